Source: an optimization exercise on an open RTL-to-GDS flow (aim: small area and a short achievable clock period). Production flows keep margins and buffers that such runs may drop. Where RTL was checked, it was by simulation tests only, not by an equivalence proof against the original. The runs stand in the order in which they began. Some may have run side by side, so a run need not build on the results above it, and the first need not be the original design. Some runs may be left out. An edit can pass the tests and still lose a function that they never use. Function not checked in run 2: the RTL went through the layout flow alone. No driver is modelled on the clock port, so clocking that relies on it looks cheaper here than on a real chip. Power and IR drop assume default switching activity.

==> flow/config.mk <==
export PLATFORM = sky130hd
export DESIGN_NAME = alu_top
export DESIGN_NICKNAME = alu_top
export VERILOG_FILES = /design/flow/design.v
export SDC_FILE = /design/flow/constraint.sdc
export NUM_CORES = 4
export LEC_CHECK = 0
export CAP_MARGIN = 20
export CORE_MARGIN = 2
export CORE_UTILIZATION = 40
export PLACE_DENSITY = 0.6
export SLEW_MARGIN = 20
==> flow/constraint.sdc <==
create_clock -name core_clock -period 7.0 [get_ports {clk}]
set_input_delay 1.4000 -clock core_clock [delete_from_list [all_inputs] [get_ports {clk}]]
set_output_delay 1.4000 -clock core_clock [all_outputs]
set_load 0.01 [all_outputs]
==> flow/design.v <==
`timescale 1ns / 1ps
module alu_top (
    input  logic        clk,
    input  logic [31:0] op1,
    input  logic [31:0] op2,
    input  logic [3:0]  alu_ctrl,
    output logic [31:0] alu_result,
    output logic        zero
    );
logic [31:0] op1_q;
logic [31:0] op2_q;
logic [3:0]  alu_ctrl_q;
logic [31:0] result_d;
logic        zero_d;
always_ff @(posedge clk)
begin
    op1_q      <= op1;
    op2_q      <= op2;
    alu_ctrl_q <= alu_ctrl;
    alu_result <= result_d;
    zero       <= zero_d;
end
alu computation (
    .op1(op1_q),
    .op2(op2_q),
    .alu_ctrl(alu_ctrl_q),
    .alu_result(result_d),
    .zero(zero_d)
    );
endmodule

`timescale 1ns / 1ps
module alu (
    input logic [31:0] op1,
    input logic [31:0] op2,
    input logic [3:0] alu_ctrl,
    output logic [31:0] alu_result,
    output logic zero
    );
logic [31:0]add_result;
logic [31:0]sub_result;
logic [31:0]and_result;
logic [31:0]or_result;
logic [31:0]xor_result;
logic [31:0]sll_result;
logic [31:0]srl_result;
logic [31:0]sra_result;
logic [31:0]slt_result;
logic [31:0]sltu_result;
assign add_result = op1 + op2 ;
assign sub_result = op1 - op2 ;
assign or_result  = op1 | op2 ; 
assign and_result = op1 & op2 ;
assign xor_result  = op1 ^ op2 ;
assign sll_result  = op1 << op2 ;
assign srl_result  = op1 >> op2 ;
assign sra_result  = $signed(op1) >>> op2 ;
assign slt_result  = ($signed(op1) < $signed(op2)) ? 1 : 0 ;
assign sltu_result  = (op1 < op2) ? 1 : 0 ;
always@(*)
begin
    case(alu_ctrl)
       4'b0000: alu_result = add_result ;
       4'b1000: alu_result = sub_result ;
       4'b0001: alu_result = sll_result ;
       4'b0010: alu_result = slt_result ;
       4'b0011: alu_result = sltu_result ;
       4'b0100: alu_result = xor_result ;
       4'b0101: alu_result = srl_result ;
       4'b1101: alu_result = sra_result ;
       4'b0110: alu_result = or_result ;
       4'b0111: alu_result = and_result ;
       default: alu_result = 32'b0 ;
    endcase
end
assign zero = (alu_result == 0)? 1 : 0 ;    
endmodule
==> flow/run.sh <==
#!/bin/bash
# synth_recipe.tcl (not shown) runs the flow's synth.tcl, then flattens the netlist and writes it again
# the make line also repeats each setting of config.mk as NAME=value (left out here)
make -C /OpenROAD-flow-scripts/flow DESIGN_CONFIG=/design/flow/config.mk WORK_HOME=/design/flow/orfs CLKGATE_MAP_FILE= SYNTH_SCRIPT=/design/flow/synth_recipe.tcl finish
==> qor.yml, run 1 <==
clock_tree:
  postCtsResizedCells: 0
  cts_made_buffers: 9
  cts-hold-fix-buffers: 0
  clk_pin_slew_worst_paths_ns: 0.07
  clkLatencyLatePin_ns: 0.39
  htree_levels: 3
  clk_path_buf_depth: 2
  post_cts_buffers: 0
  root_buffer: "clkbuf_16"
  cts_sinks: 101
  cts_tree: "built"
synthesis:
  synth_edf_count: 0
  synthArstFlopShare_pct: 0
  synthTopCellsByArea: "dfxtp_1 16%, ha_1 9.9%, mux4_2 7.7%"
  syn_nets: 1799
  syn_area_um2: 12300
  synth_seq_cells: 101
  synth.distinct_cells: 87
  synth_top_area_share_pct: 16.4
  syn_avg_cell_area_um2: 7.54
  yosysSeqAreaShare_pct: 16.4
  synthCells: 1631
  yosys.area.top_type: "dfxtp_1"
  synth_flop_cell: "dfxtp_1"
  ys.warnings.count: 2
placement:
  port_buffers: 101
  place.gp.congestion: 1.09
  place_hpwl_um: 50600
die:
  start_util_pct: 40.4
  core-area_um2: 30400
  die_h_um: 179
  die_area_um2: 32200
  die_w_um: 179
  rows: 64
  ios: 102
pwr:
  p_leak_nw: 5.52
  p_per_area_nw_per_um2: 158
  max-vdd-ir-drop_mv: 0.131
detailed_routing:
  routed_via_density: 6.94
  drc: 0
  vias: 14300
  drtPass1Iterations: 7
  wl_per_cell_um: 31.1
  wirelength_um: 64300
  ant_nets: 0
  drtIter0Drc: 2122
run:
  max-cap-violations: 0
timing:
  final.period_utilization_pct: 85.4
  relSlewSlack_pct: 24.0
  tightest_slew_ns: 1.13
  rsz0062_at_grt: "false"
  setup_viol_count_final: 0
  whs_ns: 0.972
  finClkSkew_ns: 0.0117
  period_needed_ns: 5.98
  final.setup.tns_ns: 0
  hold_violations: 0
  fmax_ghz: 0.167
  report.final.slew_viol_count: 0
grt:
  grt_usage_pct: 40.0
  antenna_found_initial: 7
  grt_pass1_wl_um: 92300
  overflow: 0
  grt_pass1_vias: 13200
  grt_max_degree: 61
setup_path:
  r2r-start: "op2_q[2]$_DFF_P_"
  rrSetupSlack_ns: 1.02
  r2r_cells: 14
  arrival_ns: 6.30
  path_class: "reg2reg"
  startpoint_type: "register"
  crit_required_ns: 7.32
  r2r-end: "zero$_DFF_P_"
  crit_path_end_kind: "register"
  crit_fanout: 36
cells_and_area:
  nets: 1833
  area_delta_synth_final_pct: 14.3
  final_core_util_pct: 46.2
  drive_gt1_share_pct: 10.1
  fillCellCount: 3153
  layout_common_cells: "157 x nor2_1, 133 x a21oi_1, 124 x nand2_1"
  final_common_cell: "nor2_1"
min_path:
  hold_path.class: "reg2reg"
  holdPathStages: 3
  min_from: "alu_ctrl_q[2]$_DFF_P_"
  hold_end: "alu_result[29]$_DFF_P_"
outcome:
  status: "finished clean"
[synth_stat cells (19+ instances only)]
library cell,instances
a31oi_1,22
buf_1,21
nor4_1,19
nand2_1,124
o22ai_1,34
a211oi_1,55
mux2_2,21
mux2i_1,50
o21ai_0,93
dfxtp_1,101
nor2_1,157
clkbuf_1,95
nor3_1,50
a21oi_1,133
inv_1,91
o211ai_1,34
nand3_1,32
ha_1,97
mux4_2,42
[critical path: stages, from the launching register on]
cell,delay [ns]
dfxtp_4,0.63
inv_2,0.34
ha_1,0.47
nor2_1,0.18
o221ai_1,0.30
a211oi_1,0.74
nor3_1,0.21
xnor2_1,0.27
o22ai_1,0.15
nand4b_1,0.22
or4b_2,0.69
or4_1,0.49
or4_1,0.49
or4b_1,0.53
nor3_2,0.17
[flip-flops by register name, indices dropped and copies added (netlist names)]
name        cells
op2_q          32
op1_q          32
alu_ctrl_q      4
zero            1
alu_result     32
[metrics by stage]
stage | power [mW] | cell area (um^2) | setup WS, ns | instances
6_report | 2.22 | 14100 | 1.02 | 2067
5_1_grt | 2.29 | 14100 | 0.926 | 2066
4_1_cts | 2.19 | 14100 | 1.28 | 2066
3_5_place_dp | 1.57 | 13700 | 1.34 | 2050
3_3_place_gp | 1.57 | 13700 | 1.34 | 2049
2_1_floorplan | 1.22 | 12300 | 1.59 | 1631
[cell families after synthesis]
kind of cell             share of synthesized area [%]
adder cells (fa/ha/maj)                           10.2
AND/OR/NAND/NOR                                   19.5
XOR/XNOR                                          1.50
multiplexers                                      14.4
buffers and inverters                             7.47
AO/OA/AOI/OAI                                     30.4
flip-flops                                        16.4
[worst max path at each step]
stage	from	to	slack, ns	cells past startpoint
after floorplan	op2_q[1]$_DFF_P_	zero$_DFF_P_	1.59	17
after global placement	op2_q[2]$_DFF_P_	zero$_DFF_P_	1.34	14
after detailed placement	op2_q[2]$_DFF_P_	zero$_DFF_P_	1.34	14
after CTS	op2_q[2]$_DFF_P_	zero$_DFF_P_	1.28	14
after global routing	op2_q[2]$_DFF_P_	zero$_DFF_P_	0.93	14
final	op2_q[2]$_DFF_P_	zero$_DFF_P_	1.02	14
[power breakdown]
| part | total [mW] | switching (mW) | internal, mW |
|---|---|---|---|
| Sequential | 0.701 | 0.0829 | 0.618 |
| Combinational | 0.897 | 0.542 | 0.355 |
| Clock | 0.619 | 0.258 | 0.361 |
| Total | 2.22 | 0.883 | 1.33 |
[routing by layer]
layer,global-route usage (%),vias to the layer above,wire length [um]
met5,0,-,27
met4,16.7,4,2740
met3,7.24,169,7030
met2,60.9,989,27900
met1,55.6,6976,26600
li1,-,6197,-
[cell type report]
cell class	count	area (um^2)	area share, %
repair buffers	158	1450	10.3
flip-flops and latches	101	2030	14.5
clock buffers	11	243	1.73
well taps	396	495	3.53
inverters	98	368	2.62
clock inverters	5	105	0.748
diodes	1	2.50	0.0178
multi-input cells	1297	9360	66.6
==> run 2: changes to the inputs <==
==> flow/design.v (replaced) <==
`timescale 1ns / 1ps
module alu_top (
    input  logic        clk,
    input  logic [31:0] op1,
    input  logic [31:0] op2,
    input  logic [3:0]  alu_ctrl,
    output logic [31:0] alu_result,
    output logic        zero
    );
logic [31:0] op1_q;
logic [31:0] op2_q;
logic [3:0]  alu_ctrl_q;
logic [31:0] result_d;
logic        zero_d;
always_ff @(posedge clk)
begin
    op1_q      <= op1;
    op2_q      <= op2;
    alu_ctrl_q <= alu_ctrl;
    alu_result <= result_d;
    zero       <= zero_d;
end
alu computation (
    .op1(op1_q),
    .op2(op2_q),
    .alu_ctrl(alu_ctrl_q),
    .alu_result(result_d),
    .zero(zero_d)
    );
endmodule

`timescale 1ns / 1ps
module alu (
    input  logic [31:0] op1,
    input  logic [31:0] op2,
    input  logic [3:0]  alu_ctrl,
    output logic [31:0] alu_result,
    output logic        zero
    );
logic c3, c2, c1, c0;
assign {c3, c2, c1, c0} = alu_ctrl;
logic sel_add, sel_lt, sel_xor, sel_or, sel_and, sel_sr, sel_sll;
assign sel_add = ~c2 & ~c1 & ~c0;                
assign sel_sll = ~c3 & ~c2 & ~c1 &  c0;          
assign sel_lt  = ~c3 & ~c2 &  c1;                
assign sel_xor = ~c3 &  c2 & ~c1 & ~c0;          
assign sel_sr  =        c2 & ~c1 &  c0;          
assign sel_or  = ~c3 &  c2 &  c1 & ~c0;          
assign sel_and = ~c3 &  c2 &  c1 &  c0;          
logic        sub;
logic [31:0] bx;
logic [32:0] sum;
assign sub = c3 | (c1 & ~c2);                     
assign bx  = op2 ^ {32{sub}};
assign sum = {1'b0, op1} + {1'b0, bx} + {32'b0, sub};
logic lt;
assign lt = ~sum[32] ^ (~c0 & (op1[31] ^ op2[31]));
logic [31:0] a_rev, x, r, r_rev;
logic [4:0]  sh;
logic        big, fill;
always_comb for (int i = 0; i < 32; i++) a_rev[i] = op1[31-i];
assign x    = c2 ? op1 : a_rev;                   
assign sh   = op2[4:0];
assign big  = |op2[31:5];
assign fill = c3 & op1[31];                       
always_comb begin
    r = x;
    if (sh[0]) r = {{1{fill}},  r[31:1]};
    if (sh[1]) r = {{2{fill}},  r[31:2]};
    if (sh[2]) r = {{4{fill}},  r[31:4]};
    if (sh[3]) r = {{8{fill}},  r[31:8]};
    if (sh[4]) r = {{16{fill}}, r[31:16]};
    if (big)   r = {32{fill}};
end
always_comb for (int i = 0; i < 32; i++) r_rev[i] = r[31-i];
assign alu_result = ({32{sel_add}} & sum[31:0])
                  | ({32{sel_xor}} & (op1 ^ op2))
                  | ({32{sel_or}}  & (op1 | op2))
                  | ({32{sel_and}} & (op1 & op2))
                  | ({32{sel_sr}}  & r)
                  | ({32{sel_sll}} & r_rev)
                  | {31'b0, sel_lt & lt};
assign zero = ~|alu_result;
endmodule
==> run 2 against run 1 <==
Net effect: critical endpoint unchanged; still clean; global-route usage is 9.4 points lower; critical path type unchanged; critical path depth is 2 higher; die area is 25% lower; cell area is 23% lower; non-clock buffer count is 39 lower; sequential share of layout area is 4.3 points higher; clock-buffer cell count is 1 lower; flip-flop and latch count stayed put.
==> qor.yml, run 2 <==
cells_and_area:
  nets: 1296  # -29%
  top_regs: "alu_result: 32 flops, op1_q: 32 flops, op2_q: 32 flops"
  layout_common_cells: "103 x ha_1, 101 x clkdlybuf4s50_1, 99 x dfxtp_1"
  drive_gt1_share_pct: 9.40  # -0.66 points
  final_common_cell: "ha_1"
  diodes: 0  # -1
  fillCellCount: 2207  # -30%
  area_delta_synth_final_pct: 16.7
clock_tree:
  post_cts_buffers: 0  # unchanged
  clk_path_buf_depth: 2  # unchanged
  cts_made_buffers: 9  # unchanged
  clk_pin_slew_worst_paths_ns: 0.08  # about the same
  htree_levels: 3  # unchanged
  cts_tree: "built"
  cts-hold-fix-buffers: 0  # unchanged
  postCtsResizedCells: 0  # unchanged
  root_buffer: "clkbuf_16"
  cts_sinks: 101  # unchanged
  clkLatencyLatePin_ns: 0.37  # -0.02 ns
setup_path:
  startpoint_type: "register"
  arrival_ns: 5.21  # -1.09 ns
  crit_path_end_kind: "register"
  path_class: "reg2reg"
  crit_required_ns: 7.27  # -0.05 ns
  crit_fanout: 19  # -47%
detailed_routing:
  vias: 9053  # -37%
  ant_nets: 0  # unchanged
  wl_per_cell_um: 26.0  # -16%
  drtIter0Drc: 1148  # -46%
  routed_via_density: 6.41  # -7.6%
  wirelength_um: 36800  # -43%
  drc: 0  # unchanged
  drtPass1Iterations: 6  # -1
synthesis:
  ys.warnings.count: 2  # unchanged
  yosys.area.top_type: "dfxtp_1"
  synth_top_area_share_pct: 21.9  # +5.5 points
  synth.distinct_cells: 80  # -8.0%
  synth_seq_cells: 101  # unchanged
  synth.top_cells.by_count: "103 x ha_1, 101 x dfxtp_1, 73 x nor2_1, 68 x nand2_1, 67 x inv_1"
  synthTopCellsByArea: "dfxtp_1 22%, ha_1 14%, mux4_2 7.8%"
  syn_area_um2: 9220  # -25%
  synth_edf_count: 0  # unchanged
  syn_nets: 1234  # -31%
  syn_avg_cell_area_um2: 8.69  # +15%
  synthArstFlopShare_pct: 0  # unchanged
  synthCells: 1061  # -35%
  synth_flop_cell: "dfxtp_1"
  yosysSeqAreaShare_pct: 21.9  # +5.5 points
  yosysMostFrequentCell: "ha_1"
grt:
  overflow: 0  # unchanged
  grt_pass1_vias: 8411  # -36%
  antenna_found_initial: 0  # -7
  grt_usage_pct: 30.6  # -9.4 points
  grt_pass1_wl_um: 55300  # -40%
  grt_max_degree: 51  # -16%
timing:
  period_needed_ns: 4.94  # -1.04 ns
  tightest_slew_ns: 1.05  # -0.0786 ns
  final.setup.tns_ns: 0  # unchanged
  hold_violations: 0  # unchanged
  setup_viol_count_final: 0  # unchanged
  finClkSkew_ns: 0.0192  # +0.00755 ns
  report.final.slew_viol_count: 0  # unchanged
  fmax_ghz: 0.202  # +21%
  timing.final.ws_setup_ns: 2.06  # +1.04 ns
  rsz0062_at_grt: "false"
  final.period_utilization_pct: 70.6  # -15 points
  relSlewSlack_pct: 29.9  # +5.9 points
pwr:
  max-vdd-ir-drop_mv: 0.132  # +0.88%
  p_leak_nw: 4.46  # -19%
  p_per_area_nw_per_um2: 186  # +18%
  total_power_mw: 2.00  # -9.9%
die:
  die_w_um: 156  # -13%
  die_h_um: 156  # -13%
  die_area_um2: 24300  # -25%
  ios: 102  # unchanged
  rows: 55  # -14%
  start_util_pct: 40.7  # +0.29 points
  core-area_um2: 22600  # -26%
outcome:
  status: "finished clean"
placement:
  place_hpwl_um: 28500  # -44%
  port_buffers: 101  # unchanged
  place_ws_ns: 2.14  # +0.803 ns
  place.gp.congestion: 0.989  # -9.0%
min_path:
  hold_path.class: "reg2reg"
run:
  max-cap-violations: 0  # unchanged
run 2: stage by stage:
| step | utilization [%] | area, um^2 | cells | hold slack (ns) |
|---|---|---|---|---|
| 6_report | 47.5 | 10800 | 1413 | 0.859 |
| 4_1_cts | 47.5 | 10800 | 1413 | 0.845 |
| 2_1_floorplan | - | 9220 | 1061 | 0.663 |
| 3_5_place_dp | 46.1 | 10400 | 1397 | 0.813 |
| 5_1_grt | 47.5 | 10800 | 1413 | 0.914 |
| 3_3_place_gp | 46.1 | 10400 | 1397 | 0.818 |
run 2: cells by family (layout without fill, tap and decap cells):
| group | count (synthesis) | in the layout | share of synthesized area [%] |
|---|---|---|---|
| compound gates | 325 | 325 | 24.3 |
| simple gates | 256 | 256 | 13.6 |
| buf+inv | 137 | 204 | 6.20 |
| fa+ha+maj | 104 | 104 | 14.2 |
| flops | 101 | 101 | 21.9 |
| mux | 86 | 86 | 14.8 |
| xor+xnor | 52 | 52 | 4.94 |
run 2: routing by layer:
layer  routed length (um)  GRT usage [%]
met1                16200           43.4
met2                15500           45.6
met3                 3420           6.08
met4                 1740           12.2
met5                    0              0
run 2: path summary, 6_finish.rpt:
kind / from / end / slack [ns] / cells past startpoint
worst min register to register: op2_q[27]$_DFF_P_ / alu_result[27]$_DFF_P_ / 0.86 / 5
worst max register to register: alu_ctrl_q[1]$_DFF_P_ / zero$_DFF_P_ / 2.06 / 16
worst min-delay path: op2_q[27]$_DFF_P_ / alu_result[27]$_DFF_P_ / 0.86 / 5
worst max-delay path: alu_ctrl_q[1]$_DFF_P_ / zero$_DFF_P_ / 2.06 / 16
run 2: power breakdown:
| part | internal (mW) | switching [mW] | total, mW |
|---|---|---|---|
| combinational | 0.329 | 0.436 | 0.765 |
| clock | 0.295 | 0.256 | 0.551 |
| sequential | 0.619 | 0.0626 | 0.681 |
run 2: area by class of cell:
class / instances / area, um^2 / area share [%]
Clock buffer: 10 / 239 / 2.22
Clock inverter: 6 / 77.6 / 0.721
Inverter: 69 / 259 / 2.41
Multi-Input combinational cell: 823 / 6650 / 61.9
Sequential cell: 101 / 2020 / 18.8
Tap cell: 285 / 357 / 3.32
Timing Repair Buffer: 119 / 1150 / 10.7
run 2: critical path: stages (launching register included):
cell	delay, ns
dfxtp_1	0.59
nor2b_1	0.40
nor2_4	0.19
buf_4	0.30
xnor2_1	0.26
ha_1	0.31
a21oi_1	0.22
o21ai_0	0.13
nor3_1	0.27
xnor2_1	0.14
a221oi_1	0.33
nand3_1	0.18
or4_1	0.55
nor4_1	0.39
and4b_1	0.26
nand4_1	0.10
nor4b_2	0.22
==> run 3: changes to the inputs <==
==> flow/design.v (replaced) <==
`timescale 1ns / 1ps
module alu_top (
    input  logic        clk,
    input  logic [31:0] op1,
    input  logic [31:0] op2,
    input  logic [3:0]  alu_ctrl,
    output logic [31:0] alu_result,
    output logic        zero
    );
logic [31:0] op1_q;
logic [31:0] op2_q;
logic [3:0]  alu_ctrl_q;
logic [31:0] result_d;
logic        zero_d;
always_ff @(posedge clk)
begin
    op1_q      <= op1;
    op2_q      <= op2;
    alu_ctrl_q <= alu_ctrl;
    alu_result <= result_d;
    zero       <= zero_d;
end
alu computation (
    .op1(op1_q),
    .op2(op2_q),
    .alu_ctrl(alu_ctrl_q),
    .alu_result(result_d),
    .zero(zero_d)
    );
endmodule

`timescale 1ns / 1ps
module alu (
    input  logic [31:0] op1,
    input  logic [31:0] op2,
    input  logic [3:0]  alu_ctrl,
    output logic [31:0] alu_result,
    output logic        zero
    );
logic c3, c2, c1, c0;
assign {c3, c2, c1, c0} = alu_ctrl;
logic       big;
logic [4:0] sh;
assign big = |op2[31:5];
assign sh  = op2[4:0] | {5{big}};
logic sel_add, sel_lt, sel_xor, sel_or, sel_and, sel_sr, sel_sll;
assign sel_add = ~c2 & ~c1 & ~c0;                        
assign sel_sll = ~c3 & ~c2 & ~c1 &  c0 & ~big;           
assign sel_lt  = ~c3 & ~c2 &  c1;                        
assign sel_xor = ~c3 &  c2 & ~c1 & ~c0;                  
assign sel_sr  =        c2 & ~c1 &  c0 & (c3 | ~big);    
assign sel_or  = ~c3 &  c2 &  c1 & ~c0;                  
assign sel_and = ~c3 &  c2 &  c1 &  c0;                  
logic        sub;
logic [31:0] bx, p, g;
assign sub = c3 | (c1 & ~c2);                             
assign bx  = op2 ^ {32{sub}};
assign p   = op1 ^ bx;
assign g   = op1 & bx;
logic [31:0] cin_v, sum;
logic        cout;
logic g0c;
assign g0c = g[0] | (p[0] & sub);
logic G1_1, P1_1;
assign G1_1 = g[1] | (p[1] & g0c);
assign P1_1 = p[1] & p[0];
logic G1_3, P1_3;
assign G1_3 = g[3] | (p[3] & g[2]);
assign P1_3 = p[3] & p[2];
logic G1_5, P1_5;
assign G1_5 = g[5] | (p[5] & g[4]);
assign P1_5 = p[5] & p[4];
logic G1_7, P1_7;
assign G1_7 = g[7] | (p[7] & g[6]);
assign P1_7 = p[7] & p[6];
logic G1_9, P1_9;
assign G1_9 = g[9] | (p[9] & g[8]);
assign P1_9 = p[9] & p[8];
logic G1_11, P1_11;
assign G1_11 = g[11] | (p[11] & g[10]);
assign P1_11 = p[11] & p[10];
logic G1_13, P1_13;
assign G1_13 = g[13] | (p[13] & g[12]);
assign P1_13 = p[13] & p[12];
logic G1_15, P1_15;
assign G1_15 = g[15] | (p[15] & g[14]);
assign P1_15 = p[15] & p[14];
logic G1_17, P1_17;
assign G1_17 = g[17] | (p[17] & g[16]);
assign P1_17 = p[17] & p[16];
logic G1_19, P1_19;
assign G1_19 = g[19] | (p[19] & g[18]);
assign P1_19 = p[19] & p[18];
logic G1_21, P1_21;
assign G1_21 = g[21] | (p[21] & g[20]);
assign P1_21 = p[21] & p[20];
logic G1_23, P1_23;
assign G1_23 = g[23] | (p[23] & g[22]);
assign P1_23 = p[23] & p[22];
logic G1_25, P1_25;
assign G1_25 = g[25] | (p[25] & g[24]);
assign P1_25 = p[25] & p[24];
logic G1_27, P1_27;
assign G1_27 = g[27] | (p[27] & g[26]);
assign P1_27 = p[27] & p[26];
logic G1_29, P1_29;
assign G1_29 = g[29] | (p[29] & g[28]);
assign P1_29 = p[29] & p[28];
logic G1_31, P1_31;
assign G1_31 = g[31] | (p[31] & g[30]);
assign P1_31 = p[31] & p[30];
logic G2_2, P2_2;
assign G2_2 = g[2] | (p[2] & G1_1);
assign P2_2 = p[2] & P1_1;
logic G2_3, P2_3;
assign G2_3 = G1_3 | (P1_3 & G1_1);
assign P2_3 = P1_3 & P1_1;
logic G2_6, P2_6;
assign G2_6 = g[6] | (p[6] & G1_5);
assign P2_6 = p[6] & P1_5;
logic G2_7, P2_7;
assign G2_7 = G1_7 | (P1_7 & G1_5);
assign P2_7 = P1_7 & P1_5;
logic G2_10, P2_10;
assign G2_10 = g[10] | (p[10] & G1_9);
assign P2_10 = p[10] & P1_9;
logic G2_11, P2_11;
assign G2_11 = G1_11 | (P1_11 & G1_9);
assign P2_11 = P1_11 & P1_9;
logic G2_14, P2_14;
assign G2_14 = g[14] | (p[14] & G1_13);
assign P2_14 = p[14] & P1_13;
logic G2_15, P2_15;
assign G2_15 = G1_15 | (P1_15 & G1_13);
assign P2_15 = P1_15 & P1_13;
logic G2_18, P2_18;
assign G2_18 = g[18] | (p[18] & G1_17);
assign P2_18 = p[18] & P1_17;
logic G2_19, P2_19;
assign G2_19 = G1_19 | (P1_19 & G1_17);
assign P2_19 = P1_19 & P1_17;
logic G2_22, P2_22;
assign G2_22 = g[22] | (p[22] & G1_21);
assign P2_22 = p[22] & P1_21;
logic G2_23, P2_23;
assign G2_23 = G1_23 | (P1_23 & G1_21);
assign P2_23 = P1_23 & P1_21;
logic G2_26, P2_26;
assign G2_26 = g[26] | (p[26] & G1_25);
assign P2_26 = p[26] & P1_25;
logic G2_27, P2_27;
assign G2_27 = G1_27 | (P1_27 & G1_25);
assign P2_27 = P1_27 & P1_25;
logic G2_30, P2_30;
assign G2_30 = g[30] | (p[30] & G1_29);
assign P2_30 = p[30] & P1_29;
logic G2_31, P2_31;
assign G2_31 = G1_31 | (P1_31 & G1_29);
assign P2_31 = P1_31 & P1_29;
logic G3_4, P3_4;
assign G3_4 = g[4] | (p[4] & G2_3);
assign P3_4 = p[4] & P2_3;
logic G3_5, P3_5;
assign G3_5 = G1_5 | (P1_5 & G2_3);
assign P3_5 = P1_5 & P2_3;
logic G3_6, P3_6;
assign G3_6 = G2_6 | (P2_6 & G2_3);
assign P3_6 = P2_6 & P2_3;
logic G3_7, P3_7;
assign G3_7 = G2_7 | (P2_7 & G2_3);
assign P3_7 = P2_7 & P2_3;
logic G3_12, P3_12;
assign G3_12 = g[12] | (p[12] & G2_11);
assign P3_12 = p[12] & P2_11;
logic G3_13, P3_13;
assign G3_13 = G1_13 | (P1_13 & G2_11);
assign P3_13 = P1_13 & P2_11;
logic G3_14, P3_14;
assign G3_14 = G2_14 | (P2_14 & G2_11);
assign P3_14 = P2_14 & P2_11;
logic G3_15, P3_15;
assign G3_15 = G2_15 | (P2_15 & G2_11);
assign P3_15 = P2_15 & P2_11;
logic G3_20, P3_20;
assign G3_20 = g[20] | (p[20] & G2_19);
assign P3_20 = p[20] & P2_19;
logic G3_21, P3_21;
assign G3_21 = G1_21 | (P1_21 & G2_19);
assign P3_21 = P1_21 & P2_19;
logic G3_22, P3_22;
assign G3_22 = G2_22 | (P2_22 & G2_19);
assign P3_22 = P2_22 & P2_19;
logic G3_23, P3_23;
assign G3_23 = G2_23 | (P2_23 & G2_19);
assign P3_23 = P2_23 & P2_19;
logic G3_28, P3_28;
assign G3_28 = g[28] | (p[28] & G2_27);
assign P3_28 = p[28] & P2_27;
logic G3_29, P3_29;
assign G3_29 = G1_29 | (P1_29 & G2_27);
assign P3_29 = P1_29 & P2_27;
logic G3_30, P3_30;
assign G3_30 = G2_30 | (P2_30 & G2_27);
assign P3_30 = P2_30 & P2_27;
logic G3_31, P3_31;
assign G3_31 = G2_31 | (P2_31 & G2_27);
assign P3_31 = P2_31 & P2_27;
logic G4_8, P4_8;
assign G4_8 = g[8] | (p[8] & G3_7);
assign P4_8 = p[8] & P3_7;
logic G4_9, P4_9;
assign G4_9 = G1_9 | (P1_9 & G3_7);
assign P4_9 = P1_9 & P3_7;
logic G4_10, P4_10;
assign G4_10 = G2_10 | (P2_10 & G3_7);
assign P4_10 = P2_10 & P3_7;
logic G4_11, P4_11;
assign G4_11 = G2_11 | (P2_11 & G3_7);
assign P4_11 = P2_11 & P3_7;
logic G4_12, P4_12;
assign G4_12 = G3_12 | (P3_12 & G3_7);
assign P4_12 = P3_12 & P3_7;
logic G4_13, P4_13;
assign G4_13 = G3_13 | (P3_13 & G3_7);
assign P4_13 = P3_13 & P3_7;
logic G4_14, P4_14;
assign G4_14 = G3_14 | (P3_14 & G3_7);
assign P4_14 = P3_14 & P3_7;
logic G4_15, P4_15;
assign G4_15 = G3_15 | (P3_15 & G3_7);
assign P4_15 = P3_15 & P3_7;
logic G4_24, P4_24;
assign G4_24 = g[24] | (p[24] & G3_23);
assign P4_24 = p[24] & P3_23;
logic G4_25, P4_25;
assign G4_25 = G1_25 | (P1_25 & G3_23);
assign P4_25 = P1_25 & P3_23;
logic G4_26, P4_26;
assign G4_26 = G2_26 | (P2_26 & G3_23);
assign P4_26 = P2_26 & P3_23;
logic G4_27, P4_27;
assign G4_27 = G2_27 | (P2_27 & G3_23);
assign P4_27 = P2_27 & P3_23;
logic G4_28, P4_28;
assign G4_28 = G3_28 | (P3_28 & G3_23);
assign P4_28 = P3_28 & P3_23;
logic G4_29, P4_29;
assign G4_29 = G3_29 | (P3_29 & G3_23);
assign P4_29 = P3_29 & P3_23;
logic G4_30, P4_30;
assign G4_30 = G3_30 | (P3_30 & G3_23);
assign P4_30 = P3_30 & P3_23;
logic G4_31, P4_31;
assign G4_31 = G3_31 | (P3_31 & G3_23);
assign P4_31 = P3_31 & P3_23;
logic G5_16, P5_16;
assign G5_16 = g[16] | (p[16] & G4_15);
assign P5_16 = p[16] & P4_15;
logic G5_17, P5_17;
assign G5_17 = G1_17 | (P1_17 & G4_15);
assign P5_17 = P1_17 & P4_15;
logic G5_18, P5_18;
assign G5_18 = G2_18 | (P2_18 & G4_15);
assign P5_18 = P2_18 & P4_15;
logic G5_19, P5_19;
assign G5_19 = G2_19 | (P2_19 & G4_15);
assign P5_19 = P2_19 & P4_15;
logic G5_20, P5_20;
assign G5_20 = G3_20 | (P3_20 & G4_15);
assign P5_20 = P3_20 & P4_15;
logic G5_21, P5_21;
assign G5_21 = G3_21 | (P3_21 & G4_15);
assign P5_21 = P3_21 & P4_15;
logic G5_22, P5_22;
assign G5_22 = G3_22 | (P3_22 & G4_15);
assign P5_22 = P3_22 & P4_15;
logic G5_23, P5_23;
assign G5_23 = G3_23 | (P3_23 & G4_15);
assign P5_23 = P3_23 & P4_15;
logic G5_24, P5_24;
assign G5_24 = G4_24 | (P4_24 & G4_15);
assign P5_24 = P4_24 & P4_15;
logic G5_25, P5_25;
assign G5_25 = G4_25 | (P4_25 & G4_15);
assign P5_25 = P4_25 & P4_15;
logic G5_26, P5_26;
assign G5_26 = G4_26 | (P4_26 & G4_15);
assign P5_26 = P4_26 & P4_15;
logic G5_27, P5_27;
assign G5_27 = G4_27 | (P4_27 & G4_15);
assign P5_27 = P4_27 & P4_15;
logic G5_28, P5_28;
assign G5_28 = G4_28 | (P4_28 & G4_15);
assign P5_28 = P4_28 & P4_15;
logic G5_29, P5_29;
assign G5_29 = G4_29 | (P4_29 & G4_15);
assign P5_29 = P4_29 & P4_15;
logic G5_30, P5_30;
assign G5_30 = G4_30 | (P4_30 & G4_15);
assign P5_30 = P4_30 & P4_15;
logic G5_31, P5_31;
assign G5_31 = G4_31 | (P4_31 & G4_15);
assign P5_31 = P4_31 & P4_15;
assign cin_v = {G5_30, G5_29, G5_28, G5_27, G5_26, G5_25, G5_24, G5_23, G5_22, G5_21, G5_20, G5_19, G5_18, G5_17, G5_16, G4_15, G4_14, G4_13, G4_12, G4_11, G4_10, G4_9, G4_8, G3_7, G3_6, G3_5, G3_4, G2_3, G2_2, G1_1, g0c, sub};
assign sum   = p ^ cin_v;
assign cout  = G5_31;
logic lt;
assign lt = ~cout ^ (~c0 & (op1[31] ^ op2[31]));
logic [31:0] a_rev, x, r, r_rev;
logic        fill;
for (genvar k = 0; k < 32; k++) begin : rv
    assign a_rev[k] = op1[31-k];
    assign r_rev[k] = r[31-k];
end
assign x    = c2 ? op1 : a_rev;                           
assign fill = c3 & op1[31];                               
always_comb begin
    r = x;
    if (sh[0]) r = {{1{fill}},  r[31:1]};
    if (sh[1]) r = {{2{fill}},  r[31:2]};
    if (sh[2]) r = {{4{fill}},  r[31:4]};
    if (sh[3]) r = {{8{fill}},  r[31:8]};
    if (sh[4]) r = {{16{fill}}, r[31:16]};
end
logic [31:0] res_other;
assign res_other  = ({32{sel_xor}} & p)
                  | ({32{sel_or}}  & (op1 | op2))
                  | ({32{sel_and}} & (op1 & op2))
                  | ({32{sel_sr}}  & r)
                  | ({32{sel_sll}} & r_rev);
assign alu_result = ({32{sel_add}} & sum) | res_other | {31'b0, sel_lt & lt};
assign zero = ~|alu_result;
endmodule
--- a/flow/config.mk
+++ b/flow/config.mk
@@ -5,8 +5,10 @@
 export SDC_FILE = /design/flow/constraint.sdc
 export NUM_CORES = 4
 export LEC_CHECK = 0
+export ABC_AREA = 1
 export CAP_MARGIN = 20
 export CORE_MARGIN = 2
 export CORE_UTILIZATION = 40
 export PLACE_DENSITY = 0.6
+export SETUP_SLACK_MARGIN = 4
 export SLEW_MARGIN = 20
==> run 3 against run 2 <==
Net effect: largest cell class unchanged; critical path type unchanged; clock skew decreased by 0.0060 ns; cell area decreased by 2.8%; synthesized cell count increased by 22%; power decreased by 9.1%; die area decreased by 13%; cell count increased by 19%; critical endpoint unchanged; largest power group is now sequential cells; global-route usage decreased by 1.6 points; flip-flop and latch count unchanged; utilization increased by 6.0 points; non-clock buffer count increased by 38; sequential power decreased by 3.2%; clock-buffer cell count decreased by 1.
==> qor.yml, run 3 <==
outcome:
  status: "finished clean"
pwr:
  p_per_area_nw_per_um2: 174  # -6.5%
  p_leak_nw: 4.74  # +6.3%
  max-vdd-ir-drop_mv: 0.156  # +18%
cells_and_area:
  design_area_um2: 10500  # -2.8%
  nets: 1522  # +17%
  multi_input_area_um2: 5680  # -15%
  layout_common_cells: "322 x nand3_1, 318 x nand2_1, 117 x inv_1"
  top_regs: "alu_result: 32 flops, op1_q: 32 flops, op2_q: 32 flops"
  final_core_util_pct: 53.5  # +6.0 points
  seqCellArea_um2: 2030  # +0.31%
  fillCellCount: 2001  # -9.3%
  final_common_cell: "nand3_1"
  drive_gt1_share_pct: 12.7  # +3.3 points
  final_cells: 1683  # +19%
  area_delta_synth_final_pct: 31.0
  diodes: 0  # unchanged
synthesis:
  synth.area.mux_share_pct: 0  # -15 points
  synth_top_area_share_pct: 25.3  # +3.4 points
  synthCells: 1297  # +22%
  ys.warnings.count: 2  # unchanged
  synth.top_cells.by_count: "335 x nand2_1, 333 x nand3_1, 124 x inv_1, 101 x dfxtp_1, 88 x nor2_1"
  synthXorXnorAreaFrac_pct: 3.95  # -0.99 points
  synth_top_family_by_area: "simple AND/OR/NAND/NOR gates"
  synthArstFlopShare_pct: 0  # unchanged
  yosys.area.top_type: "dfxtp_1"
  syn_nets: 1406  # +14%
  synthSimpleGateAreaFrac_pct: 44.0  # +30 points
  syn_area_um2: 7980  # -13%
  yosys.area_share.adder_pct: 6.74  # -7.5 points
  synthTopCellsByArea: "dfxtp_1 25%, nand3_1 21%, nand2_1 16%"
  synth.distinct_cells: 42  # -48%
  yosysMostFrequentCell: "nand2_1"
  synth_flop_cell: "dfxtp_1"
  synth_compound_area_share_pct: 10.2  # -14 points
  synth_seq_cells: 101  # unchanged
  syn_avg_cell_area_um2: 6.15  # -29%
  yosysSeqAreaShare_pct: 25.3  # +3.4 points
  synth_edf_count: 0  # unchanged
setup_path:
  crit_fanout: 6  # -13
  path_class: "reg2reg"
  slowest_stage: "ha_1"
  worstPathCellList: "buf_12 -> o21ai_4 -> buf_12 -> buf_8 -> xor2_1 -> ha_1 -> nand2_1 -> o21ai_1 -> a21oi_4 -> nand2_4 -> inv_2 -> fa_2 -> or2_4 -> a311oi_2 -> nand3_1 -> nor2_1 -> nand3_1 -> nor2_1 -> nand2_1 -> nor2_1"
  max_stage_delay_ns: 0.37  # -0.22 ns
  cp_top_family: "simple AND/OR/NAND/NOR gates"
  crit_required_ns: 7.30  # +0.03 ns
  startpoint_type: "register"
  crit_path_end_kind: "register"
  path_buf_inv: 4  # +3
  crit_top_cell: "nor2_1"
  arrival_ns: 3.83  # -1.38 ns
die:
  core-area_um2: 19500  # -14%
  start_util_pct: 40.9  # +0.17 points
  rows: 51  # -7.3%
  die_w_um: 145  # -6.8%
  die_h_um: 145  # -6.8%
  ios: 102  # unchanged
  die_area_um2: 21100  # -13%
detailed_routing:
  wl_met2_um: 13900  # -10%
  ant_nets: 0  # unchanged
  drc: 0  # unchanged
  drtIter0Drc: 1104  # -3.8%
  wl_met3_um: 3360  # -1.7%
  wirelength_um: 32300  # -12%
  wl_per_cell_um: 19.2  # -26%
  routed_via_density: 5.62  # -12%
  highest_layer: "met5"
  met1Wirelength_um: 13500  # -17%
  vias: 9462  # +4.5%
  drtPass1Iterations: 6  # unchanged
placement:
  dpl_cell_area_um2: 9160  # -12%
  place_ws_ns: 2.32  # +0.176 ns
  place.gp.congestion: 1.01  # +1.8%
  place_inst: 1613  # +15%
  place_hpwl_um: 23100  # -19%
  port_buffers: 101  # unchanged
timing:
  relSlewSlack_pct: 34.0  # +4.1 points
  hold_violations: 0  # unchanged
  fmax_ghz: 0.284  # +40%
  timing.final.ws_setup_ns: 3.47  # +1.42 ns
  setup_viol_count_final: 0  # unchanged
  final.period_utilization_pct: 50.4  # -20 points
  period_needed_ns: 3.53  # -1.42 ns
  rsz0062_at_grt: "true"
  report.final.slew_viol_count: 0  # unchanged
  tightest_slew_ns: 0.989  # -0.0618 ns
  final.setup.tns_ns: 0  # unchanged
  finClkSkew_ns: 0.0132  # -0.00598 ns
clock_tree:
  cts_made_buffers: 9  # unchanged
  root_buffer: "clkbuf_16"
  htree_levels: 3  # unchanged
  cts-hold-fix-buffers: 0  # unchanged
  cts_tree: "built"
  clk_path_buf_depth: 2  # unchanged
  clk_pin_slew_worst_paths_ns: 0.08  # about the same
  cts_sinks: 101  # unchanged
  clkLatencyLatePin_ns: 0.37  # about the same
grt:
  grt_pass1_vias: 8426  # +0.18%
  grt_pass1_wl_um: 47700  # -14%
  overflow: 0  # unchanged
  grt_usage_pct: 29.0  # -1.6 points
  antenna_found_initial: 2  # +2
  grt_max_degree: 37  # -27%
run:
  max-cap-violations: 0  # unchanged
min_path:
  hold_path.class: "reg2reg"
[run 3: cell count changes after synthesis, moves of 27 or more]
cell	before	now
a21oi_1	60	31
ha_1	103	35
inv_1	67	124
mux2i_1	27	0
mux4_2	32	0
nand2_1	68	335
nand3_1	25	333
xnor2_1	44	3
[run 3: stage by stage]
stage,hold slack [ns],power [mW]
2_1_floorplan,0.546,0.983
3_3_place_gp,0.682,1.16
3_5_place_dp,0.693,1.16
4_1_cts,0.708,1.75
5_1_grt,0.721,1.90
6_report,0.723,1.82
[run 3: kinds of logic (layout without fill, tap and decap cells)]
| group | count (synthesis) | count (layout) |
|---|---|---|
| AO/OA/AOI/OAI | 138 | 139 |
| XOR/XNOR | 36 | 36 |
| adder cells (fa/ha/maj) | 40 | 40 |
| buffers and inverters | 189 | 305 |
| flip-flops | 101 | 101 |
| AND/OR/NAND/NOR | 793 | 797 |
[run 3: repair_timing]
action,CTS,global route
gates cloned,6,2
buffers inserted,30,16
gates resized for setup,56,73
setup endpoints to repair,33,33
pin swaps,22,26
[run 3: area by class of cell]
cell class                 count  share of cell area, %
clock buffer                   9                   2.15
sequential                   101                   19.4
timing repair buffer         157                   14.9
clock inverter                 7                  0.826
inverter                     130                   5.10
tap                          265                   3.17
timing repair inverter         2                  0.144
multi-input combinational   1012                   54.3
[run 3: power breakdown]
group | internal (mW) | total, mW | leakage (nW) | switching [mW]
clock network | 0.257 | 0.538 | 0.151 | 0.281
registers | 0.616 | 0.659 | 0.847 | 0.0431
logic | 0.267 | 0.619 | 3.74 | 0.352
[run 3: final timing paths]
check | start | end | slack, ns | cells after the start
hold / removal | op2_q[8]$_DFF_P_ | alu_result[8]$_DFF_P_ | 0.72 | 2
setup / recovery | alu_ctrl_q[2]$_DFF_P_ | zero$_DFF_P_ | 3.47 | 20
setup reg to reg | alu_ctrl_q[2]$_DFF_P_ | zero$_DFF_P_ | 3.47 | 20
hold reg to reg | op2_q[8]$_DFF_P_ | alu_result[8]$_DFF_P_ | 0.72 | 2
[run 3: per-layer routing]
| metal | GRT usage (%) | vias to the layer above |
|---|---|---|
| met5 | 0 | - |
| met4 | 13.7 | 2 |
| met3 | 7.39 | 78 |
| met2 | 43.4 | 514 |
| met1 | 39.0 | 4312 |
| li1 | - | 4556 |
[run 3: tightest hold or removal path, stage by stage, from the launching register on]
cell      delay, ns
dfxtp_1        0.44
a311oi_2       0.16
nand3_1        0.09
==> run 4: changes to the inputs <==
==> flow/flow/run.sh (new file) <==
#!/bin/bash
# Own layout flow: the standard ORFS flow (standard.sh) with two changes:
#  - ADDER_MAP_FILE empty: Yosys does not extract half/full adder cells before ABC,
#    so ABC maps the adder logic itself (smaller and faster here);
#  - port buffers are sky130_fd_sc_hd__buf_1 instead of ORFS's default choice.
# Every port still gets its buffer; synthesis, registers, clock and constraints
# are otherwise the standard flow's own.
set -euo pipefail
export ADDER_MAP_FILE=
export BUFFER_PORTS_ARGS="-buffer_cell sky130_fd_sc_hd__buf_1"
bash standard.sh > standard.log 2>&1
==> flow/standard.sh (new file) <==
#!/bin/bash
# synth_recipe.tcl (not shown) runs the flow's synth.tcl, then flattens the netlist and writes it again
# the make line also repeats each setting of config.mk as NAME=value (left out here)
make -C /OpenROAD-flow-scripts/flow DESIGN_CONFIG=/design/flow/config.mk WORK_HOME=/design/flow/orfs CLKGATE_MAP_FILE= SYNTH_SCRIPT=/design/flow/synth_recipe.tcl "${@:-finish}"
removed: flow/run.sh
==> run 4 against run 3 <==
Net effect: clock power increased by 1%; worst hold slack improved by 0.027 ns; synthesized area grew 5.6%; worst setup slack improved by 0.51 ns; largest power group unchanged; register-to-register slack gained 0.51 ns; global-route usage increased by 4.4 points; fmax grew 17%; largest cell class unchanged; clock skew decreased by 0.0041 ns; clock-buffer cell count unchanged; utilization is 0.47 points higher.
==> qor.yml, run 4 <==
cells_and_area:
  design_area_um2: 11200  # +7.6%
  drive_gt1_share_pct: 20.8  # +8.1 points
  area_delta_synth_final_pct: 33.4
  final_common_cell: "nand2_1"
  top_regs: "alu_result: 32 flops, op1_q: 32 flops, op2_q: 32 flops"
  seqCellArea_um2: 2070  # +2.1%
  nets: 1759  # +16%
  diodes: 0  # unchanged
  layout_common_cells: "428 x nand2_1, 322 x nand3_1, 167 x inv_1"
  final_cells: 1970  # +17%
  multi_input_area_um2: 6440  # +13%
  fillCellCount: 2162  # +8.0%
grt:
  grt_max_degree: 50  # +35%
  grt_pass1_wl_um: 56300  # +18%
  antenna_found_initial: 0  # -2
  grt_pass1_vias: 9889  # +17%
  grt_usage_pct: 33.5  # +4.4 points
  overflow: 0  # unchanged
detailed_routing:
  drtPass1Iterations: 8  # +2
  routed_via_density: 5.81  # +3.3%
  wirelength_um: 39600  # +23%
  drtIter0Drc: 1516  # +37%
  vias: 11400  # +21%
  wl_per_cell_um: 20.1  # +4.8%
  drc: 0  # unchanged
  ant_nets: 0  # unchanged
timing:
  tightest_slew_ns: 0.843  # -0.146 ns
  fmax_ghz: 0.332  # +17%
  rsz0062_at_grt: "true"
  final.period_utilization_pct: 43.1  # -7.3 points
  relSlewSlack_pct: 43.7  # +9.7 points
  final.setup.tns_ns: 0  # unchanged
  report.final.slew_viol_count: 0  # unchanged
  setup_viol_count_final: 0  # unchanged
  finClkSkew_ns: 0.00909  # -0.00415 ns
  hold_violations: 0  # unchanged
  period_needed_ns: 3.01  # -0.513 ns
setup_path:
  r2r-start: "op2_q[26]$_DFF_P_"
  path_class: "reg2reg"
  cp-startpoint: "op2_q[26]$_DFF_P_"
  arrival_ns: 3.31  # -0.52 ns
  crit_required_ns: 7.30  # about the same
  r2r_cells: 21  # +5.0%
  startpoint_type: "register"
  crit_fanout: 11  # +5
  crit_path_end_kind: "register"
min_path:
  hold_path.class: "reg2reg"
  min_from: "op2_q[8]$_DFF_P_"
  holdPathStages: 4  # +2
synthesis:
  synth_flop_cell: "dfxtp_1"
  syn_area_um2: 8430  # +5.6%
  synthArstFlopShare_pct: 0  # unchanged
  ys.warnings.count: 2  # unchanged
  syn_nets: 1615  # +15%
  synth_edf_count: 0  # unchanged
  synth.top_cells.by_count: "507 x nand2_1, 367 x nand3_1, 173 x inv_1, 101 x dfxtp_1, 98 x nor2_1"
  syn_avg_cell_area_um2: 5.45  # -11%
  synthTopCellsByArea: "dfxtp_1 24%, nand2_1 23%, nand3_1 22%"
  synth.distinct_cells: 39  # -7.1%
  synth_top_area_share_pct: 24.0  # -1.3 points
  yosys.area.top_type: "dfxtp_1"
  yosysSeqAreaShare_pct: 24.0  # -1.3 points
  yosysMostFrequentCell: "nand2_1"
  synthCells: 1546  # +19%
  synth_seq_cells: 101  # unchanged
clock_tree:
  cts_sinks: 101  # unchanged
  cts_made_buffers: 9  # unchanged
  cts_tree: "built"
  clk_path_buf_depth: 2  # unchanged
  clkLatencyLatePin_ns: 0.36  # about the same
  root_buffer: "clkbuf_16"
  clk_pin_slew_worst_paths_ns: 0.08  # about the same
  htree_levels: 3  # unchanged
die:
  start_util_pct: 40.5  # -0.39 points
  die_area_um2: 22300  # +5.5%
  die_h_um: 149  # +2.7%
  rows: 53  # +3.9%
  die_w_um: 149  # +2.7%
  ios: 102  # unchanged
  core-area_um2: 20800  # +6.6%
pwr:
  p_per_area_nw_per_um2: 160  # -8.1%
  max-vdd-ir-drop_mv: 0.159  # +1.6%
  p_leak_nw: 5.33  # +12%
  total_power_mw: 1.79  # -1.2%
placement:
  port_buffers: 101  # unchanged
  place_inst: 1865  # +16%
  place.gp.congestion: 1.03  # +1.8%
  dpl_cell_area_um2: 8960  # -2.1%
  place_hpwl_um: 27000  # +17%
run:
  max-cap-violations: 0  # unchanged
outcome:
  status: "finished clean"
[run 4: changes by cell type after synthesis, sizes merged, moves of 7 or more]
cell / previous run / this run
nand2: 338 / 516
inv: 125 / 183
ha: 35 / 0
nand3: 334 / 368
xor2: 33 / 7
clkbuf: 27 / 51
o22ai: 1 / 24
a21oi: 31 / 51
buf: 32 / 17
o211ai: 12 / 4
nor2: 94 / 101
[run 4: worst max-delay path: stages, from the launching register on]
cell,delay (ns)
dfxtp_2,0.35
nor2_2,0.12
nand2_1,0.11
nor2_2,0.11
nand2_2,0.11
nor2_4,0.24
buf_6,0.16
buf_12,0.12
nand3_1,0.11
nand2_1,0.12
nand2_1,0.07
nand2_1,0.08
nand2_1,0.09
nand3_1,0.18
nand3_2,0.15
nand3_2,0.11
nand4_1,0.12
nor2_1,0.15
nand2_1,0.10
nor2_2,0.14
nand2_2,0.07
nor2_1,0.11
[run 4: final cells by class]
| type | count | share of cell area [%] |
|---|---|---|
| Clock inverter | 7 | 0.890 |
| Timing Repair Buffer | 188 | 11.3 |
| Clock buffer | 9 | 2.00 |
| Tap cell | 275 | 3.06 |
| Inverter | 185 | 6.73 |
| Multi-Input combinational cell | 1201 | 57.3 |
| Timing Repair inverter | 4 | 0.300 |
| Sequential cell | 101 | 18.4 |
[run 4: power breakdown]
| group | total, mW | internal, mW | switching [mW] |
|---|---|---|---|
| clock | 0.546 | 0.289 | 0.256 |
| combinational | 0.590 | 0.194 | 0.395 |
| sequential | 0.659 | 0.614 | 0.0454 |
| total | 1.79 | 1.10 | 0.697 |
[run 4: worst paths after layout]
| path | slack [ns] | endpoint |
|---|---|---|
| worst max register to register | 3.99 | zero$_DFF_P_ |
| worst max-delay path | 3.99 | zero$_DFF_P_ |
| worst min-delay path | 0.75 | alu_result[8]$_DFF_P_ |
| worst min register to register | 0.75 | alu_result[8]$_DFF_P_ |
[run 4: per-stage QoR]
step	worst slack, ns	hold slack (ns)	util, %
2_1_floorplan	4.51	0.637	-
5_1_grt	3.89	0.837	54.0
4_1_cts	4.00	0.775	47.6
6_report	3.99	0.750	54.0
3_5_place_dp	2.48	0.746	43.0
3_3_place_gp	2.60	0.748	43.0
[run 4: repair_timing]
item / 4_1_cts / 5_1_grt
setup endpoints to repair: 33 / 1
resized for setup: 86 / 225
pin swaps: 11 / 64
cloned: 9 / 10
setup buffers: 21 / 49
hold buffers: 0 / 0
[run 4: routing by layer]
layer	share of wire [%]	track usage, %	up-vias
li1	-	-	5348
met1	40	45.3	5203
met2	42	50.5	749
met3	11	5.87	139
met4	6.5	18.2	0
met5	0	0	-
[run 4: logic make-up after synthesis]
| family | share of synthesized area, % |
|---|---|
| simple gates | 52.0 |
| buf+inv | 11.9 |
| compound gates | 10.8 |
| flops | 24.0 |
| xor+xnor | 1.22 |
| fa+ha+maj | 0.119 |
==> run 5: changes to the inputs <==
==> flow/design.v (replaced) <==
`timescale 1ns / 1ps
module alu_top (
    input  logic        clk,
    input  logic [31:0] op1,
    input  logic [31:0] op2,
    input  logic [3:0]  alu_ctrl,
    output logic [31:0] alu_result,
    output logic        zero
    );
logic [31:0] op1_q;
logic [31:0] op2_q;
logic [3:0]  alu_ctrl_q;
logic [31:0] result_d;
logic        zero_d;
always_ff @(posedge clk)
begin
    op1_q      <= op1;
    op2_q      <= op2;
    alu_ctrl_q <= alu_ctrl;
    alu_result <= result_d;
    zero       <= zero_d;
end
alu computation (
    .op1(op1_q),
    .op2(op2_q),
    .alu_ctrl(alu_ctrl_q),
    .alu_result(result_d),
    .zero(zero_d)
    );
endmodule

`timescale 1ns / 1ps
module alu (
    input  logic [31:0] op1,
    input  logic [31:0] op2,
    input  logic [3:0]  alu_ctrl,
    output logic [31:0] alu_result,
    output logic        zero
    );
logic c3, c2, c1, c0;
assign {c3, c2, c1, c0} = alu_ctrl;
logic       big;
logic [4:0] sh;
assign big = |op2[31:5];
assign sh  = op2[4:0];
logic sel_add, sel_lt, sel_xor, sel_or, sel_and, sel_sr, sel_sll, sra_big;
assign sel_add = ~c2 & ~c1 & ~c0;                        
assign sel_sll = ~c3 & ~c2 & ~c1 &  c0 & ~big;           
assign sel_lt  = ~c3 & ~c2 &  c1;                        
assign sel_xor = ~c3 &  c2 & ~c1 & ~c0;                  
assign sel_sr  =        c2 & ~c1 &  c0 & ~big;           
assign sel_or  = ~c3 &  c2 &  c1 & ~c0;                  
assign sel_and = ~c3 &  c2 &  c1 &  c0;                  
assign sra_big =  c3 &  c2 & ~c1 &  c0 & big & op1[31];  
logic        sub;
logic [31:0] bx, p, g;
assign sub = c3 | (c1 & ~c2);                             
assign bx  = op2 ^ {32{sub}};
assign p   = op1 ^ bx;
assign g   = op1 & bx;
logic [31:0] cin_v, sum;
logic        cout;
logic g0c;
assign g0c = g[0] | (p[0] & sub);
logic G1_1, P1_1;
assign G1_1 = g[1] | (p[1] & g0c);
assign P1_1 = p[1] & p[0];
logic G1_3, P1_3;
assign G1_3 = g[3] | (p[3] & g[2]);
assign P1_3 = p[3] & p[2];
logic G1_5, P1_5;
assign G1_5 = g[5] | (p[5] & g[4]);
assign P1_5 = p[5] & p[4];
logic G1_7, P1_7;
assign G1_7 = g[7] | (p[7] & g[6]);
assign P1_7 = p[7] & p[6];
logic G1_9, P1_9;
assign G1_9 = g[9] | (p[9] & g[8]);
assign P1_9 = p[9] & p[8];
logic G1_11, P1_11;
assign G1_11 = g[11] | (p[11] & g[10]);
assign P1_11 = p[11] & p[10];
logic G1_13, P1_13;
assign G1_13 = g[13] | (p[13] & g[12]);
assign P1_13 = p[13] & p[12];
logic G1_15, P1_15;
assign G1_15 = g[15] | (p[15] & g[14]);
assign P1_15 = p[15] & p[14];
logic G1_17, P1_17;
assign G1_17 = g[17] | (p[17] & g[16]);
assign P1_17 = p[17] & p[16];
logic G1_19, P1_19;
assign G1_19 = g[19] | (p[19] & g[18]);
assign P1_19 = p[19] & p[18];
logic G1_21, P1_21;
assign G1_21 = g[21] | (p[21] & g[20]);
assign P1_21 = p[21] & p[20];
logic G1_23, P1_23;
assign G1_23 = g[23] | (p[23] & g[22]);
assign P1_23 = p[23] & p[22];
logic G1_25, P1_25;
assign G1_25 = g[25] | (p[25] & g[24]);
assign P1_25 = p[25] & p[24];
logic G1_27, P1_27;
assign G1_27 = g[27] | (p[27] & g[26]);
assign P1_27 = p[27] & p[26];
logic G1_29, P1_29;
assign G1_29 = g[29] | (p[29] & g[28]);
assign P1_29 = p[29] & p[28];
logic G1_31, P1_31;
assign G1_31 = g[31] | (p[31] & g[30]);
assign P1_31 = p[31] & p[30];
logic G2_3, P2_3;
assign G2_3 = G1_3 | (P1_3 & G1_1);
assign P2_3 = P1_3 & P1_1;
logic G2_7, P2_7;
assign G2_7 = G1_7 | (P1_7 & G1_5);
assign P2_7 = P1_7 & P1_5;
logic G2_11, P2_11;
assign G2_11 = G1_11 | (P1_11 & G1_9);
assign P2_11 = P1_11 & P1_9;
logic G2_15, P2_15;
assign G2_15 = G1_15 | (P1_15 & G1_13);
assign P2_15 = P1_15 & P1_13;
logic G2_19, P2_19;
assign G2_19 = G1_19 | (P1_19 & G1_17);
assign P2_19 = P1_19 & P1_17;
logic G2_23, P2_23;
assign G2_23 = G1_23 | (P1_23 & G1_21);
assign P2_23 = P1_23 & P1_21;
logic G2_27, P2_27;
assign G2_27 = G1_27 | (P1_27 & G1_25);
assign P2_27 = P1_27 & P1_25;
logic G2_31, P2_31;
assign G2_31 = G1_31 | (P1_31 & G1_29);
assign P2_31 = P1_31 & P1_29;
logic G3_7, P3_7;
assign G3_7 = G2_7 | (P2_7 & G2_3);
assign P3_7 = P2_7 & P2_3;
logic G3_15, P3_15;
assign G3_15 = G2_15 | (P2_15 & G2_11);
assign P3_15 = P2_15 & P2_11;
logic G3_23, P3_23;
assign G3_23 = G2_23 | (P2_23 & G2_19);
assign P3_23 = P2_23 & P2_19;
logic G3_31, P3_31;
assign G3_31 = G2_31 | (P2_31 & G2_27);
assign P3_31 = P2_31 & P2_27;
logic G4_15, P4_15;
assign G4_15 = G3_15 | (P3_15 & G3_7);
assign P4_15 = P3_15 & P3_7;
logic G4_31, P4_31;
assign G4_31 = G3_31 | (P3_31 & G3_23);
assign P4_31 = P3_31 & P3_23;
logic G5_31, P5_31;
assign G5_31 = G4_31 | (P4_31 & G4_15);
assign P5_31 = P4_31 & P4_15;
logic G6_23, P6_23;
assign G6_23 = G3_23 | (P3_23 & G4_15);
assign P6_23 = P3_23 & P4_15;
logic G7_11, P7_11;
assign G7_11 = G2_11 | (P2_11 & G3_7);
assign P7_11 = P2_11 & P3_7;
logic G7_19, P7_19;
assign G7_19 = G2_19 | (P2_19 & G4_15);
assign P7_19 = P2_19 & P4_15;
logic G7_27, P7_27;
assign G7_27 = G2_27 | (P2_27 & G6_23);
assign P7_27 = P2_27 & P6_23;
logic G8_5, P8_5;
assign G8_5 = G1_5 | (P1_5 & G2_3);
assign P8_5 = P1_5 & P2_3;
logic G8_9, P8_9;
assign G8_9 = G1_9 | (P1_9 & G3_7);
assign P8_9 = P1_9 & P3_7;
logic G8_13, P8_13;
assign G8_13 = G1_13 | (P1_13 & G7_11);
assign P8_13 = P1_13 & P7_11;
logic G8_17, P8_17;
assign G8_17 = G1_17 | (P1_17 & G4_15);
assign P8_17 = P1_17 & P4_15;
logic G8_21, P8_21;
assign G8_21 = G1_21 | (P1_21 & G7_19);
assign P8_21 = P1_21 & P7_19;
logic G8_25, P8_25;
assign G8_25 = G1_25 | (P1_25 & G6_23);
assign P8_25 = P1_25 & P6_23;
logic G8_29, P8_29;
assign G8_29 = G1_29 | (P1_29 & G7_27);
assign P8_29 = P1_29 & P7_27;
logic G9_2, P9_2;
assign G9_2 = g[2] | (p[2] & G1_1);
assign P9_2 = p[2] & P1_1;
logic G9_4, P9_4;
assign G9_4 = g[4] | (p[4] & G2_3);
assign P9_4 = p[4] & P2_3;
logic G9_6, P9_6;
assign G9_6 = g[6] | (p[6] & G8_5);
assign P9_6 = p[6] & P8_5;
logic G9_8, P9_8;
assign G9_8 = g[8] | (p[8] & G3_7);
assign P9_8 = p[8] & P3_7;
logic G9_10, P9_10;
assign G9_10 = g[10] | (p[10] & G8_9);
assign P9_10 = p[10] & P8_9;
logic G9_12, P9_12;
assign G9_12 = g[12] | (p[12] & G7_11);
assign P9_12 = p[12] & P7_11;
logic G9_14, P9_14;
assign G9_14 = g[14] | (p[14] & G8_13);
assign P9_14 = p[14] & P8_13;
logic G9_16, P9_16;
assign G9_16 = g[16] | (p[16] & G4_15);
assign P9_16 = p[16] & P4_15;
logic G9_18, P9_18;
assign G9_18 = g[18] | (p[18] & G8_17);
assign P9_18 = p[18] & P8_17;
logic G9_20, P9_20;
assign G9_20 = g[20] | (p[20] & G7_19);
assign P9_20 = p[20] & P7_19;
logic G9_22, P9_22;
assign G9_22 = g[22] | (p[22] & G8_21);
assign P9_22 = p[22] & P8_21;
logic G9_24, P9_24;
assign G9_24 = g[24] | (p[24] & G6_23);
assign P9_24 = p[24] & P6_23;
logic G9_26, P9_26;
assign G9_26 = g[26] | (p[26] & G8_25);
assign P9_26 = p[26] & P8_25;
logic G9_28, P9_28;
assign G9_28 = g[28] | (p[28] & G7_27);
assign P9_28 = p[28] & P7_27;
logic G9_30, P9_30;
assign G9_30 = g[30] | (p[30] & G8_29);
assign P9_30 = p[30] & P8_29;
assign cin_v = {G9_30, G8_29, G9_28, G7_27, G9_26, G8_25, G9_24, G6_23, G9_22, G8_21, G9_20, G7_19, G9_18, G8_17, G9_16, G4_15, G9_14, G8_13, G9_12, G7_11, G9_10, G8_9, G9_8, G3_7, G9_6, G8_5, G9_4, G2_3, G9_2, G1_1, g0c, sub};
assign sum   = p ^ cin_v;
assign cout  = G5_31;
logic lt;
assign lt = ~cout ^ (~c0 & (op1[31] ^ op2[31]));
logic [31:0] a_rev, x, r, r_rev;
logic        fill;
for (genvar k = 0; k < 32; k++) begin : rv
    assign a_rev[k] = op1[31-k];
    assign r_rev[k] = r[31-k];
end
assign x    = c2 ? op1 : a_rev;                           
assign fill = c3 & op1[31];                               
always_comb begin
    r = x;
    if (sh[0]) r = {{1{fill}},  r[31:1]};
    if (sh[1]) r = {{2{fill}},  r[31:2]};
    if (sh[2]) r = {{4{fill}},  r[31:4]};
    if (sh[3]) r = {{8{fill}},  r[31:8]};
    if (sh[4]) r = {{16{fill}}, r[31:16]};
end
logic [31:0] res_other;
assign res_other  = ({32{sel_xor}} & p)
                  | ({32{sel_or}}  & (op1 | op2))
                  | ({32{sel_and}} & (op1 & op2))
                  | ({32{sel_sr}}  & r)
                  | ({32{sel_sll}} & r_rev)
                  | {32{sra_big}};
assign alu_result = ({32{sel_add}} & sum) | res_other | {31'b0, sel_lt & lt};
assign zero = ~|alu_result;
endmodule
==> flow/flow/run.sh (replaced) <==
#!/bin/bash
# Own layout flow: the standard ORFS flow (standard.sh), run in two parts,
# with these changes:
#  - ADDER_MAP_FILE empty: Yosys does not extract half/full adder cells before
#    ABC, so ABC maps the adder logic itself (smaller and faster here);
#  - port buffers are sky130_fd_sc_hd__buf_1 instead of ORFS's default choice
#    (every port still gets its buffer);
set -euo pipefail
export ADDER_MAP_FILE=
export BUFFER_PORTS_ARGS="-buffer_cell sky130_fd_sc_hd__buf_1"
SETUP_SLACK_MARGIN=4 bash standard.sh cts > standard_cts.log 2>&1
SETUP_SLACK_MARGIN=3.8 bash standard.sh finish > standard_finish.log 2>&1
--- a/flow/config.mk
+++ b/flow/config.mk
@@ -10,5 +10,4 @@
 export CORE_MARGIN = 2
 export CORE_UTILIZATION = 40
 export PLACE_DENSITY = 0.6
-export SETUP_SLACK_MARGIN = 4
 export SLEW_MARGIN = 20
==> run 5 against run 4 <==
Net effect: clock skew rose by 0.0038 ns; clock-buffer cell count up 1; critical path type unchanged; highest routed layer unchanged; flip-flop and latch count stayed put; still clean on timing, DRC and antenna; largest cell class unchanged.
==> qor.yml, run 5 <==
detailed_routing:
  drtIter0Drc: 1085  # -28%
  wl_per_cell_um: 18.8  # -6.4%
  routed_via_density: 5.61  # -3.4%
  drc: 0  # unchanged
  drtPass1Iterations: 8  # unchanged
  vias: 9628  # -16%
  ant_nets: 0  # unchanged
  wirelength_um: 32300  # -18%
pwr:
  swShare_pct: 38.5  # -0.35 points
  seq_power_share_pct: 38.4  # +1.7 points
  netSwitchingPower_mw: 0.658  # -5.7%
  p_int_mw: 1.05  # -4.3%
  power.share.clock_pct: 28.1  # -2.3 points
  p_per_area_nw_per_um2: 182  # +14%
  max-vdd-ir-drop_mv: 0.103  # -35%
  p_leak_nw: 4.54  # -15%
  comb_power_share_pct: 33.5  # +0.6 points
die:
  rows: 51  # -3.8%
  ios: 102  # unchanged
  core-area_um2: 19300  # -7.5%
  die_h_um: 144  # -3.7%
  start_util_pct: 40.5  # about the same
  die_w_um: 144  # -3.7%
  die_area_um2: 20600  # -7.3%
setup_path:
  crit_required_ns: 7.27  # -0.03 ns
  path_class: "reg2reg"
  crit_fanout: 20  # +9
  startpoint_type: "register"
  crit_path_end_kind: "register"
  arrival_ns: 3.32  # about the same
synthesis:
  synth_flop_cell: "dfxtp_1"
  syn_area_um2: 7800  # -7.5%
  synth.distinct_cells: 47  # +21%
  syn_avg_cell_area_um2: 5.77  # +5.9%
  synth.top_cells.by_count: "390 x nand2_1, 305 x nand3_1, 129 x inv_1, 101 x dfxtp_1, 92 x nor2_1"
  ys.warnings.count: 2  # unchanged
  yosys.area.top_type: "dfxtp_1"
  synthArstFlopShare_pct: 0  # unchanged
  synthCells: 1351  # -13%
  synthTopCellsByArea: "dfxtp_1 26%, nand3_1 20%, nand2_1 19%"
  synth_top_area_share_pct: 25.9  # +1.9 points
  synth_seq_cells: 101  # unchanged
  yosysMostFrequentCell: "nand2_1"
  yosysSeqAreaShare_pct: 25.9  # +1.9 points
  syn_nets: 1420  # -12%
  synth_edf_count: 0  # unchanged
clock_tree:
  root_buffer: "clkbuf_16"
  clkLatencyLatePin_ns: 0.37  # about the same
  cts_sinks: 101  # unchanged
  cts_tree: "built"
  clk_path_buf_depth: 2  # unchanged
  cts-hold-fix-buffers: 0  # unchanged
  cts_made_buffers: 9  # unchanged
  clk_pin_slew_worst_paths_ns: 0.08  # about the same
  htree_levels: 3  # unchanged
cells_and_area:
  layout_common_cells: "378 x nand2_1, 300 x nand3_1, 125 x inv_1"
  final_common_cell: "nand2_1"
  top_regs: "alu_result: 32 flops, op1_q: 32 flops, op2_q: 32 flops"
  nets: 1515  # -14%
  multi_input_area_um2: 5250  # -19%
  fillCellCount: 2081  # -3.7%
  area_delta_synth_final_pct: 20.0
  final_cells: 1716  # -13%
  drive_gt1_share_pct: 10.6  # -10 points
  seqCellArea_um2: 2040  # -1.5%
  diodes: 0  # unchanged
placement:
  place_inst: 1671  # -10%
  port_buffers: 101  # unchanged
  place_hpwl_um: 23000  # -15%
  place.gp.congestion: 0.974  # -5.0%
timing:
  hold_violations: 0  # unchanged
  setup_viol_count_final: 0  # unchanged
  fmax_ghz: 0.328  # -1.1%
  relSlewSlack_pct: 44.2  # +0.51 points
  finClkSkew_ns: 0.0129  # +0.00377 ns
  tightest_slew_ns: 0.830  # -0.0131 ns
  final.period_utilization_pct: 43.5  # +0.46 points
  report.final.slew_viol_count: 0  # unchanged
  final.setup.tns_ns: 0  # unchanged
  rsz0062_at_grt: "false"
  period_needed_ns: 3.05  # +0.0321 ns
  whs_ns: 0.741  # -0.00834 ns
grt:
  grt_pass1_wl_um: 48300  # -14%
  overflow: 0  # unchanged
  grt_max_degree: 38  # -24%
  antenna_found_initial: 0  # unchanged
  grt_usage_pct: 31.0  # -2.5 points
  grt_pass1_vias: 8515  # -14%
outcome:
  status: "finished clean"
run:
  max-cap-violations: 0  # unchanged
min_path:
  hold_path.class: "reg2reg"
==> run 5: changes by cell type in the layout (fill, tap and decap cells not counted), sizes merged, moves of 5 or more <==
cell,delta
o211ai,+10
nor2,-8
nand3,-64
o22ai,-23
o21ai,-17
a21oi,+19
nand2,-102
o221ai,+5
buf,-46
or2,+11
a221oi,+5
inv,-52
a31oi,+5
xor2,+11
==> run 5: area by class of cell <==
type | count | area share (%)
Tap cell | 265 | 3.54
Inverter | 137 | 6.03
Timing Repair inverter | 2 | 0.147
Timing Repair Buffer | 141 | 9.50
Sequential cell | 101 | 21.8
Multi-Input combinational cell | 1054 | 56.0
Clock inverter | 6 | 0.508
Clock buffer | 10 | 2.45
==> run 5: routing by layer <==
| metal | vias up | routed length [um] | track usage [%] |
|---|---|---|---|
| li1 | 4685 | - | - |
| met3 | 82 | 3110 | 6.50 |
| met1 | 4349 | 13500 | 41.3 |
| met4 | 0 | 1410 | 13.1 |
| met2 | 512 | 14300 | 48.6 |
| met5 | - | 0 | 0 |
==> run 5: logic make-up after synthesis <==
group | synth area share [%]
compound gates | 13.4
xor+xnor | 2.02
fa+ha+maj | 0.257
buf+inv | 10.3
flops | 25.9
simple gates | 48.1
==> run 5: power groups by stage <==
stage,logic [mW],clock network (mW),registers (mW)
floorplan,0.362,0,0.658
global placement,0.499,0,0.665
detailed placement,0.502,0,0.665
CTS,0.537,0.495,0.654
global route,0.637,0.520,0.659
finish,0.573,0.480,0.656
==> run 5: path summary, 6_finish.rpt <==
check	slack (ns)	from	depth (start not counted)	end
worst max-delay path	3.95	op2_q[31]$_DFF_P_	20	zero$_DFF_P_
worst min-delay path	0.74	alu_ctrl_q[3]$_DFF_P_	3	alu_result[0]$_DFF_P_
worst max register to register	3.95	op2_q[31]$_DFF_P_	20	zero$_DFF_P_
worst min register to register	0.74	alu_ctrl_q[3]$_DFF_P_	3	alu_result[0]$_DFF_P_
==> run 5: timing repair <==
item / CTS / global route
setup endpoints to repair: 22 / 1
gates resized for setup: 59 / 48
gates cloned: 8 / 3
pin swaps: 7 / 13
buffers inserted: 11 / 7
==> run 5: critical path, stage by stage, from the launching register on <==
cell,delay (ns)
dfxtp_1,0.40
inv_1,0.10
nand3_1,0.11
nor3_2,0.30
nand3_2,0.23
buf_4,0.21
nor3_2,0.09
buf_4,0.29
clkinv_2,0.21
a21oi_1,0.25
nor2_1,0.08
nand2_1,0.10
nor2_1,0.06
nand3_1,0.10
nor2_2,0.04
nand2_2,0.11
nor2_4,0.06
nand2_1,0.05
nor2_1,0.03
nand3_1,0.08
nor2_1,0.04
==> run 5: per-stage QoR <==
stage	total power [mW]	instance area, um^2	worst slack (ns)	util, %
2_1_floorplan	1.02	7800	4.55	-
6_report	1.71	9360	3.95	48.6
3_5_place_dp	1.17	8370	3.21	43.4
3_3_place_gp	1.16	8370	3.24	43.4
4_1_cts	1.69	9090	4.01	47.2
5_1_grt	1.82	9360	3.77	48.6
==> run 6: changes to the inputs <==
--- a/flow/design.v
+++ b/flow/design.v
@@ -54,7 +54,7 @@
 assign sra_big =  c3 &  c2 & ~c1 &  c0 & big & op1[31];  
 logic        sub;
 logic [31:0] bx, p, g;
-assign sub = c3 | (c1 & ~c2);                             
+assign sub = c3 | c1;                                    
 assign bx  = op2 ^ {32{sub}};
 assign p   = op1 ^ bx;
 assign g   = op1 & bx;
==> run 6 against run 5 <==
Net effect: still clean; sequential power about the same; cell count decreased by 0.70%; flip-flop and latch count unchanged; via count decreased by 0.95%; worst hold slack got worse by 0.041 ns; global-route usage increased by 0.21 points; synthesized cell count increased by 0.15%; highest routed layer unchanged.
==> qor.yml, run 6 <==
pwr:
  p_per_area_nw_per_um2: 186  # +2.0%
  max-vdd-ir-drop_mv: 0.115  # +12%
  p_leak_nw: 4.42  # -2.6%
synthesis:
  synth_top_area_share_pct: 25.8  # -0.091 points
  syn_avg_cell_area_um2: 5.79  # +0.20%
  synthTopCellsByArea: "dfxtp_1 26%, nand2_1 19%, nand3_1 19%"
  synth.distinct_cells: 46  # -2.1%
  ys.warnings.count: 2  # unchanged
  synth_edf_count: 0  # unchanged
  synthCells: 1353  # +0.15%
  syn_area_um2: 7830  # +0.35%
  synthArstFlopShare_pct: 0  # unchanged
  synth.top_cells.by_count: "400 x nand2_1, 295 x nand3_1, 129 x inv_1, 101 x dfxtp_1, 81 x nor2_1"
  yosys.area.top_type: "dfxtp_1"
  syn_nets: 1422  # +0.14%
  synth_seq_cells: 101  # unchanged
  yosysSeqAreaShare_pct: 25.8  # -0.091 points
  synth_flop_cell: "dfxtp_1"
  yosysMostFrequentCell: "nand2_1"
setup_path:
  worstSetupPathDepth: 20  # unchanged
  r2r_cells: 20  # unchanged
  crit_top_cell: "nand2_1"
  slowest_stage: "dfxtp_1"
  path_class: "reg2reg"
  path_buf_inv: 2  # -2
  cp_top_family: "simple AND/OR/NAND/NOR gates"
  r2r-start: "op2_q[13]$_DFF_P_"
  crit_required_ns: 7.30  # +0.03 ns
  worstPathCellList: "inv_1 -> nand4_1 -> nor3_2 -> nand3_1 -> nand2_1 -> buf_6 -> o211ai_1 -> nor2_2 -> nand2_1 -> nor2_1 -> nand2_1 -> nor2_2 -> nand2_1 -> nor2_1 -> nand2_1 -> nor2_2 -> nand2_1 -> nor2_1 -> nand3_1 -> nor2_1"
  startpoint_type: "register"
  crit_fanout: 18  # -10%
  max_stage_delay_ns: 0.31  # -0.09 ns
  rrSetupSlack_ns: 3.94  # -0.02 ns
  crit_path_end_kind: "register"
  r2r-end: "zero$_DFF_P_"
  arrival_ns: 3.36  # +0.04 ns
detailed_routing:
  routed_via_density: 5.60  # -0.25%
  drc: 0  # unchanged
  ant_nets: 0  # unchanged
  vias: 9537  # -0.95%
  drtIter0Drc: 999  # -7.9%
  wirelength_um: 32100  # -0.66%
  drtPass1Iterations: 6  # -2
  wl_per_cell_um: 18.8  # about the same
cells_and_area:
  top_regs: "alu_result: 32 flops, op1_q: 32 flops, op2_q: 32 flops"
  layout_common_cells: "396 x nand2_1, 292 x nand3_1, 122 x inv_1"
  seqCellArea_um2: 2040  # -0.31%
  diodes: 0  # unchanged
  area_delta_synth_final_pct: 15.3
  final_core_util_pct: 46.7  # -1.9 points
  fillCellCount: 2116  # +1.7%
  design_area_um2: 9030  # -3.6%
  multi_input_area_um2: 5080  # -3.1%
  drive_gt1_share_pct: 9.66  # -0.95 points
  final_common_cell: "nand2_1"
  nets: 1503  # -0.79%
placement:
  place.gp.congestion: 1.03  # +5.8%
  dpl_cell_area_um2: 8360  # -0.10%
  place_hpwl_um: 23800  # +3.4%
  place_ws_ns: 3.15  # -0.0603 ns
  port_buffers: 101  # unchanged
grt:
  grt.met1_usage_pct: 39.8  # -1.5 points
  antenna_found_initial: 0  # unchanged
  grt_pass1_wl_um: 48400  # +0.32%
  grt-busiest-layer: "met2"
  grtUsageMet2_pct: 48.8  # +0.25 points
  overflow: 0  # unchanged
  met3_usage_pct: 6.76  # +0.27 points
  grt_usage_pct: 31.2  # +0.21 points
  grt_pass1_vias: 8660  # +1.7%
  grt_max_degree: 44  # +16%
clock_tree:
  root_buffer: "clkbuf_16"
  cts_tree: "built"
  clk_path_buf_depth: 2  # unchanged
  cts_sinks: 101  # unchanged
  clk_pin_slew_worst_paths_ns: 0.07  # about the same
  cts-hold-fix-buffers: 0  # unchanged
  cts_made_buffers: 9  # unchanged
  clkLatencyLatePin_ns: 0.37  # about the same
  htree_levels: 3  # unchanged
timing:
  final.period_utilization_pct: 43.7  # +0.22 points
  final.setup.tns_ns: 0  # unchanged
  hold_violations: 0  # unchanged
  whs_ns: 0.700  # -0.0410 ns
  tightest_slew_ns: 0.647  # -0.184 ns
  report.final.slew_viol_count: 0  # unchanged
  period_needed_ns: 3.06  # +0.0152 ns
  fmax_ghz: 0.327  # -0.50%
  relSlewSlack_pct: 56.8  # +13 points
  setup_viol_count_final: 0  # unchanged
  rsz0062_at_grt: "false"
  finClkSkew_ns: 0.00795  # -0.00491 ns
  timing.final.ws_setup_ns: 3.94  # -0.0152 ns
die:
  die_h_um: 144  # +0.17%
  die_area_um2: 20700  # +0.34%
  core-area_um2: 19300  # +0.33%
  start_util_pct: 40.5  # about the same
  ios: 102  # unchanged
  die_w_um: 144  # +0.17%
  rows: 51  # unchanged
outcome:
  status: "finished clean"
run:
  max-cap-violations: 0  # unchanged
min_path:
  hold_end: "alu_result[0]$_DFF_P_"
  hold_path.class: "reg2reg"
  holdPathStages: 2  # -1
  min_from: "alu_ctrl_q[1]$_DFF_P_"
run 6: cell count changes in the layout (fill, tap and decap cells not counted), moves of 5 or more:
cell / change
or2_1: -6
o221ai_1: -6
nor2_1: -9
nand3_1: -8
nand2_4: -6
o21ai_0: +13
nand2_1: +18
or2_2: +5
run 6: area by class of cell:
cell class / count / area share (%)
timing repair inverter: 4 / 0.249
clock buffer: 10 / 2.65
inverter: 134 / 5.75
tap: 265 / 3.67
sequential: 101 / 22.6
clock inverter: 6 / 0.513
multi-input combinational: 1050 / 56.3
timing repair buffer: 134 / 8.30
run 6: what timing repair did:
item,4_1_cts,5_1_grt
gates cloned,4,2
endpoints found under the setup margin,18,1
resized for setup,48,17
buffers inserted,8,5
pin swaps,2,4
endpoints found under the hold margin,0,0
run 6: per-layer routing:
| layer | vias up | part of all wire (%) |
|---|---|---|
| met3 | 91 | 9.0 |
| li1 | 4639 | - |
| met1 | 4302 | 42 |
| met5 | - | 0 |
| met4 | 0 | 5.7 |
| met2 | 505 | 44 |
run 6: worst max path at each step:
| stage | startpoint | endpoint |
|---|---|---|
| after CTS | op2_q[3]$_DFF_P_ | zero$_DFF_P_ |
| final | op2_q[13]$_DFF_P_ | zero$_DFF_P_ |
| after detailed placement | op2_q[0]$_DFF_P_ | zero$_DFF_P_ |
| after floorplan | alu_ctrl_q[3]$_DFF_P_ | zero$_DFF_P_ |
| after global placement | op2_q[0]$_DFF_P_ | zero$_DFF_P_ |
| after global routing | alu_ctrl_q[3]$_DFF_P_ | zero$_DFF_P_ |
run 6: cells by family after synthesis:
logic type | after synthesis | synth area share [%]
simple gates | 841 | 47.6
flops | 101 | 25.8
compound gates | 193 | 14.2
xor+xnor | 16 | 1.89
buf+inv | 202 | 10.5
run 6: where the power goes:
part	internal (mW)	switching, mW	total [mW]
logic	0.172	0.361	0.533
registers	0.614	0.0393	0.653
clock network	0.254	0.239	0.493
run 6: worst min-delay path: stages, from the launching register on:
cell     delay [ns]
dfxtp_2        0.37
nand2_1        0.18
o21ai_2        0.10
run 6: per-stage QoR:
step | total power, mW | std cells
2_1_floorplan | 1.01 | 1353
3_3_place_gp | 1.16 | 1669
3_5_place_dp | 1.16 | 1669
4_1_cts | 1.67 | 1697
5_1_grt | 1.78 | 1704
6_report | 1.68 | 1704
==> run 7: changes to the inputs <==
--- a/flow/design.v
+++ b/flow/design.v
@@ -262,5 +262,18 @@
                   | ({32{sel_sll}} & r_rev)
                   | {32{sra_big}};
 assign alu_result = ({32{sel_add}} & sum) | res_other | {31'b0, sel_lt & lt};
-assign zero = ~|alu_result;
+logic [31:0] zk, keep;
+logic        zero_add, zero_sh, zero_lg;
+assign zk       = {op1[30:0] | bx[30:0], sub};
+assign zero_add = &(p ~^ zk);
+for (genvar k = 0; k < 32; k++) begin : th
+    assign keep[k] = (k >= sh);
+end
+assign zero_sh  = ~|(x & keep);
+assign zero_lg  = ~|(({32{sel_xor}} & p) | ({32{sel_or}} & (op1 | op2)) | ({32{sel_and}} & (op1 & op2)));
+assign zero     = sel_add ? zero_add
+                : sel_lt  ? ~lt
+                : (sel_sr | sel_sll) ? zero_sh
+                : sra_big ? 1'b0
+                : zero_lg;
 endmodule
--- a/flow/flow/run.sh
+++ b/flow/flow/run.sh
@@ -8,5 +8,5 @@
 set -euo pipefail
 export ADDER_MAP_FILE=
 export BUFFER_PORTS_ARGS="-buffer_cell sky130_fd_sc_hd__buf_1"
-SETUP_SLACK_MARGIN=4 bash standard.sh cts > standard_cts.log 2>&1
-SETUP_SLACK_MARGIN=3.8 bash standard.sh finish > standard_finish.log 2>&1
+SETUP_SLACK_MARGIN=4.5 bash standard.sh cts > standard_cts.log 2>&1
+SETUP_SLACK_MARGIN=4.3 bash standard.sh finish > standard_finish.log 2>&1
==> run 7 against run 6 <==
Net effect: cell count up 3.8%; non-clock buffer count up 37; critical path depth down 10; worst setup slack better by 0.42 ns; critical path type unchanged; highest routed layer unchanged.
==> qor.yml, run 7 <==
cells_and_area:
  top_regs: "alu_result: 32 flops, op1_q: 32 flops, op2_q: 32 flops"
  layout_common_cells: "351 x nand2_1, 132 x o21ai_0, 115 x inv_1"
  fillCellCount: 2147  # +1.5%
  final_common_cell: "nand2_1"
  area_delta_synth_final_pct: 25.6
  nets: 1563  # +4.0%
  seqCellArea_um2: 2050  # +0.55%
  diodes: 0  # unchanged
  drive_gt1_share_pct: 19.8  # +10 points
  multi_input_area_um2: 6060  # +19%
detailed_routing:
  ant_nets: 0  # unchanged
  wl_per_cell_um: 22.3  # +18%
  vias: 10400  # +8.9%
  drtPass1Iterations: 8  # +2
  drc: 0  # unchanged
  drtIter0Drc: 1351  # +35%
  routed_via_density: 5.87  # +4.9%
  wirelength_um: 39400  # +23%
synthesis:
  synth_edf_count: 0  # unchanged
  synthCells: 1375  # +1.6%
  syn_avg_cell_area_um2: 6.08  # +5.1%
  synth_seq_cells: 101  # unchanged
  ys.warnings.count: 2  # unchanged
  yosys.area.top_type: "dfxtp_1"
  syn_area_um2: 8360  # +6.8%
  yosysMostFrequentCell: "nand2_1"
  synth.top_cells.by_count: "386 x nand2_1, 172 x o21ai_0, 119 x inv_1, 101 x dfxtp_1, 92 x nor2_1"
  yosysSeqAreaShare_pct: 24.2  # -1.7 points
  synth_flop_cell: "dfxtp_1"
  synth.distinct_cells: 57  # +24%
  syn_nets: 1444  # +1.5%
  synthArstFlopShare_pct: 0  # unchanged
  synth_top_area_share_pct: 24.2  # -1.7 points
  synthTopCellsByArea: "dfxtp_1 24%, nand2_1 17%, o21ai_0 10%"
die:
  start_util_pct: 41.1  # +0.58 points
  die_w_um: 149  # +3.3%
  ios: 102  # unchanged
  rows: 52  # +2.0%
  core-area_um2: 20400  # +5.3%
  die_area_um2: 22100  # +6.6%
  die_h_um: 149  # +3.3%
setup_path:
  path_buf_inv: 1  # -1
  cp_top_family: "compound AO/OA/AOI/OAI gates"
  path_class: "reg2reg"
  crit_top_cell: "o21ai_0"
  max_stage_delay_ns: 0.61  # +0.30 ns
  crit_path_end_kind: "register"
  crit_required_ns: 7.29  # about the same
  r2r-start: "alu_ctrl_q[2]$_DFF_P_"
  crit_fanout: 31  # +13
  worstPathCellList: "buf_12 -> o21ai_1 -> mux2i_1 -> o21ai_0 -> o21ai_0 -> o22ai_1 -> a21oi_2 -> o21ai_0 -> a21oi_1 -> o21ai_0"
  arrival_ns: 2.93  # -0.43 ns
  cp-startpoint: "alu_ctrl_q[2]$_DFF_P_"
  slowest_stage: "o21ai_1"
  startpoint_type: "register"
clock_tree:
  cts_tree: "built"
  cts_sinks: 101  # unchanged
  htree_levels: 3  # unchanged
  clk_pin_slew_worst_paths_ns: 0.08  # about the same
  clk_path_buf_depth: 2  # unchanged
  cts-hold-fix-buffers: 0  # unchanged
  cts_made_buffers: 9  # unchanged
  root_buffer: "clkbuf_16"
  clkLatencyLatePin_ns: 0.37  # about the same
grt:
  grt_pass1_vias: 9106  # +5.2%
  met3_usage_pct: 11.0  # +4.2 points
  antenna_found_initial: 0  # unchanged
  grtUsageMet2_pct: 47.5  # -1.3 points
  overflow: 0  # unchanged
  grt-busiest-layer: "met1"
  grt_usage_pct: 35.1  # +3.9 points
  grt_max_degree: 63  # +43%
  grt_pass1_wl_um: 57000  # +18%
  grt.met1_usage_pct: 51.4  # +12 points
placement:
  place_hpwl_um: 29000  # +22%
  port_buffers: 101  # unchanged
  place.gp.congestion: 1.01  # -1.9%
min_path:
  min_from: "op1_q[18]$_DFF_P_"
  hold_path.class: "reg2reg"
timing:
  relSlewSlack_pct: 50.3  # -6.6 points
  rsz0062_at_grt: "true"
  hold_violations: 0  # unchanged
  fmax_ghz: 0.379  # +16%
  period_needed_ns: 2.64  # -0.422 ns
  finClkSkew_ns: 0.0131  # +0.00518 ns
  whs_ns: 0.723  # +0.0233 ns
  final.period_utilization_pct: 37.7  # -6.0 points
  tightest_slew_ns: 0.741  # +0.0941 ns
  report.final.slew_viol_count: 0  # unchanged
  setup_viol_count_final: 0  # unchanged
  final.setup.tns_ns: 0  # unchanged
pwr:
  p_leak_nw: 4.63  # +4.7%
  total_power_mw: 1.89  # +13%
  max-vdd-ir-drop_mv: 0.118  # +2.0%
  p_per_area_nw_per_um2: 180  # -3.2%
outcome:
  status: "finished clean"
run:
  max-cap-violations: 0  # unchanged
run 7: cell types whose count changed in the layout (fill, tap and decap cells not counted), moves of 9 or more:
cell,change
nand4_1,+14
o21ai_0,+70
o21ai_1,+33
o22ai_1,+28
nor2_1,+9
nand2_1,-45
nand3_1,-234
buf_4,+25
mux2i_1,+13
o22ai_2,+11
nand2_4,+24
nand2_2,+42
run 7: cell type report:
type                    instances  share of cell area, %
multi-input cells            1076                   57.7
repair buffers                171                   11.4
well taps                     270                   3.22
clock inverters                 7                  0.810
flip-flops and latches        101                   19.5
clock buffers                   9                   2.14
inverters                     135                   5.24
run 7: metal layers:
metal | share of wire [%] | wire [um]
met1 | 44 | 17200
met2 | 39 | 15300
met4 | 4.5 | 1790
met5 | 0 | 0
met3 | 13 | 5150
run 7: cell families (layout without fill, tap and decap cells):
kind of cell,Yosys count,in the layout,synth area share (%)
AND/OR/NAND/NOR,680,681,36.7
AO/OA/AOI/OAI,362,362,25.0
buffers and inverters,199,322,9.77
flip-flops,101,101,24.2
XOR/XNOR,19,19,2.62
multiplexers,13,13,1.56
adder cells (fa/ha/maj),1,1,0.120
run 7: what timing repair did:
item | in CTS | in global routing
hold endpoints to repair | 0 | 0
cloned | 7 | 3
buffers inserted | 31 | 16
gates resized for setup | 133 | 84
pin swaps | 15 | 34
endpoints found under the setup margin | 33 | 19
run 7: per-stage QoR:
stage | instances | area (um^2) | worst slack (ns) | utilization [%]
finish | 1769 | 10500 | 4.36 | 51.6
floorplan | 1375 | 8360 | 4.84 | -
global placement | 1696 | 8890 | 3.02 | 43.6
global route | 1769 | 10500 | 4.28 | 51.6
detailed placement | 1696 | 8890 | 3.05 | 43.6
CTS | 1750 | 10100 | 4.47 | 49.4
run 7: worst min-delay path, cell delays in order (launching register included):
cell	delay (ns)
dfxtp_1	0.35
nand2_2	0.14
a21oi_1	0.09
o21ai_1	0.12
run 7: power breakdown:
part / internal, mW / total [mW] / switching (mW) / leakage, nW
clock network: 0.282 / 0.535 / 0.253 / 0.149
registers: 0.614 / 0.655 / 0.0408 / 0.849
logic: 0.235 / 0.702 / 0.467 / 3.63
run 7: path summary, 6_finish.rpt:
check	endpoint	slack [ns]	cells past startpoint
setup / recovery	alu_result[21]$_DFF_P_	4.36	10
hold reg to reg	alu_result[19]$_DFF_P_	0.72	3
setup reg to reg	alu_result[21]$_DFF_P_	4.36	10
hold / removal	alu_result[19]$_DFF_P_	0.72	3
==> run 8: changes to the inputs <==
--- a/flow/design.v
+++ b/flow/design.v
@@ -262,18 +262,5 @@
                   | ({32{sel_sll}} & r_rev)
                   | {32{sra_big}};
 assign alu_result = ({32{sel_add}} & sum) | res_other | {31'b0, sel_lt & lt};
-logic [31:0] zk, keep;
-logic        zero_add, zero_sh, zero_lg;
-assign zk       = {op1[30:0] | bx[30:0], sub};
-assign zero_add = &(p ~^ zk);
-for (genvar k = 0; k < 32; k++) begin : th
-    assign keep[k] = (k >= sh);
-end
-assign zero_sh  = ~|(x & keep);
-assign zero_lg  = ~|(({32{sel_xor}} & p) | ({32{sel_or}} & (op1 | op2)) | ({32{sel_and}} & (op1 & op2)));
-assign zero     = sel_add ? zero_add
-                : sel_lt  ? ~lt
-                : (sel_sr | sel_sll) ? zero_sh
-                : sra_big ? 1'b0
-                : zero_lg;
+assign zero = ~|alu_result;
 endmodule
--- a/flow/flow/run.sh
+++ b/flow/flow/run.sh
@@ -8,5 +8,8 @@
 set -euo pipefail
 export ADDER_MAP_FILE=
 export BUFFER_PORTS_ARGS="-buffer_cell sky130_fd_sc_hd__buf_1"
-SETUP_SLACK_MARGIN=4.5 bash standard.sh cts > standard_cts.log 2>&1
-SETUP_SLACK_MARGIN=4.3 bash standard.sh finish > standard_finish.log 2>&1
+export POST_CTS_TCL="$PWD/flow/post_cts.tcl"
+export SKIP_CTS_REPAIR_TIMING=1
+export SKEW_CELLS="sky130_fd_sc_hd__clkbuf_2 sky130_fd_sc_hd__clkbuf_4"
+SETUP_SLACK_MARGIN=4.3 bash standard.sh cts > standard_cts.log 2>&1
+SETUP_SLACK_MARGIN=4.1 bash standard.sh finish > standard_finish.log 2>&1
==> flow/flow/post_cts.tcl (new file) <==
# Useful skew for the ALU's register-to-register paths. After CTS, each leaf
# clock net that reaches result registers (alu_result, zero) drives them
# through a short chain of clock buffers, so their clock arrives later than the
# operand registers'. This helps the operand -> result paths inside the design
# only: the result -> output port paths see the later clock and get slower.
# CTS's own timing repair is skipped (SKIP_CTS_REPAIR_TIMING=1) and run here,
# after the change, as cts.tcl would have.
set block [ord::get_db_block]
set db [ord::get_db]
set cells $::env(SKEW_CELLS)
set groups [dict create]
foreach inst [$block getInsts] {
  set name [$inst getName]
  if {[string match "alu_result*" $name] || [string match "zero*" $name]} {
    set it [$inst findITerm CLK]
    if {$it == "NULL"} continue
    dict lappend groups [[$it getNet] getName] $it
  }
}
set k 0
dict for {netname iterms} $groups {
  set src [$block findNet $netname]
  set sx 0; set sy 0
  foreach it $iterms {
    set loc [[$it getInst] getLocation]
    set sx [expr $sx + [lindex $loc 0]]; set sy [expr $sy + [lindex $loc 1]]
  }
  set n [llength $iterms]
  set x [expr int($sx / $n)]; set y [expr int($sy / $n)]
  set j 0
  foreach c $cells {
    set dst [odb::dbNet_create $block "clk_skew_${k}_${j}"]
    $dst setSigType CLOCK
    set b [odb::dbInst_create $block [$db findMaster $c] "clk_skew_buf_${k}_${j}"]
    [$b findITerm A] connect $src
    [$b findITerm X] connect $dst
    $b setLocation $x $y
    $b setPlacementStatus PLACED
    set src $dst
    incr j
  }
  foreach it $iterms { $it disconnect; $it connect $src }
  puts "skew: leaf $netname -> $n result registers through [llength $cells] buffer(s)"
  incr k
}
global_connect
detailed_placement
estimate_parasitics -placement
repair_timing_helper
detailed_placement
check_placement -verbose
estimate_parasitics -placement
report_worst_slack
==> run 8 against run 7 <==
Net effect: flip-flop and latch count is the same; synthesized area shrank 6.4%; cell count shrank 2.9%; clock power grew 12%; highest routed layer unchanged; die area shrank 6.2%; via count shrank 7.5%; utilization shrank 4.0 points; cell area shrank 12%; worst setup slack lost 0.14 ns; routed wire length shrank 18%.
==> qor.yml, run 8 <==
cells_and_area:
  top_regs: "alu_result: 32 flops, op1_q: 32 flops, op2_q: 32 flops"
  diodes: 0  # unchanged
  final_cells: 1717  # -2.9%
  nets: 1516  # -3.0%
  fillCellCount: 2096  # -2.4%
  final_common_cell: "nand2_1"
  area_delta_synth_final_pct: 17.6
  drive_gt1_share_pct: 11.2  # -8.6 points
  layout_common_cells: "394 x nand2_1, 290 x nand3_1, 122 x inv_1"
die:
  ios: 102  # unchanged
  rows: 51  # -1.9%
  start_util_pct: 40.5  # -0.58 points
  die_h_um: 144  # -3.2%
  die_area_um2: 20700  # -6.2%
  die_w_um: 144  # -3.2%
  core-area_um2: 19300  # -5.1%
grt:
  antenna_found_initial: 0  # unchanged
  grt_pass1_wl_um: 49200  # -14%
  grt_max_degree: 44  # -30%
  grt_usage_pct: 31.6  # -3.5 points
  overflow: 0  # unchanged
  grt_pass1_vias: 8813  # -3.2%
timing:
  final.period_utilization_pct: 39.7  # +2.0 points
  rsz0062_at_grt: "false"
  hold_violations: 0  # unchanged
  finClkSkew_ns: 0.260  # +0.247 ns
  final.setup.tns_ns: 0  # unchanged
  setup_viol_count_final: 0  # unchanged
  fmax_ghz: 0.360  # -5.1%
  relSlewSlack_pct: 57.9  # +7.6 points
  period_needed_ns: 2.78  # +0.141 ns
  tightest_slew_ns: 0.631  # -0.110 ns
  report.final.slew_viol_count: 0  # unchanged
clock_tree:
  clkLatencyLatePin_ns: 0.61  # +0.24 ns
  cts_tree: "built"
  cts_sinks: 101  # unchanged
  clk_pin_slew_worst_paths_ns: 0.08  # about the same
placement:
  place.gp.congestion: 1.03  # +2.0%
  place_hpwl_um: 23800  # -18%
  port_buffers: 101  # unchanged
  place_inst: 1669  # -1.6%
detailed_routing:
  highest_layer: "met4"
  met1Wirelength_um: 13100  # -24%
  wirelength_um: 32500  # -18%
  routed_via_density: 5.60  # -4.7%
  drc: 0  # unchanged
  drtPass1Iterations: 6  # -2
  ant_nets: 0  # unchanged
  drtIter0Drc: 1001  # -26%
  wl_met2_um: 14300  # -6.2%
  wl_met3_um: 3040  # -41%
  wl_per_cell_um: 18.9  # -15%
  vias: 9607  # -7.5%
pwr:
  p_leak_nw: 4.51  # -2.7%
  total_power_mw: 1.79  # -5.2%
  p_per_area_nw_per_um2: 195  # +8.1%
  max-vdd-ir-drop_mv: 0.136  # +15%
setup_path:
  startpoint_type: "register"
  r2r_cells: 18  # +8
  slowest_stage: "dfxtp_1"
  path_buf_inv: 3  # +2
  path_class: "reg2reg"
  worstPathCellList: "buf_6 -> inv_1 -> buf_4 -> o21ai_0 -> o21ai_0 -> a21oi_2 -> nand2_1 -> nor2_1 -> nand2_1 -> nor2_4 -> nand2_1 -> nor2_1 -> nand2_1 -> nor2_2 -> nand2_1 -> nor2_1 -> nand3_1 -> nor2_1"
  cp-startpoint: "alu_ctrl_q[0]$_DFF_P_"
  crit_path_end_kind: "register"
  cp_top_family: "simple AND/OR/NAND/NOR gates"
  crit_fanout: 43  # +39%
  arrival_ns: 3.32  # +0.39 ns
  rrSetupSlack_ns: 4.22  # -0.14 ns
  r2r-end: "zero$_DFF_P_"
  worstSetupPathDepth: 18  # +8
  critPathCapture: "zero$_DFF_P_"
  crit_required_ns: 7.54  # +0.25 ns
  max_stage_delay_ns: 0.40  # -0.21 ns
  r2r-start: "alu_ctrl_q[0]$_DFF_P_"
  crit_top_cell: "nand2_1"
synthesis:
  syn_nets: 1422  # -1.5%
  synth.top_cells.by_count: "400 x nand2_1, 295 x nand3_1, 129 x inv_1, 101 x dfxtp_1, 81 x nor2_1"
  yosys.area.top_type: "dfxtp_1"
  synth_edf_count: 0  # unchanged
  syn_avg_cell_area_um2: 5.79  # -4.9%
  ys.warnings.count: 2  # unchanged
  yosysSeqAreaShare_pct: 25.8  # +1.7 points
  synth_top_area_share_pct: 25.8  # +1.7 points
  synthArstFlopShare_pct: 0  # unchanged
  synthCells: 1353  # -1.6%
  synth.distinct_cells: 46  # -19%
  synthTopCellsByArea: "dfxtp_1 26%, nand2_1 19%, nand3_1 19%"
  yosysMostFrequentCell: "nand2_1"
  syn_area_um2: 7830  # -6.4%
  synth_seq_cells: 101  # unchanged
  synth_flop_cell: "dfxtp_1"
outcome:
  status: "finished clean"
run:
  max-cap-violations: 0  # unchanged
min_path:
  hold_path.class: "reg2reg"
==> run 8: layout make-up, clock buffers not listed <==
| class | instances | area, um^2 | share of cell area, % |
|---|---|---|---|
| tap | 265 | 332 | 3.60 |
| multi-input combinational | 1050 | 5140 | 55.8 |
| timing repair buffer | 133 | 786 | 8.53 |
| timing repair inverter | 4 | 25.0 | 0.272 |
| buffer | 14 | 87.6 | 0.951 |
| inverter | 134 | 519 | 5.64 |
| sequential | 101 | 2040 | 22.1 |
| clock inverter | 6 | 46.3 | 0.503 |
==> run 8: power by group <==
part	leakage [nW]	internal (mW)	total [mW]	switching, mW
clock network	0.202	0.325	0.597	0.272
logic	3.46	0.177	0.542	0.365
registers	0.848	0.614	0.654	0.0396
==> run 8: tightest hold or removal path, stage by stage (launching register included) <==
cell and delay [ns]:
dfxtp_2 0.37, nand2_1 0.17, o21ai_2 0.11
==> run 8: logic make-up after synthesis <==
logic type | after synthesis | share of synthesized area, %
flip-flops | 101 | 25.8
buffers and inverters | 202 | 10.5
XOR/XNOR | 16 | 1.89
AO/OA/AOI/OAI | 193 | 14.2
AND/OR/NAND/NOR | 841 | 47.6
==> run 8: metrics by stage <==
step	area (um^2)	hold WS, ns	utilization, %	setup WS [ns]
floorplan	7830	0.521	-	4.66
global placement	8360	0.730	43.3	3.11
detailed placement	8360	0.726	43.3	3.15
global route	9210	0.498	47.6	4.10
finish	9210	0.469	47.6	4.22
==> run 8: how the worst min path moves through the flow <==
stage / from / cells past startpoint / slack [ns] / endpoint
3_5_place_dp: alu_ctrl_q[1]$_DFF_P_ / 2 / 0.73 / alu_result[0]$_DFF_P_
3_3_place_gp: alu_ctrl_q[1]$_DFF_P_ / 2 / 0.73 / alu_result[0]$_DFF_P_
2_1_floorplan: alu_ctrl_q[1]$_DFF_P_ / 2 / 0.52 / alu_result[0]$_DFF_P_
5_1_grt: alu_ctrl_q[1]$_DFF_P_ / 2 / 0.50 / alu_result[0]$_DFF_P_
6_report: alu_ctrl_q[1]$_DFF_P_ / 2 / 0.47 / alu_result[0]$_DFF_P_
==> run 8: metal layers <==
metal / track usage [%] / vias to the layer above
met5: 0 / -
met4: 18.2 / 0
met3: 7.13 / 103
met2: 49.3 / 533
met1: 40.1 / 4294
li1: - / 4677
==> run 9: changes to the inputs <==
--- a/flow/design.v
+++ b/flow/design.v
@@ -262,5 +262,18 @@
                   | ({32{sel_sll}} & r_rev)
                   | {32{sra_big}};
 assign alu_result = ({32{sel_add}} & sum) | res_other | {31'b0, sel_lt & lt};
-assign zero = ~|alu_result;
+logic [31:0] zk, keep;
+logic        zero_add, zero_sh, zero_lg;
+assign zk       = {op1[30:0] | bx[30:0], sub};
+assign zero_add = &(p ~^ zk);
+for (genvar k = 0; k < 32; k++) begin : th
+    assign keep[k] = (k >= sh);
+end
+assign zero_sh  = ~|(x & keep);
+assign zero_lg  = ~|(({32{sel_xor}} & p) | ({32{sel_or}} & (op1 | op2)) | ({32{sel_and}} & (op1 & op2)));
+assign zero     = sel_add ? zero_add
+                : sel_lt  ? ~lt
+                : (sel_sr | sel_sll) ? zero_sh
+                : sra_big ? 1'b0
+                : zero_lg;
 endmodule
--- a/flow/flow/run.sh
+++ b/flow/flow/run.sh
@@ -11,5 +11,6 @@
 export POST_CTS_TCL="$PWD/flow/post_cts.tcl"
 export SKIP_CTS_REPAIR_TIMING=1
 export SKEW_CELLS="sky130_fd_sc_hd__clkbuf_2 sky130_fd_sc_hd__clkbuf_4"
-SETUP_SLACK_MARGIN=4.3 bash standard.sh cts > standard_cts.log 2>&1
-SETUP_SLACK_MARGIN=4.1 bash standard.sh finish > standard_finish.log 2>&1
+export SKEW_MAX_FANOUT=6
+SETUP_SLACK_MARGIN=4.6 bash standard.sh cts > standard_cts.log 2>&1
+SETUP_SLACK_MARGIN=4.4 bash standard.sh finish > standard_finish.log 2>&1
--- a/flow/flow/post_cts.tcl
+++ b/flow/flow/post_cts.tcl
@@ -27,8 +27,11 @@
   }
   set n [llength $iterms]
   set x [expr int($sx / $n)]; set y [expr int($sy / $n)]
+  # all but the last buffer are shared by the leaf's result registers; the
+  # last one drives at most SKEW_MAX_FANOUT of them (nearest by x), to keep
+  # the clock pins' slew low
   set j 0
-  foreach c $cells {
+  foreach c [lrange $cells 0 end-1] {
     set dst [odb::dbNet_create $block "clk_skew_${k}_${j}"]
     $dst setSigType CLOCK
     set b [odb::dbInst_create $block [$db findMaster $c] "clk_skew_buf_${k}_${j}"]
@@ -39,8 +42,28 @@
     set src $dst
     incr j
   }
-  foreach it $iterms { $it disconnect; $it connect $src }
-  puts "skew: leaf $netname -> $n result registers through [llength $cells] buffer(s)"
+  set sorted [lsort -command {apply {{a b} {expr {[lindex [[$a getInst] getLocation] 0] - [lindex [[$b getInst] getLocation] 0]}}}} $iterms]
+  set maxf $::env(SKEW_MAX_FANOUT)
+  set nchunk [expr {($n + $maxf - 1) / $maxf}]
+  set per [expr {($n + $nchunk - 1) / $nchunk}]
+  for {set ci 0} {$ci < $nchunk} {incr ci} {
+    set chunk [lrange $sorted [expr {$ci * $per}] [expr {($ci + 1) * $per - 1}]]
+    if {[llength $chunk] == 0} continue
+    set cx 0; set cy 0
+    foreach it $chunk {
+      set loc [[$it getInst] getLocation]
+      set cx [expr $cx + [lindex $loc 0]]; set cy [expr $cy + [lindex $loc 1]]
+    }
+    set dst [odb::dbNet_create $block "clk_skew_${k}_${j}_${ci}"]
+    $dst setSigType CLOCK
+    set b [odb::dbInst_create $block [$db findMaster [lindex $cells end]] "clk_skew_buf_${k}_${j}_${ci}"]
+    [$b findITerm A] connect $src
+    [$b findITerm X] connect $dst
+    $b setLocation [expr int($cx / [llength $chunk])] [expr int($cy / [llength $chunk])]
+    $b setPlacementStatus PLACED
+    foreach it $chunk { $it disconnect; $it connect $dst }
+  }
+  puts "skew: leaf $netname -> $n result registers through [llength $cells] buffer(s), $nchunk last-stage buffer(s)"
   incr k
 }
 global_connect
==> run 9 against run 8 <==
Net effect: die area is 6.6% higher; flip-flop and latch count stayed put; first-iteration DRC count is 42% higher; sequential power hardly changed; cell count is 0.87% higher; routed wire length is 14% higher; utilization is 0.22 points lower; clock power is 3% higher; critical path depth is 17 lower; cell area is 4.8% higher; sequential share of layout area is 0.97 points lower; via count is 4.5% higher; critical path type is now reg2out; largest cell class unchanged.
==> qor.yml, run 9 <==
outcome:
  status: "finished clean"
pwr:
  swShare_pct: 39.2  # +1.5 points
  comb_power_share_pct: 32.9  # +2.7 points
  max-vdd-ir-drop_mv: 0.118  # -13%
  p_per_area_nw_per_um2: 196  # +0.42%
  seq_power_share_pct: 34.6  # -1.9 points
  p_int_mw: 1.15  # +2.8%
  netSwitchingPower_mw: 0.740  # +9.3%
  p_leak_nw: 4.38  # -2.8%
  power.share.clock_pct: 32.5  # -0.8 points
cells_and_area:
  final_core_util_pct: 47.4  # -0.22 points
  top_regs: "alu_result: 32 flops, op1_q: 32 flops, op2_q: 32 flops"
  drive_gt1_share_pct: 15.4  # +4.2 points
  layout_common_cells: "384 x nand2_1, 151 x o21ai_0, 117 x inv_1"
  final_cells: 1732  # +0.87%
  multi_input_area_um2: 5620  # +9.4%
  nets: 1526  # +0.66%
  design_area_um2: 9650  # +4.8%
  fillCellCount: 2217  # +5.8%
  final_common_cell: "nand2_1"
  area_delta_synth_final_pct: 15.4
  diodes: 0  # unchanged
  seqCellArea_um2: 2040  # +0.25%
detailed_routing:
  wirelength_um: 37100  # +14%
  vias: 10000  # +4.5%
  drtIter0Drc: 1417  # +42%
  drc: 0  # unchanged
  wl_per_cell_um: 21.4  # +13%
  drtPass1Iterations: 6  # unchanged
  ant_nets: 0  # unchanged
  routed_via_density: 5.80  # +3.6%
synthesis:
  syn_area_um2: 8360  # +6.8%
  yosysSeqAreaShare_pct: 24.2  # -1.7 points
  synth_flop_cell: "dfxtp_1"
  synth_seq_cells: 101  # unchanged
  synth.distinct_cells: 57  # +24%
  syn_avg_cell_area_um2: 6.08  # +5.1%
  yosysMostFrequentCell: "nand2_1"
  synthTopCellsByArea: "dfxtp_1 24%, nand2_1 17%, o21ai_0 10%"
  synth.top_cells.by_count: "386 x nand2_1, 172 x o21ai_0, 119 x inv_1, 101 x dfxtp_1, 92 x nor2_1"
  synth_edf_count: 0  # unchanged
  synthArstFlopShare_pct: 0  # unchanged
  synthCells: 1375  # +1.6%
  syn_nets: 1444  # +1.5%
  synth_top_area_share_pct: 24.2  # -1.7 points
  ys.warnings.count: 2  # unchanged
  yosys.area.top_type: "dfxtp_1"
setup_path:
  path_class: "reg2out"
  max_stage_delay_ns: 0.33  # -0.07 ns
  arrival_ns: 1.09  # -2.23 ns
  r2r-end: "alu_result[31]$_DFF_P_"
  worstPathCellList: "buf_6"
  crit_required_ns: 5.60  # -1.94 ns
  path_buf_inv: 1  # -2
  crit_fanout: 1  # -98%
  rrSetupSlack_ns: 4.52  # +0.30 ns
  slowest_stage: "dfxtp_2"
  startpoint_type: "register"
  cp_top_family: "flip-flops"
  r2r_cells: 23  # +5
  r2r-start: "op2_q[3]$_DFF_P_"
  crit_path_end_kind: "output port"
die:
  start_util_pct: 41.1  # +0.58 points
  die_area_um2: 22100  # +6.6%
  die_h_um: 149  # +3.3%
  ios: 102  # unchanged
  core-area_um2: 20400  # +5.3%
  rows: 52  # +2.0%
  die_w_um: 149  # +3.3%
timing:
  period_needed_ns: 2.49  # -0.292 ns
  relSlewSlack_pct: 51.8  # -6.1 points
  final.setup.tns_ns: 0  # unchanged
  finClkSkew_ns: 0.306  # +0.0460 ns
  tightest_slew_ns: 0.719  # +0.0876 ns
  setup_viol_count_final: 0  # unchanged
  rsz0062_at_grt: "true"
  final.period_utilization_pct: 35.6  # -4.2 points
  report.final.slew_viol_count: 0  # unchanged
  hold_violations: 0  # unchanged
  whs_ns: 0.500  # +0.0311 ns
  fmax_ghz: 0.402  # +12%
grt:
  grt_usage_pct: 33.8  # +2.2 points
  grt_pass1_vias: 8893  # +0.91%
  overflow: 0  # unchanged
  grt_pass1_wl_um: 55300  # +12%
  antenna_found_initial: 0  # unchanged
  grt_max_degree: 63  # +43%
clock_tree:
  clkLatencyLatePin_ns: 0.65  # +0.04 ns
  clk_pin_slew_worst_paths_ns: 0.07  # about the same
  cts_tree: "built"
  cts_sinks: 101  # unchanged
min_path:
  min_from: "op1_q[14]$_DFF_P_"
  hold_path.class: "reg2reg"
  holdPathStages: 5  # +3
  hold_end: "alu_result[15]$_DFF_P_"
placement:
  port_buffers: 101  # unchanged
  place_inst: 1696  # +1.6%
  place_hpwl_um: 29000  # +22%
  dpl_cell_area_um2: 8890  # +6.3%
  place.gp.congestion: 1.01  # -1.9%
run:
  max-cap-violations: 0  # unchanged
run 9: area by class of cell, clock buffers not listed:
class                           count  area share (%)
Sequential cell                   101            21.1
Inverter                          135            5.55
Tap cell                          270            3.50
Clock inverter                      7           0.881
Buffer                             10           0.700
Timing Repair Buffer              124            7.66
Multi-Input combinational cell   1076            58.2
run 9: per-stage QoR:
step	power [mW]	setup WS, ns
3_5_place_dp	1.23	3.05
5_1_grt	1.99	4.36
6_report	1.89	4.51
3_3_place_gp	1.24	3.02
2_1_floorplan	1.05	4.84
run 9: power groups by stage:
stage | registers (mW) | clock network, mW | logic (mW)
2_1_floorplan | 0.660 | 0 | 0.386
3_3_place_gp | 0.663 | 0 | 0.573
3_5_place_dp | 0.663 | 0 | 0.567
5_1_grt | 0.658 | 0.654 | 0.673
6_report | 0.653 | 0.614 | 0.621
run 9: cell families after synthesis:
| logic type | synth area share (%) |
|---|---|
| and+or+nand+nor | 36.7 |
| xor gates and xnor gates | 2.62 |
| AOI/OAI and AO/OA | 25.0 |
| buffers and inverters | 9.77 |
| muxes | 1.56 |
| adders and majority gates | 0.120 |
| DFF | 24.2 |
run 9: worst register-to-register path, stage by stage, from the launching register on:
cell and delay [ns]:
dfxtp_1 0.33, buf_6 0.26, clkinvlp_4 0.27, buf_4 0.19
nand2_1 0.07, nand3_2 0.11, nand2_4 0.12, nor2_2 0.05
nand2_2 0.07, nand2_2 0.06, nand2_2 0.08, nand2_4 0.08
nand2_2 0.09, nand2_2 0.09, nand2_2 0.08, nand2_2 0.06
nand2_2 0.08, nand2_2 0.06, nand2_2 0.07, nand2_2 0.05
nand2_2 0.06, nand3_1 0.06, nand3_1 0.14, nand2_1 0.06
run 9: worst max path at each step:
stage,from,cells past startpoint,end,slack (ns)
floorplan,alu_ctrl_q[3]$_DFF_P_,23,alu_result[31]$_DFF_P_,4.84
global placement,op2_q[0]$_DFF_P_,11,alu_result[28]$_DFF_P_,3.02
detailed placement,op2_q[0]$_DFF_P_,11,alu_result[28]$_DFF_P_,3.05
global route,op2_q[4]$_DFF_P_,20,alu_result[15]$_DFF_P_,4.36
finish,alu_result[11]$_DFF_P_,1,alu_result[11],4.51
run 9: metal layers:
metal / global-route usage [%] / up-vias / wire [um]
met5: 0 / - / 0
met2: 45.9 / 632 / 14300
met3: 9.20 / 79 / 4530
met4: 13.1 / 0 / 1500
li1: - / 4789 / -
met1: 50.2 / 4544 / 16900
==> run 10: changes to the inputs <==
--- a/flow/flow/run.sh
+++ b/flow/flow/run.sh
@@ -12,5 +12,5 @@
 export SKIP_CTS_REPAIR_TIMING=1
 export SKEW_CELLS="sky130_fd_sc_hd__clkbuf_2 sky130_fd_sc_hd__clkbuf_4"
 export SKEW_MAX_FANOUT=6
-SETUP_SLACK_MARGIN=4.6 bash standard.sh cts > standard_cts.log 2>&1
-SETUP_SLACK_MARGIN=4.4 bash standard.sh finish > standard_finish.log 2>&1
+SETUP_SLACK_MARGIN=4.5 bash standard.sh cts > standard_cts.log 2>&1
+SETUP_SLACK_MARGIN=4.3 bash standard.sh finish > standard_finish.log 2>&1
==> run 10 against run 9 <==
Net effect: combinational power down 2%; power down 0.69%; worst hold slack worse by 0.0031 ns; fmax down 7.3%; flip-flop and latch count unchanged; sequential share of layout area up 0.28 points; clock power about the same; worst setup slack worse by 0.19 ns.
==> qor.yml, run 10 <==
outcome:
  status: "finished clean"
cells_and_area:
  diodes: 0  # unchanged
  drive_gt1_share_pct: 13.2  # -2.2 points
  final_common_cell: "nand2_1"
  top_regs: "alu_result: 32 flops, op1_q: 32 flops, op2_q: 32 flops"
  multi_input_area_um2: 5590  # -0.53%
  seqCellArea_um2: 2040  # -0.12%
  area_delta_synth_final_pct: 13.7
  layout_common_cells: "386 x nand2_1, 158 x o21ai_0, 118 x inv_1"
  nets: 1523  # -0.20%
  final_core_util_pct: 46.7  # -0.68 points
  fillCellCount: 2230  # +0.59%
timing:
  relSlewSlack_pct: 33.2  # -19 points
  tightest_slew_ns: 0.999  # +0.280 ns
  fmax_ghz: 0.373  # -7.3%
  final.setup.tns_ns: 0  # unchanged
  hold_violations: 0  # unchanged
  final.period_utilization_pct: 38.3  # +2.8 points
  setup_viol_count_final: 0  # unchanged
  rsz0062_at_grt: "false"
  finClkSkew_ns: 0.311  # +0.00513 ns
  whs_ns: 0.497  # -0.00313 ns
  report.final.slew_viol_count: 0  # unchanged
  period_needed_ns: 2.68  # +0.195 ns
  timing.final.ws_setup_ns: 4.32  # -0.195 ns
grt:
  overflow: 0  # unchanged
  grtUsageMet2_pct: 45.2  # -0.79 points
  grt.met1_usage_pct: 49.8  # -0.37 points
  grt_pass1_wl_um: 54400  # -1.5%
  antenna_found_initial: 0  # unchanged
  met3_usage_pct: 8.50  # -0.71 points
  grt_max_degree: 63  # unchanged
  grt-busiest-layer: "met1"
  grt_pass1_vias: 8809  # -0.94%
  grt_usage_pct: 33.3  # -0.57 points
min_path:
  hold_path.class: "reg2reg"
  hold_end: "alu_result[15]$_DFF_P_"
  min_from: "op1_q[14]$_DFF_P_"
  holdPathStages: 5  # unchanged
synthesis:
  synthTopCellsByArea: "dfxtp_1 24%, nand2_1 17%, o21ai_0 10%"
  syn_nets: 1444  # unchanged
  yosysSeqAreaShare_pct: 24.2  # unchanged
  synth_flop_cell: "dfxtp_1"
  synthCells: 1375  # unchanged
  synth_edf_count: 0  # unchanged
  syn_avg_cell_area_um2: 6.08  # unchanged
  synth.distinct_cells: 57  # unchanged
  synthArstFlopShare_pct: 0  # unchanged
  synth_seq_cells: 101  # unchanged
  synth.top_cells.by_count: "386 x nand2_1, 172 x o21ai_0, 119 x inv_1, 101 x dfxtp_1, 92 x nor2_1"
  yosysMostFrequentCell: "nand2_1"
  ys.warnings.count: 2  # unchanged
  syn_area_um2: 8360  # unchanged
  yosys.area.top_type: "dfxtp_1"
  synth_top_area_share_pct: 24.2  # unchanged
setup_path:
  rrSetupSlack_ns: 4.32  # -0.20 ns
  r2r-start: "alu_ctrl_q[2]$_DFF_P_"
  path_class: "reg2reg"
  crit_required_ns: 7.56  # +1.96 ns
  startpoint_type: "register"
  crit_fanout: 62  # +61
  crit_path_end_kind: "register"
  arrival_ns: 3.24  # +2.15 ns
  r2r_cells: 11  # -52%
  r2r-end: "alu_result[21]$_DFF_P_"
die:
  rows: 52  # unchanged
  start_util_pct: 41.1  # unchanged
  core-area_um2: 20400  # unchanged
  ios: 102  # unchanged
  die_h_um: 149  # unchanged
  die_area_um2: 22100  # unchanged
  die_w_um: 149  # unchanged
clock_tree:
  clk_pin_slew_worst_paths_ns: 0.07  # about the same
  cts_sinks: 101  # unchanged
  clkLatencyLatePin_ns: 0.65  # about the same
  cts_tree: "built"
placement:
  place_ws_ns: 3.05  # unchanged
  place_hpwl_um: 29000  # unchanged
  place.gp.congestion: 1.01  # unchanged
  port_buffers: 101  # unchanged
run:
  max-cap-violations: 0  # unchanged
pwr:
  max-vdd-ir-drop_mv: 0.116  # -1.2%
  p_per_area_nw_per_um2: 197  # +0.76%
  p_leak_nw: 4.26  # -2.7%
  total_power_mw: 1.87  # -0.69%
detailed_routing:
  wirelength_um: 37000  # -0.33%
  drtPass1Iterations: 5  # -1
  drtIter0Drc: 1427  # +0.71%
  drc: 0  # unchanged
  wl_per_cell_um: 21.4  # -0.16%
  ant_nets: 0  # unchanged
  vias: 9972  # -0.72%
  routed_via_density: 5.77  # -0.54%
-- run 10: critical path: stages, from the launching register on --
cell,delay [ns]
dfxtp_2,0.33
buf_8,0.29
inv_2,0.18
o21ai_0,0.61
mux2i_1,0.26
o21ai_0,0.27
o21ai_0,0.16
o22ai_1,0.28
a21oi_1,0.14
o21ai_0,0.17
a21oi_1,0.05
o21ai_0,0.09
-- run 10: cell families (layout without fill, tap and decap cells) --
logic type      after synthesis  in the layout  share of synthesized area [%]
mux                          13             13                           1.56
fa+ha+maj                     1              1                          0.120
compound gates              362            362                           25.0
xor+xnor                     19             19                           2.62
buf+inv                     199            282                           9.77
flops                       101            101                           24.2
simple gates                680            681                           36.7
-- run 10: metrics by stage --
| stage | cells | instance area [um^2] |
|---|---|---|
| after global placement | 1696 | 8890 |
| after detailed placement | 1696 | 8890 |
| after global routing | 1729 | 9510 |
| after floorplan | 1375 | 8360 |
| final | 1729 | 9510 |
-- run 10: cell type report, clock buffers not listed --
class	count	share of cell area [%]
well taps	270	3.55
clock inverters	7	0.894
plain buffers	10	0.710
flip-flops and latches	101	21.4
multi-input cells	1076	58.8
inverters	135	5.51
repair buffers	121	6.77
-- run 10: how the worst max path moves through the flow --
stage	start	cells past startpoint	slack [ns]	end
2_1_floorplan	alu_ctrl_q[3]$_DFF_P_	23	4.84	alu_result[31]$_DFF_P_
3_3_place_gp	op2_q[0]$_DFF_P_	11	3.02	alu_result[28]$_DFF_P_
3_5_place_dp	op2_q[0]$_DFF_P_	11	3.05	alu_result[28]$_DFF_P_
5_1_grt	op2_q[4]$_DFF_P_	21	4.29	alu_result[27]$_DFF_P_
6_report	alu_ctrl_q[2]$_DFF_P_	11	4.32	alu_result[21]$_DFF_P_
-- run 10: routing by layer --
metal  share of wire, %  wire [um]  vias to the layer above
li1                   -          -                     4789
met1                 46      16900                     4483
met2                 38      14100                      619
met3                 12       4420                       81
met4                4.3       1590                        0
met5                  0          0                        -
-- run 10: report_power, final --
group	total (mW)	leakage (nW)	switching, mW	internal (mW)
Combinational	0.611	3.22	0.425	0.186
Clock	0.611	0.193	0.273	0.338
Sequential	0.653	0.849	0.0376	0.615
Total	1.87	4.26	0.735	1.14
==> run 11: changes to the inputs <==
--- a/flow/flow/run.sh
+++ b/flow/flow/run.sh
@@ -12,5 +12,7 @@
 export SKIP_CTS_REPAIR_TIMING=1
 export SKEW_CELLS="sky130_fd_sc_hd__clkbuf_2 sky130_fd_sc_hd__clkbuf_4"
 export SKEW_MAX_FANOUT=6
-SETUP_SLACK_MARGIN=4.5 bash standard.sh cts > standard_cts.log 2>&1
-SETUP_SLACK_MARGIN=4.3 bash standard.sh finish > standard_finish.log 2>&1
+export SKEW_EARLY=3
+export SKEW_EARLY_CELL=sky130_fd_sc_hd__clkbuf_16
+SETUP_SLACK_MARGIN=4.65 bash standard.sh cts > standard_cts.log 2>&1
+SETUP_SLACK_MARGIN=4.55 bash standard.sh finish > standard_finish.log 2>&1
--- a/flow/flow/post_cts.tcl
+++ b/flow/flow/post_cts.tcl
@@ -66,6 +66,43 @@
   puts "skew: leaf $netname -> $n result registers through [llength $cells] buffer(s), $nchunk last-stage buffer(s)"
   incr k
 }
+# Optionally the operand registers (op1_q, op2_q, alu_ctrl_q) are taken off
+# the CTS tree and driven by SKEW_EARLY clock buffers straight from the clock
+# port's net, so their clock arrives earlier: again this helps only the
+# operand -> result paths; the input port -> operand paths get less time.
+if {[info exists ::env(SKEW_EARLY)] && $::env(SKEW_EARLY) > 0} {
+  set ops {}
+  foreach inst [$block getInsts] {
+    set name [$inst getName]
+    if {[string match "op1_q*" $name] || [string match "op2_q*" $name] || [string match "alu_ctrl_q*" $name]} {
+      lappend ops [$inst findITerm CLK]
+    }
+  }
+  set portnet [$block findNet clk]
+  set ne $::env(SKEW_EARLY)
+  # split by y into ne bands
+  set sorted [lsort -command {apply {{a b} {expr {[lindex [[$a getInst] getLocation] 1] - [lindex [[$b getInst] getLocation] 1]}}}} $ops]
+  set n [llength $sorted]
+  set per [expr {($n + $ne - 1) / $ne}]
+  for {set ci 0} {$ci < $ne} {incr ci} {
+    set chunk [lrange $sorted [expr {$ci * $per}] [expr {($ci + 1) * $per - 1}]]
+    if {[llength $chunk] == 0} continue
+    set cx 0; set cy 0
+    foreach it $chunk {
+      set loc [[$it getInst] getLocation]
+      set cx [expr $cx + [lindex $loc 0]]; set cy [expr $cy + [lindex $loc 1]]
+    }
+    set dst [odb::dbNet_create $block "clk_early_${ci}"]
+    $dst setSigType CLOCK
+    set b [odb::dbInst_create $block [$db findMaster $::env(SKEW_EARLY_CELL)] "clk_early_buf_${ci}"]
+    [$b findITerm A] connect $portnet
+    [$b findITerm X] connect $dst
+    $b setLocation [expr int($cx / [llength $chunk])] [expr int($cy / [llength $chunk])]
+    $b setPlacementStatus PLACED
+    foreach it $chunk { $it disconnect; $it connect $dst }
+  }
+  puts "skew: $n operand registers on $ne early clock buffer(s)"
+}
 global_connect
 detailed_placement
 estimate_parasitics -placement
==> run 11 against run 10 <==
Net effect: clock power rose by about 10%; synthesized cell count did not move; routed wire length fell by 0.18%; critical endpoint unchanged; sequential share of layout area fell by 0.33 points; global-route usage rose by 0.15 points.
==> qor.yml, run 11 <==
timing:
  hold_violations: 0  # unchanged
  timing.final.ws_setup_ns: 4.49  # +0.176 ns
  final.setup.tns_ns: 0  # unchanged
  relSlewSlack_pct: 49.6  # +16 points
  finClkSkew_ns: 0.501  # +0.190 ns
  rsz0062_at_grt: "true"
  setup_viol_count_final: 0  # unchanged
  fmax_ghz: 0.399  # +7.0%
  report.final.slew_viol_count: 0  # unchanged
  tightest_slew_ns: 0.748  # -0.251 ns
  final.period_utilization_pct: 35.8  # -2.5 points
  period_needed_ns: 2.51  # -0.176 ns
cells_and_area:
  final_common_cell: "nand2_1"
  final_cells: 1733  # +0.23%
  drive_gt1_share_pct: 15.5  # +2.4 points
  area_delta_synth_final_pct: 16.2
  top_regs: "alu_result: 32 flops, op1_q: 32 flops, op2_q: 32 flops"
  diodes: 0  # unchanged
  layout_common_cells: "385 x nand2_1, 153 x o21ai_0, 118 x inv_1"
  nets: 1527  # +0.26%
setup_path:
  max_stage_delay_ns: 0.63  # +0.02 ns
  crit_fanout: 62  # unchanged
  slowest_stage: "o21ai_0"
  startpoint_type: "register"
  cp_top_family: "compound AO/OA/AOI/OAI gates"
  worstPathCellList: "buf_8 -> inv_2 -> o21ai_0 -> mux2i_1 -> o21ai_0 -> o21ai_0 -> o22ai_1 -> a21oi_1 -> o21ai_0 -> a21oi_1 -> o21ai_0"
  crit_path_end_kind: "register"
  arrival_ns: 3.06  # -0.18 ns
  crit_top_cell: "o21ai_0"
  rrSetupSlack_ns: 4.49  # +0.18 ns
  path_buf_inv: 2  # unchanged
  crit_required_ns: 7.56  # about the same
  path_class: "reg2reg"
grt:
  grt-busiest-layer: "met1"
  grtUsageMet2_pct: 45.3  # +0.093 points
  grt.met1_usage_pct: 49.4  # -0.40 points
  grt_pass1_wl_um: 54500  # about the same
  antenna_found_initial: 0  # unchanged
  grt_usage_pct: 33.4  # +0.15 points
  grt_pass1_vias: 8852  # +0.49%
  overflow: 0  # unchanged
  grt_max_degree: 63  # unchanged
  met3_usage_pct: 9.69  # +1.2 points
placement:
  port_buffers: 101  # unchanged
  place.gp.congestion: 1.01  # unchanged
  place_ws_ns: 3.05  # unchanged
  place_hpwl_um: 29000  # unchanged
  place_inst: 1696  # unchanged
die:
  die_h_um: 149  # unchanged
  rows: 52  # unchanged
  die_area_um2: 22100  # unchanged
  core-area_um2: 20400  # unchanged
  start_util_pct: 41.1  # unchanged
  die_w_um: 149  # unchanged
  ios: 102  # unchanged
synthesis:
  synth.top_cells.by_count: "386 x nand2_1, 172 x o21ai_0, 119 x inv_1, 101 x dfxtp_1, 92 x nor2_1"
  synth_seq_cells: 101  # unchanged
  synthTopCellsByArea: "dfxtp_1 24%, nand2_1 17%, o21ai_0 10%"
  syn_area_um2: 8360  # unchanged
  yosysSeqAreaShare_pct: 24.2  # unchanged
  yosysMostFrequentCell: "nand2_1"
  synth_top_area_share_pct: 24.2  # unchanged
  synth.distinct_cells: 57  # unchanged
  ys.warnings.count: 2  # unchanged
  yosys.area.top_type: "dfxtp_1"
  synth_flop_cell: "dfxtp_1"
  syn_avg_cell_area_um2: 6.08  # unchanged
  syn_nets: 1444  # unchanged
  synthArstFlopShare_pct: 0  # unchanged
  synth_edf_count: 0  # unchanged
  synthCells: 1375  # unchanged
clock_tree:
  clkLatencyLatePin_ns: 0.64  # about the same
  cts_sinks: 101  # unchanged
  clk_pin_slew_worst_paths_ns: 0.09  # +0.02 ns
  cts_tree: "built"
run:
  max-cap-violations: 0  # unchanged
outcome:
  status: "finished clean"
detailed_routing:
  wirelength_um: 37000  # -0.18%
  ant_nets: 0  # unchanged
  drtIter0Drc: 1396  # -2.2%
  vias: 9972  # unchanged
  drtPass1Iterations: 7  # +2
  routed_via_density: 5.75  # -0.23%
  drc: 0  # unchanged
  wl_per_cell_um: 21.3  # -0.41%
pwr:
  netSwitchingPower_mw: 0.725  # -1.4%
  p_int_mw: 1.22  # +7.3%
  power.share.clock_pct: 34.5  # +1.9 points
  comb_power_share_pct: 31.9  # -0.7 points
  swShare_pct: 37.2  # -2.0 points
  max-vdd-ir-drop_mv: 0.193  # +66%
  p_leak_nw: 4.40  # +3.3%
  seq_power_share_pct: 33.6  # -1.2 points
  p_per_area_nw_per_um2: 200  # +1.7%
min_path:
  hold_path.class: "reg2reg"
## run 11: cell counts after synthesis
Identical to the previous run, type by type.
## run 11: worst min-delay path, stage by stage (launching register included)
cell and delay (ns):
dfxtp_1 0.34, nand2_2 0.13, nand2_1 0.07, nand2_1 0.05
nand3_1 0.07, nand4_1 0.08
## run 11: layer usage
layer,up-vias,wire length (um)
met2,632,14200
met1,4473,16700
met5,-,0
met4,0,1440
met3,71,4600
li1,4796,-
## run 11: final cells by class, clock buffers not listed
class,instances,area (um^2)
Fill cell,2209,10600
Multi-Input combinational cell,1076,5590
Sequential cell,101,2050
Timing Repair Buffer,122,759
Inverter,135,524
Tap cell,270,338
Buffer,13,143
Clock inverter,7,85.1
## run 11: per-stage QoR
step | util [%] | hold WS (ns) | cell area, um^2 | total power, mW
final | 47.7 | 0.274 | 9720 | 1.95
after global routing | 47.7 | 0.339 | 9720 | 2.05
after detailed placement | 43.6 | 0.749 | 8890 | 1.23
after global placement | 43.6 | 0.750 | 8890 | 1.24
after floorplan | - | 0.630 | 8360 | 1.05
## run 11: cells by family (layout without fill, tap and decap cells)
group | after synthesis | count (layout) | synth area share [%]
fa+ha+maj | 1 | 1 | 0.120
mux | 13 | 13 | 1.56
buf+inv | 199 | 286 | 9.77
compound gates | 362 | 362 | 25.0
simple gates | 680 | 681 | 36.7
flops | 101 | 101 | 24.2
xor+xnor | 19 | 19 | 2.62
## run 11: worst paths after layout
| path | startpoint | end | depth (start not counted) |
|---|---|---|---|
| setup / recovery | alu_ctrl_q[2]$_DFF_P_ | alu_result[21]$_DFF_P_ | 11 |
| hold / removal | op1_q[14]$_DFF_P_ | alu_result[15]$_DFF_P_ | 5 |
| setup reg to reg | alu_ctrl_q[2]$_DFF_P_ | alu_result[21]$_DFF_P_ | 11 |
| hold reg to reg | op1_q[14]$_DFF_P_ | alu_result[15]$_DFF_P_ | 5 |
## run 11: power by group through the flow
stage	Combinational, mW	Sequential (mW)	Clock (mW)
2_1_floorplan	0.386	0.660	0
3_3_place_gp	0.573	0.663	0
3_5_place_dp	0.567	0.663	0
5_1_grt	0.673	0.660	0.719
6_report	0.620	0.655	0.672
==> run 12: changes to the inputs <==
--- a/flow/flow/run.sh
+++ b/flow/flow/run.sh
@@ -5,11 +5,17 @@
 #    ABC, so ABC maps the adder logic itself (smaller and faster here);
 #  - port buffers are sky130_fd_sc_hd__buf_1 instead of ORFS's default choice
 #    (every port still gets its buffer);
+#  - CTS inserts no dummy loads (CTS_ARGS: ORFS's default arguments plus
+#    -dont_use_dummy_load).
+# Synthesis script, registers, clock and constraints are otherwise the standard flow's own.
+# Each make step writes its own log under orfs/logs; standard.sh's output goes
+# to standard_cts.log and standard_finish.log here.
 set -euo pipefail
 export ADDER_MAP_FILE=
 export BUFFER_PORTS_ARGS="-buffer_cell sky130_fd_sc_hd__buf_1"
 export POST_CTS_TCL="$PWD/flow/post_cts.tcl"
 export SKIP_CTS_REPAIR_TIMING=1
+export CTS_ARGS="-sink_clustering_enable -repair_clock_nets -dont_use_dummy_load"
 export SKEW_CELLS="sky130_fd_sc_hd__clkbuf_2 sky130_fd_sc_hd__clkbuf_4"
 export SKEW_MAX_FANOUT=6
 export SKEW_EARLY=3
--- a/flow/config.mk
+++ b/flow/config.mk
@@ -8,6 +8,6 @@
 export ABC_AREA = 1
 export CAP_MARGIN = 20
 export CORE_MARGIN = 2
-export CORE_UTILIZATION = 40
-export PLACE_DENSITY = 0.6
+export CORE_UTILIZATION = 55
+export PLACE_DENSITY = 0.7
 export SLEW_MARGIN = 20
==> run 12 against run 11 <==
Net effect: highest routed layer unchanged; clock power shrank 14%; critical endpoint is now alu_result[11]; flip-flop and latch count is the same; worst setup slack gained 0.033 ns; worst hold slack gained 0.048 ns; synthesized cell count is the same; still clean on timing, DRC and antenna; power shrank 4.6%; routed wire length shrank 2.9%; sequential power is essentially flat; cell area shrank 1.5%; via count grew 4.3%; sequential share of layout area grew 0.38 points.
==> qor.yml, run 12 <==
setup_path:
  arrival_ns: 1.07  # -1.99 ns
  max_stage_delay_ns: 0.37  # -0.26 ns
  crit_required_ns: 5.60  # -1.96 ns
  startpoint_type: "register"
  crit_fanout: 1  # -98%
  worstPathCellList: "buf_6"
  path_buf_inv: 1  # -1
  slowest_stage: "dfxtp_2"
  cp_top_family: "flip-flops"
  path_class: "reg2out"
  crit_path_end_kind: "output port"
pwr:
  comb_power_share_pct: 33.6  # +1.7 points
  netSwitchingPower_mw: 0.691  # -4.7%
  max-vdd-ir-drop_mv: 0.270  # +40%
  total_power_mw: 1.86  # -4.6%
  seq_power_share_pct: 35.4  # +1.8 points
  p_int_mw: 1.17  # -4.5%
  p_leak_nw: 4.38  # -0.57%
  p_per_area_nw_per_um2: 194  # -3.2%
  power.share.clock_pct: 31.0  # -3.5 points
  swShare_pct: 37.2  # about the same
synthesis:
  synth.top_cells.by_count: "386 x nand2_1, 172 x o21ai_0, 119 x inv_1, 101 x dfxtp_1, 92 x nor2_1"
  yosysSeqAreaShare_pct: 24.2  # unchanged
  syn_avg_cell_area_um2: 6.08  # unchanged
  synth_top_area_share_pct: 24.2  # unchanged
  synthArstFlopShare_pct: 0  # unchanged
  synth_flop_cell: "dfxtp_1"
  syn_area_um2: 8360  # unchanged
  yosysMostFrequentCell: "nand2_1"
  ys.warnings.count: 2  # unchanged
  yosys.area.top_type: "dfxtp_1"
  synth_edf_count: 0  # unchanged
  synthCells: 1375  # unchanged
  syn_nets: 1444  # unchanged
  synth.distinct_cells: 57  # unchanged
  synthTopCellsByArea: "dfxtp_1 24%, nand2_1 17%, o21ai_0 10%"
  synth_seq_cells: 101  # unchanged
timing:
  report.final.slew_viol_count: 0  # unchanged
  relSlewSlack_pct: 52.1  # +2.4 points
  finClkSkew_ns: 0.463  # -0.0376 ns
  tightest_slew_ns: 0.714  # -0.0336 ns
  period_needed_ns: 2.47  # -0.0326 ns
  hold_violations: 0  # unchanged
  final.setup.tns_ns: 0  # unchanged
  final.period_utilization_pct: 35.4  # -0.47 points
  setup_viol_count_final: 0  # unchanged
  whs_ns: 0.323  # +0.0482 ns
  timing.final.ws_setup_ns: 4.53  # +0.0326 ns
  rsz0062_at_grt: "true"
  fmax_ghz: 0.404  # +1.3%
detailed_routing:
  wirelength_um: 35900  # -2.9%
  routed_via_density: 6.32  # +9.9%
  drc: 0  # unchanged
  ant_nets: 0  # unchanged
  wl_per_cell_um: 21.8  # +2.3%
  drtPass1Iterations: 6  # -1
  drtIter0Drc: 1553  # +11%
  vias: 10400  # +4.3%
run:
  max-cap-violations: 0  # unchanged
die:
  die_h_um: 127  # -14%
  start_util_pct: 55.6  # +15 points
  ios: 102  # unchanged
  die_w_um: 127  # -14%
  die_area_um2: 16200  # -27%
  core-area_um2: 15000  # -26%
  rows: 45  # -13%
placement:
  place_hpwl_um: 27100  # -6.4%
  port_buffers: 101  # unchanged
  place.gp.congestion: 1.03  # +1.6%
  dpl_cell_area_um2: 8760  # -1.4%
  place_ws_ns: 2.98  # -0.0656 ns
  place_inst: 1611  # -5.0%
cells_and_area:
  diodes: 0  # unchanged
  design_area_um2: 9580  # -1.5%
  final_core_util_pct: 63.7  # +16 points
  final_cells: 1644  # -5.1%
  top_regs: "alu_result: 32 flops, op1_q: 32 flops, op2_q: 32 flops"
  nets: 1527  # unchanged
  seqCellArea_um2: 2060  # +0.30%
  final_common_cell: "nand2_1"
  multi_input_area_um2: 5640  # +0.76%
  layout_common_cells: "382 x nand2_1, 157 x o21ai_0, 118 x inv_1"
  drive_gt1_share_pct: 15.3  # -0.20 points
  fillCellCount: 1464  # -34%
  area_delta_synth_final_pct: 14.5
grt:
  overflow: 0  # unchanged
  grt_max_degree: 61  # -3.2%
  antenna_found_initial: 0  # unchanged
  grt_usage_pct: 43.0  # +9.6 points
  grt_pass1_vias: 9097  # +2.8%
  grt_pass1_wl_um: 52500  # -3.7%
outcome:
  status: "finished clean"
clock_tree:
  cts_tree: "built"
  clkLatencyLatePin_ns: 0.60  # -0.04 ns
  cts_sinks: 101  # unchanged
  clk_pin_slew_worst_paths_ns: 0.10  # about the same
min_path:
  hold_path.class: "reg2reg"
==> run 12: cell count changes in the layout (fill, tap and decap cells not counted), moves of 3 or more <==
cell     previous run  this run
dfxtp_2            16         9
buf_2              20        24
dfxtp_4             2         6
inv_2              10         6
o21ai_0           153       157
dfxtp_1            83        86
inv_4               2         5
nand2_1           385       382
nand2_2            49        52
o22ai_1            37        34
o22ai_2             2         5
==> run 12: final cells by class, clock buffers not listed <==
| class | count | share of cell area [%] |
|---|---|---|
| multi-input cells | 1076 | 58.9 |
| plain buffers | 14 | 1.54 |
| well taps | 188 | 2.46 |
| repair buffers | 121 | 7.67 |
| flip-flops and latches | 101 | 21.5 |
| inverters | 135 | 5.64 |
==> run 12: final timing paths <==
path	from	end	slack, ns	cells past startpoint
max	alu_result[11]$_DFF_P_	alu_result[11]	4.53	1
min	op1_q[14]$_DFF_P_	alu_result[15]$_DFF_P_	0.32	5
max reg2reg	alu_ctrl_q[2]$_DFF_P_	alu_result[12]$_DFF_P_	4.60	11
min reg2reg	op1_q[14]$_DFF_P_	alu_result[15]$_DFF_P_	0.32	5
==> run 12: kinds of logic (layout without fill, tap and decap cells) <==
family / Yosys count / in the layout / synth area share (%)
and+or+nand+nor: 680 / 681 / 36.7
AOI/OAI and AO/OA: 362 / 362 / 25.0
buffers and inverters: 199 / 279 / 9.77
DFF: 101 / 101 / 24.2
xor gates and xnor gates: 19 / 19 / 2.62
muxes: 13 / 13 / 1.56
adders and majority gates: 1 / 1 / 0.120
==> run 12: power by group through the flow <==
stage / registers (mW) / logic, mW / clock network [mW]
after floorplan: 0.660 / 0.386 / 0
after global placement: 0.668 / 0.552 / 0
after detailed placement: 0.669 / 0.553 / 0
after global routing: 0.661 / 0.670 / 0.603
final: 0.657 / 0.624 / 0.576
==> run 12: routing by layer <==
layer  global-route usage [%]  up-vias  part of all wire [%]
li1                         -     4783                     -
met1                     61.2     4647                    40
met2                     57.6      844                    39
met3                     14.9      124                    16
met4                     20.3        0                   5.6
met5                        0        -                     0
==> run 13: changes to the inputs <==
--- a/flow/flow/run.sh
+++ b/flow/flow/run.sh
@@ -18,7 +18,5 @@
 export CTS_ARGS="-sink_clustering_enable -repair_clock_nets -dont_use_dummy_load"
 export SKEW_CELLS="sky130_fd_sc_hd__clkbuf_2 sky130_fd_sc_hd__clkbuf_4"
 export SKEW_MAX_FANOUT=6
-export SKEW_EARLY=3
-export SKEW_EARLY_CELL=sky130_fd_sc_hd__clkbuf_16
-SETUP_SLACK_MARGIN=4.65 bash standard.sh cts > standard_cts.log 2>&1
-SETUP_SLACK_MARGIN=4.55 bash standard.sh finish > standard_finish.log 2>&1
+SETUP_SLACK_MARGIN=4.6 bash standard.sh cts > standard_cts.log 2>&1
+SETUP_SLACK_MARGIN=4.4 bash standard.sh finish > standard_finish.log 2>&1
--- a/flow/flow/post_cts.tcl
+++ b/flow/flow/post_cts.tcl
@@ -66,43 +66,6 @@
   puts "skew: leaf $netname -> $n result registers through [llength $cells] buffer(s), $nchunk last-stage buffer(s)"
   incr k
 }
-# Optionally the operand registers (op1_q, op2_q, alu_ctrl_q) are taken off
-# the CTS tree and driven by SKEW_EARLY clock buffers straight from the clock
-# port's net, so their clock arrives earlier: again this helps only the
-# operand -> result paths; the input port -> operand paths get less time.
-if {[info exists ::env(SKEW_EARLY)] && $::env(SKEW_EARLY) > 0} {
-  set ops {}
-  foreach inst [$block getInsts] {
-    set name [$inst getName]
-    if {[string match "op1_q*" $name] || [string match "op2_q*" $name] || [string match "alu_ctrl_q*" $name]} {
-      lappend ops [$inst findITerm CLK]
-    }
-  }
-  set portnet [$block findNet clk]
-  set ne $::env(SKEW_EARLY)
-  # split by y into ne bands
-  set sorted [lsort -command {apply {{a b} {expr {[lindex [[$a getInst] getLocation] 1] - [lindex [[$b getInst] getLocation] 1]}}}} $ops]
-  set n [llength $sorted]
-  set per [expr {($n + $ne - 1) / $ne}]
-  for {set ci 0} {$ci < $ne} {incr ci} {
-    set chunk [lrange $sorted [expr {$ci * $per}] [expr {($ci + 1) * $per - 1}]]
-    if {[llength $chunk] == 0} continue
-    set cx 0; set cy 0
-    foreach it $chunk {
-      set loc [[$it getInst] getLocation]
-      set cx [expr $cx + [lindex $loc 0]]; set cy [expr $cy + [lindex $loc 1]]
-    }
-    set dst [odb::dbNet_create $block "clk_early_${ci}"]
-    $dst setSigType CLOCK
-    set b [odb::dbInst_create $block [$db findMaster $::env(SKEW_EARLY_CELL)] "clk_early_buf_${ci}"]
-    [$b findITerm A] connect $portnet
-    [$b findITerm X] connect $dst
-    $b setLocation [expr int($cx / [llength $chunk])] [expr int($cy / [llength $chunk])]
-    $b setPlacementStatus PLACED
-    foreach it $chunk { $it disconnect; $it connect $dst }
-  }
-  puts "skew: $n operand registers on $ne early clock buffer(s)"
-}
 global_connect
 detailed_placement
 estimate_parasitics -placement
==> run 13 against run 12 <==
Net effect: largest power group unchanged; routed wire length rose by 0.94%; critical path depth rose by 9; global-route usage rose by 1.1 points; critical path type is now reg2reg.
==> qor.yml, run 13 <==
setup_path:
  cp-startpoint: "alu_ctrl_q[2]$_DFF_P_"
  crit_path_end_kind: "register"
  path_class: "reg2reg"
  crit_required_ns: 7.51  # +1.91 ns
  arrival_ns: 3.22  # +2.15 ns
  r2r-start: "alu_ctrl_q[2]$_DFF_P_"
  crit_fanout: 17  # +16
  startpoint_type: "register"
min_path:
  hold_path.class: "reg2reg"
  min_from: "op1_q[14]$_DFF_P_"
synthesis:
  ys.warnings.count: 2  # unchanged
  syn_area_um2: 8360  # unchanged
  syn_avg_cell_area_um2: 6.08  # unchanged
  synth.top_cells.by_count: "386 x nand2_1, 172 x o21ai_0, 119 x inv_1, 101 x dfxtp_1, 92 x nor2_1"
  synthArstFlopShare_pct: 0  # unchanged
  yosys.area.top_type: "dfxtp_1"
  synthCells: 1375  # unchanged
  synth_flop_cell: "dfxtp_1"
  synth_edf_count: 0  # unchanged
  yosysSeqAreaShare_pct: 24.2  # unchanged
  yosysMostFrequentCell: "nand2_1"
  synth.distinct_cells: 57  # unchanged
  synth_top_area_share_pct: 24.2  # unchanged
  synth_seq_cells: 101  # unchanged
  synthTopCellsByArea: "dfxtp_1 24%, nand2_1 17%, o21ai_0 10%"
  syn_nets: 1444  # unchanged
detailed_routing:
  drtPass1Iterations: 7  # +1
  drtIter0Drc: 1703  # +9.7%
  routed_via_density: 6.37  # +0.67%
  vias: 10500  # +0.55%
  ant_nets: 0  # unchanged
  drc: 0  # unchanged
  wl_per_cell_um: 22.1  # +1.1%
  wirelength_um: 36200  # +0.94%
die:
  die_w_um: 127  # unchanged
  start_util_pct: 55.6  # unchanged
  die_h_um: 127  # unchanged
  core-area_um2: 15000  # unchanged
  die_area_um2: 16200  # unchanged
  rows: 45  # unchanged
  ios: 102  # unchanged
grt:
  grt.met1_usage_pct: 63.0  # +1.8 points
  antenna_found_initial: 0  # unchanged
  grt_max_degree: 61  # unchanged
  overflow: 0  # unchanged
  grtUsageMet2_pct: 59.2  # +1.6 points
  grt_pass1_wl_um: 53900  # +2.7%
  grt_usage_pct: 44.1  # +1.1 points
  grt_pass1_vias: 9188  # +1.0%
  grt-busiest-layer: "met1"
  met3_usage_pct: 14.9  # unchanged
pwr:
  p_int_mw: 1.10  # -5.8%
  max-vdd-ir-drop_mv: 0.171  # -37%
  netSwitchingPower_mw: 0.703  # +1.8%
  p_per_area_nw_per_um2: 189  # -2.7%
  comb_power_share_pct: 34.9  # +1.3 points
  swShare_pct: 39.0  # +1.8 points
  seq_power_share_pct: 36.5  # +1.1 points
  power.share.clock_pct: 28.6  # -2.4 points
  p_leak_nw: 4.37  # -0.16%
  total_power_mw: 1.80  # -3.0%
timing:
  fmax_ghz: 0.369  # -8.7%
  hold_violations: 0  # unchanged
  final.period_utilization_pct: 38.7  # +3.4 points
  tightest_slew_ns: 0.925  # +0.211 ns
  whs_ns: 0.526  # +0.203 ns
  final.setup.tns_ns: 0  # unchanged
  setup_viol_count_final: 0  # unchanged
  finClkSkew_ns: 0.284  # -0.180 ns
  relSlewSlack_pct: 37.7  # -14 points
  rsz0062_at_grt: "true"
  period_needed_ns: 2.71  # +0.236 ns
  report.final.slew_viol_count: 0  # unchanged
cells_and_area:
  fillCellCount: 1478  # +0.96%
  diodes: 0  # unchanged
  final_cells: 1642  # -0.12%
  layout_common_cells: "382 x nand2_1, 151 x o21ai_0, 118 x inv_1"
  nets: 1525  # -0.13%
  area_delta_synth_final_pct: 14.2
  top_regs: "alu_result: 32 flops, op1_q: 32 flops, op2_q: 32 flops"
  final_common_cell: "nand2_1"
  drive_gt1_share_pct: 15.3  # -0.048 points
  design_area_um2: 9550  # -0.29%
clock_tree:
  cts_sinks: 101  # unchanged
  clk_pin_slew_worst_paths_ns: 0.08  # -0.02 ns
  clkLatencyLatePin_ns: 0.61  # about the same
  cts_tree: "built"
placement:
  place_hpwl_um: 27100  # unchanged
  port_buffers: 101  # unchanged
  dpl_cell_area_um2: 8760  # unchanged
  place.gp.congestion: 1.03  # unchanged
  place_inst: 1611  # unchanged
outcome:
  status: "finished clean"
run:
  max-cap-violations: 0  # unchanged
## run 13: metrics by stage
step           utilization (%)  setup slack [ns]
3_5_place_dp              58.3              2.98
5_1_grt                   63.5              4.33
6_report                  63.5              4.29
2_1_floorplan                -              4.84
3_3_place_gp              58.3              3.09
## run 13: cell families after synthesis
logic type      count (synthesis)  synth area share, %
flops                         101                 24.2
xor+xnor                       19                 2.62
compound gates                362                 25.0
fa+ha+maj                       1                0.120
mux                            13                 1.56
simple gates                  680                 36.7
buf+inv                       199                 9.77
## run 13: worst paths after layout
kind | to | slack (ns) | depth (start not counted)
max reg2reg | alu_result[12]$_DFF_P_ | 4.29 | 10
min | alu_result[15]$_DFF_P_ | 0.53 | 5
max | alu_result[12]$_DFF_P_ | 4.29 | 10
min reg2reg | alu_result[15]$_DFF_P_ | 0.53 | 5
## run 13: power groups by stage
stage	registers, mW	logic [mW]	clock network [mW]
floorplan	0.660	0.386	0
global placement	0.668	0.552	0
detailed placement	0.669	0.553	0
global route	0.662	0.674	0.545
finish	0.659	0.629	0.515
## run 13: cell type report, clock buffers not listed
cell class              instances  area, um^2  share of cell area (%)
repair buffers                122         758                    7.94
well taps                     188         235                    2.46
multi-input cells            1076        5670                    59.3
inverters                     135         541                    5.66
flip-flops and latches        101        2050                    21.5
plain buffers                  11        72.6                   0.760
## run 13: critical path: stages (launching register included)
cell and delay, ns:
dfxtp_4 0.43, buf_6 0.20, o21ai_0 0.53, mux2i_1 0.20, o21ai_0 0.45, o21ai_0 0.19
inv_1 0.08, o21ai_0 0.10, o21ai_0 0.46, nand2_1 0.10, o2111ai_1 0.12
## run 13: metal layers
layer / wire [um] / up-vias
met5: 0 / -
met4: 1820 / 0
met3: 5560 / 120
met2: 14000 / 880
met1: 14800 / 4664
li1: - / 4791

[re-timing with driven ports]
Ports are ideal in the flow. The routed layouts listed here were re-timed in OpenROAD. Step 1, drivers: a clkbuf_16 drives clk and a buf_2 each remaining input, both assumed. Step 2, shift: input delay + t, output delay - t, t = (earliest + latest rising clock arrival at the registers) / 2. This alone moves slack from input paths to output paths. Slacks: ideal / step 1 / step 2; pairs: ideal / step 1.
run | shift t [ns] | setup WS [ns] | hold WS [ns] | clock arrival spread, ns | slew at the worst register clock pin (ns)
run 1 | 0.439 | 1.019 / 1.019 / 1.019 | 0.972 / 0.972 / 0.972 | 0.011 / 0.011 | 0.08 / 0.08
run 2 | 0.404 | 2.057 / 2.057 / 2.057 | 0.859 / 0.859 / 0.859 | 0.019 / 0.019 | 0.08 / 0.08
run 3 | 0.407 | 3.473 / 3.473 / 3.473 | 0.723 / 0.723 / 0.723 | 0.013 / 0.014 | 0.09 / 0.09
run 4 | 0.408 | 3.987 / 3.987 / 3.987 | 0.750 / 0.750 / 0.750 | 0.010 / 0.010 | 0.08 / 0.08
run 5 | 0.408 | 3.954 / 3.954 / 3.954 | 0.741 / 0.741 / 0.741 | 0.013 / 0.013 | 0.08 / 0.08
run 6 | 0.409 | 3.939 / 3.939 / 3.939 | 0.700 / 0.700 / 0.700 | 0.008 / 0.008 | 0.08 / 0.08
run 7 | 0.415 | 4.361 / 4.361 / 4.361 | 0.723 / 0.723 / 0.723 | 0.014 / 0.014 | 0.08 / 0.08
run 8 | 0.525 | 4.219 / 4.219 / 4.219 | 0.469 / 0.469 / 0.469 | 0.260 / 0.260 | 0.08 / 0.08
run 9 | 0.542 | 4.511 / 4.463 / 4.523 | 0.500 / 0.500 / 0.500 | 0.306 / 0.306 | 0.08 / 0.08
run 10 | 0.541 | 4.317 / 4.317 / 4.317 | 0.497 / 0.497 / 0.497 | 0.311 / 0.311 | 0.08 / 0.08
run 11 | 0.481 | 4.493 / 4.426 / 4.493 | 0.274 / 0.274 / 0.274 | 0.501 / 0.501 | 0.09 / 0.09
run 12 | 0.459 | 4.525 / 4.438 / 4.604 | 0.323 / 0.323 / 0.323 | 0.463 / 0.464 | 0.10 / 0.10
run 13 | 0.516 | 4.289 / 4.289 / 4.289 | 0.526 / 0.526 / 0.526 | 0.284 / 0.283 | 0.10 / 0.10
Clock arrivals are far apart in run 9, run 10, run 11 and run 12, so t is only a midpoint there and step 2 fits no single register.
